What follows belongs to an exercise in optimizing a design on an open flow for small area; a production flow would make more cautious choices. RTL that was checked went through simulation tests only; none was proved equivalent to the original. Order is by start time. A run may have started before the one above it ended, and the first run may already hold edits. Not every run is shown, and edits may drop behaviour that the tests do not exercise. For runs 12 and 16, only the layout was checked, not whether the RTL still works. The flow treats the clock pin as an ideal source, which a real chip does not have. Power is estimated from default activity; no workload was simulated.

==> config.mk <==
export PLATFORM = sky130hd
export DESIGN_NAME = topModule
export DESIGN_NICKNAME = topModule
export VERILOG_FILES = /design/flow/design.v
export SDC_FILE = /design/flow/constraint.sdc
export NUM_CORES = 4
export LEC_CHECK = 0
export ABC_AREA = 1
export CAP_MARGIN = 20
export CORE_MARGIN = 2
export CORE_UTILIZATION = 40
export SLEW_MARGIN = 20
==> constraint.sdc <==
create_clock -name core_clock -period 10.0 [get_ports {clk}]
set_input_delay 2.0000 -clock core_clock [delete_from_list [all_inputs] [get_ports {clk}]]
set_output_delay 2.0000 -clock core_clock [all_outputs]
set_load 0.01 [all_outputs]
==> design.v <==
`timescale 1ns / 1ps
module pushButton(input logic clk, pb,
                  output logic pb_out);
logic Q1,Q2,Q2_bar;
always @ (posedge clk) 
begin
       Q1 <= pb ;
       Q2 <= Q1;
end
assign Q2_bar = ~Q2;
assign pb_out = Q1 & Q2_bar;
endmodule
module mainMemory(input logic clk, reset, we,
                  input logic [3:0] wAddr,
                  input logic [3:0] rAddr,
                  input logic [7:0] data,
                  output logic [7:0] out);
    logic [7:0] RAM [16];
    genvar k;
    generate
        for (k = 0; k < 16; k = k + 1) begin : word
            always_ff @(posedge clk)
                if (reset || (we && wAddr == k))
                    RAM[k] <= reset ? 8'(k) : data;
        end
    endgenerate
    assign out = RAM[rAddr];
endmodule
module sevSeg(input logic clk, reset,
              input logic [1:0] mode,  
              input logic [7:0] data,
              input logic [3:0] addr,
              output logic a, b, c, d, e, f, g, dp,
              output logic [3:0] an);
    logic [3:0] count;
    always_ff @(posedge clk, posedge reset)
        if (reset)
            count <= 4'b0;
        else
            count <= count + 1;
    logic [1:0] dig;
    assign dig = count[3:2];
    logic [3:0] hv;
    always_comb
        case (dig)
            2'b00: hv = data[3:0];
            2'b01: hv = data[7:4];
            default: hv = (mode == 2'b00) ? addr : 4'd12;  
        endcase
    logic [6:0] hex;
    always_comb
        case (hv)
            4'd0:  hex = 7'b0000001;
            4'd1:  hex = 7'b1001111;
            4'd2:  hex = 7'b0010010;
            4'd3:  hex = 7'b0000110;
            4'd4:  hex = 7'b1001100;
            4'd5:  hex = 7'b0100100;
            4'd6:  hex = 7'b0100000;
            4'd7:  hex = 7'b0001111;
            4'd8:  hex = 7'b0000000;
            4'd9:  hex = 7'b0000100;
            4'd10: hex = 7'b0001000;
            4'd11: hex = 7'b1100000;
            4'd12: hex = 7'b0110001;
            4'd13: hex = 7'b1000010;
            4'd14: hex = 7'b0110000;
            default: hex = 7'b0111000;
        endcase
    logic [6:0] seg;
    always_comb begin
        if (mode == 2'b11)
            seg = 7'b1111110;                        
        else if (dig == 2'b10)
            seg = (mode == 2'b01) ? 7'b1110110 :     
                  (mode == 2'b10) ? 7'b1111111 : 7'b1111110;
        else if (dig == 2'b11 && mode == 2'b10)
            seg = 7'b1111111;
        else
            seg = hex;
    end
    assign {a, b, c, d, e, f, g} = seg;
    assign dp = 1'b1;
    always_comb
        case (dig)
            2'b00: an = 4'b1110;
            2'b01: an = 4'b1101;
            2'b10: an = 4'b1011;
            default: an = 4'b0111;
        endcase
endmodule
module hlsm(input logic clk, reset,
            input logic next, prev, compute, counter, enter,
            input logic [3:0] addr,
            input logic [7:0] rd,           
            output logic [3:0] rAddr,       
            output logic [3:0] dAddr,       
            output logic we,
            output logic [1:0] mode,
            output logic [7:0] out);
    localparam logic [2:0] INIT = 3'd0, WAIT = 3'd1, ENT = 3'd2, CLR = 3'd3,
                           SUM = 3'd4, DSUM = 3'd5, DCNT = 3'd6;
    logic [2:0] state, nextstate;
    logic [4:0] c;           
    logic [7:0] sum;
    logic done;              
    logic [3:0] addrReg, addr_q;
    wire inSum  = (state == SUM);
    wire endSum = inSum & c[4];
    wire endDsp = c[4] & c[3] & c[2] & c[1];    
    always_comb begin
        nextstate = state;
        case (state)
            INIT: nextstate = WAIT;
            WAIT: if (compute) nextstate = CLR;
                  else if (enter) nextstate = ENT;
                  else if (counter) nextstate = DCNT;
            ENT:  nextstate = WAIT;
            CLR:  nextstate = SUM;
            SUM:  if (c[4]) nextstate = DSUM;
            DSUM, DCNT: if (endDsp) nextstate = WAIT;
            default: nextstate = INIT;
        endcase
    end
    always_ff @(posedge clk, posedge reset)
        if (reset) begin
            state <= INIT;
            c <= 0;
            done <= 0;
        end else begin
            state <= nextstate;
            c <= ((inSum & ~c[4]) | state == DSUM | state == DCNT) ? c + 5'd1 : 5'd0;
            if (endSum) done <= 1'b1;
        end
    always_ff @(posedge clk)
        if (state == CLR)
            sum <= 0;
        else if (inSum & ~c[4])
            sum <= sum - rd;
    always_ff @(posedge clk)
        addr_q <= addr;
    always_ff @(posedge clk, posedge reset)
        if (reset)
            addrReg <= 0;
        else if (next)
            addrReg <= addrReg + 1;
        else if (prev)
            addrReg <= addrReg - 1;
        else if (addr_q != addr)
            addrReg <= addr;
    always_comb
        case (state)
            WAIT, ENT, CLR: mode = 2'b00;
            DSUM: mode = 2'b01;
            DCNT: mode = 2'b10;
            default: mode = 2'b11;
        endcase
    assign we = (state == ENT);
    assign rAddr = inSum ? c[3:0] : addrReg;
    assign dAddr = addrReg;
    assign out = (state == DSUM) ? sum : {3'b000, done, 4'b0000};
endmodule
module topModule(input logic clk, reset,
                 input logic [3:0] wAddr,  
                 input logic [7:0] data,  
                 input logic next, prev, compute, counter, enter,  
                 output logic a, b, c, d, e, f, g, dp,  
                 output logic [3:0] an,  
                 output logic [7:0] lData,
                 output logic [3:0] lAddr,
                 output logic lReset
    );
logic nextB, prevB, computeB, counterB, enterB;
logic we;
logic [3:0] rAddr, dAddr;
logic [1:0] mode;
logic [7:0] rd, outCntrl, dataSSeg;
pushButton n(clk, next, nextB);
pushButton p(clk, prev, prevB);
pushButton cmp(clk, compute, computeB);
pushButton cnt(clk, counter, counterB);
pushButton ent(clk, enter, enterB);
hlsm HighLevelSM(.clk, .reset, .next(nextB), .prev(prevB), .compute(computeB),
                 .counter(counterB), .enter(enterB), .addr(wAddr), .rd,
                 .rAddr, .dAddr, .we, .mode, .out(outCntrl));
mainMemory memory(.clk, .reset, .we, .wAddr, .rAddr, .data, .out(rd));
assign dataSSeg = (mode == 2'b00) ? rd : outCntrl;
sevSeg sevenSegment(clk, reset, mode, dataSSeg, dAddr, a, b, c, d, e, f, g, dp, an);
assign lData = data;
assign lAddr = wAddr;
assign lReset = reset;
endmodule
==> run.sh <==
#!/bin/bash
# synth_recipe.tcl (not shown) runs the flow's synth.tcl, then flattens the netlist and writes it again
# the make line also repeats each setting of config.mk as NAME=value (left out here)
make -C /OpenROAD-flow-scripts/flow DESIGN_CONFIG=/design/flow/config.mk WORK_HOME=/design/flow/orfs CLKGATE_MAP_FILE= SYNTH_SCRIPT=/design/flow/synth_recipe.tcl finish
==> results.json, run 1 <==
{
  "instances_no_fill": 1137,
  "root_buffer": "clkbuf_16",
  "rsz0062_at_grt": "false",
  "status": "complete, no violations",
  "synthFlopType": "edfxtp_1",
  "finClkSkew_ps": 6.897,
  "syn_avg_cell_area_um2": 9.779,
  "yosysUniqueCellTypes": 41,
  "tritoncts": "yes",
  "ys_seq_area_frac": 0.5997,
  "synthToLayoutAreaGrowth_pct": 16.70,
  "p_leak_uw": 0.003894,
  "finalCriticalPeriod_ps": 6187,
  "grt.total_usage": 0.1898,
  "yosysTopAreaCell": "edfxtp_1",
  "ios": 44,
  "final_common_cell": "nand2_1",
  "insertion_delay_ps": 420,
  "drc": 0,
  "crit_top_cell": "nand2_1",
  "die-height_um": 144.1,
  "required_ps": 8000,
  "num_rows": 51,
  "final_cell_mix": "245 x nand2_1, 128 x edfxtp_1, 73 x inv_1",
  "crit_type": "reg -> out",
  "synth-edff-count": 128,
  "power.total_uw": 2633,
  "ir_drop_mv": 0.1262,
  "die_area_um2": 20770,
  "slew_violations": 0,
  "fin_crit_sh": 0.6187,
  "clock_path_buffers": 2,
  "routed_via_density": 4.913,
  "max_stage_delay_ps": 530,
  "post_cts_resized": 0,
  "final_nets": 897,
  "hp-class": "reg -> reg",
  "drtPass1Iterations": 5,
  "cp_max_fo": 15,
  "via_count": 5586,
  "drv_cap": 0,
  "slew_headroom": 0.3929,
  "overflow": 0,
  "grt_pass1_wl_mm": 29.27,
  "start_util": 0.4061,
  "grt_max_degree": 36,
  "cts_sinks": 167,
  "synthTopCellsByArea": "edfxtp_1 49%, nand2_1 12%, dfxtp_1 5.6%",
  "synth_top_area_frac": 0.4895,
  "synth.yosys.warnings": 5,
  "cp_slowest_cell": "clkdlybuf4s50_1",
  "syn_nets": 840,
  "dpl.hpwl_mm": 13.72,
  "fmax_mhz": 161.6,
  "cts_hold_buffers": 0,
  "path_clk_slew_ps": 60,
  "wl_mm": 18.69,
  "ys_async_sr_fraction": 0.1018,
  "cellPowerDensity_nw_per_um2": 287.3,
  "fp.coreArea_um2": 19330,
  "syn_area_um2": 7853,
  "tns_ps": 0,
  "cts_buffers": 17,
  "drive_above_1_share": 0.1239,
  "dp_cells": 1106,
  "start_kind": "register",
  "synthCells": 803,
  "tightest_slew_ps": 904.5,
  "n_antenna_cell": 0,
  "die_w_um": 144.1,
  "antenna_found_initial": 0,
  "finalSetupViolCount": 0,
  "drt-wirelength-per-cell_um": 16.44,
  "worstPathArrival_ps": 4190,
  "port-buffer-count": 42,
  "synth-seq-cells": 167,
  "place_congestion": 0.8715,
  "cts_max_level": 4,
  "setup.worst_path.end_class": "output port",
  "finalHoldViolCount": 0,
  "ant_nets": 0,
  "grt_pass1_vias": 5231,
  "first_iter_violations": 425,
  "fin_hold_ws_ps": 349.7,
  "cts_setup_buffers": 0,
  "path_cells": "nor2_4 > nand2_2 > nand2_1 > nand2_2 > nand2_4 > inv_2 > nand2_4 > nand2_1 > nor2_1 > nand2_1 > o21ai_1 > nand2_1 > nand2_1 > nand2_1 > nor2_2 > inv_1 > ha_1 > nand2_1 > nand2_1 > nand2_1 > nand3_1 > nand2_1 > nand2_1 > clkdlybuf4s50_1"
}
## critical path: cells and delay by family, from the launching register on
kind            cells  cell delay (ps)
compound gates      1              280
fa+ha+maj           1              270
buf+inv             3              670
flops               1              440
simple gates       19             2090
## flip-flops by register name (all words and copies together) (netlist names), 3 cells and up
name	cells
HighLevelSM.addrReg	4
HighLevelSM.addr_q	4
memory.RAM	128
HighLevelSM.c	5
sevenSegment.count	4
HighLevelSM.sum	8
HighLevelSM.state	3
## logic make-up (layout without fill, tap and decap cells)
group                      count (synthesis)  count (layout)  share of synthesized area
adders and majority gates                 18              18                    0.02964
AOI/OAI and AO/OA                         91              91                    0.06373
and+or+nand+nor                          412             412                     0.2342
xor gates and xnor gates                  14              14                    0.01561
other                                      1               1                  0.0004776
buffers and inverters                    100             169                    0.05656
DFF                                      167             167                     0.5997
## synthesized netlist by cell type (12+ instances only)
library cell,n
o21ai_0,45
nand2_2,12
nor2_1,66
buf_4,14
ha_1,17
nand4_1,12
a21oi_1,27
dfrtp_1,17
nor2_2,16
dfxtp_1,22
inv_1,73
edfxtp_1,128
nand3_1,34
nand2_4,12
nand2_1,245
## path summary, 6_finish.rpt
path / from / to / slack, ps / cells after the start
setup / recovery: HighLevelSM.state[1]$_DFFE_PP0P_ / d / 3810 / 24
hold / removal: p.Q1$_DFF_P_ / p.Q2$_DFF_P_ / 350 / 0
setup reg to reg: HighLevelSM.state[1]$_DFFE_PP0P_ / HighLevelSM.sum[7]$_SDFFE_PP0P_ / 6080 / 25
hold reg to reg: p.Q1$_DFF_P_ / p.Q2$_DFF_P_ / 350 / 0
max in group asynchronous: reset / sevenSegment.count[3]$_DFF_PP0_ / 7320 / 3
min in group asynchronous: reset / HighLevelSM.addrReg[1]$_DFFE_PP0P_ / 2380 / 3
## report_power, final
part	internal, uW	switching [uW]	leakage, uW
Combinational	419	704	0.00195
Sequential	821	48.4	0.00166
Clock	368	273	0.000285
## per-layer routing
layer | GRT usage | wire, um
met1 | 0.2763 | 8976
met2 | 0.2895 | 8514
met3 | 0.03874 | 903
met4 | 0.05212 | 297
met5 | 0 | 0
## per-stage QoR
| step | setup WS, ps | instance area (um^2) | utilization |
|---|---|---|---|
| after detailed placement | 4292 | 8588 | 0.4442 |
| after global placement | 4271 | 8588 | 0.4442 |
| final | 3813 | 9164 | 0.4740 |
| after global routing | 3390 | 9164 | 0.4740 |
| after CTS | 3820 | 9161 | 0.4738 |
| after floorplan | 5377 | 7853 | - |
## area by class of cell
class	count	area, um^2
clock inverter	14	147.6
fill	1779	10170
sequential	167	4710
tap	265	331.6
clock buffer	17	425.4
multi-input combinational	536	2701
inverter	78	292.8
timing repair buffer	60	555.5
==> run 2: changes to the inputs <==
--- a/design.v
+++ b/design.v
@@ -17,5 +17,5 @@
                   output logic [7:0] out);
     logic [7:0] RAM [16];
-    genvar k;
+    genvar k, b;
     generate
         for (k = 0; k < 16; k = k + 1) begin : word
@@ -25,5 +25,23 @@
         end
     endgenerate
-    assign out = RAM[rAddr];
+    logic [15:0] sel;
+    always_comb
+        for (int j = 0; j < 16; j = j + 1)
+            sel[j] = (rAddr == j);
+    generate
+        for (b = 0; b < 8; b = b + 1) begin : rbit
+            logic [5:0] y;
+            for (k = 0; k < 5; k = k + 1) begin : g
+                aoi222 u(.a1(sel[3*k]), .a2(RAM[3*k][b]),
+                         .b1(sel[3*k+1]), .b2(RAM[3*k+1][b]),
+                         .c1(sel[3*k+2]), .c2(RAM[3*k+2][b]), .y(y[k]));
+            end
+            assign y[5] = ~(sel[15] & RAM[15][b]);
+            assign out[b] = ~&y;
+        end
+    endgenerate
+endmodule
+module aoi222(input logic a1, a2, b1, b2, c1, c2, output logic y);
+    assign y = ~((a1 & a2) | (b1 & b2) | (c1 & c2));
 endmodule
 module sevSeg(input logic clk, reset,
--- a/config.mk
+++ b/config.mk
@@ -6,7 +6,9 @@
 export NUM_CORES = 4
 export LEC_CHECK = 0
-export ABC_AREA = 1
 export CAP_MARGIN = 20
 export CORE_MARGIN = 2
-export CORE_UTILIZATION = 40
+export CORE_UTILIZATION = 65
+export CTS_BUF_LIST = sky130_fd_sc_hd__clkbuf_8
 export SLEW_MARGIN = 20
+export SYNTH_HIERARCHICAL = 1
+export SYNTH_MINIMUM_KEEP_SIZE = 0
==> results.json, run 2 <==
{
  "synthTopCellsByArea": "edfxtp_1 52%, dfxtp_1 5.9%, dfrtp_1 5.7%",
  "synth_top_area_frac": 0.5160,
  "grt.total_usage": 0.2973,
  "cts_max_level": 4,
  "drv_cap": 0,
  "yosysTopAreaCell": "edfxtp_1",
  "cts_buffers": 17,
  "finalSetupViolCount": 0,
  "drt-wirelength-per-cell_um": 23.17,
  "hp-class": "reg -> reg",
  "ys_async_sr_fraction": 0.1018,
  "start_kind": "register",
  "root_buffer": "clkbuf_8",
  "die_w_um": 111.1,
  "path_clk_slew_ps": 90,
  "cts_setup_buffers": 0,
  "synth-seq-cells": 167,
  "start_util": 0.6580,
  "synth-edff-count": 128,
  "p_leak_uw": 0.003177,
  "top_register": "memory.RAM",
  "n_fill_cell": 751,
  "fin_crit_sh": 0.7630,
  "overflow": 0,
  "cts_sinks": 167,
  "place_ws_ps": 2956,
  "drtPass1Iterations": 7,
  "wl_mm": 17.63,
  "finalCriticalPeriod_ps": 7630,
  "slew_headroom": 0.3027,
  "dpl.hpwl_mm": 12.26,
  "fmax_mhz": 131.1,
  "max_stage_delay_ps": 680,
  "grt_pass1_vias": 4979,
  "final_cell_mix": "128 x edfxtp_1, 42 x clkdlybuf4s50_1, 40 x nand2_1, 40 x a222oi_1, 25 x nor2_1",
  "syn_nets": 593,
  "synthAdderAreaFrac": 0.03258,
  "post_cts_resized": 0,
  "synth_compound_area_frac": 0.1431,
  "synth.yosys.warnings": 12,
  "insertion_delay_ps": 470,
  "path_cells": "nor3b_4 > o21ai_0 > nand2b_1 > nor2_1 > a222oi_1 > nand3_1 > a211o_1 > mux2_2 > mux2i_1 > o21ai_1 > ha_1 > a211o_1 > a21oi_2 > nor3_2 > clkdlybuf4s50_1",
  "cp_max_fo": 12,
  "worstPathArrival_ps": 5630,
  "tightest_slew_ps": 1038,
  "place_congestion": 0.9294,
  "syn_area_um2": 7450,
  "synth_common_cells": "128 x edfxtp_1, 40 x a222oi_1, 40 x nand2_1, 25 x nor2_1, 24 x inv_1",
  "synthToLayoutAreaGrowth_pct": 13.13,
  "finClkSkew_ps": 14.05,
  "synth_top_family_by_area": "compound AO/OA/AOI/OAI gates",
  "ant_nets": 0,
  "cellPowerDensity_nw_per_um2": 296.6,
  "fp.coreArea_um2": 11320,
  "rsz0062_at_grt": "false",
  "status": "complete, no violations",
  "largest_register_ff_count": 128,
  "ys_seq_area_frac": 0.6322,
  "first_iter_violations": 760,
  "setup.worst_path.end_class": "output port",
  "port-buffer-count": 42,
  "tritoncts": "yes",
  "final_nets": 642,
  "grt_max_degree": 21,
  "finalHoldViolCount": 0,
  "die-height_um": 111.1,
  "routed_via_density": 6.637,
  "synth-simple-area-share": 0.1156,
  "synth.most_common_cell": "edfxtp_1",
  "crit_type": "reg -> out",
  "muxShareOfSynthArea": 0.02637,
  "n_antenna_cell": 0,
  "drc": 0,
  "synth-xor-area-share": 0.01293,
  "drive_above_1_share": 0.1424,
  "tns_ps": 0,
  "via_count": 5051,
  "ios": 44,
  "cts_hold_buffers": 0,
  "clock_path_buffers": 2,
  "cp_slowest_cell": "o21ai_0",
  "largestRegisters": "memory.RAM x128, HighLevelSM.sum x8, HighLevelSM.c x5",
  "final_common_cell": "edfxtp_1",
  "num_rows": 39,
  "ir_drop_mv": 0.3651,
  "yosysUniqueCellTypes": 70,
  "syn_avg_cell_area_um2": 13.40,
  "synthCells": 556,
  "antenna_found_initial": 0,
  "required_ps": 8000,
  "slew_violations": 0,
  "finalWorstSetupSlack_ps": 2370,
  "crit_top_cell": "a211o_1",
  "grt_pass1_wl_mm": 27.29,
  "synthFlopType": "edfxtp_1",
  "die_area_um2": 12330
}
[run 2: layer usage]
layer	global-route usage	vias up	part of all wire	wire length [um]
met4	0.1037	0	0.019	342
met2	0.4466	313	0.46	8164
met5	0	-	0	0
li1	-	2268	-	-
met1	0.4359	2442	0.41	7294
met3	0.06670	28	0.10	1829
[run 2: cell families (layout without fill, tap and decap cells)]
family,Yosys count,after routing
other,1,1
AOI/OAI and AO/OA,135,135
DFF,167,167
and+or+nand+nor,153,153
adders and majority gates,19,19
buffers and inverters,52,114
muxes,18,18
xor gates and xnor gates,11,11
[run 2: stage by stage]
stage	area (um^2)	instances	hold WS [ps]	power, uW	utilization
global route	8428	761	377.6	2644	0.7445
detailed placement	7988	729	343.5	1977	0.7056
finish	8428	761	362.4	2500	0.7445
CTS	8426	761	364.2	2488	0.7443
floorplan	7450	556	331.5	1629	-
global placement	7981	729	347.8	1937	0.7050
[run 2: critical path: cells and delay by family (launching register included)]
family | cells | cell delay [ps]
muxes | 2 | 560
adders and majority gates | 1 | 350
buffers and inverters | 1 | 480
and+or+nand+nor | 5 | 830
DFF | 1 | 590
AOI/OAI and AO/OA | 6 | 2360
[run 2: path summary, 6_finish.rpt]
path	end	slack, ps	from	cells after the start
worst min register to register	ent.Q2$_DFF_P_	360	ent.Q1$_DFF_P_	0
worst max register to register	HighLevelSM.sum[6]$_SDFFE_PP0P_	5300	HighLevelSM.state[0]$_DFFE_PP0P_	15
worst min-delay path	ent.Q2$_DFF_P_	360	ent.Q1$_DFF_P_	0
worst max-delay path	d	2370	HighLevelSM.state[1]$_DFFE_PP0P_	15
min in group asynchronous	sevenSegment.count[1]$_DFF_PP0_	1950	reset	3
max in group asynchronous	HighLevelSM.addrReg[1]$_DFFE_PP0P_	7580	reset	3
[run 2: Yosys stat by module, one instance, submodules excluded]
module      cell area, um^2  copies in the design  cells inside  flops+latches
sevSeg                650.6                     1            79              4
pushButton            53.80                     5             3              2
aoi222                10.01                    40             1              0
mainMemory             4359                     1           217            128
hlsm                   1572                     1           183             25
topModule             198.9                     1            22              0
[run 2: report_power, final]
part	switching [uW]	leakage [uW]	internal [uW]
Sequential	56.2	0.00166	817
Clock	279	0.000221	238
Combinational	626	0.00129	483
Total	962	0.00318	1540
[run 2: final cells by class]
class / instances / area [um^2] / share of cell area
clock buffer: 17 / 234.0 / 0.02776
sequential: 167 / 4710 / 0.5588
tap: 143 / 178.9 / 0.02123
clock inverter: 15 / 203.9 / 0.02420
timing repair buffer: 57 / 533.0 / 0.06324
multi-input combinational: 337 / 2475 / 0.2936
inverter: 25 / 93.84 / 0.01113
==> run 3: changes to the inputs <==
--- a/design.v
+++ b/design.v
@@ -17,5 +17,5 @@
                   output logic [7:0] out);
     logic [7:0] RAM [16];
-    genvar k, b;
+    genvar k;
     generate
         for (k = 0; k < 16; k = k + 1) begin : word
@@ -25,23 +25,5 @@
         end
     endgenerate
-    logic [15:0] sel;
-    always_comb
-        for (int j = 0; j < 16; j = j + 1)
-            sel[j] = (rAddr == j);
-    generate
-        for (b = 0; b < 8; b = b + 1) begin : rbit
-            logic [5:0] y;
-            for (k = 0; k < 5; k = k + 1) begin : g
-                aoi222 u(.a1(sel[3*k]), .a2(RAM[3*k][b]),
-                         .b1(sel[3*k+1]), .b2(RAM[3*k+1][b]),
-                         .c1(sel[3*k+2]), .c2(RAM[3*k+2][b]), .y(y[k]));
-            end
-            assign y[5] = ~(sel[15] & RAM[15][b]);
-            assign out[b] = ~&y;
-        end
-    endgenerate
-endmodule
-module aoi222(input logic a1, a2, b1, b2, c1, c2, output logic y);
-    assign y = ~((a1 & a2) | (b1 & b2) | (c1 & c2));
+    assign out = RAM[rAddr];
 endmodule
 module sevSeg(input logic clk, reset,
==> flow/run.sh (new file) <==
#!/bin/bash
# Layout flow: the standard flow (standard.sh), with two changes:
#  - ABC maps the logic with an area-only script (no buffering or upsizing;
#    the placer's repair steps size and buffer what timing needs);
#  - the port buffers are the smallest buffer cell.
# The synthesis is otherwise the standard flow's own (synth_recipe.tcl, ORFS synth.tcl).
set -euo pipefail
here=$PWD
sed "s#source \$::env(SCRIPTS_DIR)/synth.tcl#source $here/area_synth.tcl#" synth_recipe.tcl > area_synth_recipe.tcl
sed "s#^  log_cmd abc {\*}\$abc_args#  set abc_args [lreplace \$abc_args 1 1 $here/flow/abc_area.script]\n  log_cmd abc {*}\$abc_args#" \
    "$FLOW_HOME/scripts/synth.tcl" > area_synth.tcl
grep -q "area_synth.tcl" area_synth_recipe.tcl
grep -q "abc_area.script" area_synth.tcl
bash standard.sh SYNTH_SCRIPT=$here/area_synth_recipe.tcl \
    "BUFFER_PORTS_ARGS=-buffer_cell sky130_fd_sc_hd__buf_1" finish > flow_make.log 2>&1
==> flow/abc_area.script (new file) <==
strash
dch
amap
strash
dch
amap
topo
==> standard.sh (new file) <==
#!/bin/bash
# synth_recipe.tcl (not shown) runs the flow's synth.tcl, then flattens the netlist and writes it again
# the make line also repeats each setting of config.mk as NAME=value (left out here)
make -C /OpenROAD-flow-scripts/flow DESIGN_CONFIG=/design/flow/config.mk WORK_HOME=/design/flow/orfs CLKGATE_MAP_FILE= SYNTH_SCRIPT=/design/flow/synth_recipe.tcl "${@:-finish}"
--- a/config.mk
+++ b/config.mk
@@ -11,4 +11,2 @@
 export CTS_BUF_LIST = sky130_fd_sc_hd__clkbuf_8
 export SLEW_MARGIN = 20
-export SYNTH_HIERARCHICAL = 1
-export SYNTH_MINIMUM_KEEP_SIZE = 0
removed: run.sh
==> results.json, run 3 <==
{
  "status": "complete, no violations",
  "fin_crit_sh": 0.8680,
  "port-buffer-count": 42,
  "crit_buf_inv": 6,
  "synthCells": 570,
  "n_fill_cell": 787,
  "grt_pass1_wl_mm": 26.78,
  "num_rows": 38,
  "tns_ps": 0,
  "largestRegisters": "memory.RAM x128, HighLevelSM.sum x8, HighLevelSM.c x5",
  "synth_common_cells": "128 x edfxtp_1, 55 x nor2_1, 51 x clkinv_1, 40 x o21ai_0, 39 x a22oi_1",
  "critPathLaunch": "HighLevelSM.state[2]$_DFFE_PP0P_",
  "tightest_slew_ps": 1133,
  "slew_headroom": 0.2394,
  "synth.most_common_cell": "edfxtp_1",
  "cts_sinks": 167,
  "dpl.hpwl_mm": 12.23,
  "cts_hold_buffers": 0,
  "ir_drop_mv": 0.2152,
  "power_frac_clock": 0.174,
  "r2r-end": "HighLevelSM.sum[7]$_SDFFE_PP0P_",
  "fp.coreArea_um2": 10750,
  "antenna_found_initial": 0,
  "cp_slowest_cell": "nor4_1",
  "r2r_slack_ps": 3880,
  "ant_nets": 0,
  "drtPass1Iterations": 5,
  "regArea_um2": 4710,
  "cp_top_family": "simple AND/OR/NAND/NOR gates",
  "overflow": 0,
  "finalCriticalPeriod_ps": 8680,
  "p_sw_frac": 0.4219,
  "insertion_delay_ps": 460,
  "power.total_uw": 2402,
  "routed_via_density": 6.548,
  "synth_top_area_frac": 0.5429,
  "synth.yosys.warnings": 5,
  "cts_setup_buffers": 0,
  "rsz0062_at_grt": "false",
  "root_buffer": "clkbuf_8",
  "start_kind": "register",
  "synthToLayoutAreaGrowth_pct": 10.48,
  "max_stage_delay_ps": 960,
  "largest_register_ff_count": 128,
  "cts_max_level": 4,
  "start_util": 0.6588,
  "syn_nets": 607,
  "cp-endpoint": "g",
  "seq_power_share": 0.359,
  "grt_max_degree": 38,
  "synthFlopType": "edfxtp_1",
  "cp.depth": 20,
  "fmax_mhz": 115.2,
  "slew_violations": 0,
  "synth-seq-cells": 167,
  "multi_input_area_um2": 2082,
  "crit_type": "reg -> out",
  "die_area_um2": 11740,
  "drv_cap": 0,
  "finalSetupViolCount": 0,
  "hp-class": "reg -> reg",
  "synth-edff-count": 128,
  "via_count": 5173,
  "pwr-share-comb": 0.467,
  "grt.total_usage": 0.3249,
  "finClkSkew_ps": 8.476,
  "clock_path_buffers": 2,
  "synthTopCellsByArea": "edfxtp_1 54%, dfxtp_1 6.2%, dfrtp_1 6.0%",
  "ios": 44,
  "die-height_um": 108.4,
  "top_register": "memory.RAM",
  "cellPowerDensity_nw_per_um2": 307.1,
  "wl_mm": 17.72,
  "p_leak_uw": 0.002730,
  "syn_area_um2": 7079,
  "place_congestion": 0.8878,
  "drive_above_1_share": 0.08923,
  "path_clk_slew_ps": 80,
  "final_nets": 674,
  "n_antenna_cell": 0,
  "ys_seq_area_frac": 0.6653,
  "crit_top_cell": "clkinv_1",
  "yosysUniqueCellTypes": 37,
  "ys_async_sr_fraction": 0.1018,
  "required_ps": 8000,
  "worstPathArrival_ps": 6680,
  "first_iter_violations": 553,
  "die_w_um": 108.4,
  "cp_max_fo": 10,
  "grt_pass1_vias": 4771,
  "drt-wirelength-per-cell_um": 22.43,
  "finalHoldViolCount": 0,
  "p_switching_uw": 1013,
  "final_common_cell": "edfxtp_1",
  "path_cells": "clkinv_1 > nor3_1 > clkinv_1 > o22ai_1 > clkinv_1 > nor4_1 > buf_4 > a22oi_1 > nand4_1 > o32ai_1 > nor2_1 > a211oi_1 > nor3_1 > clkinv_1 > nor2b_1 > a21oi_1 > a21oi_1 > nand2_1 > a21oi_1 > buf_1",
  "yosysTopAreaCell": "edfxtp_1",
  "reg2reg_depth": 20,
  "syn_avg_cell_area_um2": 12.42,
  "drc": 0,
  "worstReg2RegStart": "HighLevelSM.state[2]$_DFFE_PP0P_",
  "cts_buffers": 17,
  "post_cts_resized": 0,
  "internal-power_uw": 1389,
  "final_cell_mix": "128 x edfxtp_1, 55 x nor2_1, 51 x clkinv_1",
  "tritoncts": "yes",
  "setup.worst_path.end_class": "output port"
}
run 3: cell types whose count changed after synthesis, moves of 13 or more:
cell / delta
nand2_1: -14
nor2_1: +30
o21ai_0: +20
a22oi_1: +39
clkinv_1: +51
mux2_2: -13
nor4_1: +15
a222oi_1: -33
inv_1: -24
run 3: final cells by class:
type,count,area share
clock buffers,17,0.02992
clock inverters,15,0.01360
inverters,51,0.02448
flip-flops and latches,167,0.6021
multi-input cells,336,0.2662
well taps,140,0.02240
repair buffers,64,0.04127
run 3: worst min path at each step:
stage,slack [ps],startpoint,cells after the start,endpoint
detailed placement,330,p.Q1$_DFF_P_,0,p.Q2$_DFF_P_
finish,350,n.Q1$_DFF_P_,0,n.Q2$_DFF_P_
global placement,330,n.Q1$_DFF_P_,0,n.Q2$_DFF_P_
global route,360,n.Q1$_DFF_P_,0,n.Q2$_DFF_P_
floorplan,320,ent.Q1$_DFF_P_,0,ent.Q2$_DFF_P_
CTS,350,p.Q1$_DFF_P_,0,p.Q2$_DFF_P_
run 3: power by group through the flow:
stage,sequential (uW),clock (uW),combinational [uW]
after detailed placement,878,0,1090
final,863,417,1120
after global placement,874,0,1050
after CTS,863,422,1090
after global routing,870,450,1240
after floorplan,863,0,773
run 3: per-layer routing:
layer	GRT usage	share of wire	vias up	routed length, um
li1	-	-	2342	-
met1	0.4611	0.42	2502	7421
met2	0.4757	0.46	288	8195
met3	0.1013	0.096	41	1706
met4	0.1236	0.023	0	400
met5	0	0	-	0
run 3: through the flow:
stage,hold slack [ps],util,setup slack (ps),cell area [um^2],instances
after floorplan,323.5,-,3118,7079,570
after global placement,329.2,0.6953,2472,7471,758
after detailed placement,333.4,0.6955,2063,7473,758
after CTS,351.2,0.7272,1532,7814,790
after global routing,357.2,0.7279,788.0,7821,790
final,349.4,0.7279,1320,7821,790
run 3: kinds of logic after synthesis:
| group | after synthesis | share of synthesized area |
|---|---|---|
| fa+ha+maj | 18 | 0.03287 |
| compound gates | 173 | 0.1631 |
| simple gates | 144 | 0.09526 |
| other cells | 1 | 0.0005297 |
| buf+inv | 67 | 0.04295 |
| flops | 167 | 0.6653 |
==> run 4: changes to the inputs <==
--- a/design.v
+++ b/design.v
@@ -11,5 +11,5 @@
 assign pb_out = Q1 & Q2_bar;
 endmodule
-module mainMemory(input logic clk, reset, we,
+module mainMemory(input logic clk, reset, we, ren,
                   input logic [3:0] wAddr,
                   input logic [3:0] rAddr,
@@ -25,5 +25,9 @@
         end
     endgenerate
-    assign out = RAM[rAddr];
+    always_comb begin
+        out = 8'b0;
+        for (int j = 0; j < 16; j = j + 1)
+            out = out | ({8{ren && rAddr == j}} & RAM[j]);
+    end
 endmodule
 module sevSeg(input logic clk, reset,
@@ -42,10 +46,6 @@
     assign dig = count[3:2];
     logic [3:0] hv;
-    always_comb
-        case (dig)
-            2'b00: hv = data[3:0];
-            2'b01: hv = data[7:4];
-            default: hv = (mode == 2'b00) ? addr : 4'd12;  
-        endcase
+    assign hv = dig[1] ? ((mode == 2'b00) ? addr : 4'd12)
+                       : (dig[0] ? data[7:4] : data[3:0]);
     logic [6:0] hex;
     always_comb
@@ -68,25 +68,12 @@
             default: hex = 7'b0111000;
         endcase
+    wire special = (mode == 2'b11) | (dig == 2'b10) | (dig[1] & mode == 2'b10);
+    wire eq      = (mode == 2'b01) & (dig == 2'b10);
+    wire blank   = (mode == 2'b10) & dig[1];
     logic [6:0] seg;
-    always_comb begin
-        if (mode == 2'b11)
-            seg = 7'b1111110;                        
-        else if (dig == 2'b10)
-            seg = (mode == 2'b01) ? 7'b1110110 :     
-                  (mode == 2'b10) ? 7'b1111111 : 7'b1111110;
-        else if (dig == 2'b11 && mode == 2'b10)
-            seg = 7'b1111111;
-        else
-            seg = hex;
-    end
+    assign seg = special ? {3'b111, ~eq, 2'b11, blank} : hex;
     assign {a, b, c, d, e, f, g} = seg;
     assign dp = 1'b1;
-    always_comb
-        case (dig)
-            2'b00: an = 4'b1110;
-            2'b01: an = 4'b1101;
-            2'b10: an = 4'b1011;
-            default: an = 4'b0111;
-        endcase
+    assign an = {~(dig == 2'b11), ~(dig == 2'b10), ~(dig == 2'b01), ~(dig == 2'b00)};
 endmodule
 module hlsm(input logic clk, reset,
@@ -95,17 +82,19 @@
             input logic [7:0] rd,           
             output logic [3:0] rAddr,       
+            output logic ren,               
             output logic [3:0] dAddr,       
             output logic we,
             output logic [1:0] mode,
-            output logic [7:0] out);
+            output logic [7:0] out);        
     localparam logic [2:0] INIT = 3'd0, WAIT = 3'd1, ENT = 3'd2, CLR = 3'd3,
                            SUM = 3'd4, DSUM = 3'd5, DCNT = 3'd6;
     logic [2:0] state, nextstate;
     logic [4:0] c;           
-    logic [7:0] sum;
+    logic [7:0] n;           
     logic done;              
     logic [3:0] addrReg, addr_q;
     wire inSum  = (state == SUM);
-    wire endSum = inSum & c[4];
+    wire dsum   = (state == DSUM);
+    wire dcnt   = (state == DCNT);
     wire endDsp = c[4] & c[3] & c[2] & c[1];    
     always_comb begin
@@ -123,4 +112,13 @@
         endcase
     end
+    wire cen = (inSum & ~c[4]) | dsum | dcnt;
+    logic [4:0] cinc;
+    always_comb begin
+        cinc[0] = ~c[0];
+        cinc[1] = c[1] ^ c[0];
+        cinc[2] = c[2] ^ (c[1] & c[0]);
+        cinc[3] = c[3] ^ (c[2] & c[1] & c[0]);
+        cinc[4] = c[4] ^ (c[3] & c[2] & c[1] & c[0]);
+    end
     always_ff @(posedge clk, posedge reset)
         if (reset) begin
@@ -130,12 +128,21 @@
         end else begin
             state <= nextstate;
-            c <= ((inSum & ~c[4]) | state == DSUM | state == DCNT) ? c + 5'd1 : 5'd0;
-            if (endSum) done <= 1'b1;
+            c <= cen ? cinc : 5'd0;
+            if (inSum & c[4]) done <= 1'b1;
         end
+    logic [7:0] s;
+    logic [8:0] cy;
+    always_comb begin
+        cy[0] = 1'b0;
+        for (int i = 0; i < 8; i = i + 1) begin
+            s[i] = n[i] ^ rd[i] ^ cy[i];
+            cy[i+1] = (n[i] & rd[i]) | (n[i] & cy[i]) | (rd[i] & cy[i]);
+        end
+    end
     always_ff @(posedge clk)
         if (state == CLR)
-            sum <= 0;
+            n <= 8'hFF;
         else if (inSum & ~c[4])
-            sum <= sum - rd;
+            n <= s;
     always_ff @(posedge clk)
         addr_q <= addr;
@@ -157,7 +164,8 @@
         endcase
     assign we = (state == ENT);
+    assign ren = ~(dsum | dcnt);
     assign rAddr = inSum ? c[3:0] : addrReg;
     assign dAddr = addrReg;
-    assign out = (state == DSUM) ? sum : {3'b000, done, 4'b0000};
+    assign out = rd | ({8{dsum}} & ~n) | {3'b000, dcnt & done, 4'b0000};
 endmodule
 module topModule(input logic clk, reset,
@@ -172,8 +180,8 @@
     );
 logic nextB, prevB, computeB, counterB, enterB;
-logic we;
+logic we, ren;
 logic [3:0] rAddr, dAddr;
 logic [1:0] mode;
-logic [7:0] rd, outCntrl, dataSSeg;
+logic [7:0] rd, dataSSeg;
 pushButton n(clk, next, nextB);
 pushButton p(clk, prev, prevB);
@@ -183,7 +191,6 @@
 hlsm HighLevelSM(.clk, .reset, .next(nextB), .prev(prevB), .compute(computeB),
                  .counter(counterB), .enter(enterB), .addr(wAddr), .rd,
-                 .rAddr, .dAddr, .we, .mode, .out(outCntrl));
-mainMemory memory(.clk, .reset, .we, .wAddr, .rAddr, .data, .out(rd));
-assign dataSSeg = (mode == 2'b00) ? rd : outCntrl;
+                 .rAddr, .ren, .dAddr, .we, .mode, .out(dataSSeg));
+mainMemory memory(.clk, .reset, .we, .ren, .wAddr, .rAddr, .data, .out(rd));
 sevSeg sevenSegment(clk, reset, mode, dataSSeg, dAddr, a, b, c, d, e, f, g, dp, an);
 assign lData = data;
--- a/flow/run.sh
+++ b/flow/run.sh
@@ -1,7 +1,8 @@
 #!/bin/bash
-# Layout flow: the standard flow (standard.sh), with two changes:
+# Layout flow: the standard flow (standard.sh) with these changes:
 #  - ABC maps the logic with an area-only script (no buffering or upsizing;
 #    the placer's repair steps size and buffer what timing needs);
-#  - the port buffers are the smallest buffer cell.
+#  - pass-through wires and ports are buffered with the smallest buffer cell;
+#  - clock tree synthesis inserts no dummy loads.
 # The synthesis is otherwise the standard flow's own (synth_recipe.tcl, ORFS synth.tcl).
 set -euo pipefail
@@ -13,3 +14,6 @@
 grep -q "abc_area.script" area_synth.tcl
 bash standard.sh SYNTH_SCRIPT=$here/area_synth_recipe.tcl \
-    "BUFFER_PORTS_ARGS=-buffer_cell sky130_fd_sc_hd__buf_1" finish > flow_make.log 2>&1
+    "MIN_BUF_CELL_AND_PORTS=sky130_fd_sc_hd__buf_1 A X" \
+    "BUFFER_PORTS_ARGS=-buffer_cell sky130_fd_sc_hd__buf_1" \
+    "CTS_ARGS=-sink_clustering_enable -repair_clock_nets -dont_use_dummy_load -buf_list sky130_fd_sc_hd__clkbuf_8" \
+    finish > flow_make.log 2>&1
--- a/config.mk
+++ b/config.mk
@@ -8,5 +8,4 @@
 export CAP_MARGIN = 20
 export CORE_MARGIN = 2
-export CORE_UTILIZATION = 65
-export CTS_BUF_LIST = sky130_fd_sc_hd__clkbuf_8
+export CORE_UTILIZATION = 70
 export SLEW_MARGIN = 20
==> results.json, run 4 <==
{
  "slew_violations": 0,
  "syn_nets": 566,
  "ant_nets": 0,
  "cts_hold_buffers": 0,
  "drt-wirelength-per-cell_um": 22.67,
  "finalCriticalPeriod_ps": 7694,
  "synth.most_common_cell": "edfxtp_1",
  "finClkSkew_ps": 12.75,
  "clock_path_buffers": 2,
  "grt.total_usage": 0.3348,
  "status": "complete, no violations",
  "drtPass1Iterations": 7,
  "ir_drop_mv": 0.2031,
  "synth_common_cells": "128 x edfxtp_1, 49 x clkinv_1, 42 x o21ai_0, 35 x nand2_1, 30 x nor2_1",
  "die-height_um": 103.1,
  "largestRegisters": "memory.RAM x128, HighLevelSM.n x8, HighLevelSM.c x5",
  "post_cts_resized": 0,
  "finalSetupViolCount": 0,
  "drv_cap": 0,
  "start_kind": "register",
  "drive_above_1_share": 0.07264,
  "die_area_um2": 10620,
  "grt_pass1_wl_mm": 24.75,
  "tns_ps": 0,
  "synth.yosys.warnings": 5,
  "final_common_cell": "edfxtp_1",
  "dpl.hpwl_mm": 11.31,
  "routed_via_density": 6.662,
  "place_congestion": 0.9386,
  "ys_seq_area_frac": 0.6857,
  "crit_type": "reg -> out",
  "worstPathArrival_ps": 5690,
  "slew_headroom": 0.2865,
  "cp_top_family": "compound AO/OA/AOI/OAI gates",
  "path_cells": "nor2_1 > nand2_1 > clkinv_1 > o22ai_1 > clkinv_1 > nand4_1 > nor3_2 > a22o_1 > a221oi_1 > nand3_1 > a2111oi_0 > nand2_1 > a221oi_1 > o21ai_0 > o221ai_1 > clkinv_1 > nor2_1 > nor2_1 > o22a_1 > o21ai_0 > buf_1",
  "top_register": "memory.RAM",
  "insertion_delay_ps": 450,
  "synth-edff-count": 128,
  "crit_buf_inv": 4,
  "yosysUniqueCellTypes": 38,
  "hp-class": "reg -> reg",
  "final_nets": 630,
  "fmax_mhz": 130.0,
  "root_buffer": "clkbuf_8",
  "synth_top_area_frac": 0.5597,
  "cellPowerDensity_nw_per_um2": 288.9,
  "final_cell_mix": "128 x edfxtp_1, 48 x clkinv_1, 42 x buf_1",
  "first_iter_violations": 654,
  "n_antenna_cell": 0,
  "cts_max_level": 4,
  "syn_area_um2": 6868,
  "synthTopCellsByArea": "edfxtp_1 56%, dfxtp_1 6.4%, dfrtp_1 6.2%",
  "max_stage_delay_ps": 570,
  "cts_setup_buffers": 0,
  "place_ws_ps": 2828,
  "tightest_slew_ps": 1063,
  "largest_register_ff_count": 128,
  "start_util": 0.7125,
  "synthFlopType": "edfxtp_1",
  "grt_max_degree": 38,
  "setup.worst_path.end_class": "output port",
  "path_clk_slew_ps": 70,
  "fin_crit_sh": 0.7694,
  "p_leak_uw": 0.002638,
  "yosysTopAreaCell": "edfxtp_1",
  "antenna_found_initial": 0,
  "cts_buffers": 17,
  "required_ps": 8000,
  "syn_avg_cell_area_um2": 12.96,
  "cp_max_fo": 9,
  "grt_pass1_vias": 4470,
  "cts_sinks": 167,
  "die_w_um": 103.1,
  "finalHoldViolCount": 0,
  "wl_mm": 16.44,
  "rsz0062_at_grt": "false",
  "synthCells": 530,
  "drc": 0,
  "port-buffer-count": 42,
  "n_fill_cell": 628,
  "tritoncts": "yes",
  "synth-seq-cells": 167,
  "final_util": 0.7815,
  "synthToLayoutAreaGrowth_pct": 9.692,
  "fp.coreArea_um2": 9639,
  "ys_async_sr_fraction": 0.1018,
  "ios": 44,
  "cp_slowest_cell": "o221ai_1",
  "finalWorstSetupSlack_ps": 2306,
  "num_rows": 36,
  "overflow": 0,
  "via_count": 4830
}
==> run 4: changes by cell type after synthesis, sizes merged, moves of 6 or more <==
cell	delta
ha	-6
a222oi	+8
a21oi	-7
nor3	+8
nor2	-25
nand2	+9
a22oi	-11
a211oi	-8
nor4	-16
==> run 4: power by group <==
group	switching, uW	internal (uW)	leakage [uW]	total [uW]
Clock	199	150	0.000122	349
Combinational	621	338	0.000835	959
Sequential	44.2	825	0.00168	869
Total	864	1310	0.00264	2180
==> run 4: routing by layer <==
| layer | up-vias | wire length, um | share of wire | GRT usage |
|---|---|---|---|---|
| met4 | 0 | 472 | 0.029 | 0.1123 |
| met1 | 2299 | 6499 | 0.40 | 0.4814 |
| met2 | 321 | 7248 | 0.44 | 0.4810 |
| met3 | 47 | 2218 | 0.13 | 0.1234 |
| li1 | 2163 | - | - | - |
| met5 | - | 0 | 0 | 0 |
==> run 4: path summary, 6_finish.rpt <==
path / startpoint / to / slack (ps) / cells past startpoint
worst min register to register: p.Q1$_DFF_P_ / p.Q2$_DFF_P_ / 350 / 0
worst max-delay path: HighLevelSM.state[1]$_DFFE_PP0P_ / d / 2310 / 21
min in group asynchronous: reset / HighLevelSM.addrReg[2]$_DFFE_PP0P_ / 1900 / 2
worst max register to register: HighLevelSM.state[1]$_DFFE_PP0P_ / HighLevelSM.n[7]$_SDFFE_PP1P_ / 3020 / 21
max in group asynchronous: reset / HighLevelSM.addrReg[0]$_DFFE_PP0P_ / 7700 / 2
worst min-delay path: p.Q1$_DFF_P_ / p.Q2$_DFF_P_ / 350 / 0
==> run 4: area by class of cell <==
class	count	area, um^2	area share
repair buffers	59	285.3	0.03787
inverters	49	183.9	0.02441
flip-flops and latches	167	4710	0.6251
well taps	133	166.4	0.02209
clock buffers	17	234.0	0.03106
multi-input cells	300	1954	0.2594
==> run 4: per-stage QoR <==
step                std cells  total power, uW  instance area, um^2  hold slack (ps)
floorplan                 530             1532                 6868            323.5
global placement          708             1784                 7267            329.6
detailed placement        708             1822                 7277            337.4
CTS                       725             2161                 7511            352.4
global route              725             2323                 7533            356.2
finish                    725             2176                 7533            347.7
==> run 4: cell families after synthesis <==
kind of cell	share of synthesized area
DFF	0.6857
AOI/OAI and AO/OA	0.1578
other	0.0005460
adders and majority gates	0.03753
buffers and inverters	0.03443
and+or+nand+nor	0.08399
==> run 5: changes to the inputs <==
--- a/flow/run.sh
+++ b/flow/run.sh
@@ -3,4 +3,5 @@
 #  - ABC maps the logic with an area-only script (no buffering or upsizing;
 #    the placer's repair steps size and buffer what timing needs);
+#  - only full adders are extracted as adder cells (no half adders);
 #  - pass-through wires and ports are buffered with the smallest buffer cell;
 #  - clock tree synthesis inserts no dummy loads.
@@ -9,8 +10,10 @@
 here=$PWD
 sed "s#source \$::env(SCRIPTS_DIR)/synth.tcl#source $here/area_synth.tcl#" synth_recipe.tcl > area_synth_recipe.tcl
-sed "s#^  log_cmd abc {\*}\$abc_args#  set abc_args [lreplace \$abc_args 1 1 $here/flow/abc_area.script]\n  log_cmd abc {*}\$abc_args#" \
+sed -e "s#^  log_cmd abc {\*}\$abc_args#  set abc_args [lreplace \$abc_args 1 1 $here/flow/abc_area.script]\n  log_cmd abc {*}\$abc_args#" \
+    -e "s#^  extract_fa {\*}\[dont_use_extract_fa_args\]#  extract_fa -fa#" \
     "$FLOW_HOME/scripts/synth.tcl" > area_synth.tcl
 grep -q "area_synth.tcl" area_synth_recipe.tcl
 grep -q "abc_area.script" area_synth.tcl
+grep -q "extract_fa -fa" area_synth.tcl
 bash standard.sh SYNTH_SCRIPT=$here/area_synth_recipe.tcl \
     "MIN_BUF_CELL_AND_PORTS=sky130_fd_sc_hd__buf_1 A X" \
==> flow/abc_area.script (replaced) <==
strash
&get -n
&deepsyn -T 20
&put
dch -f
amap
topo
--- a/config.mk
+++ b/config.mk
@@ -6,6 +6,7 @@
 export NUM_CORES = 4
 export LEC_CHECK = 0
-export CAP_MARGIN = 20
+export CAP_MARGIN = 0
 export CORE_MARGIN = 2
 export CORE_UTILIZATION = 70
-export SLEW_MARGIN = 20
+export GPL_TIMING_DRIVEN = 0
+export SLEW_MARGIN = 0
==> results.json, run 5 <==
{
  "fmax_mhz": 123.0,
  "cts_hold_buffers": 0,
  "ys_async_sr_fraction": 0.1018,
  "ios": 44,
  "cellPowerDensity_nw_per_um2": 318.3,
  "ant_nets": 0,
  "place_congestion": 0.9286,
  "top_register": "memory.RAM",
  "synth.most_common_cell": "edfxtp_1",
  "synthCells": 523,
  "p_sw_frac": 0.4227,
  "synthFlopType": "edfxtp_1",
  "port-buffer-count": 42,
  "synthTopCellsByArea": "edfxtp_1 57%, dfxtp_1 6.6%, dfrtp_1 6.3%",
  "finalCriticalPeriod_ps": 8133,
  "synth.yosys.warnings": 5,
  "placed_cell_area_um2": 7078,
  "min_from": "p.Q1$_DFF_P_",
  "status": "complete, but fails checks",
  "slew_headroom": -0.04871,
  "n_fill_cell": 634,
  "final_nets": 617,
  "hold_end": "p.Q2$_DFF_P_",
  "reg2reg_depth": 19,
  "post_cts_resized": 0,
  "die_w_um": 101.9,
  "antenna_found_initial": 0,
  "tns_ps": 0,
  "seq_power_share": 0.371,
  "finClkSkew_ps": 30.93,
  "cts_max_level": 4,
  "die_area_um2": 10380,
  "drtPass1Iterations": 5,
  "fin_crit_sh": 0.8133,
  "required_ps": 8000,
  "synth-seq-cells": 167,
  "syn_avg_cell_area_um2": 12.83,
  "final_cell_mix": "128 x edfxtp_1, 56 x nor2_1, 56 x buf_1",
  "synth_top_area_frac": 0.5729,
  "worstPathArrival_ps": 6130,
  "drt-wirelength-per-cell_um": 22.10,
  "hold_depth": 0,
  "cp_max_fo": 7,
  "critPathLaunch": "HighLevelSM.state[2]$_DFFE_PP0P_",
  "first_iter_violations": 592,
  "r2r-end": "HighLevelSM.n[7]$_SDFFE_PP1P_",
  "grt_pass1_wl_mm": 24.18,
  "grt_max_degree": 37,
  "final_common_cell": "edfxtp_1",
  "crit_type": "reg -> out",
  "synthToLayoutAreaGrowth_pct": 9.064,
  "place_ws_ps": 2551,
  "die-height_um": 101.9,
  "power_frac_clock": 0.148,
  "start_util": 0.7226,
  "synth-edff-count": 128,
  "r2r_slack_ps": 2790,
  "yosysTopAreaCell": "edfxtp_1",
  "grt.total_usage": 0.3292,
  "fin_area_um2": 7317,
  "insertion_delay_ps": 450,
  "largest_register_ff_count": 128,
  "grt_pass1_vias": 4398,
  "worstReg2RegStart": "HighLevelSM.state[2]$_DFFE_PP0P_",
  "n_antenna_cell": 0,
  "synth_common_cells": "128 x edfxtp_1, 56 x nor2_1, 43 x clkinv_1, 42 x nand2_1, 37 x o21ai_0",
  "setup.worst_path.end_class": "output port",
  "num_rows": 35,
  "syn_nets": 548,
  "cts_sinks": 167,
  "syn_area_um2": 6709,
  "tritoncts": "yes",
  "yosysUniqueCellTypes": 42,
  "clock_path_buffers": 2,
  "overflow": 0,
  "finalHoldViolCount": 0,
  "slew_violations": 9,
  "so_faults": "max-capacitance violations, max-slew violations",
  "drive_above_1_share": 0.04237,
  "routed_via_density": 6.612,
  "path_clk_slew_ps": 90,
  "finalSetupViolCount": 0,
  "drv_cap": 1,
  "finalWorstSetupSlack_ps": 1867,
  "rsz0062_at_grt": "false",
  "ys_seq_area_frac": 0.7020,
  "cts_buffers": 17,
  "tightest_slew_ps": 1561,
  "ir_drop_mv": 0.2196,
  "p_switching_uw": 984.6,
  "drc": 0,
  "internal-power_uw": 1345,
  "dpl.hpwl_mm": 11.02,
  "via_count": 4754,
  "start_kind": "register",
  "root_buffer": "clkbuf_8",
  "hp-class": "reg -> reg",
  "p_leak_uw": 0.002546,
  "cts_setup_buffers": 0,
  "largestRegisters": "memory.RAM x128, HighLevelSM.n x8, HighLevelSM.c x5",
  "pwr-share-comb": 0.481,
  "final_util": 0.7881,
  "fp.coreArea_um2": 9284,
  "wl_mm": 15.89
}
-- run 5: cell types whose count changed after synthesis, sizes merged, moves of 4 or more --
| cell | change |
|---|---|
| nand2 | +7 |
| a22oi | -11 |
| o21ai | -5 |
| nor2 | +26 |
| nand4 | -6 |
| clkinv | -6 |
| o32ai | +4 |
| o22ai | -11 |
| a22o | +9 |
| ha | -11 |
-- run 5: worst max-delay path: stages, from the launching register on --
cell and delay, ps:
dfrtp_1 400, clkinv_1 190, nor3_1 610, clkinv_1 290, o22ai_1 470, clkinv_1 290, nor3_1 930, buf_2 310
a222oi_1 110, nand3_1 230, nor2_1 140, a221oi_1 510, clkinv_1 260, nor2_1 250, nor2_1 110, a31oi_1 240
o311ai_0 170, buf_1 160
-- run 5: layout make-up --
type | count | area (um^2) | share of cell area
Buffer | 14 | 52.55 | 0.007182
Clock buffer | 17 | 234.0 | 0.03198
Inverter | 43 | 161.4 | 0.02206
Multi-Input combinational cell | 299 | 1785 | 0.2440
Sequential cell | 167 | 4710 | 0.6436
Tap cell | 129 | 161.4 | 0.02206
Timing Repair Buffer | 50 | 212.7 | 0.02907
-- run 5: worst max path at each step --
stage | cells after the start | slack, ps | end
floorplan | 18 | 3890 | a
global placement | 16 | 2590 | a
global route | 17 | 1410 | d
detailed placement | 16 | 2550 | a
CTS | 16 | 2040 | a
finish | 17 | 1870 | a
-- run 5: routing by layer --
metal | wire, um | part of all wire | GRT usage
met1 | 6095 | 0.38 | 0.4729
met4 | 286 | 0.018 | 0.1159
met2 | 7592 | 0.48 | 0.4970
met3 | 1914 | 0.12 | 0.09029
met5 | 0 | 0 | 0
-- run 5: power groups by stage --
stage | Combinational [uW] | Sequential, uW | Clock, uW
after floorplan | 767 | 864 | 0
after global placement | 1030 | 874 | 0
after detailed placement | 1100 | 877 | 0
after CTS | 1100 | 864 | 348
after global routing | 1230 | 871 | 370
final | 1120 | 865 | 344
-- run 5: cell families after synthesis --
logic type / synth area share
DFF: 0.7020
and+or+nand+nor: 0.09959
AOI/OAI and AO/OA: 0.1481
buffers and inverters: 0.03189
adders and majority gates: 0.01790
other: 0.0005590
-- run 5: stage by stage --
step / std cells / total power (uW) / hold slack, ps
after floorplan: 523 / 1630 / 323.5
after global placement: 694 / 1906 / 329.4
after detailed placement: 701 / 1980 / 336.7
after CTS: 718 / 2317 / 353.9
after global routing: 719 / 2474 / 360.6
final: 719 / 2329 / 352.4
==> run 6: changes to the inputs <==
--- a/config.mk
+++ b/config.mk
@@ -6,7 +6,7 @@
 export NUM_CORES = 4
 export LEC_CHECK = 0
-export CAP_MARGIN = 0
+export CAP_MARGIN = 20
 export CORE_MARGIN = 2
 export CORE_UTILIZATION = 70
 export GPL_TIMING_DRIVEN = 0
-export SLEW_MARGIN = 0
+export SLEW_MARGIN = 20
==> results.json, run 6 <==
{
  "finalCriticalPeriod_ps": 8370,
  "wl_mm": 16.08,
  "instances_no_fill": 720,
  "required_ps": 8000,
  "slew_violations": 0,
  "r2r_slack_ps": 2960,
  "drv_cap": 0,
  "n_antenna_cell": 0,
  "final_cell_mix": "128 x edfxtp_1, 56 x nor2_1, 56 x buf_1",
  "synth.yosys.warnings": 5,
  "via_count": 4715,
  "syn_avg_cell_area_um2": 12.83,
  "cp-endpoint": "a",
  "grt_max_degree": 37,
  "n_fill_cell": 591,
  "die-height_um": 101.9,
  "synth.most_common_cell": "edfxtp_1",
  "finalHoldViolCount": 0,
  "worstPathArrival_ps": 6370,
  "synthFlopType": "edfxtp_1",
  "ir_drop_mv": 0.2009,
  "routed_via_density": 6.549,
  "drc": 0,
  "ios": 44,
  "start_kind": "register",
  "die_area_um2": 10380,
  "synthToLayoutAreaGrowth_pct": 9.978,
  "cts_max_level": 4,
  "cts_hold_buffers": 0,
  "drt-wirelength-per-cell_um": 22.34,
  "syn_area_um2": 6709,
  "die_w_um": 101.9,
  "reg2reg_depth": 19,
  "root_buffer": "clkbuf_8",
  "drtPass1Iterations": 8,
  "p_leak_uw": 0.002565,
  "critPathLaunch": "HighLevelSM.state[2]$_DFFE_PP0P_",
  "cts_setup_buffers": 0,
  "grt_pass1_wl_mm": 24.19,
  "num_rows": 35,
  "slew_headroom": 0.3398,
  "post_cts_resized": 0,
  "drive_above_1_share": 0.06430,
  "ys_async_sr_fraction": 0.1018,
  "multi_input_area_um2": 1834,
  "crit_type": "reg -> out",
  "port-buffer-count": 42,
  "antenna_found_initial": 0,
  "cts_buffers": 17,
  "cellPowerDensity_nw_per_um2": 319.4,
  "place_congestion": 0.9286,
  "dpl.hpwl_mm": 11.25,
  "top_register": "memory.RAM",
  "tns_ps": 0,
  "setup.worst_path.end_class": "output port",
  "synthCells": 523,
  "first_iter_violations": 641,
  "synth_common_cells": "128 x edfxtp_1, 56 x nor2_1, 43 x clkinv_1, 42 x nand2_1, 37 x o21ai_0",
  "fin_hold_ws_ps": 344.7,
  "synthTopCellsByArea": "edfxtp_1 57%, dfxtp_1 6.6%, dfrtp_1 6.3%",
  "regArea_um2": 4710,
  "overflow": 0,
  "fmax_mhz": 119.5,
  "hp-class": "reg -> reg",
  "clock_path_buffers": 2,
  "dp_cells": 703,
  "ant_nets": 0,
  "insertion_delay_ps": 460,
  "synth_top_area_frac": 0.5729,
  "final_nets": 618,
  "largestRegisters": "memory.RAM x128, HighLevelSM.n x8, HighLevelSM.c x5",
  "status": "complete, no violations",
  "fp.coreArea_um2": 9284,
  "cts_sinks": 167,
  "fin_crit_sh": 0.8370,
  "tritoncts": "yes",
  "r2r-end": "HighLevelSM.n[7]$_SDFFE_PP1P_",
  "largest_register_ff_count": 128,
  "grt_pass1_vias": 4435,
  "yosysUniqueCellTypes": 42,
  "synth-seq-cells": 167,
  "ys_seq_area_frac": 0.7020,
  "syn_nets": 548,
  "final_util": 0.7947,
  "yosysTopAreaCell": "edfxtp_1",
  "finalSetupViolCount": 0,
  "grt.total_usage": 0.3319,
  "start_util": 0.7226,
  "rsz0062_at_grt": "false",
  "tightest_slew_ps": 988.3,
  "worstReg2RegStart": "HighLevelSM.state[2]$_DFFE_PP0P_",
  "cp_max_fo": 8,
  "final_common_cell": "edfxtp_1",
  "path_clk_slew_ps": 90,
  "finClkSkew_ps": 27.83,
  "synth-edff-count": 128
}
## run 6: changes by cell type in the layout (fill, tap and decap cells not counted), moves of 2 or more
cell     previous run  this run
buf_2               2         0
o21ai_0            24        21
nor2b_1             7         4
buf_4               6         9
nor3_2              0         8
o21ai_1            13        16
nor2b_2             0         3
nor3_1             20        12
## run 6: layout make-up
cell class,instances,share of cell area
plain buffers,14,0.007122
multi-input cells,299,0.2486
well taps,129,0.02188
inverters,43,0.02188
repair buffers,51,0.03052
flip-flops and latches,167,0.6383
clock buffers,17,0.03171
## run 6: report_power, final
group	total, uW	switching (uW)	internal, uW
Clock	348	198	150
Sequential	864	42.1	822
Combinational	1140	768	377
## run 6: worst min path at each step
stage / from / slack, ps / to / cells past startpoint
detailed placement: p.Q1$_DFF_P_ / 330 / p.Q2$_DFF_P_ / 0
finish: p.Q1$_DFF_P_ / 340 / p.Q2$_DFF_P_ / 0
floorplan: n.Q1$_DFF_P_ / 320 / n.Q2$_DFF_P_ / 0
global placement: p.Q1$_DFF_P_ / 330 / p.Q2$_DFF_P_ / 0
CTS: p.Q1$_DFF_P_ / 350 / p.Q2$_DFF_P_ / 0
global route: n.Q1$_DFF_P_ / 350 / n.Q2$_DFF_P_ / 0
## run 6: logic make-up (layout without fill, tap and decap cells)
family / after synthesis / in the layout / synth area share
flip-flops: 167 / 167 / 0.7020
AND/OR/NAND/NOR: 151 / 151 / 0.09959
AO/OA/AOI/OAI: 141 / 141 / 0.1481
buffers and inverters: 57 / 125 / 0.03189
adder cells (fa/ha/maj): 6 / 6 / 0.01790
other: 1 / 1 / 0.0005590
## run 6: worst max-delay path, stage by stage, from the launching register on
cell      delay (ps)
dfrtp_1          400
clkinv_1         190
nor3_1           640
clkinv_1         300
o22ai_1          560
clkinv_1         380
nand2_1          240
nor2_1           210
a22o_1           290
a221oi_1         380
nand4_1          180
nor3b_1          460
a22oi_1          130
o32ai_1          360
clkinv_1         220
nor2_1           250
nor2_1           110
a31oi_1          250
o311ai_0         180
buf_1            170
## run 6: metal layers
layer,vias to the layer above,track usage,routed length [um]
li1,2120,-,-
met1,2240,0.4676,6258
met2,318,0.5000,7591
met3,37,0.1033,1911
met4,0,0.1190,322
met5,-,0,0
## run 6: through the flow
step / setup slack (ps) / instance area [um^2] / total power (uW)
after CTS: 1813 / 7371 / 2335
after detailed placement: 2333 / 7137 / 1998
after global placement: 2589 / 7028 / 1906
final: 1630 / 7378 / 2357
after floorplan: 3894 / 6709 / 1630
after global routing: 1206 / 7378 / 2499
==> run 7: changes to the inputs <==
--- a/config.mk
+++ b/config.mk
@@ -6,7 +6,7 @@
 export NUM_CORES = 4
 export LEC_CHECK = 0
-export CAP_MARGIN = 20
+export CAP_MARGIN = 10
 export CORE_MARGIN = 2
-export CORE_UTILIZATION = 70
+export CORE_UTILIZATION = 80
 export GPL_TIMING_DRIVEN = 0
-export SLEW_MARGIN = 20
+export SLEW_MARGIN = 10
==> results.json, run 7 <==
{
  "synth.yosys.warnings": 5,
  "grt_pass1_vias": 4919,
  "cts_setup_buffers": 0,
  "power.total_uw": 2493,
  "setup.worst_path.end_class": "output port",
  "crit_type": "reg -> out",
  "worstPathArrival_ps": 6910,
  "cp_max_fo": 8,
  "dr_wl_met3_mm": 3.105,
  "ant_nets": 0,
  "first_iter_violations": 1265,
  "final_util": 0.8936,
  "fp.coreArea_um2": 8175,
  "wl_met1_mm": 5.727,
  "dr_wl_met2_mm": 8.451,
  "cts_hold_buffers": 0,
  "worstReg2RegStart": "HighLevelSM.state[2]$_DFFE_PP0P_",
  "synth_common_cells": "128 x edfxtp_1, 56 x nor2_1, 43 x clkinv_1, 42 x nand2_1, 37 x o21ai_0",
  "port-buffer-count": 42,
  "placed_cell_area_um2": 7051,
  "cp_top_family": "compound AO/OA/AOI/OAI gates",
  "crit_buf_inv": 5,
  "slew_violations": 9,
  "fin_area_um2": 7306,
  "synth-edff-count": 128,
  "synthCells": 523,
  "num_rows": 33,
  "ir_drop_mv": 0.1789,
  "cts_sinks": 167,
  "drc": 0,
  "status": "complete, but fails checks",
  "drt-wirelength-per-cell_um": 26.98,
  "grt_pass1_wl_mm": 27.63,
  "die_w_um": 95.58,
  "critPathLaunch": "HighLevelSM.state[2]$_DFFE_PP0P_",
  "cts_max_level": 4,
  "syn_area_um2": 6709,
  "largest_register_ff_count": 128,
  "finalCriticalPeriod_ps": 8913,
  "reg2reg_depth": 19,
  "drive_above_1_share": 0.04746,
  "cts_buffers": 17,
  "ios": 44,
  "yosysTopAreaCell": "edfxtp_1",
  "cp.depth": 16,
  "final_cell_mix": "128 x edfxtp_1, 56 x nor2_1, 56 x buf_1",
  "synthTopCellsByArea": "edfxtp_1 57%, dfxtp_1 6.6%, dfrtp_1 6.3%",
  "routed_via_density": 7.601,
  "post_cts_resized": 0,
  "yosysUniqueCellTypes": 42,
  "tns_ps": 0,
  "synth.most_common_cell": "edfxtp_1",
  "synthToLayoutAreaGrowth_pct": 8.896,
  "crit_top_cell": "clkinv_1",
  "antenna_found_initial": 0,
  "final_common_cell": "edfxtp_1",
  "clock_path_buffers": 2,
  "start_kind": "register",
  "fin_crit_sh": 0.8913,
  "cp-endpoint": "g",
  "start_util": 0.8206,
  "path_cells": "clkinv_1 > nor3_1 > clkinv_1 > o22ai_1 > clkinv_1 > nor3_1 > a22oi_1 > nand3_1 > a2111oi_1 > o211a_1 > o32ai_1 > clkinv_1 > nor2_1 > a21oi_1 > o21ai_0 > buf_1",
  "drv_cap": 1,
  "rsz0062_at_grt": "false",
  "p_leak_uw": 0.002549,
  "synthFlopType": "edfxtp_1",
  "path_clk_slew_ps": 80,
  "grt.total_usage": 0.4356,
  "drtPass1Iterations": 20,
  "tightest_slew_ps": 1545,
  "place_congestion": 0.8915,
  "ys_seq_area_frac": 0.7020,
  "synth-seq-cells": 167,
  "n_fill_cell": 321,
  "tritoncts": "yes",
  "ys_async_sr_fraction": 0.1018,
  "min_from": "n.Q1$_DFF_P_",
  "top_register": "memory.RAM",
  "fmax_mhz": 112.2,
  "dpl.hpwl_mm": 12.14,
  "final_nets": 617,
  "required_ps": 8000,
  "syn_nets": 548,
  "die_area_um2": 9135,
  "routed.top_layer": "met5",
  "hp-class": "reg -> reg",
  "largestRegisters": "memory.RAM x128, HighLevelSM.n x8, HighLevelSM.c x5",
  "n_antenna_cell": 0,
  "r2r_slack_ps": 2100,
  "slew_headroom": -0.03796,
  "finClkSkew_ps": 27.98,
  "synth_top_area_frac": 0.5729,
  "insertion_delay_ps": 460,
  "root_buffer": "clkbuf_8",
  "cellPowerDensity_nw_per_um2": 341.2,
  "syn_avg_cell_area_um2": 12.83,
  "finalSetupViolCount": 0,
  "die-height_um": 95.58,
  "max_stage_delay_ps": 1080,
  "so_faults": "max-capacitance violations, max-slew violations",
  "grt_max_degree": 37,
  "cp_slowest_cell": "nor3_1",
  "r2r-end": "HighLevelSM.n[7]$_SDFFE_PP1P_",
  "finalHoldViolCount": 0,
  "wl_mm": 18.75,
  "overflow": 0,
  "via_count": 5283
}
## run 7: routing by layer
layer / vias up / global-route usage
li1: 2107 / -
met1: 2365 / 0.5496
met2: 635 / 0.6515
met3: 174 / 0.1597
met4: 2 / 0.2619
met5: - / 0
## run 7: how the worst min path moves through the flow
| stage | endpoint | cells after the start | slack (ps) |
|---|---|---|---|
| after floorplan | n.Q2$_DFF_P_ | 0 | 320 |
| after global placement | p.Q2$_DFF_P_ | 0 | 330 |
| after detailed placement | n.Q2$_DFF_P_ | 0 | 330 |
| after CTS | n.Q2$_DFF_P_ | 0 | 350 |
| after global routing | n.Q2$_DFF_P_ | 0 | 360 |
| final | n.Q2$_DFF_P_ | 0 | 350 |
## run 7: cells by family (layout without fill, tap and decap cells)
group	Yosys count	in the layout	synth area share
AOI/OAI and AO/OA	141	141	0.1481
adders and majority gates	6	6	0.01790
buffers and inverters	57	124	0.03189
DFF	167	167	0.7020
other	1	1	0.0005590
and+or+nand+nor	151	151	0.09959
## run 7: cell type report
type | instances | area, um^2 | area share
Buffer | 14 | 52.55 | 0.007193
Tap cell | 105 | 131.4 | 0.01798
Timing Repair Buffer | 50 | 215.2 | 0.02946
Clock buffer | 17 | 234.0 | 0.03203
Inverter | 43 | 161.4 | 0.02209
Multi-Input combinational cell | 299 | 1802 | 0.2466
Sequential cell | 167 | 4710 | 0.6446
## run 7: worst reg2reg max path, delay by kind of cell (launching register included)
| family | cells | cell delay [ps] |
|---|---|---|
| fa+ha+maj | 6 | 2780 |
| simple gates | 4 | 2180 |
| compound gates | 6 | 1470 |
| buf+inv | 3 | 950 |
| flops | 1 | 420 |
## run 7: metrics by stage
stage / instances / hold slack [ps] / setup WS, ps
6_report: 695 / 349.6 / 1087
5_1_grt: 695 / 360.5 / 1058
4_1_cts: 694 / 351.6 / 1449
3_5_place_dp: 677 / 334.2 / 2102
3_3_place_gp: 670 / 329.7 / 2830
2_1_floorplan: 523 / 323.5 / 3894
## run 7: report_power, final
group | leakage [uW] | total [uW] | internal [uW] | switching [uW]
combinational | 0.000763 | 1260 | 388 | 876
sequential | 0.00166 | 870 | 822 | 47.8
clock | 0.000122 | 359 | 150 | 209
total | 0.00255 | 2490 | 1360 | 1130
==> run 8: changes to the inputs <==
--- a/flow/run.sh
+++ b/flow/run.sh
@@ -5,5 +5,6 @@
 #  - only full adders are extracted as adder cells (no half adders);
 #  - pass-through wires and ports are buffered with the smallest buffer cell;
-#  - clock tree synthesis inserts no dummy loads.
+#  - clock tree synthesis inserts no dummy loads;
+#  - synthesis buffers are removed before placement, as with timing-driven placement.
 # The synthesis is otherwise the standard flow's own (synth_recipe.tcl, ORFS synth.tcl).
 set -euo pipefail
@@ -20,3 +21,4 @@
     "BUFFER_PORTS_ARGS=-buffer_cell sky130_fd_sc_hd__buf_1" \
     "CTS_ARGS=-sink_clustering_enable -repair_clock_nets -dont_use_dummy_load -buf_list sky130_fd_sc_hd__clkbuf_8" \
+    "PRE_GLOBAL_PLACE_TCL=$here/flow/pre_global_place.tcl" \
     finish > flow_make.log 2>&1
==> flow/pre_global_place.tcl (new file) <==
# Remove synthesis buffers (the pass-through buffers) before the ports are
# buffered, as the standard flow's timing-driven placement does.
remove_buffers
--- a/config.mk
+++ b/config.mk
@@ -6,7 +6,7 @@
 export NUM_CORES = 4
 export LEC_CHECK = 0
-export CAP_MARGIN = 10
+export CAP_MARGIN = 20
 export CORE_MARGIN = 2
-export CORE_UTILIZATION = 80
+export CORE_UTILIZATION = 70
 export GPL_TIMING_DRIVEN = 0
-export SLEW_MARGIN = 10
+export SLEW_MARGIN = 20
==> results.json, run 8 <==
{
  "syn_area_um2": 6709,
  "grt_pass1_vias": 4263,
  "ios": 44,
  "cp_top_family": "compound AO/OA/AOI/OAI gates",
  "place_ws_ps": 2248,
  "die-height_um": 101.9,
  "cp_max_fo": 8,
  "num_rows": 35,
  "cts_hold_buffers": 0,
  "die_area_um2": 10380,
  "ant_nets": 0,
  "dp_cells": 685,
  "synth-edff-count": 128,
  "n_fill_cell": 597,
  "drive_above_1_share": 0.05759,
  "drtPass1Iterations": 6,
  "place_congestion": 0.9028,
  "worstPathArrival_ps": 6430,
  "worstReg2RegStart": "HighLevelSM.state[2]$_DFFE_PP0P_",
  "regArea_um2": 4710,
  "routed_via_density": 6.862,
  "ir_drop_mv": 0.2381,
  "crit_top_cell": "clkinv_1",
  "first_iter_violations": 633,
  "synthToLayoutAreaGrowth_pct": 8.709,
  "port-buffer-count": 42,
  "tightest_slew_ps": 1103,
  "setup.worst_path.end_class": "output port",
  "synthFlopType": "edfxtp_1",
  "rsz0062_at_grt": "false",
  "slew_violations": 0,
  "drv_cap": 0,
  "instances_no_fill": 702,
  "synthCells": 523,
  "synth_common_cells": "128 x edfxtp_1, 56 x nor2_1, 43 x clkinv_1, 42 x nand2_1, 37 x o21ai_0",
  "critPathLaunch": "HighLevelSM.state[2]$_DFFE_PP0P_",
  "max_stage_delay_ps": 630,
  "cellPowerDensity_nw_per_um2": 323.6,
  "min_from": "p.Q1$_DFF_P_",
  "root_buffer": "clkbuf_8",
  "syn_nets": 548,
  "yosysUniqueCellTypes": 42,
  "path_clk_slew_ps": 90,
  "finalWorstSetupSlack_ps": 1573,
  "syn_avg_cell_area_um2": 12.83,
  "top_register": "memory.RAM",
  "wl_mm": 15.90,
  "cts_setup_buffers": 0,
  "finalSetupViolCount": 0,
  "ys_seq_area_frac": 0.7020,
  "crit_type": "reg -> out",
  "internal-power_uw": 1343,
  "p_sw_frac": 0.4308,
  "grt_max_degree": 37,
  "post_cts_resized": 0,
  "finClkSkew_ps": 40.69,
  "drt-wirelength-per-cell_um": 22.66,
  "synth_top_area_frac": 0.5729,
  "fin_area_um2": 7293,
  "seq_power_share": 0.366,
  "clock_path_buffers": 2,
  "synth-seq-cells": 167,
  "finalHoldViolCount": 0,
  "largestRegisters": "memory.RAM x128, HighLevelSM.n x8, HighLevelSM.c x5",
  "grt_pass1_wl_mm": 23.81,
  "finalCriticalPeriod_ps": 8427,
  "overflow": 0,
  "final_nets": 600,
  "synth.yosys.warnings": 5,
  "placed_cell_area_um2": 7053,
  "cts_buffers": 17,
  "power_frac_clock": 0.148,
  "die_w_um": 101.9,
  "synthTopCellsByArea": "edfxtp_1 57%, dfxtp_1 6.6%, dfrtp_1 6.3%",
  "tns_ps": 0,
  "final_cell_mix": "128 x edfxtp_1, 56 x nor2_1, 42 x clkinv_1, 42 x nand2_1, 42 x buf_1",
  "cts_sinks": 167,
  "hp-class": "reg -> reg",
  "fp.coreArea_um2": 9284,
  "final_common_cell": "edfxtp_1",
  "largest_register_ff_count": 128,
  "dpl.hpwl_mm": 10.95,
  "start_util": 0.7226,
  "grt.total_usage": 0.3244,
  "required_ps": 8000,
  "fin_crit_sh": 0.8427,
  "path_cells": "clkinv_1 > nor3_1 > clkinv_1 > o22ai_1 > clkinv_1 > nand2_1 > nor2_1 > a22o_1 > a221oi_1 > nand4_1 > nor3b_1 > a22oi_1 > o32ai_1 > clkinv_1 > nor2_1 > nor2_1 > a31oi_1 > o311ai_0 > buf_1",
  "final_util": 0.7856,
  "fmax_mhz": 118.7,
  "yosysTopAreaCell": "edfxtp_1",
  "synth.most_common_cell": "edfxtp_1",
  "p_switching_uw": 1017,
  "n_antenna_cell": 0,
  "ys_async_sr_fraction": 0.1018,
  "status": "complete, no violations",
  "cts_max_level": 4,
  "antenna_found_initial": 0,
  "start_kind": "register",
  "crit_buf_inv": 5,
  "drc": 0,
  "p_leak_uw": 0.002528,
  "multi_input_area_um2": 1832,
  "insertion_delay_ps": 450,
  "via_count": 4817,
  "cp_slowest_cell": "nor3_1",
  "tritoncts": "yes",
  "pwr-share-comb": 0.486,
  "slew_headroom": 0.2596
}
==> run 8: cell counts after synthesis <==
No cell type changed its count.
==> run 8: power groups by stage <==
stage	sequential (uW)	clock, uW	combinational (uW)
2_1_floorplan	864	0	767
3_3_place_gp	873	0	1030
3_5_place_dp	877	0	1120
4_1_cts	862	344	1130
5_1_grt	871	372	1260
6_report	864	348	1150
==> run 8: area by class of cell <==
type,instances,share of cell area
Multi-Input combinational cell,299,0.2512
Timing Repair Buffer,47,0.02676
Clock buffer,17,0.03208
Inverter,43,0.02213
Sequential cell,167,0.6457
Tap cell,129,0.02213
==> run 8: through the flow <==
stage                     hold WS (ps)  total power [uW]
after global placement           329.5              1906
after CTS                        355.1              2332
after detailed placement         336.1              1996
after global routing             366.6              2501
after floorplan                  323.5              1630
final                            352.6              2360
==> run 8: final timing paths <==
| check | slack, ps | end | cells past startpoint |
|---|---|---|---|
| setup / recovery | 1570 | a | 19 |
| min in group asynchronous | 1920 | HighLevelSM.addrReg[0]$_DFFE_PP0P_ | 2 |
| max in group asynchronous | 7630 | sevenSegment.count[2]$_DFF_PP0_ | 2 |
| hold reg to reg | 350 | p.Q2$_DFF_P_ | 0 |
| hold / removal | 350 | p.Q2$_DFF_P_ | 0 |
| setup reg to reg | 2890 | HighLevelSM.n[7]$_SDFFE_PP1P_ | 19 |
==> run 8: cell families (layout without fill, tap and decap cells) <==
family	count (synthesis)	after routing	share of synthesized area
AOI/OAI and AO/OA	141	141	0.1481
and+or+nand+nor	151	151	0.09959
buffers and inverters	57	107	0.03189
DFF	167	167	0.7020
other	1	1	0.0005590
adders and majority gates	6	6	0.01790
==> run 8: per-layer routing <==
layer,track usage,up-vias,part of all wire
met2,0.4914,364,0.46
met5,0,-,0
met1,0.4883,2329,0.38
met3,0.07729,34,0.13
li1,-,2090,-
met4,0.08103,0,0.026
==> run 9: changes to the inputs <==
--- a/flow/run.sh
+++ b/flow/run.sh
@@ -6,5 +6,6 @@
 #  - pass-through wires and ports are buffered with the smallest buffer cell;
 #  - clock tree synthesis inserts no dummy loads;
-#  - synthesis buffers are removed before placement, as with timing-driven placement.
+#  - synthesis buffers are removed before placement, as with timing-driven placement;
+#  - leaf clock buffers with few flip-flops are downsized after CTS (post_cts.tcl).
 # The synthesis is otherwise the standard flow's own (synth_recipe.tcl, ORFS synth.tcl).
 set -euo pipefail
@@ -22,3 +23,4 @@
     "CTS_ARGS=-sink_clustering_enable -repair_clock_nets -dont_use_dummy_load -buf_list sky130_fd_sc_hd__clkbuf_8" \
     "PRE_GLOBAL_PLACE_TCL=$here/flow/pre_global_place.tcl" \
+    "POST_CTS_TCL=$here/flow/post_cts.tcl" \
     finish > flow_make.log 2>&1
==> flow/post_cts.tcl (new file) <==
set limit 0.112
proc worst_ff_clk_slew {} {
  set worst 0
  foreach pin [get_pins -hierarchical */CLK] {
    foreach p {slew_max_rise slew_max_fall} {
      set v [get_property $pin $p]
      if {$v > $worst} { set worst $v }
    }
  }
  return $worst
}
estimate_parasitics -placement
puts "post_cts: worst flip-flop clock slew before [worst_ff_clk_slew]"
set leaves {}
foreach inst [get_cells clkbuf_*] {
  if {[get_property $inst ref_name] ne "sky130_fd_sc_hd__clkbuf_8"} { continue }
  set net [get_nets -of_objects [get_pins [get_full_name $inst]/X]]
  set loads [get_pins -of_objects $net -filter "direction == input"]
  set leaf 1
  foreach l $loads {
    if {[get_property $l lib_pin_name] ne "CLK"} { set leaf 0 }
  }
  if {$leaf} { lappend leaves [list [llength $loads] [get_full_name $inst]] }
}
set n 0
foreach item [lsort -integer -index 0 $leaves] {
  set inst [get_cells [lindex $item 1]]
  replace_cell $inst sky130_fd_sc_hd__clkbuf_4
  estimate_parasitics -placement
  set w [worst_ff_clk_slew]
  if {$w > $limit} {
    replace_cell $inst sky130_fd_sc_hd__clkbuf_8
    estimate_parasitics -placement
  } else {
    incr n
  }
}
puts "post_cts: $n of [llength $leaves] leaf buffers set to clkbuf_4, worst flip-flop clock slew [worst_ff_clk_slew]"
==> results.json, run 9 <==
{
  "path_clk_slew_ps": 90,
  "insertion_delay_ps": 430,
  "synthCells": 523,
  "tns_ps": 0,
  "power.total_uw": 2314,
  "antenna_found_initial": 0,
  "finalHoldViolCount": 0,
  "top_register": "memory.RAM",
  "start_util": 0.7226,
  "p_sw_frac": 0.4373,
  "syn_area_um2": 6709,
  "p_leak_uw": 0.002502,
  "largest_register_ff_count": 128,
  "final_common_cell": "edfxtp_1",
  "ys_seq_area_frac": 0.7020,
  "finalSetupViolCount": 0,
  "tritoncts": "yes",
  "dpl.hpwl_mm": 10.95,
  "cp_slowest_cell": "nor3_1",
  "synthAdderAreaFrac": 0.01790,
  "synthTopCellsByArea": "edfxtp_1 57%, dfxtp_1 6.6%, dfrtp_1 6.3%",
  "setup.worst_path.end_class": "output port",
  "final_nets": 600,
  "place_congestion": 0.9028,
  "r2r-end": "HighLevelSM.n[7]$_SDFFE_PP1P_",
  "yosysUniqueCellTypes": 42,
  "start_kind": "register",
  "first_iter_violations": 602,
  "grt_max_degree": 37,
  "synth.yosys.warnings": 5,
  "port-buffer-count": 42,
  "internal-power_uw": 1302,
  "drtPass1Iterations": 6,
  "drc": 0,
  "grt_pass1_vias": 4267,
  "grt.total_usage": 0.3253,
  "synth-seq-cells": 167,
  "via_count": 4696,
  "synth_top_area_frac": 0.5729,
  "synth_top_family_by_area": "compound AO/OA/AOI/OAI gates",
  "syn_avg_cell_area_um2": 12.83,
  "yosysTopAreaCell": "edfxtp_1",
  "ys_async_sr_fraction": 0.1018,
  "worstReg2RegStart": "HighLevelSM.state[2]$_DFFE_PP0P_",
  "hold_end": "p.Q2$_DFF_P_",
  "required_ps": 8000,
  "synth.most_common_cell": "edfxtp_1",
  "worstPathArrival_ps": 6350,
  "power_frac_clock": 0.130,
  "syn_nets": 548,
  "reg2reg_depth": 19,
  "drv_cap": 0,
  "crit_top_cell": "clkinv_1",
  "seq_power_share": 0.373,
  "num_rows": 35,
  "max_stage_delay_ps": 640,
  "ir_drop_mv": 0.2424,
  "fp.coreArea_um2": 9284,
  "pwr-share-comb": 0.498,
  "r2r_slack_ps": 2920,
  "die_w_um": 101.9,
  "hp-class": "reg -> reg",
  "slew_violations": 0,
  "muxShareOfSynthArea": 0,
  "fmax_mhz": 119.8,
  "synth_compound_area_frac": 0.1481,
  "synth-simple-area-share": 0.09959,
  "path_cells": "clkinv_1 > nor3_1 > clkinv_1 > o22ai_1 > clkinv_1 > nand2_1 > nor2_1 > a22o_1 > a221oi_1 > nand4_1 > nor3b_1 > a22oi_1 > o32ai_1 > clkinv_1 > nor2_1 > nor2_1 > a31oi_1 > o311ai_0 > buf_1",
  "cp_max_fo": 8,
  "crit_type": "reg -> out",
  "largestRegisters": "memory.RAM x128, HighLevelSM.n x8, HighLevelSM.c x5",
  "grt_pass1_wl_mm": 23.88,
  "drive_above_1_share": 0.05759,
  "rsz0062_at_grt": "false",
  "drt-wirelength-per-cell_um": 22.59,
  "tightest_slew_ps": 1079,
  "final_cell_mix": "128 x edfxtp_1, 56 x nor2_1, 42 x clkinv_1, 42 x nand2_1, 42 x buf_1",
  "synth-xor-area-share": 0,
  "cellPowerDensity_nw_per_um2": 320.1,
  "die_area_um2": 10380,
  "finalCriticalPeriod_ps": 8348,
  "hold_depth": 0,
  "ios": 44,
  "synthFlopType": "edfxtp_1",
  "routed_via_density": 6.689,
  "overflow": 0,
  "synth_common_cells": "128 x edfxtp_1, 56 x nor2_1, 43 x clkinv_1, 42 x nand2_1, 37 x o21ai_0",
  "status": "complete, no violations",
  "ant_nets": 0,
  "synth-edff-count": 128,
  "synthToLayoutAreaGrowth_pct": 7.777,
  "wl_mm": 15.86,
  "min_from": "p.Q1$_DFF_P_",
  "cts_sinks": 167,
  "fin_crit_sh": 0.8348,
  "n_antenna_cell": 0,
  "slew_headroom": 0.2759,
  "finClkSkew_ps": 35.84,
  "p_switching_uw": 1012,
  "die-height_um": 101.9
}
-- run 9: how the worst max path moves through the flow --
stage	startpoint	end	slack [ps]	depth (start not counted)
2_1_floorplan	HighLevelSM.state[2]$_DFFE_PP0P_	a	3890	18
3_3_place_gp	HighLevelSM.state[2]$_DFFE_PP0P_	g	2790	16
3_5_place_dp	HighLevelSM.state[2]$_DFFE_PP0P_	a	2250	19
5_1_grt	HighLevelSM.state[2]$_DFFE_PP0P_	a	1130	19
6_report	HighLevelSM.state[2]$_DFFE_PP0P_	a	1650	19
-- run 9: area by class of cell --
cell class / instances / area, um^2
flip-flops and latches: 167 / 4710
multi-input cells: 299 / 1832
inverters: 43 / 161.4
well taps: 129 / 161.4
fillers: 609 / 2053
repair buffers: 47 / 195.2
clock buffers: 17 / 171.4
-- run 9: kinds of logic after synthesis --
| group | count (synthesis) |
|---|---|
| compound gates | 141 |
| buf+inv | 57 |
| fa+ha+maj | 6 |
| flops | 167 |
| simple gates | 151 |
| other cells | 1 |
-- run 9: critical path, delay by kind of cell, from the launching register on --
| family | cells | cell delay, ps |
|---|---|---|
| buf+inv | 5 | 1250 |
| flops | 1 | 400 |
| simple gates | 7 | 2090 |
| compound gates | 7 | 2200 |
-- run 9: stage by stage --
step / instance area, um^2 / cells / hold WS [ps] / util / setup slack (ps)
after global placement: 6975 / 680 / 329.5 / 0.7513 / 2791
final: 7231 / 702 / 354.7 / 0.7788 / 1652
after global routing: 7231 / 702 / 366.5 / 0.7788 / 1125
after floorplan: 6709 / 523 / 323.5 / - / 3894
after detailed placement: 7053 / 685 / 336.1 / 0.7597 / 2248
-- run 9: per-layer routing --
layer / GRT usage / wire length, um
met1: 0.4912 / 6112
met2: 0.4899 / 7370
met3: 0.07866 / 2086
met4: 0.08205 / 288
met5: 0 / 0
-- run 9: power by group through the flow --
stage | Combinational, uW | Clock, uW | Sequential (uW)
6_report | 1150 | 300 | 863
5_1_grt | 1260 | 325 | 871
3_5_place_dp | 1120 | 0 | 877
3_3_place_gp | 1030 | 0 | 873
2_1_floorplan | 767 | 0 | 864
==> run 10: changes to the inputs <==
--- a/config.mk
+++ b/config.mk
@@ -8,5 +8,5 @@
 export CAP_MARGIN = 20
 export CORE_MARGIN = 2
-export CORE_UTILIZATION = 70
+export CORE_UTILIZATION = 75
 export GPL_TIMING_DRIVEN = 0
 export SLEW_MARGIN = 20
==> results.json, run 10 <==
{
  "ys_async_sr_fraction": 0.1018,
  "setup.worst_path.end_class": "output port",
  "fp.coreArea_um2": 8678,
  "first_iter_violations": 786,
  "multi_input_area_um2": 1829,
  "antenna_found_initial": 0,
  "drive_above_1_share": 0.05585,
  "die_area_um2": 9718,
  "worstPathArrival_ps": 6510,
  "finClkSkew_ps": 26.57,
  "drtPass1Iterations": 8,
  "top_register": "memory.RAM",
  "rsz0062_at_grt": "false",
  "grt.total_usage": 0.3530,
  "status": "complete, no violations",
  "crit_type": "reg -> out",
  "die_w_um": 98.58,
  "insertion_delay_ps": 430,
  "regArea_um2": 4710,
  "grt_max_degree": 37,
  "finalHoldViolCount": 0,
  "largest_register_ff_count": 128,
  "cp_max_fo": 8,
  "tightest_slew_ps": 1074,
  "n_fill_cell": 494,
  "place_congestion": 0.9047,
  "wl_mm": 16.18,
  "synthFlopType": "edfxtp_1",
  "largestRegisters": "memory.RAM x128, HighLevelSM.n x8, HighLevelSM.c x5",
  "start_util": 0.7731,
  "synthTopCellsByArea": "edfxtp_1 57%, dfxtp_1 6.6%, dfrtp_1 6.3%",
  "syn_avg_cell_area_um2": 12.83,
  "tritoncts": "yes",
  "slew_violations": 0,
  "synth.yosys.warnings": 5,
  "fin_crit_sh": 0.8512,
  "place_ws_ps": 2274,
  "grt_pass1_wl_mm": 25.07,
  "num_rows": 34,
  "fmax_mhz": 117.5,
  "synthToLayoutAreaGrowth_pct": 7.068,
  "ys_seq_area_frac": 0.7020,
  "start_kind": "register",
  "via_count": 4856,
  "routed_via_density": 7.131,
  "hp-class": "reg -> reg",
  "synthCells": 523,
  "cellPowerDensity_nw_per_um2": 320.7,
  "tns_ps": 0,
  "slew_headroom": 0.2828,
  "final_nets": 600,
  "finalWorstSetupSlack_ps": 1488,
  "yosysUniqueCellTypes": 42,
  "ios": 44,
  "drc": 0,
  "p_leak_uw": 0.002493,
  "port-buffer-count": 42,
  "cts_sinks": 167,
  "die-height_um": 98.58,
  "fin_hold_ws_ps": 350.2,
  "ant_nets": 0,
  "yosysTopAreaCell": "edfxtp_1",
  "synth_top_area_frac": 0.5729,
  "finalSetupViolCount": 0,
  "synth-edff-count": 128,
  "ir_drop_mv": 0.1936,
  "syn_nets": 548,
  "dpl.hpwl_mm": 11.34,
  "synth-seq-cells": 167,
  "drv_cap": 0,
  "grt_pass1_vias": 4622,
  "synth_common_cells": "128 x edfxtp_1, 56 x nor2_1, 43 x clkinv_1, 42 x nand2_1, 37 x o21ai_0",
  "final_common_cell": "edfxtp_1",
  "power.total_uw": 2303,
  "synth.most_common_cell": "edfxtp_1",
  "overflow": 0,
  "syn_area_um2": 6709,
  "drt-wirelength-per-cell_um": 23.76,
  "path_clk_slew_ps": 100,
  "final_cell_mix": "128 x edfxtp_1, 56 x nor2_1, 42 x clkinv_1, 42 x nand2_1, 42 x buf_1",
  "finalCriticalPeriod_ps": 8512,
  "required_ps": 8000,
  "n_antenna_cell": 0
}
==> run 10: per-layer routing <==
| layer | part of all wire | GRT usage |
|---|---|---|
| met5 | 0 | 0 |
| met3 | 0.13 | 0.1021 |
| met1 | 0.36 | 0.5010 |
| met2 | 0.48 | 0.5479 |
| met4 | 0.026 | 0.1043 |
==> run 10: through the flow <==
step	util	cell area (um^2)	instances
after floorplan	-	6709	523
after global placement	0.8008	6949	659
after detailed placement	0.8087	7018	664
after global routing	0.8277	7183	681
final	0.8277	7183	681
==> run 10: cells by family after synthesis <==
group,after synthesis,synth area share
compound gates,141,0.1481
fa+ha+maj,6,0.01790
buf+inv,57,0.03189
flops,167,0.7020
other cells,1,0.0005590
simple gates,151,0.09959
==> run 10: final timing paths <==
kind / slack [ps] / startpoint / cells after the start / endpoint
min: 350 / cmp.Q1$_DFF_P_ / 0 / cmp.Q2$_DFF_P_
min in group asynchronous: 1910 / reset / 2 / HighLevelSM.c[0]$_DFF_PP0_
max reg2reg: 2880 / HighLevelSM.state[2]$_DFFE_PP0P_ / 19 / HighLevelSM.n[7]$_SDFFE_PP1P_
max: 1490 / HighLevelSM.state[2]$_DFFE_PP0P_ / 19 / a
min reg2reg: 350 / cmp.Q1$_DFF_P_ / 0 / cmp.Q2$_DFF_P_
max in group asynchronous: 7670 / reset / 2 / HighLevelSM.addrReg[3]$_DFFE_PP0P_
==> run 10: where the power goes <==
part / leakage [uW] / switching, uW / total, uW / internal, uW
sequential: 0.00166 / 42.9 / 864 / 821
clock: 0.0000886 / 191 / 288 / 96.4
combinational: 0.000742 / 781 / 1150 / 371
total: 0.00249 / 1010 / 2300 / 1290
==> run 10: area by class of cell <==
class / instances / share of cell area
clock buffers: 17 / 0.02125
inverters: 43 / 0.02247
multi-input cells: 299 / 0.2547
flip-flops and latches: 167 / 0.6556
well taps: 108 / 0.01881
repair buffers: 47 / 0.02717
==> run 10: worst max-delay path, stage by stage, from the launching register on <==
cell      delay [ps]
dfrtp_1          420
clkinv_1         190
nor3_1           620
clkinv_1         310
o22ai_1          610
clkinv_1         430
nand2_1          240
nor2_1           200
a22o_1           280
a221oi_1         380
nand4_1          170
nor3b_1          570
a22oi_1          160
o32ai_1          380
clkinv_1         210
nor2_1           210
nor2_1           100
a31oi_1          260
o311ai_0         170
buf_1            160
==> run 11: changes to the inputs <==
--- a/design.v
+++ b/design.v
@@ -25,9 +25,24 @@
         end
     endgenerate
-    always_comb begin
-        out = 8'b0;
+    logic [15:0] sel;
+    always_comb
         for (int j = 0; j < 16; j = j + 1)
-            out = out | ({8{ren && rAddr == j}} & RAM[j]);
-    end
+            sel[j] = ren && rAddr == j;
+    genvar b;
+    generate
+        for (b = 0; b < 8; b = b + 1) begin : rbit
+            logic [5:0] y;
+            for (k = 0; k < 5; k = k + 1) begin : g
+                aoi222 u(.a1(sel[3*k]), .a2(RAM[3*k][b]),
+                         .b1(sel[3*k+1]), .b2(RAM[3*k+1][b]),
+                         .c1(sel[3*k+2]), .c2(RAM[3*k+2][b]), .y(y[k]));
+            end
+            assign y[5] = ~(sel[15] & RAM[15][b]);
+            assign out[b] = ~&y;
+        end
+    endgenerate
+endmodule
+module aoi222(input logic a1, a2, b1, b2, c1, c2, output logic y);
+    assign y = ~((a1 & a2) | (b1 & b2) | (c1 & c2));
 endmodule
 module sevSeg(input logic clk, reset,
--- a/flow/run.sh
+++ b/flow/run.sh
@@ -7,5 +7,7 @@
 #  - clock tree synthesis inserts no dummy loads;
 #  - synthesis buffers are removed before placement, as with timing-driven placement;
-#  - leaf clock buffers with few flip-flops are downsized after CTS (post_cts.tcl).
+#  - leaf clock buffers with few flip-flops are downsized after CTS (post_cts.tcl);
+#  - the and-or-invert cells of the memory read port (module aoi222) are
+#    kept as modules through synthesis, so ABC maps each to one cell.
 # The synthesis is otherwise the standard flow's own (synth_recipe.tcl, ORFS synth.tcl).
 set -euo pipefail
@@ -19,4 +21,5 @@
 grep -q "extract_fa -fa" area_synth.tcl
 bash standard.sh SYNTH_SCRIPT=$here/area_synth_recipe.tcl \
+    SYNTH_HIERARCHICAL=1 SYNTH_MINIMUM_KEEP_SIZE=100000 SYNTH_KEEP_MODULES=aoi222 \
     "MIN_BUF_CELL_AND_PORTS=sky130_fd_sc_hd__buf_1 A X" \
     "BUFFER_PORTS_ARGS=-buffer_cell sky130_fd_sc_hd__buf_1" \
--- a/flow/post_cts.tcl
+++ b/flow/post_cts.tcl
@@ -1,3 +1,3 @@
-set limit 0.112
+set limit 0.108
 proc worst_ff_clk_slew {} {
   set worst 0
--- a/config.mk
+++ b/config.mk
@@ -8,5 +8,5 @@
 export CAP_MARGIN = 20
 export CORE_MARGIN = 2
-export CORE_UTILIZATION = 75
+export CORE_UTILIZATION = 70
 export GPL_TIMING_DRIVEN = 0
 export SLEW_MARGIN = 20
==> results.json, run 11 <==
{
  "place_congestion": 0.8637,
  "num_rows": 35,
  "final_nets": 580,
  "start_util": 0.7201,
  "yosysUniqueCellTypes": 35,
  "synthToLayoutAreaGrowth_pct": 6.669,
  "path_clk_slew_ps": 100,
  "grtUsageMet1": 0.4361,
  "top_register": "memory.RAM",
  "hp-class": "reg -> reg",
  "internal-power_uw": 1276,
  "dpl.hpwl_mm": 10.26,
  "status": "complete, no violations",
  "gr-usage-met3": 0.07660,
  "cellPowerDensity_nw_per_um2": 309.3,
  "finClkSkew_ps": 35.40,
  "syn_area_um2": 6623,
  "die_area_um2": 10250,
  "worstPathArrival_ps": 5620,
  "cp_slowest_cell": "o21ai_0",
  "routed_via_density": 6.709,
  "via_count": 4455,
  "ios": 44,
  "finalCriticalPeriod_ps": 7623,
  "largestRegisters": "memory.RAM x128, HighLevelSM.n x8, HighLevelSM.c x5",
  "p_sw_frac": 0.4160,
  "wl_mm": 14.56,
  "required_ps": 8000,
  "overflow": 0,
  "dp_cells": 647,
  "p_leak_uw": 0.002463,
  "grt_use_met2": 0.4595,
  "finalSetupViolCount": 0,
  "synth.yosys.warnings": 12,
  "drc": 0,
  "n_antenna_cell": 0,
  "crit_buf_inv": 4,
  "tritoncts": "yes",
  "yosysTopAreaCell": "edfxtp_1",
  "syn_avg_cell_area_um2": 13.09,
  "drv_cap": 0,
  "cts_sinks": 167,
  "synth_top_area_frac": 0.5804,
  "grt.total_usage": 0.3048,
  "synth-seq-cells": 167,
  "setup.worst_path.end_class": "output port",
  "fmax_mhz": 131.2,
  "synth_common_cells": "128 x edfxtp_1, 67 x nor2_1, 46 x clkinv_1, 40 x a222oi_1, 38 x nand2_1",
  "start_kind": "register",
  "largest_register_ff_count": 128,
  "critPathLaunch": "HighLevelSM.state[0]$_DFFE_PP0P_",
  "die-height_um": 101.3,
  "pwr-share-comb": 0.465,
  "first_iter_violations": 539,
  "min_from": "n.Q1$_DFF_P_",
  "top_usage_layer": "met2",
  "instances_no_fill": 664,
  "seq_power_share": 0.393,
  "synthCells": 506,
  "finalHoldViolCount": 0,
  "syn_nets": 531,
  "cp_top_family": "compound AO/OA/AOI/OAI gates",
  "max_stage_delay_ps": 600,
  "tns_ps": 0,
  "final_cell_mix": "128 x edfxtp_1, 67 x nor2_1, 45 x clkinv_1",
  "grt_pass1_vias": 4216,
  "slew_headroom": 0.4042,
  "ir_drop_mv": 0.2060,
  "antenna_found_initial": 0,
  "fin_hold_ws_ps": 351.7,
  "grt_pass1_wl_mm": 22.66,
  "port-buffer-count": 42,
  "grt_max_degree": 38,
  "fin_crit_sh": 0.7623,
  "drive_above_1_share": 0.04340,
  "ys_seq_area_frac": 0.7111,
  "synth-edff-count": 128,
  "final_common_cell": "edfxtp_1",
  "synthTopCellsByArea": "edfxtp_1 58%, dfxtp_1 6.7%, dfrtp_1 6.4%",
  "ant_nets": 0,
  "ys_async_sr_fraction": 0.1018,
  "path_cells": "clkinv_1 > nand2_1 > nor2_1 > clkinv_1 > o21ai_0 > nor2_1 > a222oi_1 > nand3_1 > a211oi_1 > a21oi_1 > nor2_1 > clkinv_1 > nor2_1 > nor2_1 > nand2_1 > a21oi_1 > nor2b_1 > o21ai_0 > buf_1",
  "slew_violations": 0,
  "cp_max_fo": 11,
  "rsz0062_at_grt": "false",
  "tightest_slew_ps": 887.7,
  "power_frac_clock": 0.142,
  "p_switching_uw": 908.8,
  "crit_top_cell": "nor2_1",
  "crit_type": "reg -> out",
  "drtPass1Iterations": 5,
  "insertion_delay_ps": 440,
  "worstReg2RegStart": "HighLevelSM.state[0]$_DFFE_PP0P_",
  "synthFlopType": "edfxtp_1",
  "fp.coreArea_um2": 9196,
  "die_w_um": 101.3,
  "drt-wirelength-per-cell_um": 21.93,
  "synth.most_common_cell": "edfxtp_1"
}
[run 11: cell count changes after synthesis, sizes merged, moves of 4 or more]
cell,change
a22oi,-17
nor2,+11
a22o,-13
a222oi,+26
a211oi,+7
a221oi,-4
nor3,-15
nand2,-4
[run 11: worst paths after layout]
check                                                      to  cells past startpoint  slack (ps)
max reg2reg                     HighLevelSM.n[7]$_SDFFE_PP1P_                     22        3500
min in group asynchronous          HighLevelSM.c[0]$_DFF_PP0_                      2        1860
max in group asynchronous  HighLevelSM.addrReg[3]$_DFFE_PP0P_                      2        7660
min reg2reg                                      n.Q2$_DFF_P_                      0         350
max                                                         d                     19        2380
min                                              n.Q2$_DFF_P_                      0         350
[run 11: cell families (layout without fill, tap and decap cells)]
family	Yosys count	in the layout	synth area share
AO/OA/AOI/OAI	132	132	0.1464
adder cells (fa/ha/maj)	6	6	0.01814
buffers and inverters	60	107	0.03401
flip-flops	167	167	0.7111
other	1	1	0.0005662
AND/OR/NAND/NOR	140	140	0.08974
[run 11: through the flow]
stage          cell area (um^2)    util  total power, uW  worst slack [ps]
5_1_grt                    7064  0.7682             2332              1970
6_report                   7064  0.7682             2185              2377
3_3_place_gp               6867  0.7467             1813              3212
2_1_floorplan              6623       -             1573              4216
3_5_place_dp               6877  0.7478             1866              2962
[run 11: area by class of cell]
cell class	count	area, um^2
multi-input cells	279	1698
clock buffers	17	177.7
inverters	46	172.7
flip-flops and latches	167	4710
repair buffers	44	167.7
well taps	111	138.9
fillers	574	2132
[run 11: routing by layer]
metal	wire, um	up-vias
li1	-	2033
met1	5914	2139
met2	6756	257
met3	1497	26
met4	391	0
met5	0	-
[run 11: power groups by stage]
stage               sequential [uW]  combinational, uW  clock, uW
floorplan                       861                712          0
global placement                869                944          0
detailed placement              872                994          0
global route                    866               1130        338
finish                          858               1020        310
[run 11: Yosys stat by module, one instance, submodules excluded]
module	copies in the design	cells	area (um^2)
topModule	1	466	6222
aoi222	40	1	10.01
[run 11: worst reg2reg max path, stage by stage (launching register included)]
cell	delay, ps
dfrtp_1	420
clkinv_1	190
nand2_1	120
nor2_1	340
clkinv_1	270
o21ai_0	600
nand3_1	290
nor2_1	610
a222oi_1	250
nand2_1	140
a211oi_1	100
nor2b_1	240
fa_1	220
clkinv_1	80
fa_1	390
fa_1	410
fa_1	420
fa_1	410
fa_1	390
o21ai_0	160
a21oi_1	80
nor3_1	180
a21oi_1	60
==> run 12: changes to the inputs <==
--- a/design.v
+++ b/design.v
@@ -19,7 +19,16 @@
     genvar k;
     generate
+        logic [3:0] pa_n, pb_n;
+        logic nreset;
+        assign nreset = ~reset;
+        for (k = 0; k < 4; k = k + 1) begin : pre
+            assign pa_n[k] = ~(we && wAddr[1:0] == k);
+            assign pb_n[k] = ~(wAddr[3:2] == k);
+        end
         for (k = 0; k < 16; k = k + 1) begin : word
+            logic en;
+            oai21 u(.a1(pa_n[k % 4]), .a2(pb_n[k / 4]), .b1(nreset), .y(en));
             always_ff @(posedge clk)
-                if (reset || (we && wAddr == k))
+                if (en)
                     RAM[k] <= reset ? 8'(k) : data;
         end
@@ -45,4 +54,7 @@
 module aoi222(input logic a1, a2, b1, b2, c1, c2, output logic y);
     assign y = ~((a1 & a2) | (b1 & b2) | (c1 & c2));
+endmodule
+module oai21(input logic a1, a2, b1, output logic y);
+    assign y = ~((a1 | a2) & b1);
 endmodule
 module sevSeg(input logic clk, reset,
--- a/flow/run.sh
+++ b/flow/run.sh
@@ -8,5 +8,6 @@
 #  - synthesis buffers are removed before placement, as with timing-driven placement;
 #  - leaf clock buffers with few flip-flops are downsized after CTS (post_cts.tcl);
-#  - the and-or-invert cells of the memory read port (module aoi222) are
+#  - the and-or-invert cells of the memory read port (module aoi222) and
+#    the or-and-invert cells of its write enables (module oai21) are
 #    kept as modules through synthesis, so ABC maps each to one cell.
 # The synthesis is otherwise the standard flow's own (synth_recipe.tcl, ORFS synth.tcl).
@@ -21,5 +22,5 @@
 grep -q "extract_fa -fa" area_synth.tcl
 bash standard.sh SYNTH_SCRIPT=$here/area_synth_recipe.tcl \
-    SYNTH_HIERARCHICAL=1 SYNTH_MINIMUM_KEEP_SIZE=100000 SYNTH_KEEP_MODULES=aoi222 \
+    SYNTH_HIERARCHICAL=1 SYNTH_MINIMUM_KEEP_SIZE=100000 "SYNTH_KEEP_MODULES=aoi222 oai21" \
     "MIN_BUF_CELL_AND_PORTS=sky130_fd_sc_hd__buf_1 A X" \
     "BUFFER_PORTS_ARGS=-buffer_cell sky130_fd_sc_hd__buf_1" \
==> results.json, run 12 <==
{
  "worstPathArrival_ps": 5730,
  "path_clk_slew_ps": 100,
  "grt_max_degree": 38,
  "fmax_mhz": 129.4,
  "crit_type": "reg -> out",
  "r2r-end": "HighLevelSM.n[7]$_SDFFE_PP1P_",
  "slew_headroom": 0.3996,
  "synth-seq-cells": 167,
  "tightest_slew_ps": 894.6,
  "synth_top_area_frac": 0.5796,
  "drc": 0,
  "cp_max_fo": 8,
  "rsz0062_at_grt": "false",
  "drv_cap": 0,
  "port-buffer-count": 42,
  "ys_seq_area_frac": 0.7102,
  "insertion_delay_ps": 430,
  "synthCells": 506,
  "syn_area_um2": 6631,
  "finalSetupViolCount": 0,
  "finClkSkew_ps": 29.16,
  "via_count": 4491,
  "grt.total_usage": 0.3095,
  "ys_async_sr_fraction": 0.1018,
  "hp-class": "reg -> reg",
  "antenna_found_initial": 0,
  "synth-edff-count": 128,
  "top_register": "memory.RAM",
  "routed_via_density": 6.774,
  "synth_common_cells": "128 x edfxtp_1, 60 x nor2_1, 48 x clkinv_1, 40 x a222oi_1, 38 x o21ai_0",
  "die_w_um": 101.3,
  "cp_slowest_cell": "nor2_1",
  "synthTopCellsByArea": "edfxtp_1 58%, dfxtp_1 6.6%, dfrtp_1 6.4%",
  "finalCriticalPeriod_ps": 7730,
  "wl_mm": 14.83,
  "die_area_um2": 10270,
  "ir_drop_mv": 0.1826,
  "drt-wirelength-per-cell_um": 22.37,
  "hold_end": "n.Q2$_DFF_P_",
  "yosysUniqueCellTypes": 34,
  "synthFlopType": "edfxtp_1",
  "fp.coreArea_um2": 9196,
  "cts_sinks": 167,
  "status": "complete, no violations",
  "final_util": 0.7697,
  "first_iter_violations": 451,
  "placed_cell_area_um2": 6889,
  "fin_hold_ws_ps": 360.0,
  "final_common_cell": "edfxtp_1",
  "start_kind": "register",
  "r2r_slack_ps": 3400,
  "fin_area_um2": 7078,
  "die-height_um": 101.3,
  "drtPass1Iterations": 7,
  "cellPowerDensity_nw_per_um2": 323.8,
  "start_util": 0.7211,
  "setup.worst_path.end_class": "output port",
  "slew_violations": 0,
  "fin_crit_sh": 0.7730,
  "grt_pass1_vias": 4216,
  "ios": 44,
  "max_stage_delay_ps": 610,
  "hold_depth": 0,
  "num_rows": 35,
  "synth.yosys.warnings": 12,
  "required_ps": 8000,
  "syn_avg_cell_area_um2": 13.11,
  "largestRegisters": "memory.RAM x128, HighLevelSM.n x8, HighLevelSM.c x5",
  "min_from": "n.Q1$_DFF_P_",
  "final_nets": 579,
  "tns_ps": 0,
  "finalHoldViolCount": 0,
  "p_leak_uw": 0.002469,
  "path_cells": "clkinv_1 > nand2_1 > nor2_1 > clkinv_1 > nand2_1 > nor2_1 > a31oi_1 > nand3_1 > nor2_1 > a222oi_1 > nand3_1 > a211oi_1 > o311a_1 > o22a_1 > o21ai_0 > clkinv_1 > o22ai_1 > nor3_1 > nor2_1 > clkinv_1 > a31oi_1 > o21ai_0 > buf_1",
  "n_antenna_cell": 0,
  "dpl.hpwl_mm": 10.27,
  "place_congestion": 0.8421,
  "tritoncts": "yes",
  "synth.most_common_cell": "edfxtp_1",
  "largest_register_ff_count": 128,
  "yosysTopAreaCell": "edfxtp_1",
  "final_cell_mix": "128 x edfxtp_1, 60 x nor2_1, 47 x clkinv_1",
  "synthToLayoutAreaGrowth_pct": 6.736,
  "drive_above_1_share": 0.03986,
  "grt_pass1_wl_mm": 22.72,
  "reg2reg_depth": 24,
  "syn_nets": 531,
  "overflow": 0,
  "worstReg2RegStart": "HighLevelSM.state[0]$_DFFE_PP0P_",
  "ant_nets": 0
}
## run 12: changes by cell type after synthesis, moves of 3 or more
cell,delta
a211oi_1,-3
o21ai_0,+4
nand2_1,-3
o21a_1,+4
nor2_1,-7
nand4_1,-4
or3_1,+5
o22ai_1,+4
## run 12: worst max-delay path by stage
stage / from / to / slack (ps)
finish: HighLevelSM.state[0]$_DFFE_PP0P_ / c / 2270
global route: HighLevelSM.state[0]$_DFFE_PP0P_ / c / 1910
detailed placement: HighLevelSM.state[0]$_DFFE_PP0P_ / c / 2880
global placement: HighLevelSM.state[0]$_DFFE_PP0P_ / f / 3010
floorplan: HighLevelSM.state[0]$_DFFE_PP0P_ / c / 4210
## run 12: Yosys stat by module, one instance, submodules excluded
module,cell area [um^2],flip-flops and latches
aoi222,10.01,0
oai21,5.005,0
topModule,6151,167
## run 12: layout make-up
class	instances	area (um^2)
sequential	167	4710
fill	581	2118
multi-input combinational	277	1697
clock buffer	17	183.9
inverter	48	180.2
timing repair buffer	43	168.9
tap	111	138.9
## run 12: cells by family after synthesis
logic type	count (synthesis)	share of synthesized area
AOI/OAI and AO/OA	136	0.1491
adders and majority gates	6	0.01811
buffers and inverters	62	0.03509
DFF	167	0.7102
other	1	0.0005655
and+or+nand+nor	134	0.08698
## run 12: layer usage
layer / part of all wire / global-route usage / up-vias / wire [um]
li1: - / - / 2029 / -
met1: 0.39 / 0.4393 / 2200 / 5806
met2: 0.50 / 0.4941 / 238 / 7436
met3: 0.095 / 0.05590 / 24 / 1402
met4: 0.012 / 0.1071 / 0 / 184
met5: 0 / 0 / - / 0
## run 12: report_power, final
| part | internal (uW) | total, uW | switching, uW | leakage [uW] |
|---|---|---|---|---|
| Sequential | 822 | 864 | 41.5 | 0.00166 |
| Clock | 117 | 309 | 192 | 0.000102 |
| Combinational | 390 | 1120 | 729 | 0.000703 |
| Total | 1330 | 2290 | 963 | 0.00247 |
## run 12: critical path: cells and delay by family, from the launching register on
family	cells	cell delay [ps]
and+or+nand+nor	9	2030
AOI/OAI and AO/OA	9	1990
buffers and inverters	5	840
DFF	1	430
## run 12: through the flow
step | total power [uW] | cells | setup WS, ps
floorplan | 1653 | 506 | 4210
global route | 2451 | 663 | 1908
detailed placement | 1972 | 646 | 2875
finish | 2292 | 663 | 2270
global placement | 1920 | 645 | 3010
==> run 13: changes to the inputs <==
--- a/design.v
+++ b/design.v
@@ -19,16 +19,7 @@
     genvar k;
     generate
-        logic [3:0] pa_n, pb_n;
-        logic nreset;
-        assign nreset = ~reset;
-        for (k = 0; k < 4; k = k + 1) begin : pre
-            assign pa_n[k] = ~(we && wAddr[1:0] == k);
-            assign pb_n[k] = ~(wAddr[3:2] == k);
-        end
         for (k = 0; k < 16; k = k + 1) begin : word
-            logic en;
-            oai21 u(.a1(pa_n[k % 4]), .a2(pb_n[k / 4]), .b1(nreset), .y(en));
             always_ff @(posedge clk)
-                if (en)
+                if (reset || (we && wAddr == k))
                     RAM[k] <= reset ? 8'(k) : data;
         end
@@ -54,7 +45,4 @@
 module aoi222(input logic a1, a2, b1, b2, c1, c2, output logic y);
     assign y = ~((a1 & a2) | (b1 & b2) | (c1 & c2));
-endmodule
-module oai21(input logic a1, a2, b1, output logic y);
-    assign y = ~((a1 | a2) & b1);
 endmodule
 module sevSeg(input logic clk, reset,
--- a/flow/run.sh
+++ b/flow/run.sh
@@ -8,6 +8,5 @@
 #  - synthesis buffers are removed before placement, as with timing-driven placement;
 #  - leaf clock buffers with few flip-flops are downsized after CTS (post_cts.tcl);
-#  - the and-or-invert cells of the memory read port (module aoi222) and
-#    the or-and-invert cells of its write enables (module oai21) are
+#  - the and-or-invert cells of the memory read port (module aoi222) are
 #    kept as modules through synthesis, so ABC maps each to one cell.
 # The synthesis is otherwise the standard flow's own (synth_recipe.tcl, ORFS synth.tcl).
@@ -22,5 +21,5 @@
 grep -q "extract_fa -fa" area_synth.tcl
 bash standard.sh SYNTH_SCRIPT=$here/area_synth_recipe.tcl \
-    SYNTH_HIERARCHICAL=1 SYNTH_MINIMUM_KEEP_SIZE=100000 "SYNTH_KEEP_MODULES=aoi222 oai21" \
+    SYNTH_HIERARCHICAL=1 SYNTH_MINIMUM_KEEP_SIZE=100000 SYNTH_KEEP_MODULES=aoi222 \
     "MIN_BUF_CELL_AND_PORTS=sky130_fd_sc_hd__buf_1 A X" \
     "BUFFER_PORTS_ARGS=-buffer_cell sky130_fd_sc_hd__buf_1" \
--- a/config.mk
+++ b/config.mk
@@ -8,5 +8,5 @@
 export CAP_MARGIN = 20
 export CORE_MARGIN = 2
-export CORE_UTILIZATION = 70
+export CORE_UTILIZATION = 76
 export GPL_TIMING_DRIVEN = 0
 export SLEW_MARGIN = 20
==> results.json, run 13 <==
{
  "largestRegisters": "memory.RAM x128, HighLevelSM.n x8, HighLevelSM.c x5",
  "tightest_slew_ps": 828.8,
  "synth_top_area_frac": 0.5793,
  "finalCriticalPeriod_ps": 7867,
  "syn_avg_cell_area_um2": 13.14,
  "fin_area_um2": 7063,
  "place_ws_ps": 2710,
  "synthToLayoutAreaGrowth_pct": 6.449,
  "finClkSkew_ps": 28.28,
  "slew_violations": 0,
  "crit_top_cell": "nor2_1",
  "yosysTopAreaCell": "edfxtp_1",
  "path_clk_slew_ps": 80,
  "synth-edff-count": 128,
  "tns_ps": 0,
  "setup.worst_path.end_class": "output port",
  "grt_pass1_vias": 4399,
  "ys_seq_area_frac": 0.7098,
  "synthCells": 505,
  "antenna_found_initial": 0,
  "drive_above_1_share": 0.04000,
  "final_common_cell": "edfxtp_1",
  "n_antenna_cell": 0,
  "drc": 0,
  "syn_area_um2": 6635,
  "grt.total_usage": 0.3303,
  "num_rows": 34,
  "cts_sinks": 167,
  "via_count": 4560,
  "start_util": 0.7721,
  "drv_cap": 0,
  "worstPathArrival_ps": 5870,
  "slew_headroom": 0.4416,
  "gr-usage-met3": 0.09065,
  "routed_via_density": 6.930,
  "tritoncts": "yes",
  "multi_input_area_um2": 1695,
  "r2r-end": "HighLevelSM.n[7]$_SDFFE_PP1P_",
  "n_fill_cell": 483,
  "port-buffer-count": 42,
  "regArea_um2": 4710,
  "overflow": 0,
  "finalHoldViolCount": 0,
  "largest_register_ff_count": 128,
  "top_usage_layer": "met2",
  "synthFlopType": "edfxtp_1",
  "synth-seq-cells": 167,
  "start_kind": "register",
  "die_w_um": 97.44,
  "fin_crit_sh": 0.7867,
  "fmax_mhz": 127.1,
  "hp-class": "reg -> reg",
  "drt-wirelength-per-cell_um": 22.83,
  "status": "complete, no violations",
  "cellPowerDensity_nw_per_um2": 311.9,
  "r2r_slack_ps": 3290,
  "cp_slowest_cell": "a222oi_1",
  "finalSetupViolCount": 0,
  "hold_depth": 0,
  "drtPass1Iterations": 6,
  "placed_cell_area_um2": 6875,
  "path_cells": "clkinv_1 > nor2_1 > clkinv_1 > nor2_1 > clkinv_1 > nand2_1 > nor2_1 > a31oi_1 > nor2_1 > a222oi_1 > nand3_1 > a211oi_1 > o21a_1 > o22a_1 > o21ai_0 > nor2_1 > o21ai_0 > nor3_1 > a21oi_1 > nand3_1 > o211ai_1 > buf_1",
  "power.total_uw": 2203,
  "synthTopCellsByArea": "edfxtp_1 58%, dfxtp_1 6.6%, dfrtp_1 6.4%",
  "dpl.hpwl_mm": 10.38,
  "ant_nets": 0,
  "insertion_delay_ps": 430,
  "yosysUniqueCellTypes": 37,
  "fp.coreArea_um2": 8593,
  "syn_nets": 530,
  "grtUsageMet1": 0.4523,
  "synth.yosys.warnings": 12,
  "grt_use_met2": 0.5141,
  "die-height_um": 97.44,
  "cp_max_fo": 8,
  "required_ps": 8000,
  "synth.most_common_cell": "edfxtp_1",
  "synth_common_cells": "128 x edfxtp_1, 61 x nor2_1, 50 x clkinv_1, 40 x a222oi_1, 35 x o21ai_0",
  "grt_pass1_wl_mm": 23.40,
  "ys_async_sr_fraction": 0.1018,
  "final_util": 0.8219,
  "reg2reg_depth": 25,
  "place_congestion": 0.9260,
  "ios": 44,
  "die_area_um2": 9494,
  "first_iter_violations": 634,
  "hold_end": "n.Q2$_DFF_P_",
  "finalWorstSetupSlack_ps": 2133,
  "top_register": "memory.RAM",
  "final_nets": 577,
  "min_from": "n.Q1$_DFF_P_",
  "max_stage_delay_ps": 460,
  "wl_mm": 15.02,
  "grt_max_degree": 38,
  "p_leak_uw": 0.002419,
  "worstReg2RegStart": "HighLevelSM.state[2]$_DFFE_PP0P_",
  "crit_type": "reg -> out",
  "ir_drop_mv": 0.1695,
  "rsz0062_at_grt": "false",
  "final_cell_mix": "128 x edfxtp_1, 61 x nor2_1, 49 x clkinv_1"
}
[run 13: cell types whose count changed after synthesis, sizes merged, moves of 3 or more]
cell	delta
o21a	-3
nand2	-3
o21ai	-3
a21oi	+3
[run 13: worst max-delay path by stage]
| stage | startpoint | to | slack, ps |
|---|---|---|---|
| after global routing | HighLevelSM.state[2]$_DFFE_PP0P_ | b | 1420 |
| after floorplan | HighLevelSM.state[2]$_DFFE_PP0P_ | b | 4140 |
| after detailed placement | HighLevelSM.state[2]$_DFFE_PP0P_ | b | 2710 |
| after global placement | HighLevelSM.state[2]$_DFFE_PP0P_ | b | 2960 |
| final | HighLevelSM.state[2]$_DFFE_PP0P_ | b | 2130 |
[run 13: per-module statistics from Yosys (local to each module, per instance)]
module     cell area (um^2)  cells  flops+latches  times used
topModule              6235    465            167           1
aoi222                10.01      1              0          40
[run 13: critical path, delay by kind of cell (launching register included)]
kind                   cells  cell delay, ps
buffers and inverters      4             760
and+or+nand+nor            9            2050
DFF                        1             370
AOI/OAI and AO/OA          9            2290
[run 13: cell families after synthesis]
kind of cell | after synthesis | share of synthesized area
adder cells (fa/ha/maj) | 6 | 0.01810
other | 1 | 0.0005652
buffers and inverters | 64 | 0.03621
AND/OR/NAND/NOR | 129 | 0.08335
AO/OA/AOI/OAI | 138 | 0.1520
flip-flops | 167 | 0.7098
[run 13: final cells by class]
| class | count | area share |
|---|---|---|
| Tap cell | 108 | 0.01913 |
| Timing Repair Buffer | 42 | 0.02232 |
| Sequential cell | 167 | 0.6668 |
| Inverter | 50 | 0.02657 |
| Multi-Input combinational cell | 274 | 0.2400 |
| Clock buffer | 17 | 0.02515 |
[run 13: metrics by stage]
| stage | cells | hold slack, ps |
|---|---|---|
| floorplan | 505 | 323.5 |
| global placement | 641 | 325.6 |
| detailed placement | 641 | 336.7 |
| global route | 658 | 362.4 |
| finish | 658 | 351.1 |
[run 13: power by group]
group / total [uW] / leakage [uW] / switching [uW] / internal [uW]
combinational: 1030 / 0.000663 / 683 / 348
clock: 308 / 0.0000989 / 195 / 113
sequential: 864 / 0.00166 / 39.9 / 824
[run 13: layer usage]
layer	vias to the layer above	wire, um
met2	329	7179
met4	0	547
met5	-	0
li1	2036	-
met1	2145	5496
met3	50	1797
==> run 14: changes to the inputs <==
--- a/config.mk
+++ b/config.mk
@@ -8,5 +8,6 @@
 export CAP_MARGIN = 20
 export CORE_MARGIN = 2
-export CORE_UTILIZATION = 76
+export CORE_UTILIZATION = 70
 export GPL_TIMING_DRIVEN = 0
+export PLACE_DENSITY = 0.9
 export SLEW_MARGIN = 20
==> results.json, run 14 <==
{
  "drt-wirelength-per-cell_um": 22.00,
  "syn_avg_cell_area_um2": 13.14,
  "grt_pass1_vias": 4487,
  "required_ps": 8000,
  "pwr-share-comb": 0.467,
  "syn_area_um2": 6635,
  "drive_above_1_share": 0.04000,
  "worstReg2RegStart": "HighLevelSM.state[2]$_DFFE_PP0P_",
  "crit_type": "reg -> out",
  "fp.coreArea_um2": 9240,
  "setup.worst_path.end_class": "output port",
  "die-height_um": 101.4,
  "tritoncts": "yes",
  "p_switching_uw": 920.6,
  "final_common_cell": "edfxtp_1",
  "min_from": "cnt.Q1$_DFF_P_",
  "fin_hold_ws_ps": 352.9,
  "slew_headroom": 0.3948,
  "start_kind": "register",
  "synth_common_cells": "128 x edfxtp_1, 61 x nor2_1, 50 x clkinv_1, 40 x a222oi_1, 35 x o21ai_0",
  "critPathLaunch": "HighLevelSM.state[2]$_DFFE_PP0P_",
  "syn_nets": 530,
  "synth-edff-count": 128,
  "synth-seq-cells": 167,
  "grt.total_usage": 0.3102,
  "routed_via_density": 6.804,
  "wl_mm": 14.94,
  "internal-power_uw": 1283,
  "tns_ps": 0,
  "fin_crit_sh": 0.7963,
  "num_rows": 35,
  "finalSetupViolCount": 0,
  "drtPass1Iterations": 8,
  "ys_async_sr_fraction": 0.1018,
  "final_util": 0.7672,
  "hp-class": "reg -> reg",
  "antenna_found_initial": 0,
  "yosysTopAreaCell": "edfxtp_1",
  "finalHoldViolCount": 0,
  "synthCells": 505,
  "start_util": 0.7181,
  "first_iter_violations": 655,
  "ant_nets": 0,
  "fmax_mhz": 125.6,
  "cp_max_fo": 8,
  "die_w_um": 101.4,
  "ys_seq_area_frac": 0.7098,
  "finalWorstSetupSlack_ps": 2037,
  "cts_sinks": 167,
  "n_antenna_cell": 0,
  "p_leak_uw": 0.002419,
  "place_ws_ps": 2745,
  "slew_violations": 0,
  "final_cell_mix": "128 x edfxtp_1, 61 x nor2_1, 49 x clkinv_1",
  "grt_pass1_wl_mm": 22.99,
  "via_count": 4620,
  "top_register": "memory.RAM",
  "port-buffer-count": 42,
  "r2r_slack_ps": 3350,
  "tightest_slew_ps": 901.8,
  "synthFlopType": "edfxtp_1",
  "final_nets": 577,
  "yosysUniqueCellTypes": 37,
  "power_frac_clock": 0.140,
  "p_sw_frac": 0.4177,
  "grt_max_degree": 38,
  "die_area_um2": 10270,
  "finClkSkew_ps": 31.76,
  "finalCriticalPeriod_ps": 7963,
  "synthToLayoutAreaGrowth_pct": 6.845,
  "worstPathArrival_ps": 5960,
  "largest_register_ff_count": 128,
  "path_clk_slew_ps": 80,
  "dpl.hpwl_mm": 10.39,
  "ir_drop_mv": 0.2300,
  "ios": 44,
  "drv_cap": 0,
  "synth_top_area_frac": 0.5793,
  "overflow": 0,
  "cellPowerDensity_nw_per_um2": 310.9,
  "synth.most_common_cell": "edfxtp_1",
  "drc": 0,
  "n_fill_cell": 540,
  "insertion_delay_ps": 450,
  "largestRegisters": "memory.RAM x128, HighLevelSM.n x8, HighLevelSM.c x5",
  "place_congestion": 0.9410,
  "status": "complete, no violations",
  "seq_power_share": 0.392,
  "power.total_uw": 2204,
  "synth.yosys.warnings": 12,
  "synthTopCellsByArea": "edfxtp_1 58%, dfxtp_1 6.6%, dfrtp_1 6.4%",
  "rsz0062_at_grt": "false"
}
-- run 14: cell counts in the layout (fill, tap and decap cells not counted) --
No cell type changed its count.
-- run 14: cells by family after synthesis --
| logic type | Yosys count | synth area share |
|---|---|---|
| other cells | 1 | 0.0005652 |
| flops | 167 | 0.7098 |
| compound gates | 138 | 0.1520 |
| simple gates | 129 | 0.08335 |
| fa+ha+maj | 6 | 0.01810 |
| buf+inv | 64 | 0.03621 |
-- run 14: critical path: stages, from the launching register on --
cell,delay [ps]
dfrtp_1,360
clkinv_1,200
nor2_1,190
clkinv_1,120
nor2_1,320
clkinv_1,260
o21ai_0,600
nand3_1,310
nor2_1,670
a222oi_1,200
nand3_1,230
a211oi_1,130
o21ai_0,520
clkinv_1,240
nor2_1,220
o21ai_0,160
nor3_1,300
a21oi_1,110
nand3_1,140
o211ai_1,90
buf_1,140
-- run 14: per-layer routing --
metal / track usage / vias up / wire, um
met4: 0.1351 / 0 / 543
met2: 0.5084 / 336 / 7458
met1: 0.3972 / 2195 / 5379
met5: 0 / - / 0
met3: 0.08075 / 60 / 1554
li1: - / 2029 / -
-- run 14: stage by stage --
| step | cell area (um^2) | cells |
|---|---|---|
| floorplan | 6635 | 505 |
| global placement | 6902 | 662 |
| detailed placement | 6902 | 662 |
| global route | 7089 | 679 |
| finish | 7089 | 679 |
-- run 14: power groups by stage --
stage	clock, uW	sequential [uW]	combinational (uW)
2_1_floorplan	0	867	711
3_3_place_gp	0	874	931
3_5_place_dp	0	879	1000
5_1_grt	337	872	1140
6_report	310	865	1030
-- run 14: layout make-up --
cell class	instances	area (um^2)	share of cell area
clock buffer	17	177.7	0.02506
inverter	50	187.7	0.02647
sequential	167	4710	0.6643
timing repair buffer	42	157.7	0.02224
multi-input combinational	274	1695	0.2391
tap	129	161.4	0.02277
-- run 14: worst paths after layout --
check,endpoint,depth (start not counted)
min,cnt.Q2$_DFF_P_,0
max in group asynchronous,sevenSegment.count[1]$_DFF_PP0_,2
min reg2reg,cnt.Q2$_DFF_P_,0
min in group asynchronous,HighLevelSM.addrReg[2]$_DFFE_PP0P_,2
max,b,20
max reg2reg,HighLevelSM.n[7]$_SDFFE_PP1P_,23
-- run 14: modules after synthesis, one instance, submodules excluded --
module / cells / flip-flops and latches
aoi222: 1 / 0
topModule: 465 / 167
==> run 15: changes to the inputs <==
--- a/design.v
+++ b/design.v
@@ -139,11 +139,11 @@
         if (reset) begin
             state <= INIT;
-            c <= 0;
             done <= 0;
         end else begin
             state <= nextstate;
-            c <= cen ? cinc : 5'd0;
             if (inSum & c[4]) done <= 1'b1;
         end
+    always_ff @(posedge clk)
+        c <= cen ? cinc : 5'd0;
     logic [7:0] s;
     logic [8:0] cy;
--- a/config.mk
+++ b/config.mk
@@ -10,4 +10,3 @@
 export CORE_UTILIZATION = 70
 export GPL_TIMING_DRIVEN = 0
-export PLACE_DENSITY = 0.9
 export SLEW_MARGIN = 20
==> results.json, run 15 <==
{
  "pwr-share-comb": 0.465,
  "status": "complete, no violations",
  "synthToLayoutAreaGrowth_pct": 6.541,
  "yosysUniqueCellTypes": 36,
  "yosysTopAreaCell": "edfxtp_1",
  "synthTopCellsByArea": "edfxtp_1 58%, dfxtp_1 8.2%, a222oi_1 6.1%",
  "fin_hold_ws_ps": 342.0,
  "fmax_mhz": 123.9,
  "path_cells": "clkinv_1 > nor2_1 > clkinv_1 > nor2_1 > clkinv_1 > nand2_1 > nor2_1 > a31oi_1 > nand3_1 > nor2_1 > a222oi_1 > nand3_1 > a211oi_1 > a221oi_1 > clkinv_1 > o21ai_0 > clkinv_1 > nand2_1 > a22oi_1 > nor2_1 > nand2_1 > nand3_1 > buf_1",
  "tns_ps": 0,
  "drc": 0,
  "synth_common_cells": "128 x edfxtp_1, 63 x nor2_1, 44 x clkinv_1, 40 x a222oi_1, 33 x o21ai_0",
  "p_sw_frac": 0.4115,
  "n_antenna_cell": 0,
  "cellPowerDensity_nw_per_um2": 307.3,
  "drtPass1Iterations": 6,
  "grt_max_degree": 32,
  "finalSetupViolCount": 0,
  "multi_input_area_um2": 1688,
  "drt-wirelength-per-cell_um": 22.26,
  "fin_crit_sh": 0.8072,
  "power_frac_clock": 0.139,
  "ys_async_sr_fraction": 0.07186,
  "antenna_found_initial": 0,
  "largest_register_ff_count": 128,
  "finalCriticalPeriod_ps": 8072,
  "die-height_um": 101.0,
  "routed_via_density": 6.688,
  "internal-power_uw": 1268,
  "hold_depth": 0,
  "synth.yosys.warnings": 12,
  "synth_top_area_frac": 0.5841,
  "cp_max_fo": 8,
  "overflow": 0,
  "worstPathArrival_ps": 6070,
  "cp_slowest_cell": "nor2_1",
  "finClkSkew_ps": 38.12,
  "largestRegisters": "memory.RAM x128, HighLevelSM.n x8, HighLevelSM.c x5",
  "die_w_um": 101.0,
  "wl_mm": 14.56,
  "slew_headroom": 0.3402,
  "final_cell_mix": "128 x edfxtp_1, 63 x nor2_1, 44 x clkinv_1",
  "start_util": 0.7155,
  "cp.depth": 23,
  "final_common_cell": "edfxtp_1",
  "grt.total_usage": 0.3002,
  "die_area_um2": 10190,
  "final_nets": 570,
  "synthCells": 497,
  "dpl.hpwl_mm": 10.11,
  "grt_pass1_wl_mm": 21.77,
  "grt_pass1_vias": 4025,
  "ir_drop_mv": 0.2142,
  "finalHoldViolCount": 0,
  "hp-class": "reg -> reg",
  "regArea_um2": 4684,
  "crit_type": "reg -> out",
  "ant_nets": 0,
  "drv_cap": 0,
  "syn_avg_cell_area_um2": 13.24,
  "top_register": "memory.RAM",
  "syn_nets": 522,
  "port-buffer-count": 42,
  "p_leak_uw": 0.002408,
  "reg2reg_depth": 25,
  "syn_area_um2": 6580,
  "n_fill_cell": 615,
  "p_switching_uw": 886.4,
  "place_congestion": 0.8793,
  "seq_power_share": 0.396,
  "synth-edff-count": 128,
  "first_iter_violations": 496,
  "cts_sinks": 167,
  "max_stage_delay_ps": 630,
  "synth-seq-cells": 167,
  "ios": 44,
  "rsz0062_at_grt": "false",
  "ys_seq_area_frac": 0.7119,
  "tritoncts": "yes",
  "drive_above_1_share": 0.04052,
  "slew_violations": 0,
  "insertion_delay_ps": 430,
  "synthFlopType": "edfxtp_1",
  "fp.coreArea_um2": 9196,
  "start_kind": "register",
  "cp_top_family": "simple AND/OR/NAND/NOR gates",
  "path_clk_slew_ps": 80,
  "synth.most_common_cell": "edfxtp_1",
  "num_rows": 35,
  "tightest_slew_ps": 983.6,
  "required_ps": 8000,
  "crit_buf_inv": 6,
  "via_count": 4374,
  "setup.worst_path.end_class": "output port"
}
## run 15: cells by family (layout without fill, tap and decap cells)
group,after synthesis,count (layout),synth area share
xor+xnor,1,1,0.001331
other cells,1,1,0.0005699
fa+ha+maj,6,6,0.01826
flops,167,167,0.7119
simple gates,130,130,0.08481
buf+inv,58,104,0.03309
compound gates,134,134,0.1500
## run 15: power groups by stage
stage / registers [uW] / logic (uW) / clock network [uW]
after detailed placement: 869 / 979 / 0
after global placement: 865 / 953 / 0
after floorplan: 858 / 715 / 0
after global routing: 860 / 1110 / 320
final: 853 / 1000 / 300
## run 15: stage by stage
step / instance area [um^2] / total power [uW] / utilization / cells / setup slack, ps
after global routing: 7010 / 2295 / 0.7623 / 654 / 1320
after global placement: 6824 / 1818 / 0.7420 / 636 / 2597
after floorplan: 6580 / 1573 / - / 497 / 3978
final: 7010 / 2154 / 0.7623 / 654 / 1928
after detailed placement: 6827 / 1848 / 0.7423 / 636 / 2434
## run 15: modules after synthesis (local to each module, per instance)
| module | cell area, um^2 | cells inside | flip-flops and latches |
|---|---|---|---|
| topModule | 6180 | 457 | 167 |
| aoi222 | 10.01 | 1 | 0 |
## run 15: final timing paths
path / slack (ps) / from / to
worst min register to register: 340 / cmp.Q1$_DFF_P_ / cmp.Q2$_DFF_P_
worst max-delay path: 1930 / HighLevelSM.state[2]$_DFFE_PP0P_ / a
worst min-delay path: 340 / cmp.Q1$_DFF_P_ / cmp.Q2$_DFF_P_
worst max register to register: 3250 / HighLevelSM.state[2]$_DFFE_PP0P_ / HighLevelSM.n[7]$_SDFFE_PP1P_
max in group asynchronous: 7570 / reset / HighLevelSM.done$_DFFE_PP0P_
min in group asynchronous: 1980 / reset / HighLevelSM.addrReg[3]$_DFFE_PP0P_
## run 15: routing by layer
metal	track usage	share of wire	vias to the layer above	routed length, um
met5	0	0	-	0
met4	0.09459	0.015	0	224
met3	0.06380	0.089	26	1297
met2	0.4831	0.50	229	7209
met1	0.4192	0.40	2108	5827
li1	-	-	2011	-
## run 15: cell type report
class,instances,area share
clock buffers,17,0.02445
well taps,111,0.01981
flip-flops and latches,167,0.6682
repair buffers,43,0.02320
inverters,44,0.02356
multi-input cells,272,0.2408
==> run 16: changes to the inputs <==
--- a/design.v
+++ b/design.v
@@ -11,5 +11,6 @@
 assign pb_out = Q1 & Q2_bar;
 endmodule
-module mainMemory(input logic clk, reset, we, ren,
+module mainMemory(input logic clk, reset, we, ren, dsum, dcnt, done,
+                  input logic [7:0] n,
                   input logic [3:0] wAddr,
                   input logic [3:0] rAddr,
@@ -38,5 +39,8 @@
                          .c1(sel[3*k+2]), .c2(RAM[3*k+2][b]), .y(y[k]));
             end
-            assign y[5] = ~(sel[15] & RAM[15][b]);
+            if (b == 4)
+                assign y[5] = ~((sel[15] & RAM[15][b]) | (dsum & ~n[b]) | (dcnt & done));
+            else
+                assign y[5] = ~((sel[15] & RAM[15][b]) | (dsum & ~n[b]));
             assign out[b] = ~&y;
         end
@@ -101,15 +105,15 @@
             output logic we,
             output logic [1:0] mode,
-            output logic [7:0] out);        
+            output logic [7:0] out,         
+            output logic dsum, dcnt, done,
+            output logic [7:0] n);
     localparam logic [2:0] INIT = 3'd0, WAIT = 3'd1, ENT = 3'd2, CLR = 3'd3,
                            SUM = 3'd4, DSUM = 3'd5, DCNT = 3'd6;
     logic [2:0] state, nextstate;
     logic [4:0] c;           
-    logic [7:0] n;           
-    logic done;              
     logic [3:0] addrReg, addr_q;
     wire inSum  = (state == SUM);
-    wire dsum   = (state == DSUM);
-    wire dcnt   = (state == DCNT);
+    assign dsum = (state == DSUM);
+    assign dcnt = (state == DCNT);
     wire endDsp = c[4] & c[3] & c[2] & c[1];    
     always_comb begin
@@ -182,5 +186,5 @@
     assign rAddr = inSum ? c[3:0] : addrReg;
     assign dAddr = addrReg;
-    assign out = rd | ({8{dsum}} & ~n) | {3'b000, dcnt & done, 4'b0000};
+    assign out = rd;
 endmodule
 module topModule(input logic clk, reset,
@@ -198,5 +202,6 @@
 logic [3:0] rAddr, dAddr;
 logic [1:0] mode;
-logic [7:0] rd, dataSSeg;
+logic [7:0] rd, dataSSeg, nsum;
+logic dsum, dcnt, done;
 pushButton n(clk, next, nextB);
 pushButton p(clk, prev, prevB);
@@ -206,6 +211,7 @@
 hlsm HighLevelSM(.clk, .reset, .next(nextB), .prev(prevB), .compute(computeB),
                  .counter(counterB), .enter(enterB), .addr(wAddr), .rd,
-                 .rAddr, .ren, .dAddr, .we, .mode, .out(dataSSeg));
-mainMemory memory(.clk, .reset, .we, .ren, .wAddr, .rAddr, .data, .out(rd));
+                 .rAddr, .ren, .dAddr, .we, .mode, .out(dataSSeg),
+                 .dsum, .dcnt, .done, .n(nsum));
+mainMemory memory(.clk, .reset, .we, .ren, .dsum, .dcnt, .done, .n(nsum), .wAddr, .rAddr, .data, .out(rd));
 sevSeg sevenSegment(clk, reset, mode, dataSSeg, dAddr, a, b, c, d, e, f, g, dp, an);
 assign lData = data;
==> results.json, run 16 <==
{
  "synth_common_cells": "128 x edfxtp_1, 68 x nor2_1, 44 x clkinv_1, 41 x a222oi_1, 33 x o21ai_0",
  "grtUsageMet1": 0.4089,
  "p_leak_uw": 0.002401,
  "status": "complete, no violations",
  "place_ws_ps": 2578,
  "grt_max_degree": 30,
  "crit_top_cell": "nor2_1",
  "grt_pass1_wl_mm": 22.47,
  "synth-edff-count": 128,
  "ios": 44,
  "n_antenna_cell": 0,
  "syn_area_um2": 6585,
  "drtPass1Iterations": 14,
  "finalWorstSetupSlack_ps": 2128,
  "top_usage_layer": "met2",
  "drv_cap": 0,
  "finalSetupViolCount": 0,
  "wl_mm": 14.75,
  "fin_crit_sh": 0.7872,
  "hp-class": "reg -> reg",
  "max_stage_delay_ps": 860,
  "grt_use_met2": 0.5041,
  "cp_max_fo": 8,
  "fp.coreArea_um2": 9196,
  "ir_drop_mv": 0.2243,
  "tightest_slew_ps": 1165,
  "ant_nets": 0,
  "num_rows": 35,
  "place_congestion": 0.8051,
  "fin_hold_ws_ps": 361.1,
  "synthCells": 499,
  "drive_above_1_share": 0.04029,
  "start_util": 0.7161,
  "setup.worst_path.end_class": "output port",
  "finalHoldViolCount": 0,
  "synth.most_common_cell": "edfxtp_1",
  "antenna_found_initial": 0,
  "syn_avg_cell_area_um2": 13.20,
  "routed_via_density": 6.836,
  "finalCriticalPeriod_ps": 7872,
  "worstPathArrival_ps": 5870,
  "cp_slowest_cell": "a2111oi_0",
  "fmax_mhz": 127.0,
  "top_register": "memory.RAM",
  "final_nets": 573,
  "path_cells": "nor2_1 > nand2_1 > o21ai_0 > nor2_1 > a31oi_1 > nor2_1 > a222oi_1 > nand2_1 > a2111oi_0 > o22ai_1 > a21oi_1 > clkinv_1 > nor2_1 > clkinv_1 > a211oi_1 > clkinv_1 > o21ai_0 > o21a_1 > buf_1",
  "rsz0062_at_grt": "false",
  "first_iter_violations": 726,
  "tritoncts": "yes",
  "synthFlopType": "edfxtp_1",
  "port-buffer-count": 42,
  "die-height_um": 101.0,
  "insertion_delay_ps": 440,
  "required_ps": 8000,
  "die_w_um": 101.0,
  "ys_seq_area_frac": 0.7114,
  "synth_top_area_frac": 0.5837,
  "gr-usage-met3": 0.06796,
  "synth.yosys.warnings": 12,
  "power.total_uw": 2080,
  "largest_register_ff_count": 128,
  "synthToLayoutAreaGrowth_pct": 6.517,
  "slew_violations": 0,
  "drc": 0,
  "slew_headroom": 0.2215,
  "grt.total_usage": 0.3096,
  "drt-wirelength-per-cell_um": 22.45,
  "overflow": 0,
  "yosysTopAreaCell": "edfxtp_1",
  "critPathLaunch": "HighLevelSM.state[1]$_DFFE_PP0P_",
  "worstReg2RegStart": "HighLevelSM.state[1]$_DFFE_PP0P_",
  "synth-seq-cells": 167,
  "crit_type": "reg -> out",
  "cts_sinks": 167,
  "finClkSkew_ps": 36.79,
  "min_from": "cmp.Q1$_DFF_P_",
  "yosysUniqueCellTypes": 36,
  "die_area_um2": 10200,
  "final_cell_mix": "128 x edfxtp_1, 68 x nor2_1, 44 x clkinv_1",
  "largestRegisters": "memory.RAM x128, HighLevelSM.n x8, HighLevelSM.c x5",
  "path_clk_slew_ps": 100,
  "final_common_cell": "edfxtp_1",
  "tns_ps": 0,
  "via_count": 4491,
  "start_kind": "register",
  "grt_pass1_vias": 4229,
  "synthTopCellsByArea": "edfxtp_1 58%, dfxtp_1 8.2%, a222oi_1 6.2%",
  "cellPowerDensity_nw_per_um2": 296.5,
  "ys_async_sr_fraction": 0.07186,
  "dpl.hpwl_mm": 10.14,
  "syn_nets": 524
}
[run 16: routing by layer]
metal | up-vias | routed length, um
met5 | - | 0
met2 | 293 | 7311
met4 | 0 | 421
met3 | 39 | 1537
li1 | 2008 | -
met1 | 2151 | 5480
[run 16: logic make-up after synthesis]
family / after synthesis / share of synthesized area
buf+inv: 58 / 0.03306
other cells: 1 / 0.0005695
compound gates: 126 / 0.1431
simple gates: 141 / 0.09368
fa+ha+maj: 6 / 0.01824
flops: 167 / 0.7114
[run 16: power breakdown]
part	switching [uW]	internal [uW]
registers	36.5	819
logic	624	306
clock network	189	105
[run 16: layout make-up]
| cell class | count | area (um^2) |
|---|---|---|
| Inverter | 44 | 165.2 |
| Multi-Input combinational cell | 274 | 1693 |
| Timing Repair Buffer | 44 | 167.7 |
| Fill cell | 623 | 2182 |
| Sequential cell | 167 | 4684 |
| Clock buffer | 17 | 165.2 |
| Tap cell | 111 | 138.9 |
[run 16: critical path: cells and delay by family (launching register included)]
kind | cells | cell delay (ps)
AO/OA/AOI/OAI | 9 | 3230
buffers and inverters | 4 | 620
flip-flops | 1 | 420
AND/OR/NAND/NOR | 6 | 1190
[run 16: worst paths after layout]
path	endpoint	slack, ps	cells past startpoint
worst min register to register	cmp.Q2$_DFF_P_	360	0
worst min-delay path	cmp.Q2$_DFF_P_	360	0
min in group asynchronous	HighLevelSM.addrReg[0]$_DFFE_PP0P_	1940	2
worst max-delay path	g	2130	19
max in group asynchronous	sevenSegment.count[2]$_DFF_PP0_	7590	2
worst max register to register	HighLevelSM.n[7]$_SDFFE_PP1P_	3710	21
[run 16: per-stage QoR]
| step | instances | instance area, um^2 | utilization |
|---|---|---|---|
| finish | 657 | 7014 | 0.7627 |
| global route | 657 | 7014 | 0.7627 |
| detailed placement | 640 | 6839 | 0.7437 |
| global placement | 638 | 6829 | 0.7426 |
| floorplan | 499 | 6585 | - |
[run 16: modules after synthesis (local to each module, per instance)]
module	cells	cell area (um^2)	flip-flops and latches
topModule	459	6185	167
aoi222	1	10.01	0

## port drivers added, routing unchanged
Ports are ideal in the flow. The routed layouts listed here were re-timed in OpenROAD.
Step 1 assumes that a clkbuf_16 drives the clock port and a buf_2 every other input.
Step 2, shift: input delay + t, output delay - t, t = (earliest + latest rising clock arrival at the registers) / 2. This alone moves slack from input paths to output paths.
Three values: ideal, step 1, step 2; two values: the first two.
| run | t, ns | setup WS [ns] | pins driven straight from the clock port |
|---|---|---|---|
| run 1 | 0.463 | 3.813 / 3.770 / 4.233 | 1 |
| run 2 | 0.506 | 2.370 / 2.331 / 2.836 | 1 |
| run 3 | 0.492 | 1.320 / 1.280 / 1.773 | 1 |
| run 4 | 0.479 | 2.306 / 2.270 / 2.749 | 1 |
| run 5 | 0.474 | 1.867 / 1.831 / 2.304 | 1 |
| run 6 | 0.480 | 1.630 / 1.595 / 2.075 | 1 |
| run 7 | 0.473 | 1.087 / 1.058 / 1.530 | 1 |
| run 8 | 0.463 | 1.573 / 1.539 / 2.001 | 1 |
| run 9 | 0.445 | 1.652 / 1.618 / 2.063 | 1 |
| run 10 | 0.452 | 1.488 / 1.453 / 1.905 | 1 |
| run 11 | 0.459 | 2.377 / 2.342 / 2.800 | 1 |
| run 12 | 0.451 | 2.270 / 2.235 / 2.686 | 1 |
| run 13 | 0.450 | 2.133 / 2.098 / 2.548 | 1 |
| run 14 | 0.469 | 2.037 / 2.005 / 2.474 | 1 |
| run 15 | 0.447 | 1.928 / 1.895 / 2.342 | 1 |
| run 16 | 0.455 | 2.128 / 2.094 / 2.549 | 1 |
